What follows belongs to an exercise in optimizing a design on an open flow for small area; a production flow would make more cautious choices.
RTL that was checked went through simulation tests only; none was proved equivalent to the original.
The runs stand in the order in which they began. Some may have run side by side, so a run need not build on the results above it, and the first need not be the original design.
The series may have gaps, and a smaller design here may also do less where the tests do not look.
The RTL of runs 8, 10 to 12 and 15 was laid out without a check of its function.
The clock cells of runs 17 to 19 come from the design's own scripts or RTL, not from TritonCTS.
No driver is modelled on the clock port, so clock power and skew are understated where the tree is cut down; a real chip needs a root buffer or a tree.
Power figures rest on the tool's default switching activity, not on a simulated workload.

### flow/run.sh
#!/bin/bash
# synth_recipe.tcl (not shown) runs the flow's synth.tcl, then flattens the netlist and writes it again
# the make line also repeats each setting of config.mk as NAME=value (left out here)
make -C /OpenROAD-flow-scripts/flow DESIGN_CONFIG=/design/flow/config.mk WORK_HOME=/design/flow/orfs CLKGATE_MAP_FILE= SYNTH_SCRIPT=/design/flow/synth_recipe.tcl finish
### flow/config.mk
export PLATFORM = sky130hd
export DESIGN_NAME = alu_calculator
export DESIGN_NICKNAME = alu_calculator
export VERILOG_FILES = /design/flow/design.v
export SDC_FILE = /design/flow/constraint.sdc
export NUM_CORES = 4
export LEC_CHECK = 0
export ABC_AREA = 1
export CAP_MARGIN = 20
export CORE_MARGIN = 2
export CORE_UTILIZATION = 40
export GPL_TIMING_DRIVEN = 0
export SLEW_MARGIN = 20
### flow/constraint.sdc
create_clock -name core_clock -period 16.0 [get_ports {clk}]
set_input_delay 3.2000 -clock core_clock [delete_from_list [all_inputs] [get_ports {clk}]]
set_output_delay 3.2000 -clock core_clock [all_outputs]
set_load 0.01 [all_outputs]
### flow/design.v
module alu(
    input [7:0] A,
    input [7:0] B,
    input [2:0] sel,
    output [7:0] Y
    );
    wire [7:0] q;
    wire [7:0] r [0:8];
    assign r[8] = A;
    genvar i, k;
    generate
        for (i = 7; i >= 0; i = i - 1) begin : drow
            wire [8:0] c;
            wire [7:0] s;
            wire hz;
            if (i == 0) begin : hz0
                assign hz = 1'b1;
            end else begin : hzn
                assign hz = ~|B[7:8-i];
            end
            assign c[i] = 1'b1;
            for (k = i; k < 8; k = k + 1) begin : dbit
                wire x = r[i+1][k];
                wire y = ~B[k-i];
                assign s[k] = x ^ y ^ c[k];
                assign c[k+1] = (x & y) | (x & c[k]) | (y & c[k]);
            end
            assign q[i] = c[8] & hz;
            for (k = 0; k < 8; k = k + 1) begin : dmux
                if (k < i) begin : keep
                    assign r[i][k] = r[i+1][k];
                end else begin : upd
                    assign r[i][k] = q[i] ? s[k] : r[i+1][k];
                end
            end
        end
    endgenerate
    wire [7:0] Arev = {A[0], A[1], A[2], A[3], A[4], A[5], A[6], A[7]};
    wire shr = sel[2] & sel[0];
    wire [7:0] Op = shr ? Arev : A;
    wire [7:0] oh = (B[7:3] == 5'd0) ? (8'd1 << B[2:0]) : 8'd0;
    wire [7:0] bm = sel[2] ? oh : (sel[1] ? B : 8'd1);
    wire addsub = ~sel[2] & ~sel[1];
    wire cin = addsub & sel[0];
    wire [7:0] X = addsub ? (B ^ {8{sel[0]}}) : 8'd0;
    wire [7:0] acc [0:8];
    assign acc[0] = X;
    generate
        for (i = 0; i < 8; i = i + 1) begin : mrow
            wire [8:0] c;
            assign c[i] = (i == 0) ? cin : 1'b0;
            for (k = 0; k < 8; k = k + 1) begin : mbit
                if (k < i) begin : keep
                    assign acc[i+1][k] = acc[i][k];
                end else begin : add
                    wire x = acc[i][k];
                    wire y = Op[k-i] & bm[i];
                    assign acc[i+1][k] = x ^ y ^ c[k];
                    assign c[k+1] = (x & y) | (x & c[k]) | (y & c[k]);
                end
            end
        end
    endgenerate
    wire [7:0] m = acc[8];
    wire [7:0] mrev = {m[0], m[1], m[2], m[3], m[4], m[5], m[6], m[7]};
    reg [7:0] y;
    always @(*) begin
        case (sel)
            3'd3: y = q;
            3'd5: y = mrev;
            3'd6: y = A | B;
            3'd7: y = A & B;
            default: y = m;
        endcase
    end
    assign Y = y;
endmodule
module alu_calculator(
    input clk,
    input rst,
    input btn1,
    input btn2,
    input [7:0] in,
    input [2:0] sel,
    output [7:0] Y,
    output [6:0] seg,
    output [3:0] an
    );
    reg p1_0, p1_1, p2_0, p2_1;
    always @(posedge clk) begin
        p1_0 <= btn1;
        p1_1 <= p1_0 & (btn1 | p1_1);
        p2_0 <= btn2;
        p2_1 <= p2_0 & (btn2 | p2_1);
    end
    wire ld1 = p1_1 & ~p1_0;
    wire ld2 = p2_1 & ~p2_0;
    reg [7:0] A, B;
    always @(posedge clk or posedge rst) begin
        if (rst) begin
            A <= 8'd0;
            B <= 8'd0;
        end else begin
            if (ld1) A <= in;
            if (ld2) B <= in;
        end
    end
    alu DUT(.A(A), .B(B), .sel(sel), .Y(Y));
    reg [13:0] lf;
    reg trig;
    reg [1:0] ds, dd;
    reg [3:0] current;
    wire z13 = ~|lf[12:0];
    wire fb = lf[13] ^ lf[4] ^ lf[2] ^ lf[0] ^ z13;
    always @(posedge clk or posedge rst) begin
        if (rst) begin
            lf <= 14'd1;
            trig <= 1'b0;
            ds <= 2'd0;
        end else begin
            lf <= {lf[12:0], fb};
            trig <= z13 & ~lf[13];
            ds <= ds + {1'b0, trig};
        end
    end
    always @(posedge clk) begin
        dd <= ds;
        current <= (ds == 2'd0) ? Y[3:0] : (ds == 2'd1) ? Y[7:4] : 4'd0;
    end
    assign an = {~(dd[1] & dd[0]), ~(dd[1] & ~dd[0]), ~(~dd[1] & dd[0]), ~(~dd[1] & ~dd[0])};
    reg [6:0] D;
    always @(*) begin
        case (current)
            4'h0: D = 7'b1000000;
            4'h1: D = 7'b1111001;
            4'h2: D = 7'b0100100;
            4'h3: D = 7'b0110000;
            4'h4: D = 7'b0011001;
            4'h5: D = 7'b0010010;
            4'h6: D = 7'b0000010;
            4'h7: D = 7'b1111000;
            4'h8: D = 7'b0000000;
            4'h9: D = 7'b0010000;
            4'hA: D = 7'b0001000;
            4'hB: D = 7'b0000011;
            4'hC: D = 7'b1000110;
            4'hD: D = 7'b0100001;
            4'hE: D = 7'b0000110;
            default: D = 7'b0001110;
        endcase
    end
    assign seg = D;
endmodule
==> results by group, run 1 <==
Global route
  • Grt ovf: 0
  • Number of global-route vias before repair: between 4,000 and 5,000
  • Antenna violations before repair: 0
  • GRT Overall Usage: around 20%
  • First-pass GRT wire length: approximately 21,000 um
  • Largest net degree at the start of global routing: 34

STA
  • Max-slew violation count: 0
  • Worst hold margin: 0.379 ns
  • Max Clock Skew: between 0.005 and 0.006 ns
  • Max Freq: ~66 MHz
  • Worst slew margin: 50.3%
  • RSZ-0062 raised after global routing: no
  • Hold Vio Cnt, Final: 0
  • Tmin final: around 15 ns
  • Fin Setup TNS: 0 ns
  • Slew at the pin closest to its max-slew limit: between 0.7 and 0.8 ns
  • Tcrit/Tclk final: a little over nine tenths
  • Setup violations, final: 0

Floorplanning
  • FP Rows: 39
  • Die area: 12,600 um2
  • Die Span Y: around 110 um
  • Core Footprint: 11,400 um2
  • Initial Utilization: between 40% and 50%
  • IO Pins: 34
  • Chip width: approximately 110 um

Detailed routing
  • DRC Markers: 0
  • Routed Antenna Nets: 0
  • Vias per cell: 5.27
  • Total routed wirelength: about 12,000 um
  • DR WL/cell: roughly 15 um
  • Router iterations before antenna repair: 6
  • Routed vias: about 4,400
  • Initial drt markers: roughly 410

Final layout
  • Fill count: ~1,200
  • Fraction of layout cells with a size suffix above 1: about 14%
  • Fin nets: around 770
  • Diode count: 0
  • Most frequent cells in the layout: nand2_1, inv_1, nor2_1
  • Finished Cell Area: around 5500 um2
  • Fin cells: 834
  • Commonest non-fill, non-tap cell in the layout: nand2_1
  • Area Growth Syn to Fin: 17.2%
  • Register area: around 1100 um2
  • Area of the multi-input gates: around 3200 um2

Place
  • DP Wirelength: ~10000 um
  • Number of port buffers: 31
  • Post-Place Cell Area: a little over 5000 um2
  • DP Cell Count: 811
  • Gpl congestion: just over 0.9

Yosys
  • Sequential share of the synthesized area: approximately a quarter
  • #FFs+latches synth: 46
  • Post-synth EDFFs: 0
  • Ys flop type: dfrtp_1
  • Synthesis Warnings: 2
  • Fraction of registers with async set/reset: 71.7%
  • Post-synthesis average cell area: 7.34 um2
  • Syn Nets: 715
  • Mapped cell area: between 4000 and 5000 um2
  • Cells after synthesis: ~640
  • Unique masters post-synth: slightly below 50

Setup path
  • Cell family with most CP delay: adder cells
  • Worst endpoint required time: 12.80 ns
  • Crit-path max FO: 7
  • Critical Path Start Type: flop
  • Buf+Inv Stages, Crit Path: 9
  • Critical path arrival: 11.92 ns
  • Endpoint type of the worst setup path: output pin
  • CP Class: reg2out
  • Largest stage delay on the critical path: approximately 0.48 ns
  • Slowest cell on crit path: dfrtp_4
  • Crit path launch: B[2]
  • CP most frequent cell: nand2_1
  • Reg2Reg Launch Point: B[2]

Power and ir drop
  • P per Cell Area: around 130 nW/um2
  • VDD IR max: 61.2 uV
  • Leakage power: about 2.6 nW
  • Clock Power Share: 14.9%
  • Reported net switching power: ~0.32 mW
  • Int Pwr: roughly 0.37 mW
  • Sequential power share: 20.9%
  • Comb power frac: around 64%
  • Sw frac: 46.4%

Clocking
  • Reg clk slew, reported paths: ~0.07 ns
  • Clock Path Buffers: 2
  • CTS Sinks: 46
  • H-tree depth: 2
  • Total CTS buffers: 5
  • Clock latency at the later pin of the worst-skew pair: about 0.28 ns
  • Clk Tree Root Cell: clkbuf_16
  • Hold buffers post-CTS: 0
  • CTS tree: done

Flow run
  • Max cap viols: 0

Min path
  • Worst hold start: lf[9]
  • Hold WC Path Type: reg2reg

Run status
  • Status: no timing/DRC/antenna violations
per-layer routing:
metal | vias to the layer above | routed length [um] | track usage, %
met4 | 0 | 212 | 5.45
li1 | 2127 | - | -
met5 | - | 0 | 0
met2 | 169 | 6090 | 34.9
met3 | 19 | 762 | 1.67
met1 | 2078 | 5430 | 28.2
metrics by stage:
step	util, %	setup slack [ns]	power [mW]
floorplan	-	1.29	0.452
global placement	45.2	-0.451	0.562
detailed placement	45.2	-0.554	0.571
CTS	47.3	0.0166	0.692
global route	48.0	0.0265	0.774
finish	48.0	0.879	0.699
Yosys cell counts, drive strengths merged (10+ instances only):
| library cell | number | area, um2 |
|---|---|---|
| nand2 | 171 | 669 |
| inv | 107 | 404 |
| nor2 | 61 | 279 |
| nand3 | 49 | 260 |
| o21ai | 45 | 233 |
| fa | 37 | 741 |
| dfrtp | 32 | 801 |
| ha | 26 | 325 |
| a21oi | 18 | 93.8 |
| dfxtp | 13 | 260 |
| or2 | 11 | 68.8 |
| xnor2 | 10 | 87.6 |
sequential cells by signal, summed over array words and instances, names as in the netlist:
name,flops
lf,14
ds,2
p2_1,1
A,8
p1_0,1
dd,2
p2_0,1
p1_1,1
trig,1
B,8
seg,7
layout make-up:
type                            count  share of cell area [%]
Sequential cell                    46                    20.0
Clock buffer                        5                    2.28
Timing Repair Buffer               46                    7.63
Tap cell                          143                    3.26
Clock inverter                      3                   0.502
Buffer                              9                   0.845
Inverter                          107                    7.44
Multi-Input combinational cell    475                    58.0
final timing paths:
kind | endpoint | slack [ns] | cells after the start
max in group asynchronous | B[2] | 12.19 | 2
worst min register to register | lf[10] | 0.38 | 0
worst max-delay path | Y[0] | 0.88 | 74
min in group asynchronous | lf[9] | 3.33 | 2
worst max register to register | seg[3] | 3.53 | 80
worst min-delay path | lf[10] | 0.38 | 0
power groups by stage:
stage / clock [mW] / sequential [mW] / combinational [mW]
2_1_floorplan: 0 / 0.152 / 0.300
3_3_place_gp: 0 / 0.156 / 0.407
3_5_place_dp: 0 / 0.156 / 0.415
4_1_cts: 0.108 / 0.147 / 0.437
5_1_grt: 0.113 / 0.148 / 0.513
6_report: 0.104 / 0.146 / 0.449
cell families (layout without fill, tap and decap cells):
logic type,Yosys count,after routing,synth area share (%)
AND/OR/NAND/NOR,309,309,29.8
adder cells (fa/ha/maj),63,63,22.8
AO/OA/AOI/OAI,86,86,11.3
buffers and inverters,116,170,9.63
flip-flops,46,46,23.3
XOR/XNOR,17,17,3.18
worst register-to-register path: cells and delay by family, from the launching register on:
| kind | cells | cell delay, ns |
|---|---|---|
| adders and majority gates | 22 | 6.70 |
| and+or+nand+nor | 40 | 3.77 |
| buffers and inverters | 9 | 0.62 |
| AOI/OAI and AO/OA | 9 | 0.80 |
| DFF | 1 | 0.48 |
repair_timing:
action                     in CTS  in global routing
setup endpoints to repair       1                  2
resized for setup              11                 18
setup buffers                   9                  6
pin swaps                       2                  4
==> inputs of run 2 (changes only) <==
--- a/flow/design.v
+++ b/flow/design.v
@@ -1,14 +1,52 @@
-module alu(
+module alu #(parameter K = 6) (
+    input clk,
     input [7:0] A,
     input [7:0] B,
+    input [7:0] An,
+    input [7:0] Bn,
     input [2:0] sel,
     output [7:0] Y
     );
+    genvar i, k;
+    wire [7:0] rn [K:8];
+    wire [7:0] qn;
+    assign rn[8] = An;
+    generate
+        for (i = 7; i >= K; i = i - 1) begin : prow
+            wire [8:0] c;
+            wire [7:0] s;
+            wire hz = ~|Bn[7:8-i];
+            assign c[i] = 1'b1;
+            for (k = i; k < 8; k = k + 1) begin : pbit
+                wire x = rn[i+1][k];
+                wire y = ~Bn[k-i];
+                assign s[k] = x ^ y ^ c[k];
+                assign c[k+1] = (x & y) | (x & c[k]) | (y & c[k]);
+            end
+            assign qn[i] = c[8] & hz;
+            for (k = 0; k < 8; k = k + 1) begin : pmux
+                if (k < i) begin : keep
+                    assign rn[i][k] = rn[i+1][k];
+                end else begin : upd
+                    assign rn[i][k] = qn[i] ? s[k] : rn[i+1][k];
+                end
+            end
+        end
+    endgenerate
+    reg [7:K] qh, rh;
+    always @(posedge clk) begin
+        qh <= qn[7:K];
+        rh <= rn[K][7:K];
+    end
     wire [7:0] q;
-    wire [7:0] r [0:8];
-    assign r[8] = A;
-    genvar i, k;
+    wire [7:0] r [0:K];
+    assign q[7:K] = qh;
     generate
-        for (i = 7; i >= 0; i = i - 1) begin : drow
+        if (K > 0) begin : lowpart
+            assign r[K] = {rh, A[K-1:0]};
+        end else begin : nolow
+            assign r[K] = rh;
+        end
+        for (i = K - 1; i >= 0; i = i - 1) begin : drow
             wire [8:0] c;
             wire [7:0] s;
@@ -97,14 +135,11 @@
     wire ld2 = p2_1 & ~p2_0;
     reg [7:0] A, B;
-    always @(posedge clk or posedge rst) begin
-        if (rst) begin
-            A <= 8'd0;
-            B <= 8'd0;
-        end else begin
-            if (ld1) A <= in;
-            if (ld2) B <= in;
-        end
+    wire [7:0] An = rst ? 8'd0 : (ld1 ? in : A);
+    wire [7:0] Bn = rst ? 8'd0 : (ld2 ? in : B);
+    always @(posedge clk) begin
+        A <= An;
+        B <= Bn;
     end
-    alu DUT(.A(A), .B(B), .sel(sel), .Y(Y));
+    alu DUT(.clk(clk), .A(A), .B(B), .An(An), .Bn(Bn), .sel(sel), .Y(Y));
     reg [13:0] lf;
     reg trig;
==> flow/flow/run.sh (new file) <==
#!/bin/bash
set -o pipefail
export BUFFER_PORTS_ARGS="-buffer_cell sky130_fd_sc_hd__buf_1"
export CTS_ARGS="-sink_clustering_enable -repair_clock_nets -buf_list sky130_fd_sc_hd__clkbuf_16 -sink_clustering_size 30 -dont_use_dummy_load"
export RECOVER_POWER=100
bash standard.sh > standard.log 2>&1
==> flow/standard.sh (new file) <==
#!/bin/bash
# synth_recipe.tcl (not shown) runs the flow's synth.tcl, then flattens the netlist and writes it again
# the make line also repeats each setting of config.mk as NAME=value (left out here)
make -C /OpenROAD-flow-scripts/flow DESIGN_CONFIG=/design/flow/config.mk WORK_HOME=/design/flow/orfs CLKGATE_MAP_FILE= SYNTH_SCRIPT=/design/flow/synth_recipe.tcl "${@:-finish}"
--- a/flow/config.mk
+++ b/flow/config.mk
@@ -10,4 +10,5 @@
 export CORE_MARGIN = 2
 export CORE_UTILIZATION = 40
+export CTS_BUF_LIST = sky130_fd_sc_hd__clkbuf_8
 export GPL_TIMING_DRIVEN = 0
 export SLEW_MARGIN = 20
removed: flow/run.sh
==> run 2 against run 1 <==
Register-to-register slack improved by 0.02 ns. Die area is 0.78% higher. Critical path depth is 23 lower. Wire length increased by 0.38%. Still clean. Largest cell class unchanged. Final cell count rose by 0.24%. Sequential share of layout area up 1.2 points. Critical path type unchanged. Total power down 25%.
==> results by group, run 2 <==
STA
  • RSZ-0062 raised after global routing: no
  • Fin Setup TNS: 0 ns
  • Worst slew margin: ~23%
  • Max-slew violation count: 0
  • PnR worst setup slack: slightly below 0.8 ns
  • Slew at the pin closest to its max-slew limit: roughly 1.2 ns
  • Hold Vio Cnt, Final: 0
  • Max Clock Skew: roughly 0.014 ns
  • Worst hold margin: 0.377 ns
  • Max Freq: about 66 MHz
  • Tcrit/Tclk final: between 90% and 100%
  • Setup violations, final: 0
  • Tmin final: 15.20 ns

Yosys
  • Synth top cells by count: nand2_1, inv_1, nor2_1, nand3_1, fa_1
  • Cell taking the most area after synthesis: fa_1
  • Syn Nets: 733
  • Cells after synthesis: approximately 660
  • Ys flop type: dfxtp_1
  • Mapped cell area: between 4000 and 5000 um2
  • Post-synth EDFFs: 0
  • #FFs+latches synth: 50
  • Fraction of registers with async set/reset: 34.0%
  • Post-synthesis average cell area: 7.20 um2
  • Sequential share of the synthesized area: between 20% and 30%
  • Synth area leaders: fa_1, dfxtp_1, nand2_1
  • Count leader, synth: nand2_1
  • Synthesis Warnings: 2
  • Unique masters post-synth: 43
  • Area share of the largest cell type after synthesis: 17.0%

Detailed routing
  • Routed vias: 4,221
  • DR WL/cell: 15.0 um
  • Routed Antenna Nets: 0
  • Total routed wirelength: between 10,000 and 15,000 um
  • DRC Markers: 0
  • Vias per cell: slightly above 5
  • Router iterations before antenna repair: 5
  • Initial drt markers: about 280

Final layout
  • Commonest non-fill, non-tap cell in the layout: nand2_1
  • Max reg flops: 14
  • Fin nets: 773
  • Fraction of layout cells with a size suffix above 1: 7.79%
  • Top reg by flops: lf
  • Largest registers: lf x14, A x8, B x8
  • Diode count: 0
  • Finished Cell Area: around 5000 um2
  • Finished Core Util: 44.9%
  • Area Growth Syn to Fin: 9.24%
  • Most frequent cells in the layout: nand2_1, inv_1, nor2_1
  • Fin cells: ~840

Power and ir drop
  • Total power: ~0.52 mW
  • Leakage power: ~2.4 nW
  • P per Cell Area: just over 100 nW/um2
  • VDD IR max: around 66 uV

Setup path
  • Endpoint type of the worst setup path: output pin
  • Crit-path max FO: 9
  • Critical path arrival: between 10 and 15 ns
  • RR Endpoint: seg[3]
  • Reg2Reg Launch Point: B[1]
  • Buf+Inv Stages, Crit Path: 7
  • Slowest cell on crit path: fa_1
  • Cell family with most CP delay: adder cells
  • Worst endpoint required time: 12.80 ns
  • Reg2Reg Depth: 58
  • CP Class: reg2out
  • Largest stage delay on the critical path: slightly above 0.5 ns
  • Reg-to-reg slack, setup: roughly 3.6 ns
  • CP most frequent cell: fa_1
  • Critical Path Start Type: flop

Place
  • DP Wirelength: about 10,000 um
  • Number of port buffers: 33
  • Post-Place Cell Area: approximately 5000 um2
  • Pre-CTS setup slack: 0.750 ns
  • Gpl congestion: between 0.8 and 0.9
  • DP Cell Count: slightly above 800

Run status
  • Status: no timing/DRC/antenna violations

Min path
  • Worst Hold End: lf[4]
  • Hold Path Depth: 0
  • Worst hold start: lf[3]
  • Hold WC Path Type: reg2reg

Global route
  • First-pass GRT wire length: 21,100 um
  • Grt ovf: 0
  • GRT Overall Usage: 21.0%
  • Largest net degree at the start of global routing: 27
  • Antenna violations before repair: 0
  • Number of global-route vias before repair: 4,284

Floorplanning
  • IO Pins: 34
  • Core Footprint: 11,500 um2
  • Initial Utilization: 41.1%
  • Die area: 12,700 um2
  • Die Span Y: ~110 um
  • FP Rows: 39
  • Chip width: ~110 um

Clocking
  • CTS Sinks: 50
  • Hold buffers post-CTS: 0
  • Clk Tree Root Cell: clkbuf_16
  • Total CTS buffers: 5
  • Reg clk slew, reported paths: 0.06 ns
  • H-tree depth: 2
  • CTS tree: done
  • Clock Path Buffers: 2
  • Clock latency at the later pin of the worst-skew pair: a little under 0.3 ns

Flow run
  • Max cap viols: 0
## run 2: cell count changes in the layout (fill, tap and decap cells not counted), moves of 7 or more
cell,previous run,this run
fa_2,9,0
buf_4,15,0
clkdlybuf4s50_1,30,0
nor3_1,2,10
buf_1,1,31
dfxtp_1,13,31
xnor2_1,10,3
inv_2,10,3
o21ai_0,38,26
nor2_1,52,59
fa_1,28,40
a21oi_1,17,29
dfrtp_1,26,16
## run 2: metal layers
metal,routed length (um),GRT usage [%],vias to the layer above
met5,0,0,-
met2,5800,33.5,106
li1,-,-,2150
met3,636,3.83,20
met1,5870,29.1,1945
met4,237,6.26,0
## run 2: kinds of logic (layout without fill, tap and decap cells)
group / after synthesis / in the layout / share of synthesized area (%)
and+or+nand+nor: 329 / 329 / 31.2
buffers and inverters: 114 / 152 / 9.50
AOI/OAI and AO/OA: 86 / 86 / 10.7
adders and majority gates: 63 / 63 / 23.1
DFF: 50 / 50 / 23.1
xor gates and xnor gates: 11 / 11 / 2.04
muxes: 2 / 2 / 0.425
## run 2: worst max-delay path by stage
stage,from,end,slack [ns],cells past startpoint
finish,B[1],Y[0],0.80,51
global route,B[1],Y[0],0.003,52
CTS,B[0],Y[0],0.40,52
detailed placement,B[0],Y[0],0.75,52
global placement,B[0],Y[0],0.92,52
floorplan,B[0],Y[0],2.07,52
## run 2: report_power, final
| part | leakage [nW] | switching (mW) | total [mW] | internal (mW) |
|---|---|---|---|---|
| sequential | 0.471 | 0.00942 | 0.146 | 0.137 |
| clock | 0.0616 | 0.0396 | 0.0947 | 0.0551 |
| combinational | 1.90 | 0.177 | 0.283 | 0.106 |
## run 2: area by class of cell
| cell class | count | area, um2 |
|---|---|---|
| fill | 1191 | 6320 |
| multi-input combinational | 491 | 3180 |
| sequential | 50 | 1090 |
| inverter | 105 | 397 |
| tap | 143 | 179 |
| clock buffer | 5 | 125 |
| timing repair buffer | 33 | 124 |
| buffer | 9 | 51.3 |
## run 2: what timing repair did
item                                   4_1_cts  5_1_grt
setup endpoints to repair                    0        1
resized for setup                            0        4
setup buffers                                0        0
endpoints found under the hold margin        0        0
==> inputs of run 3 (changes only) <==
==> flow/flow/run.sh (replaced) <==
#!/bin/bash
set -o pipefail
export BUFFER_PORTS_ARGS="-buffer_cell sky130_fd_sc_hd__buf_1"
export CTS_ARGS="-sink_clustering_enable -repair_clock_nets -buf_list sky130_fd_sc_hd__clkbuf_16 -sink_clustering_size 30 -dont_use_dummy_load"
bash standard.sh > standard.log 2>&1
==> run 3 against run 2 <==
Wire length is 0.12% higher. Non-clock buffer count stayed put. First-iteration DRC count is 6.9% higher. Sequential power hardly changed. Global-route usage stayed put. Via count hardly changed. Total power hardly changed. Synthesized cell count stayed put. Flip-flop and latch count stayed put. Combinational power hardly changed. Area after synthesis stayed put. Maximum frequency hardly changed. Critical endpoint unchanged.
==> results by group, run 3 <==
Detailed routing
  • Routed Antenna Nets: 0
  • DRC Markers: 0
  • Router iterations before antenna repair: 5
  • Initial drt markers: slightly below 300
  • Total routed wirelength: about 13,000 um
  • Routed vias: around 4,200
  • DR WL/cell: roughly 15 um
  • Vias per cell: 5.05

Power and ir drop
  • Leakage power: between 2 and 2.5 nW
  • P per Cell Area: about 100 nW/um2
  • VDD IR max: approximately 66 uV

STA
  • Tcrit/Tclk final: 95.0%
  • Setup violations, final: 0
  • Fin Setup TNS: 0 ns
  • Tmin final: about 15 ns
  • Slew at the pin closest to its max-slew limit: between 0.7 and 0.8 ns
  • RSZ-0062 raised after global routing: no
  • Max Clock Skew: between 0.01 and 0.015 ns
  • Worst slew margin: 51.9%
  • Max-slew violation count: 0
  • Hold Vio Cnt, Final: 0
  • Max Freq: between 60 and 70 MHz

Place
  • Gpl congestion: approximately 0.89
  • DP Wirelength: between 10,000 and 15,000 um
  • Number of port buffers: 33

Clocking
  • Number of setup buffers added after CTS: 0
  • Clock Path Buffers: 2
  • CTS tree: done
  • Reg clk slew, reported paths: ~0.06 ns
  • Clk Tree Root Cell: clkbuf_16
  • Total CTS buffers: 5
  • Post-CTS sizing: 0
  • Hold buffers post-CTS: 0
  • H-tree depth: 2
  • Clock latency at the later pin of the worst-skew pair: roughly 0.29 ns
  • CTS Sinks: 50

Final layout
  • Commonest non-fill, non-tap cell in the layout: nand2_1
  • Diode count: 0
  • Finished Core Util: approximately 45%
  • Largest registers: lf x14, A x8, B x8
  • Fin nets: about 770
  • Top reg by flops: lf
  • Max reg flops: 14
  • Most frequent cells in the layout: nand2_1, inv_1, nor2_1
  • Fraction of layout cells with a size suffix above 1: between 8 and 9%
  • Area Growth Syn to Fin: 9.32%
  • Fill count: about 1,200

Global route
  • Number of global-route vias before repair: ~4,300
  • First-pass GRT wire length: around 21,000 um
  • Grt ovf: 0
  • Largest net degree at the start of global routing: 27
  • GRT Overall Usage: a little over a fifth
  • Antenna violations before repair: 0

Yosys
  • #FFs+latches synth: 50
  • Synthesis Warnings: 2
  • Cell taking the most area after synthesis: fa_1
  • Syn Nets: 733
  • Fraction of registers with async set/reset: roughly a third
  • Mapped cell area: approximately 4700 um2
  • Synth top cells by count: nand2_1, inv_1, nor2_1, nand3_1, fa_1
  • Ys flop type: dfxtp_1
  • Post-synthesis average cell area: between 7 and 8 um2
  • Synth area leaders: fa_1, dfxtp_1, nand2_1
  • Count leader, synth: nand2_1
  • Post-synth EDFFs: 0
  • Sequential share of the synthesized area: 23.1%
  • Unique masters post-synth: 43
  • Area share of the largest cell type after synthesis: between 10% and 20%
  • Cells after synthesis: approximately 660

Floorplanning
  • FP Rows: 39
  • Core Footprint: 11,500 um2
  • Die Span Y: between 100 and 150 um
  • IO Pins: 34
  • Chip width: 113 um
  • Die area: ~13,000 um2
  • Initial Utilization: 41.1%

Run status
  • Status: no timing/DRC/antenna violations

Setup path
  • Endpoint type of the worst setup path: output pin
  • Slowest cell on crit path: fa_1
  • CP Class: reg2out
  • Buf+Inv Stages, Crit Path: 7
  • Cell family with most CP delay: adder cells
  • Crit-path max FO: 9
  • Critical path arrival: 12.00 ns
  • Worst endpoint required time: about 13 ns
  • Largest stage delay on the critical path: approximately 0.51 ns
  • CP most frequent cell: fa_1
  • Critical Path Start Type: flop

Flow run
  • Max cap viols: 0

Min path
  • Hold WC Path Type: reg2reg
run 3: routing by layer:
layer / part of all wire (%) / global-route usage [%] / wire length, um / vias to the layer above
met2: 46 / 33.5 / 5790 / 95
met3: 4.7 / 3.83 / 586 / 19
met1: 47 / 29.1 / 5960 / 1959
li1: - / - / - / 2145
met5: 0 / 0 / 0 / -
met4: 1.8 / 6.26 / 228 / 0
run 3: cell type report:
class	instances	area [um2]	share of cell area, %
sequential	50	1090	21.2
clock buffer	5	125	2.43
inverter	105	397	7.70
tap	143	179	3.47
buffer	9	52.6	1.02
multi-input combinational	491	3180	61.8
timing repair buffer	33	124	2.40
run 3: path summary, 6_finish.rpt:
path | startpoint | endpoint | slack [ns] | cells after the start
min | lf[3] | lf[4] | 0.37 | 0
min in group asynchronous | rst | lf[10] | 3.17 | 3
min reg2reg | lf[3] | lf[4] | 0.37 | 0
max reg2reg | B[1] | seg[3] | 3.55 | 58
max in group asynchronous | rst | lf[0] | 12.46 | 3
max | B[1] | Y[0] | 0.80 | 51
run 3: where the power goes:
group	internal (mW)	switching, mW
combinational	0.106	0.177
clock	0.0551	0.0394
sequential	0.137	0.00943
total	0.298	0.226
run 3: kinds of logic after synthesis:
| family | after synthesis | synth area share (%) |
|---|---|---|
| adders and majority gates | 63 | 23.1 |
| muxes | 2 | 0.425 |
| buffers and inverters | 114 | 9.50 |
| and+or+nand+nor | 329 | 31.2 |
| xor gates and xnor gates | 11 | 2.04 |
| AOI/OAI and AO/OA | 86 | 10.7 |
| DFF | 50 | 23.1 |
run 3: metrics by stage:
stage	cell area [um2]	setup slack, ns	hold WS [ns]	instances	power, mW
CTS	5140	0.400	0.378	836	0.528
detailed placement	5020	0.750	0.361	831	0.432
floorplan	4710	2.07	0.354	655	0.362
global route	5150	0.00299	0.390	836	0.579
global placement	5020	0.920	0.361	831	0.423
finish	5150	0.798	0.375	836	0.524
==> inputs of run 4 (changes only) <==
==> flow/flow/run.sh (replaced) <==
#!/bin/bash
set -o pipefail
export BUFFER_PORTS_ARGS="-buffer_cell sky130_fd_sc_hd__buf_1"
export CTS_ARGS="-sink_clustering_enable -repair_clock_nets -buf_list \"sky130_fd_sc_hd__clkbuf_4 sky130_fd_sc_hd__clkbuf_8\" -dont_use_dummy_load"
bash standard.sh > standard.log 2>&1
==> run 4 against run 3 <==
Still clean. Total power shrank 5.6%. Synthesized cell count is the same. Clock skew grew 0.010 ns. Largest power group unchanged.
==> results by group, run 4 <==
Yosys
  • Fraction of registers with async set/reset: approximately 34%
  • Synthesis Warnings: 2
  • Synth area leaders: fa_1, dfxtp_1, nand2_1
  • Ys flop type: dfxtp_1
  • Cell taking the most area after synthesis: fa_1
  • Unique masters post-synth: between 40 and 50
  • #FFs+latches synth: 50
  • Sequential share of the synthesized area: around 23%
  • Cells after synthesis: approximately 660
  • Mapped cell area: ~4700 um2
  • Count leader, synth: nand2_1
  • Syn Nets: approximately 730
  • Synth top cells by count: nand2_1, inv_1, nor2_1, nand3_1, fa_1
  • Post-synthesis average cell area: around 7.2 um2
  • Post-synth EDFFs: 0
  • Area share of the largest cell type after synthesis: 17.0%

Floorplanning
  • Initial Utilization: approximately two fifths
  • Chip width: roughly 110 um
  • Die Span Y: about 110 um
  • IO Pins: 34
  • Die area: 12,700 um2
  • FP Rows: 39
  • Core Footprint: about 11,000 um2

Setup path
  • CP most frequent cell: fa_1
  • Reg-to-reg slack, setup: 3.61 ns
  • Slowest cell on crit path: fa_1
  • Critical Path Start Type: flop
  • Reg2Reg Depth: 58
  • Worst endpoint required time: between 10 and 15 ns
  • RR Endpoint: seg[3]
  • Crit-path max FO: 9
  • Endpoint type of the worst setup path: output pin
  • Reg2Reg Launch Point: B[1]
  • Cell family with most CP delay: adder cells
  • Critical path arrival: between 10 and 15 ns
  • Largest stage delay on the critical path: 0.47 ns
  • Buf+Inv Stages, Crit Path: 7
  • CP Class: reg2out

Detailed routing
  • Vias per cell: between 5 and 6
  • Initial drt markers: about 280
  • Routed Antenna Nets: 0
  • Routed vias: about 4,200
  • Total routed wirelength: ~13,000 um
  • DR WL/cell: approximately 15 um
  • DRC Markers: 0
  • Router iterations before antenna repair: 5

Clocking
  • Clock Path Buffers: 2
  • Hold buffers post-CTS: 0
  • CTS Sinks: 50
  • Clock latency at the later pin of the worst-skew pair: a little over 0.3 ns
  • Reg clk slew, reported paths: ~0.09 ns
  • CTS tree: done
  • Clk Tree Root Cell: clkbuf_8
  • H-tree depth: 2
  • Total CTS buffers: 5

Global route
  • Grt ovf: 0
  • First-pass GRT wire length: 21,100 um
  • Antenna violations before repair: 0
  • GRT Overall Usage: roughly a fifth
  • Largest net degree at the start of global routing: 27
  • Number of global-route vias before repair: between 4,000 and 5,000

STA
  • Setup violations, final: 0
  • Tmin final: roughly 15 ns
  • Max Clock Skew: around 0.023 ns
  • Max Freq: between 60 and 70 MHz
  • Worst slew margin: around half
  • Slew at the pin closest to its max-slew limit: 0.714 ns
  • Max-slew violation count: 0
  • Hold Vio Cnt, Final: 0
  • Tcrit/Tclk final: 94.7%
  • RSZ-0062 raised after global routing: no
  • Fin Setup TNS: 0 ns

Final layout
  • Most frequent cells in the layout: nand2_1, inv_1, nor2_1
  • Fraction of layout cells with a size suffix above 1: under 10%
  • Fill count: 1,199
  • Diode count: 0
  • Finished Core Util: 44.6%
  • Largest registers: lf x14, A x8, B x8
  • Area Growth Syn to Fin: 8.52%
  • Finished Cell Area: 5110 um2
  • Fin nets: a little under 800
  • Commonest non-fill, non-tap cell in the layout: nand2_1
  • Top reg by flops: lf
  • Max reg flops: 14

Power and ir drop
  • P per Cell Area: just under 100 nW/um2
  • Leakage power: roughly 2.4 nW
  • VDD IR max: 62.0 uV

Place
  • Number of port buffers: 33
  • Gpl congestion: between 0.8 and 0.9
  • DP Wirelength: 10,400 um
  • Post-Place Cell Area: between 5000 and 6000 um2

Min path
  • Hold WC Path Type: reg2reg
  • Worst hold start: lf[3]
  • Hold Path Depth: 0
  • Worst Hold End: lf[4]

Run status
  • Status: no timing/DRC/antenna violations

Flow run
  • Max cap viols: 0
==> run 4: kinds of logic after synthesis <==
| kind of cell | synth area share, % |
|---|---|
| fa+ha+maj | 23.1 |
| compound gates | 10.7 |
| simple gates | 31.2 |
| mux | 0.425 |
| xor+xnor | 2.04 |
| buf+inv | 9.50 |
| flops | 23.1 |
==> run 4: power by group <==
group          switching [mW]  total, mW  internal [mW]
combinational           0.178      0.284          0.106
sequential            0.00950      0.146          0.137
clock                  0.0360     0.0642         0.0282
==> run 4: worst max-delay path by stage <==
stage	slack, ns	start	cells past startpoint	end
floorplan	2.07	B[0]	52	Y[0]
global placement	0.92	B[0]	52	Y[0]
detailed placement	0.75	B[0]	52	Y[0]
CTS	0.37	B[0]	52	Y[0]
global route	0.02	A[5]	54	Y[0]
finish	0.84	B[1]	51	Y[0]
==> run 4: worst register-to-register path, delay by kind of cell (launching register included) <==
family	cells	cell delay, ns
AOI/OAI and AO/OA	4	0.52
adders and majority gates	19	7.40
buffers and inverters	7	0.84
DFF	1	0.46
and+or+nand+nor	28	3.10
==> run 4: per-layer routing <==
metal	GRT usage, %	vias to the layer above	part of all wire [%]
met3	2.65	20	4.3
li1	-	2150	-
met5	0	-	0
met1	29.3	1953	48
met4	6.18	0	2.1
met2	33.5	106	46
==> run 4: timing repair <==
action | in CTS | in global routing
buffers inserted | 0 | 2
resized for setup | 0 | 5
endpoints found under the setup margin | 0 | 1
==> run 4: final cells by class <==
class | count | area, um2 | share of cell area (%)
Buffer | 9 | 52.6 | 1.03
Clock buffer | 5 | 68.8 | 1.35
Inverter | 105 | 400 | 7.83
Multi-Input combinational cell | 491 | 3180 | 62.2
Sequential cell | 50 | 1090 | 21.4
Tap cell | 143 | 179 | 3.50
Timing Repair Buffer | 35 | 139 | 2.72
==> run 4: stage by stage <==
stage	power, mW	std cells	setup WS [ns]	hold slack (ns)
4_1_cts	0.497	836	0.372	0.377
5_1_grt	0.549	838	0.0168	0.397
2_1_floorplan	0.362	655	2.07	0.354
3_3_place_gp	0.423	831	0.920	0.361
6_report	0.494	838	0.843	0.380
3_5_place_dp	0.432	831	0.750	0.361
==> inputs of run 5 (changes only) <==
==> flow/flow/run.sh (replaced) <==
#!/bin/bash
set -o pipefail
export BUFFER_PORTS_ARGS="-buffer_cell sky130_fd_sc_hd__buf_1"
export CTS_ARGS="-sink_clustering_enable -repair_clock_nets -buf_list sky130_fd_sc_hd__clkbuf_8 -dont_use_dummy_load"
bash standard.sh > standard.log 2>&1
==> run 5 against run 4 <==
Still clean on timing, DRC and antenna. Wire length stayed put. Clock power hardly changed. Total power stayed put. Setup slack stayed put. Flip-flop and latch count stayed put. Die area stayed put. Area after synthesis stayed put. Non-clock buffer count stayed put. Hold slack stayed put. Final area stayed put. Largest cell class unchanged.
==> results by group, run 5 <==
Power and ir drop
  • VDD IR max: between 60 and 70 uV
  • Sw frac: between 40 and 50%
  • Int Pwr: between 0.2 and 0.3 mW
  • Total power: between 0.4 and 0.5 mW
  • Sequential power share: about 30%
  • Reported net switching power: between 0.2 and 0.25 mW
  • Comb power frac: between 50 and 60%
  • Clock Power Share: a little over an eighth
  • P per Cell Area: just under 100 nW/um2
  • Leakage power: 2.42 nW

Global route
  • Antenna violations before repair: 0
  • Number of global-route vias before repair: about 4,300
  • First-pass GRT wire length: roughly 21,000 um
  • Grt ovf: 0
  • Largest net degree at the start of global routing: 27
  • GRT Overall Usage: 20.8%

Yosys
  • Compound-Gate Fraction of Synth Area: 10.7%
  • Syn Nets: roughly 730
  • Synth Area in Adders: between 20% and 30%
  • Post-synthesis mux area share: less than 1%
  • #FFs+latches synth: 50
  • Largest family of logic cells by synthesized area: simple AND/OR/NAND/NOR gates
  • Unique masters post-synth: 43
  • Simple-Gate Fraction of Synth Area: 31.2%
  • XOR/XNOR Fraction of Synth Area: 2.04%
  • Sequential share of the synthesized area: between 20% and 30%
  • Ys flop type: dfxtp_1
  • Cell taking the most area after synthesis: fa_1
  • Post-synthesis average cell area: ~7 um2
  • Fraction of registers with async set/reset: 34.0%
  • Area share of the largest cell type after synthesis: 17.0%
  • Count leader, synth: nand2_1
  • Cells after synthesis: 655
  • Synth area leaders: fa_1, dfxtp_1, nand2_1
  • Synthesis Warnings: 2
  • Mapped cell area: 4710 um2
  • Post-synth EDFFs: 0
  • Synth top cells by count: nand2_1, inv_1, nor2_1, nand3_1, fa_1

Place
  • Gpl congestion: 0.886
  • Number of port buffers: 33
  • DP Wirelength: about 10,000 um
  • Post-Place Cell Area: between 5000 and 6000 um2

Floorplanning
  • Die Span Y: ~110 um
  • FP Rows: 39
  • Chip width: 113 um
  • Initial Utilization: between 40 and 50%
  • Die area: between 10,000 and 15,000 um2
  • IO Pins: 34
  • Core Footprint: approximately 11,000 um2

Detailed routing
  • Router iterations before antenna repair: 5
  • Routed Antenna Nets: 0
  • Routed vias: ~4,200
  • DR WL/cell: approximately 15 um
  • Vias per cell: between 5 and 6
  • Total routed wirelength: about 13,000 um
  • Initial drt markers: ~280
  • DRC Markers: 0

Setup path
  • Slowest cell on crit path: fa_1
  • Crit-path max FO: 9
  • Buf+Inv Stages, Crit Path: 7
  • CP Class: reg2out
  • Worst endpoint required time: approximately 13 ns
  • Largest stage delay on the critical path: 0.47 ns
  • Cell family with most CP delay: adder cells
  • Reg-to-reg slack, setup: 3.61 ns
  • Critical path arrival: 11.96 ns
  • Reg2Reg Depth: 58
  • Endpoint type of the worst setup path: output pin
  • Critical path depth: 51
  • Critical Path Start Type: flop
  • CP most frequent cell: fa_1

Final layout
  • Largest registers: lf x14, A x8, B x8
  • Fin nets: 775
  • Area Growth Syn to Fin: 8.52%
  • Commonest non-fill, non-tap cell in the layout: nand2_1
  • Most frequent cells in the layout: nand2_1, inv_1, nor2_1
  • Fraction of layout cells with a size suffix above 1: roughly 8.6%
  • Max reg flops: 14
  • Finished Cell Area: between 5000 and 6000 um2
  • Diode count: 0
  • Top reg by flops: lf

STA
  • Tmin final: 15.16 ns
  • Fin Setup TNS: 0 ns
  • Setup violations, final: 0
  • Tcrit/Tclk final: between 90% and 100%
  • RSZ-0062 raised after global routing: no
  • Worst hold margin: between 0.3 and 0.4 ns
  • Max Clock Skew: 0.0234 ns
  • Hold Vio Cnt, Final: 0
  • Max Freq: 66.0 MHz
  • Slew at the pin closest to its max-slew limit: 0.714 ns
  • Worst slew margin: roughly half
  • Max-slew violation count: 0

Clocking
  • Total CTS buffers: 5
  • CTS tree: done
  • Clock Path Buffers: 2
  • Clk Tree Root Cell: clkbuf_8
  • Reg clk slew, reported paths: 0.09 ns
  • CTS Sinks: 50
  • Clock latency at the later pin of the worst-skew pair: roughly 0.31 ns
  • H-tree depth: 2

Min path
  • Hold WC Path Type: reg2reg
  • Hold Path Depth: 0

Run status
  • Status: no timing/DRC/antenna violations

Flow run
  • Max cap viols: 0
[run 5: cell counts in the layout (fill, tap and decap cells not counted)]
No cell type changed its count.
[run 5: layout make-up]
| class | count | area, um2 |
|---|---|---|
| fillers | 1199 | 6350 |
| multi-input cells | 491 | 3180 |
| flip-flops and latches | 50 | 1090 |
| inverters | 105 | 400 |
| well taps | 143 | 179 |
| repair buffers | 35 | 139 |
| clock buffers | 5 | 68.8 |
| plain buffers | 9 | 52.6 |
[run 5: path summary, 6_finish.rpt]
| check | startpoint | endpoint |
|---|---|---|
| worst max-delay path | B[1] | Y[0] |
| worst min-delay path | lf[3] | lf[4] |
| worst max register to register | B[1] | seg[3] |
| worst min register to register | lf[3] | lf[4] |
| max in group asynchronous | rst | lf[0] |
| min in group asynchronous | rst | lf[13] |
[run 5: worst reg2reg max path: cells and delay by family, from the launching register on]
kind / cells / cell delay [ns]
AO/OA/AOI/OAI: 4 / 0.52
AND/OR/NAND/NOR: 28 / 3.10
buffers and inverters: 7 / 0.84
flip-flops: 1 / 0.46
adder cells (fa/ha/maj): 19 / 7.40
[run 5: cell families (layout without fill, tap and decap cells)]
| family | after synthesis | after routing |
|---|---|---|
| mux | 2 | 2 |
| xor+xnor | 11 | 11 |
| fa+ha+maj | 63 | 63 |
| simple gates | 329 | 329 |
| buf+inv | 114 | 154 |
| flops | 50 | 50 |
| compound gates | 86 | 86 |
[run 5: per-stage QoR]
stage,utilization [%],cells,setup slack (ns)
finish,44.6,838,0.843
global route,44.6,838,0.0168
CTS,44.3,836,0.372
detailed placement,43.7,831,0.750
global placement,43.7,831,0.920
floorplan,-,655,2.07
[run 5: per-layer routing]
layer	part of all wire [%]	track usage [%]	wire length (um)	vias to the layer above
li1	-	-	-	2150
met1	48	29.3	6010	1953
met2	46	33.5	5760	106
met3	4.3	2.65	545	20
met4	2.1	6.18	258	0
met5	0	0	0	-
[run 5: timing repair]
item / in CTS / in global routing
setup endpoints to repair: 0 / 1
gates resized for setup: 0 / 5
hold buffers: 0 / 0
setup buffers: 0 / 2
[run 5: power by group through the flow]
stage / logic, mW / registers [mW] / clock network [mW]
after detailed placement: 0.283 / 0.149 / 0
after global routing: 0.330 / 0.147 / 0.0716
after floorplan: 0.214 / 0.149 / 0
after global placement: 0.274 / 0.148 / 0
final: 0.284 / 0.146 / 0.0642
after CTS: 0.283 / 0.146 / 0.0671
==> inputs of run 6 (changes only) <==
==> flow/flow/run.sh (replaced) <==
#!/bin/bash
# The standard layout (standard.sh) with these changes:
#  - synthesis maps the logic with ABC using flow/abc_area.script instead of
#    ORFS's area script (registers, names and all other synthesis steps are
#    the standard ones: synth_recipe.tcl is used as is);
#  - the ports are buffered with sky130_fd_sc_hd__buf_1;
#  - the clock tree is built from clkbuf_8 cells, without dummy loads.
# Each tool's full output stays in orfs/logs; make's output is in standard.log.
set -o pipefail
here=$(pwd)
cat > my_synth.tcl <<EOF
proc abc {args} {
  set i [lsearch -exact \$args -script]
  if { \$i >= 0 } { lset args [expr {\$i + 1}] $here/flow/abc_area.script }
  yosys abc {*}\$args
}
source $here/synth_recipe.tcl
EOF
export BUFFER_PORTS_ARGS="-buffer_cell sky130_fd_sc_hd__buf_1"
export CTS_ARGS="-sink_clustering_enable -repair_clock_nets -buf_list sky130_fd_sc_hd__clkbuf_8 -dont_use_dummy_load"
bash standard.sh SYNTH_SCRIPT=$here/my_synth.tcl finish > standard.log 2>&1
==> flow/flow/abc_area.script (new file) <==
strash
dch -f
map -a
topo
upsize -c
dnsize -c
stime -c
==> run 6 against run 5 <==
Global-route usage decreased by 0.88 points. First-iteration DRC count increased by 25%. Via count decreased by 11%. Setup slack got worse by 0.076 ns. Total power increased by 3.6%. Critical path type unchanged.
==> results by group, run 6 <==
Flow run
  • Max cap viols: 0

Run status
  • Status: no timing/DRC/antenna violations

STA
  • Slew at the pin closest to its max-slew limit: roughly 0.85 ns
  • Setup violations, final: 0
  • Tmin final: approximately 15 ns
  • Worst slew margin: approximately 43%
  • Max-slew violation count: 0
  • Tcrit/Tclk final: 95.2%
  • Max Clock Skew: roughly 0.027 ns
  • Max Freq: ~66 MHz
  • Hold Vio Cnt, Final: 0
  • RSZ-0062 raised after global routing: no
  • PnR worst setup slack: around 0.77 ns

Yosys
  • Cell taking the most area after synthesis: fa_1
  • Cells after synthesis: about 530
  • Unique masters post-synth: ~50
  • Synth Area in Adders: 25.9%
  • Fraction of registers with async set/reset: between 30% and 40%
  • Synthesis Warnings: 2
  • Largest family of logic cells by synthesized area: adder cells
  • Mapped cell area: 4330 um2
  • Sequential share of the synthesized area: 25.1%
  • Compound-Gate Fraction of Synth Area: between 10% and 20%
  • Post-synthesis mux area share: 1.91%
  • Synth area leaders: fa_1, dfxtp_1, dfrtp_1
  • Post-synthesis average cell area: approximately 8.1 um2
  • Ys flop type: dfxtp_1
  • Syn Nets: 610
  • #FFs+latches synth: 50
  • XOR/XNOR Fraction of Synth Area: ~4.5%
  • Simple-Gate Fraction of Synth Area: about a fifth
  • Post-synth EDFFs: 0
  • Synth top cells by count: nand2_1, nor2_1, clkinv_1, fa_1, o21ai_0
  • Area share of the largest cell type after synthesis: a little under a fifth

Place
  • DP Wirelength: 8980 um
  • Number of port buffers: 33
  • DP Cell Count: roughly 700
  • Pre-CTS setup slack: -0.451 ns
  • Gpl congestion: 0.969

Final layout
  • Fin nets: 658
  • Most frequent cells in the layout: nor2_1, nand2_1, clkinv_1
  • Fin cells: between 700 and 800
  • Fraction of layout cells with a size suffix above 1: about an eighth
  • Largest registers: lf x14, A x8, B x8
  • Area Growth Syn to Fin: 11.2%
  • Top reg by flops: lf
  • Finished Core Util: a little under half
  • Max reg flops: 14
  • Diode count: 0

Floorplanning
  • IO Pins: 34
  • Core Footprint: roughly 10,000 um2
  • Die Span Y: 108 um
  • Initial Utilization: between 40% and 50%
  • FP Rows: 37
  • Chip width: approximately 110 um
  • Die area: 11,700 um2

Setup path
  • Crit-path max FO: 9
  • Largest stage delay on the critical path: about 0.43 ns
  • Critical path arrival: approximately 12 ns
  • Slowest cell on crit path: fa_1
  • CP most frequent cell: fa_1
  • Reg2Reg Launch Point: A[5]
  • CP Class: reg2out
  • Worst endpoint required time: between 10 and 15 ns
  • Critical Path Start Type: flop
  • Crit path launch: A[5]
  • Endpoint type of the worst setup path: output pin

Power and ir drop
  • Leakage power: roughly 1.9 nW
  • P per Cell Area: roughly 110 nW/um2
  • Total power: approximately 0.5 mW
  • VDD IR max: 49.3 uV

Detailed routing
  • Routed vias: 3,748
  • Initial drt markers: 343
  • Router iterations before antenna repair: 6
  • Vias per cell: roughly 5.2
  • Routed Antenna Nets: 0
  • DR WL/cell: roughly 16 um
  • Total routed wirelength: approximately 11,000 um
  • DRC Markers: 0

Min path
  • Worst hold start: lf[3]
  • Hold WC Path Type: reg2reg

Global route
  • Number of global-route vias before repair: about 3,600
  • First-pass GRT wire length: 18,100 um
  • Grt ovf: 0
  • Largest net degree at the start of global routing: 29
  • GRT Overall Usage: 19.9%
  • Antenna violations before repair: 0

Clocking
  • Reg clk slew, reported paths: approximately 0.1 ns
  • CTS Sinks: 50
  • Total CTS buffers: 5
  • CTS tree: done
  • Clock latency at the later pin of the worst-skew pair: 0.29 ns
  • Clock Path Buffers: 2
  • H-tree depth: 2
  • Clk Tree Root Cell: clkbuf_8
run 6: cell types whose count changed after synthesis, moves of 7 or more:
| cell | before | now |
|---|---|---|
| nand2_1 | 164 | 74 |
| nand2_2 | 13 | 6 |
| clkinv_1 | 0 | 71 |
| inv_1 | 101 | 0 |
| xor2_1 | 8 | 16 |
| o21ai_0 | 26 | 35 |
| nand3_1 | 49 | 12 |
| nor2_1 | 59 | 74 |
run 6: final timing paths:
kind	depth (start not counted)	slack [ns]	endpoint
setup / recovery	52	0.77	Y[0]
hold / removal	0	0.38	lf[4]
setup reg to reg	58	3.41	seg[3]
hold reg to reg	0	0.38	lf[4]
max in group asynchronous	2	12.53	lf[2]
min in group asynchronous	2	3.06	lf[1]
run 6: power by group:
| group | internal, mW | switching, mW |
|---|---|---|
| clock network | 0.0283 | 0.0356 |
| registers | 0.138 | 0.00992 |
| logic | 0.120 | 0.180 |
run 6: cell families (layout without fill, tap and decap cells):
| family | count (synthesis) | in the layout |
|---|---|---|
| AND/OR/NAND/NOR | 196 | 196 |
| flip-flops | 50 | 50 |
| buffers and inverters | 82 | 128 |
| AO/OA/AOI/OAI | 108 | 108 |
| adder cells (fa/ha/maj) | 66 | 66 |
| multiplexers | 8 | 8 |
| XOR/XNOR | 22 | 22 |
run 6: critical path, delay by kind of cell (launching register included):
| family | cells | cell delay [ns] |
|---|---|---|
| adder cells (fa/ha/maj) | 24 | 8.23 |
| AND/OR/NAND/NOR | 13 | 1.53 |
| AO/OA/AOI/OAI | 10 | 1.14 |
| buffers and inverters | 5 | 0.49 |
| flip-flops | 1 | 0.36 |
run 6: area by class of cell:
type                            count  area (um2)
Inverter                           82         324
Fill cell                        1060        5600
Timing Repair Buffer               41         185
Multi-Input combinational cell    400        2970
Tap cell                          136         170
Clock buffer                        5        68.8
Sequential cell                    50        1100
run 6: per-stage QoR:
step                instance area [um2]  setup TNS, ns  hold WS, ns
finish                             4810              0        0.383
global route                       4810              0        0.408
CTS                                4730              0        0.384
detailed placement                 4620         -0.451        0.361
global placement                   4620         -0.334        0.361
floorplan                          4330              0        0.354
run 6: repair_timing:
item | 4_1_cts | 5_1_grt
resized for setup | 9 | 14
hold buffers | 0 | 0
setup buffers | 2 | 6
setup endpoints to repair | 1 | 1
pin swaps | 3 | 3
run 6: routing by layer:
metal	part of all wire, %	GRT usage [%]
met5	0	0
met4	2.0	5.22
met3	5.9	2.83
met2	45	32.0
met1	47	28.3
==> inputs of run 7 (changes only) <==
==> flow/flow/abc_area.script (replaced) <==
strash
dch -f
map -a
topo
stime -c
==> run 7 against run 6 <==
Still clean on timing, DRC and antenna. Final area is 1.4% lower. Area after synthesis is 2.7% lower. Flip-flop and latch count stayed put.
==> results by group, run 7 <==
Run status
  • Status: no timing/DRC/antenna violations

Yosys
  • Post-synthesis average cell area: about 7.9 um2
  • Synth area leaders: fa_1, dfxtp_1, dfrtp_1
  • Sequential share of the synthesized area: about a quarter
  • #FFs+latches synth: 50
  • Mapped cell area: 4210 um2
  • Synth top cells by count: clkinv_1, nand2_1, nor2_1, o21ai_0, fa_1
  • Fraction of registers with async set/reset: about a third
  • Ys flop type: dfxtp_1
  • Post-synth EDFFs: 0
  • Syn Nets: 610
  • Area share of the largest cell type after synthesis: a little under a fifth
  • Cell taking the most area after synthesis: fa_1
  • Count leader, synth: clkinv_1
  • Synthesis Warnings: 2
  • Unique masters post-synth: 35
  • Cells after synthesis: about 530

Detailed routing
  • Vias per cell: around 5.3
  • Router iterations before antenna repair: 5
  • Routed Antenna Nets: 0
  • DRC Markers: 0
  • Initial drt markers: ~300
  • DR WL/cell: 15.4 um
  • Total routed wirelength: 11,000 um
  • Routed vias: approximately 3,800

Final layout
  • Most frequent cells in the layout: nand2_1, nor2_1, clkinv_1
  • Diode count: 0
  • Area of the multi-input gates: roughly 2900 um2
  • Area Growth Syn to Fin: 12.7%
  • Top reg by flops: lf
  • Fin nets: between 600 and 700
  • Fraction of layout cells with a size suffix above 1: under 10%
  • Register area: around 1100 um2
  • Commonest non-fill, non-tap cell in the layout: nand2_1
  • Largest registers: lf x14, A x8, B x8
  • Fill count: 1,027
  • Max reg flops: 14
  • Fin cells: roughly 700

Min path
  • Hold WC Path Type: reg2reg
  • Worst hold start: lf[7]
  • Hold Path Depth: 0

STA
  • Max-slew violation count: 0
  • RSZ-0062 raised after global routing: no
  • Worst hold margin: 0.381 ns
  • Worst slew margin: approximately two fifths
  • Setup violations, final: 0
  • Max Clock Skew: 0.0263 ns
  • Tcrit/Tclk final: between 90% and 100%
  • Slew at the pin closest to its max-slew limit: ~0.88 ns
  • Max Freq: approximately 65 MHz
  • Tmin final: approximately 15 ns
  • Fin Setup TNS: 0 ns
  • Hold Vio Cnt, Final: 0
  • PnR worst setup slack: 0.667 ns

Setup path
  • Reg2Reg Depth: 57
  • Worst endpoint required time: roughly 13 ns
  • Endpoint type of the worst setup path: output pin
  • Reg2Reg Launch Point: B[0]
  • Reg-to-reg slack, setup: ~3.2 ns
  • Crit-path max FO: 10
  • Critical path arrival: roughly 12 ns
  • CP most frequent cell: fa_1
  • CP Class: reg2out
  • RR Endpoint: seg[6]
  • Slowest cell on crit path: dfxtp_4
  • Crit path launch: B[0]
  • Critical path capture point: Y[0]
  • Critical Path Start Type: flop
  • Largest stage delay on the critical path: around 0.45 ns

Clocking
  • CTS Sinks: 50
  • Reg clk slew, reported paths: roughly 0.080 ns
  • CTS tree: done
  • H-tree depth: 2
  • Clock latency at the later pin of the worst-skew pair: approximately 0.30 ns
  • Clk Tree Root Cell: clkbuf_8
  • Hold buffers post-CTS: 0
  • Total CTS buffers: 5
  • Clock Path Buffers: 2

Global route
  • First-pass GRT wire length: roughly 19,000 um
  • GRT Overall Usage: 20.4%
  • Number of global-route vias before repair: 3,758
  • Antenna violations before repair: 0
  • Grt ovf: 0
  • Largest net degree at the start of global routing: 29

Power and ir drop
  • Leakage power: 1.86 nW
  • VDD IR max: between 40 and 50 uV
  • Total power: around 0.51 mW
  • P per Cell Area: about 110 nW/um2

Place
  • Gpl congestion: 0.939
  • DP Cell Count: about 700
  • DP Wirelength: 8830 um
  • Pre-CTS setup slack: -2.29 ns
  • Number of port buffers: 33

Floorplanning
  • Core Footprint: around 10,000 um2
  • Chip width: roughly 110 um
  • Die Span Y: about 110 um
  • Initial Utilization: roughly two fifths
  • Die area: approximately 11,000 um2
  • FP Rows: 37
  • IO Pins: 34

Flow run
  • Max cap viols: 0
==> run 7: changes by cell type after synthesis, sizes merged <==
cell | previous run | this run
inv | 9 | 0
clkinv | 73 | 82
==> run 7: final cells by class <==
class                      instances  share of cell area [%]
tap                              136                    3.59
clock buffer                       5                    1.45
timing repair buffer              42                    4.06
multi-input combinational        400                    61.0
sequential                        50                    23.1
inverter                          82                    6.75
==> run 7: per-layer routing <==
metal | vias up | global-route usage, % | wire length (um)
met5 | - | 0 | 0
met4 | 0 | 4.73 | 224
met3 | 18 | 2.31 | 596
met2 | 108 | 33.3 | 5090
met1 | 1813 | 29.2 | 5090
li1 | 1845 | - | -
==> run 7: timing repair <==
action | in CTS | in global routing
pin swaps | 4 | 7
setup endpoints to repair | 4 | 2
setup buffers | 5 | 4
gates resized for setup | 26 | 17
==> run 7: cells by family after synthesis <==
group,count (synthesis),share of synthesized area (%)
AO/OA/AOI/OAI,108,14.8
buffers and inverters,82,7.31
XOR/XNOR,22,4.58
adder cells (fa/ha/maj),66,26.6
AND/OR/NAND/NOR,196,18.9
flip-flops,50,25.8
multiplexers,8,1.96
==> run 7: how the worst min path moves through the flow <==
stage,to,slack (ns)
finish,lf[8],0.38
global route,lf[10],0.40
CTS,lf[8],0.38
detailed placement,lf[12],0.37
global placement,lf[11],0.36
floorplan,lf[4],0.35
==> run 7: stage by stage <==
step                      cell area, um2  util (%)
after floorplan                     4210         -
after global placement              4500      43.8
after detailed placement            4500      43.8
after CTS                           4680      45.5
after global routing                4740      46.2
final                               4740      46.2
==> run 7: report_power, final <==
group / switching [mW] / internal, mW / total (mW)
Sequential: 0.00986 / 0.138 / 0.148
Combinational: 0.176 / 0.119 / 0.295
Clock: 0.0362 / 0.0283 / 0.0644
Total: 0.222 / 0.286 / 0.508
==> run 7: critical path: cells and delay by family, from the launching register on <==
family / cells / cell delay [ns]
adders and majority gates: 24 / 8.26
and+or+nand+nor: 13 / 1.54
AOI/OAI and AO/OA: 9 / 1.07
buffers and inverters: 5 / 0.52
DFF: 1 / 0.45
==> inputs of run 8 (changes only) <==
--- a/flow/design.v
+++ b/flow/design.v
@@ -1,3 +1,3 @@
-module alu #(parameter K = 6) (
+module alu #(parameter K = 4) (
     input clk,
     input [7:0] A,
==> run 8 against run 7 <==
Die area up 2.7%. Still clean. Highest routed layer unchanged. Area after synthesis up 2.8%. Register-to-register slack better by 0.15 ns. Synthesized cell count up 3.4%. Final area down 0.95%. Clock-buffer cell count unchanged. Global-route usage down 0.37 points. Via count up 1.1%. First-iteration DRC count down 11%. Flip-flop and latch count up 4.
==> results by group, run 8 <==
Global route
  • GRT Overall Usage: between 20% and 30%
  • Number of global-route vias before repair: between 3,000 and 4,000
  • First-pass GRT wire length: roughly 18,000 um
  • Grt ovf: 0
  • Antenna violations before repair: 0
  • Largest net degree at the start of global routing: 24

Yosys
  • Post-synth EDFFs: 0
  • Area share of the largest cell type after synthesis: between 10% and 20%
  • Post-synthesis mux area share: 0.694%
  • Compound-Gate Fraction of Synth Area: 14.1%
  • Syn Nets: between 600 and 700
  • Synth top cells by count: clkinv_1, nor2_1, nand2_1, fa_1, dfxtp_1
  • Cells after synthesis: between 500 and 600
  • XOR/XNOR Fraction of Synth Area: 4.05%
  • Largest family of logic cells by synthesized area: adder cells
  • Synthesis Warnings: 2
  • Post-synthesis average cell area: a little under 8 um2
  • #FFs+latches synth: between 50 and 60
  • Cell taking the most area after synthesis: fa_1
  • Unique masters post-synth: 31
  • Ys flop type: dfxtp_1
  • Simple-Gate Fraction of Synth Area: 20.2%
  • Synth area leaders: fa_1, dfxtp_1, dfrtp_1
  • Synth Area in Adders: around 26%
  • Fraction of registers with async set/reset: about a third
  • Sequential share of the synthesized area: approximately 27%
  • Mapped cell area: approximately 4300 um2

Floorplanning
  • Initial Utilization: approximately two fifths
  • IO Pins: 34
  • Die Span Y: about 110 um
  • Core Footprint: 10,400 um2
  • Die area: about 12,000 um2
  • Chip width: between 100 and 150 um
  • FP Rows: 37

Clocking
  • Total CTS buffers: 5
  • CTS tree: done
  • Hold buffers post-CTS: 0
  • Clock Path Buffers: 2
  • H-tree depth: 2
  • Reg clk slew, reported paths: approximately 0.1 ns
  • Clk Tree Root Cell: clkbuf_8
  • CTS Sinks: 54
  • Clock latency at the later pin of the worst-skew pair: 0.30 ns

Detailed routing
  • Vias per cell: around 5.3
  • Wire length on met3: slightly below 500 um
  • Routed Antenna Nets: 0
  • WL met2: between 5000 and 6000 um
  • M1 WL: ~5000 um
  • Top Metal Used: met4
  • Routed vias: around 3,800
  • Initial drt markers: about 270
  • Router iterations before antenna repair: 6
  • DR WL/cell: about 15 um
  • Total routed wirelength: between 10,000 and 15,000 um
  • DRC Markers: 0

Setup path
  • Reg2Reg Depth: 47
  • Largest stage delay on the critical path: around 0.56 ns
  • Crit path launch: sel[0]
  • Critical path depth: 29
  • Critical path arrival: about 12 ns
  • Endpoint type of the worst setup path: output pin
  • CP Class: in2out
  • Slowest cell on crit path: fa_1
  • Reg2Reg Launch Point: B[1]
  • Buf+Inv Stages, Crit Path: 7
  • CP most frequent cell: fa_1
  • Crit-path max FO: 13
  • Worst endpoint required time: approximately 13 ns
  • Cell family with most CP delay: adder cells
  • Critical Path Start Type: input pin

Final layout
  • Area Growth Syn to Fin: 8.62%
  • Top reg by flops: lf
  • Most frequent cells in the layout: clkinv_1, nor2_1, nand2_1
  • Fin nets: 668
  • Finished Core Util: between 40% and 50%
  • Largest registers: lf x14, A x8, B x8
  • Diode count: 0
  • Commonest non-fill, non-tap cell in the layout: clkinv_1
  • Register area: between 1000 and 1500 um2
  • Fraction of layout cells with a size suffix above 1: 3.57%
  • Fill count: between 1,000 and 1,500
  • Area of the multi-input gates: 2820 um2
  • Max reg flops: 14
  • Fin cells: about 720
  • Finished Cell Area: 4700 um2

STA
  • Max Freq: between 60 and 70 MHz
  • Tmin final: around 15 ns
  • Worst slew margin: just over 30%
  • Hold Vio Cnt, Final: 0
  • Max-slew violation count: 0
  • Tcrit/Tclk final: a little over nine tenths
  • Slew at the pin closest to its max-slew limit: between 1 and 1.5 ns
  • Max Clock Skew: 0.0206 ns
  • Fin Setup TNS: 0 ns
  • RSZ-0062 raised after global routing: no
  • Setup violations, final: 0

Min path
  • Hold Path Depth: 0
  • Hold WC Path Type: reg2reg
  • Worst hold start: lf[9]

Place
  • Post-Place Cell Area: 4620 um2
  • DP Wirelength: slightly below 9000 um
  • Gpl congestion: between 0.9 and 1
  • DP Cell Count: 719
  • Number of port buffers: 33

Run status
  • Status: no timing/DRC/antenna violations

Power and ir drop
  • Leakage power: approximately 1.8 nW
  • VDD IR max: 62.9 uV
  • P per Cell Area: approximately 100 nW/um2

Flow run
  • Max cap viols: 0
==> run 8: cell count changes after synthesis, sizes merged, moves of 5 or more <==
cell,delta
o21ai,-14
nor2,+12
clkinv,+10
or2,+9
a22oi,+5
nand3,-5
==> run 8: layout make-up <==
class	count	share of cell area, %
clock buffers	5	1.46
inverters	92	7.35
multi-input cells	404	60.1
flip-flops and latches	54	24.8
well taps	136	3.62
repair buffers	33	2.64
==> run 8: final timing paths <==
kind                            endpoint  slack [ns]
worst max-delay path                Y[7]        0.70
worst min-delay path              lf[10]        0.39
worst max register to register    seg[3]        3.39
worst min register to register    lf[10]        0.39
max in group asynchronous          lf[0]       12.52
min in group asynchronous          lf[9]        3.12
==> run 8: cell families (layout without fill, tap and decap cells) <==
kind of cell / Yosys count / count (layout)
simple gates: 214 / 214
compound gates: 102 / 102
fa+ha+maj: 65 / 65
buf+inv: 92 / 130
mux: 3 / 3
flops: 54 / 54
xor+xnor: 20 / 20
==> run 8: what timing repair did <==
action                                  4_1_cts  5_1_grt
endpoints found under the setup margin        0        2
setup buffers                                 0        0
gates resized for setup                       0        3
==> run 8: power breakdown <==
group / switching (mW) / internal, mW / leakage [nW]
registers: 0.0117 / 0.152 / 0.503
clock network: 0.0392 / 0.0283 / 0.0359
logic: 0.152 / 0.0890 / 1.30
total: 0.202 / 0.269 / 1.84
==> run 8: stage by stage <==
stage	total power [mW]	setup WS, ns	hold slack [ns]
2_1_floorplan	0.344	1.76	0.354
3_3_place_gp	0.398	0.301	0.358
3_5_place_dp	0.405	0.285	0.363
4_1_cts	0.474	0.270	0.388
5_1_grt	0.514	0.102	0.393
6_report	0.472	0.696	0.388
==> run 8: routing by layer <==
metal / vias up / global-route usage [%]
li1: 1857 / -
met1: 1833 / 27.3
met2: 116 / 33.2
met3: 20 / 1.93
met4: 0 / 7.42
met5: - / 0
==> inputs of run 9 (changes only) <==
--- a/flow/design.v
+++ b/flow/design.v
@@ -1,3 +1,3 @@
-module alu #(parameter K = 4) (
+module alu #(parameter K = 5) (
     input clk,
     input [7:0] A,
==> run 9 against run 8 <==
Final area shrank 0.72%. Non-clock buffer count unchanged. Synthesized cell count decreased by 1.1%. Critical path depth up 15. Flip-flop and latch count shrank 2. Hold slack better by 0.0018 ns. Core utilization is 0.12 points lower. Global-route usage down 0.63 points. Clock skew up 0.011 ns. Combinational power grew 5%. Final cell count is 0.83% lower. Clock power shrank 4.6%. Largest cell class unchanged.
==> results by group, run 9 <==
Power and ir drop
  • Total power: about 0.47 mW
  • Leakage power: about 1.8 nW
  • P per Cell Area: between 100 and 150 nW/um2
  • VDD IR max: around 56 uV

Final layout
  • Fin nets: around 660
  • Top reg by flops: lf
  • Diode count: 0
  • Fill count: roughly 1,100
  • Commonest non-fill, non-tap cell in the layout: clkinv_1
  • Area Growth Syn to Fin: 9.10%
  • Fin cells: roughly 720
  • Largest registers: lf x14, A x8, B x8
  • Most frequent cells in the layout: clkinv_1, nand2_1, nor2_1
  • Fraction of layout cells with a size suffix above 1: about 2.7%
  • Finished Core Util: 45.0%
  • Finished Cell Area: ~4700 um2
  • Max reg flops: 14

Clocking
  • CTS Sinks: 52
  • Reg clk slew, reported paths: roughly 0.1 ns
  • Clock latency at the later pin of the worst-skew pair: ~0.30 ns
  • Hold buffers post-CTS: 0
  • H-tree depth: 2
  • Number of setup buffers added after CTS: 0
  • Total CTS buffers: 5
  • Clock Path Buffers: 2
  • CTS tree: done
  • Clk Tree Root Cell: clkbuf_8

STA
  • Max Freq: 64.8 MHz
  • Fin Setup TNS: 0 ns
  • Tmin final: roughly 15 ns
  • Hold Vio Cnt, Final: 0
  • Max Clock Skew: around 0.032 ns
  • Slew at the pin closest to its max-slew limit: ~0.98 ns
  • Max-slew violation count: 0
  • Worst hold margin: between 0.3 and 0.4 ns
  • Worst slew margin: 34.0%
  • Setup violations, final: 0
  • PnR worst setup slack: 0.567 ns
  • Tcrit/Tclk final: about 96%

Min path
  • Hold Path Depth: 0
  • Hold WC Path Type: reg2reg

Yosys
  • Fraction of registers with async set/reset: 32.7%
  • Largest family of logic cells by synthesized area: adder cells
  • Syn Nets: a little over 600
  • Synthesis Warnings: 2
  • #FFs+latches synth: 52
  • Mapped cell area: between 4000 and 5000 um2
  • Count leader, synth: clkinv_1
  • XOR/XNOR Fraction of Synth Area: under 10%
  • Post-synthesis average cell area: 7.86 um2
  • Synth area leaders: fa_1, dfxtp_1, dfrtp_1
  • Unique masters post-synth: 29
  • Synth Area in Adders: roughly 26%
  • Post-synthesis mux area share: about 1.6%
  • Cells after synthesis: between 500 and 600
  • Post-synth EDFFs: 0
  • Simple-Gate Fraction of Synth Area: 18.9%
  • Cell taking the most area after synthesis: fa_1
  • Sequential share of the synthesized area: approximately a quarter
  • Compound-Gate Fraction of Synth Area: ~15%
  • Synth top cells by count: clkinv_1, nand2_1, nor2_1, fa_1, o21ai_0
  • Ys flop type: dfxtp_1
  • Area share of the largest cell type after synthesis: between 10% and 20%

Floorplanning
  • IO Pins: 34
  • Die area: 11,500 um2
  • Die Span Y: between 100 and 150 um
  • Core Footprint: 10,400 um2
  • FP Rows: 37
  • Chip width: 107 um
  • Initial Utilization: approximately two fifths

Setup path
  • Worst endpoint required time: approximately 13 ns
  • CP most frequent cell: fa_1
  • Critical Path Start Type: flop
  • Crit-path max FO: 10
  • CP Class: reg2out
  • Largest stage delay on the critical path: about 0.5 ns
  • Endpoint type of the worst setup path: output pin
  • Slowest cell on crit path: dfxtp_2
  • Reg2Reg Depth: 50
  • Critical path arrival: roughly 12 ns

Detailed routing
  • Router iterations before antenna repair: 5
  • Routed Antenna Nets: 0
  • DR WL/cell: 14.9 um
  • Initial drt markers: 254
  • Vias per cell: 5.20
  • Routed vias: approximately 3,700
  • DRC Markers: 0
  • Total routed wirelength: between 10,000 and 15,000 um

Global route
  • First-pass GRT wire length: between 15,000 and 20,000 um
  • Antenna violations before repair: 0
  • Largest net degree at the start of global routing: 24
  • Grt ovf: 0
  • GRT Overall Usage: 19.4%
  • Number of global-route vias before repair: approximately 3,600

Place
  • Pre-CTS setup slack: -0.436 ns
  • DP Cell Count: 713
  • Gpl congestion: roughly 0.90
  • Post-Place Cell Area: about 4600 um2
  • DP Wirelength: 8800 um
  • Number of port buffers: 33

Run status
  • Status: no timing/DRC/antenna violations

Flow run
  • Max cap viols: 0
## run 9: cell types whose count changed after synthesis, sizes merged, moves of 2 or more
cell and delta:
nor2 -15, or2 -11, nand4 +7, a21oi +5, nand3 +5, mux2i +4
o21ai +4, a22oi -3, nor3 -3, o311ai -3, a211oi +2, clkinv +2
dfxtp -2, xnor2 +2
## run 9: timing repair
action	CTS	global route
gates cloned	0	0
resized for setup	5	5
endpoints found under the setup margin	1	1
## run 9: cell type report
type	instances	area [um2]	area share, %
Multi-Input combinational cell	398	2820	60.4
Inverter	94	354	7.59
Clock buffer	5	68.8	1.47
Sequential cell	52	1130	24.2
Tap cell	136	170	3.65
Timing Repair Buffer	33	124	2.65
## run 9: routing by layer
layer  vias to the layer above  part of all wire (%)  global-route usage [%]
met3                        16                   5.3                    2.06
met5                         -                     0                       0
met1                      1750                    47                    26.9
met4                         0                   1.6                    4.40
met2                       107                    47                    32.8
li1                       1858                     -                       -
## run 9: cells by family (layout without fill, tap and decap cells)
| logic type | count (synthesis) | in the layout |
|---|---|---|
| buf+inv | 94 | 132 |
| mux | 7 | 7 |
| xor+xnor | 21 | 21 |
| flops | 52 | 52 |
| fa+ha+maj | 64 | 64 |
| compound gates | 108 | 108 |
| simple gates | 198 | 198 |
## run 9: worst paths after layout
path | end | startpoint | slack, ns
max in group asynchronous | lf[0] | rst | 12.49
min | lf[8] | lf[7] | 0.39
min in group asynchronous | lf[13] | rst | 3.13
max reg2reg | seg[3] | B[1] | 3.07
max | Y[0] | B[1] | 0.57
min reg2reg | lf[8] | lf[7] | 0.39
## run 9: report_power, final
part	switching [mW]	internal, mW	leakage [nW]	total (mW)
sequential	0.0106	0.144	0.487	0.155
clock	0.0361	0.0283	0.0359	0.0644
combinational	0.161	0.0922	1.29	0.253
total	0.208	0.265	1.81	0.472
## run 9: critical path: cells and delay by family (launching register included)
| family | cells | cell delay [ns] |
|---|---|---|
| simple gates | 8 | 1.62 |
| fa+ha+maj | 19 | 7.28 |
| compound gates | 13 | 1.92 |
| flops | 1 | 0.49 |
| buf+inv | 4 | 0.64 |
==> inputs of run 10 (changes only) <==
--- a/flow/design.v
+++ b/flow/design.v
@@ -83,9 +83,9 @@
     wire [7:0] X = addsub ? (B ^ {8{sel[0]}}) : 8'd0;
     wire [7:0] acc [0:8];
-    assign acc[0] = X;
+    assign acc[0] = ~X;
     generate
         for (i = 0; i < 8; i = i + 1) begin : mrow
             wire [8:0] c;
-            assign c[i] = (i == 0) ? cin : 1'b0;
+            assign c[i] = (i == 0) ? ~cin : 1'b1;
             for (k = 0; k < 8; k = k + 1) begin : mbit
                 if (k < i) begin : keep
@@ -93,5 +93,5 @@
                 end else begin : add
                     wire x = acc[i][k];
-                    wire y = Op[k-i] & bm[i];
+                    wire y = ~(Op[k-i] & bm[i]);
                     assign acc[i+1][k] = x ^ y ^ c[k];
                     assign c[k+1] = (x & y) | (x & c[k]) | (y & c[k]);
@@ -100,5 +100,5 @@
         end
     endgenerate
-    wire [7:0] m = acc[8];
+    wire [7:0] m = ~acc[8];
     wire [7:0] mrev = {m[0], m[1], m[2], m[3], m[4], m[5], m[6], m[7]};
     reg [7:0] y;
==> run 10 against run 9 <==
Still clean. Die area fell by 1.4%. Global-route usage rose by 1.7 points. Clock power rose by 2%. Critical path depth decreased by 18. Flip-flop and latch count did not move. Clock-buffer cell count unchanged. First-iteration DRC count is 7.5% higher. Critical endpoint unchanged.
==> results by group, run 10 <==
Run status
  • Status: no timing/DRC/antenna violations

Clocking
  • Clock latency at the later pin of the worst-skew pair: approximately 0.30 ns
  • Reg clk slew, reported paths: ~0.10 ns
  • H-tree depth: 2
  • CTS Sinks: 52
  • Clk Tree Root Cell: clkbuf_8
  • CTS tree: done
  • Total CTS buffers: 5
  • Clock Path Buffers: 2

Yosys
  • Compound-Gate Fraction of Synth Area: around an eighth
  • Syn Nets: approximately 610
  • Post-synthesis average cell area: between 7 and 8 um2
  • Synth top cells by count: nor2_1, nand2_1, clkinv_1, fa_1, o21ai_0
  • Synth area leaders: fa_1, dfxtp_1, dfrtp_1
  • Simple-Gate Fraction of Synth Area: a little over a fifth
  • XOR/XNOR Fraction of Synth Area: about 4.2%
  • Count leader, synth: nor2_1
  • Ys flop type: dfxtp_1
  • Cell taking the most area after synthesis: fa_1
  • Mapped cell area: approximately 4200 um2
  • Cells after synthesis: approximately 530
  • Largest family of logic cells by synthesized area: adder cells
  • Post-synth EDFFs: 0
  • Unique masters post-synth: 30
  • Synth Area in Adders: 27.2%
  • Synthesis Warnings: 2
  • #FFs+latches synth: 52
  • Fraction of registers with async set/reset: about a third
  • Post-synthesis mux area share: between 1 and 1.5%
  • Sequential share of the synthesized area: a little over a quarter
  • Area share of the largest cell type after synthesis: around a fifth

Setup path
  • Reg2Reg Launch Point: B[0]
  • Crit-path max FO: 13
  • Endpoint type of the worst setup path: output pin
  • Critical path arrival: roughly 12 ns
  • CP Class: in2out
  • Crit path launch: sel[0]
  • Critical Path Start Type: input pin
  • Largest stage delay on the critical path: approximately 0.57 ns
  • Worst endpoint required time: around 13 ns
  • Slowest cell on crit path: fa_1
  • CP most frequent cell: fa_1

Floorplanning
  • Initial Utilization: between 40% and 50%
  • Die area: around 11,000 um2
  • IO Pins: 34
  • Chip width: 107 um
  • FP Rows: 37
  • Core Footprint: 10,300 um2
  • Die Span Y: between 100 and 150 um

STA
  • Worst slew margin: 32.2%
  • Slew at the pin closest to its max-slew limit: 1.01 ns
  • Max Clock Skew: about 0.033 ns
  • Setup violations, final: 0
  • Max Freq: ~64 MHz
  • Max-slew violation count: 0
  • Hold Vio Cnt, Final: 0
  • RSZ-0062 raised after global routing: no
  • Tmin final: between 15 and 20 ns
  • Tcrit/Tclk final: around 98%

Final layout
  • Commonest non-fill, non-tap cell in the layout: nor2_1
  • Fin cells: ~710
  • Area Growth Syn to Fin: 11.3%
  • Fraction of layout cells with a size suffix above 1: about 5.7%
  • Most frequent cells in the layout: nor2_1, nand2_1, clkinv_1
  • Diode count: 0
  • Max reg flops: 14
  • Fin nets: ~660
  • Largest registers: lf x14, A x8, B x8
  • Top reg by flops: lf

Place
  • Number of port buffers: 33
  • DP Wirelength: 9170 um
  • DP Cell Count: 700
  • Gpl congestion: about 0.98

Power and ir drop
  • Int Pwr: between 0.2 and 0.3 mW
  • Sw frac: between 40 and 50%
  • Comb power frac: 55.6%
  • Reported net switching power: about 0.22 mW
  • Total power: around 0.50 mW
  • P per Cell Area: roughly 110 nW/um2
  • Leakage power: roughly 1.9 nW
  • VDD IR max: 43.8 uV
  • Clock Power Share: approximately an eighth
  • Sequential power share: a little under a third

Global route
  • GRT Overall Usage: around a fifth
  • Number of global-route vias before repair: around 3,700
  • Grt ovf: 0
  • Largest net degree at the start of global routing: 24
  • Antenna violations before repair: 0
  • First-pass GRT wire length: ~19,000 um

Detailed routing
  • Initial drt markers: roughly 270
  • Total routed wirelength: 11,300 um
  • Vias per cell: about 5.3
  • Routed vias: approximately 3,800
  • DR WL/cell: between 15 and 20 um
  • Routed Antenna Nets: 0
  • DRC Markers: 0
  • Router iterations before antenna repair: 5

Min path
  • Hold WC Path Type: reg2reg
  • Worst hold start: lf[6]

Flow run
  • Max cap viols: 0
-- run 10: area by class of cell --
type	count	area, um2
fillers	1057	5580
multi-input cells	404	2850
flip-flops and latches	52	1130
inverters	75	288
repair buffers	42	191
well taps	136	170
clock buffers	5	68.8
-- run 10: power by group through the flow --
stage | Sequential [mW] | Combinational [mW] | Clock, mW
after floorplan | 0.158 | 0.182 | 0
after global placement | 0.157 | 0.239 | 0
after detailed placement | 0.158 | 0.248 | 0
after CTS | 0.156 | 0.260 | 0.0688
after global routing | 0.158 | 0.316 | 0.0745
final | 0.155 | 0.277 | 0.0657
-- run 10: worst max-delay path: cells and delay by family --
family | cells | cell delay [ns]
simple gates | 2 | 0.77
compound gates | 2 | 0.51
xor+xnor | 3 | 0.72
fa+ha+maj | 13 | 5.84
buf+inv | 6 | 1.36
-- run 10: cell families after synthesis --
kind of cell,count (synthesis)
compound gates,91
buf+inv,75
mux,5
flops,52
fa+ha+maj,68
simple gates,220
xor+xnor,20
-- run 10: path summary, 6_finish.rpt --
kind                       depth (start not counted)      to  slack, ns
min in group asynchronous                          2  lf[10]       3.12
hold / removal                                     0   lf[7]       0.39
hold reg to reg                                    0   lf[7]       0.39
setup reg to reg                                  49  seg[3]       3.25
setup / recovery                                  26    Y[0]       0.38
max in group asynchronous                          2   lf[0]      12.51
-- run 10: per-layer routing --
metal  GRT usage [%]  share of wire, %  vias up
met5               0                 0        -
met1            29.6                47     1833
li1                -                 -     1833
met3            2.86               4.4       27
met2            33.3                46      103
met4            7.88               2.8        0
-- run 10: per-stage QoR --
stage	utilization (%)	setup TNS, ns	cell area [um2]	hold WS, ns	worst slack, ns
3_3_place_gp	43.9	-1.64	4510	0.360	-1.64
5_1_grt	45.7	0	4690	0.406	0.0135
2_1_floorplan	-	0	4220	0.354	0.781
6_report	45.7	0	4690	0.388	0.383
4_1_cts	45.0	0	4630	0.391	0.0868
3_5_place_dp	43.9	-1.75	4510	0.363	-1.75
-- run 10: timing repair --
item,CTS,global route
resized for setup,13,6
hold buffers,0,0
setup buffers,2,7
setup endpoints to repair,1,3
pin swaps,1,3
hold endpoints to repair,0,0
==> inputs of run 11 (changes only) <==
--- a/flow/design.v
+++ b/flow/design.v
@@ -164,25 +164,8 @@
     end
     assign an = {~(dd[1] & dd[0]), ~(dd[1] & ~dd[0]), ~(~dd[1] & dd[0]), ~(~dd[1] & ~dd[0])};
-    reg [6:0] D;
-    always @(*) begin
-        case (current)
-            4'h0: D = 7'b1000000;
-            4'h1: D = 7'b1111001;
-            4'h2: D = 7'b0100100;
-            4'h3: D = 7'b0110000;
-            4'h4: D = 7'b0011001;
-            4'h5: D = 7'b0010010;
-            4'h6: D = 7'b0000010;
-            4'h7: D = 7'b1111000;
-            4'h8: D = 7'b0000000;
-            4'h9: D = 7'b0010000;
-            4'hA: D = 7'b0001000;
-            4'hB: D = 7'b0000011;
-            4'hC: D = 7'b1000110;
-            4'hD: D = 7'b0100001;
-            4'hE: D = 7'b0000110;
-            default: D = 7'b0001110;
-        endcase
-    end
-    assign seg = D;
+    localparam [15:0] SEG_A = 16'h2812, SEG_B = 16'hD860, SEG_C = 16'hD004,
+                      SEG_D = 16'h8492, SEG_E = 16'h02BA, SEG_F = 16'h208E,
+                      SEG_G = 16'h1083;
+    assign seg = {SEG_G[current], SEG_F[current], SEG_E[current], SEG_D[current],
+                  SEG_C[current], SEG_B[current], SEG_A[current]};
 endmodule
==> run 11 against run 10 <==
Setup slack better by 0.16 ns. Critical path type unchanged. Clock power is 5.0% lower. Wire length is 7.9% lower. Area after synthesis is 2.6% lower. Critical path depth is 1 lower. Highest routed layer unchanged. Flip-flop and latch count is 3 lower. Via count is 5.1% lower. Final cell count is 4.8% lower. Synthesized cell count is 4.5% lower. Largest cell class unchanged.
==> results by group, run 11 <==
Setup path
  • Reg2Reg Launch Point: B[0]
  • Critical path arrival: 12.26 ns
  • Reg-to-reg slack, setup: 4.03 ns
  • Slowest cell on crit path: fa_1
  • Largest stage delay on the critical path: 0.53 ns
  • Reg2Reg Depth: 45
  • CP most frequent cell: fa_1
  • CP Class: in2out
  • Critical Path Start Type: input pin
  • Worst endpoint required time: roughly 13 ns
  • RR Endpoint: current[0]
  • Crit-path max FO: 15
  • Endpoint type of the worst setup path: output pin

Yosys
  • Syn Nets: approximately 590
  • Area share of the largest cell type after synthesis: 20.0%
  • Unique masters post-synth: 31
  • Synth top cells by count: nor2_1, clkinv_1, nand2_1, o21ai_0, fa_1
  • Post-synth EDFFs: 0
  • Cells after synthesis: 507
  • Fraction of registers with async set/reset: between 30% and 40%
  • Sequential share of the synthesized area: 26.0%
  • Count leader, synth: nor2_1
  • #FFs+latches synth: between 40 and 50
  • Synthesis Warnings: 2
  • Ys flop type: dfxtp_1
  • Post-synthesis average cell area: just over 8 um2
  • Mapped cell area: 4110 um2
  • Cell taking the most area after synthesis: fa_1
  • Synth area leaders: fa_1, dfxtp_1, dfrtp_1

Global route
  • Routing usage on met1: 26.0%
  • GR Layer Usage met2: roughly a third
  • First-pass GRT wire length: ~18,000 um
  • Largest net degree at the start of global routing: 24
  • GRT Overall Usage: 20.0%
  • Grt ovf: 0
  • Top Usage Layer GRT: met2
  • M3 GR Usage: just under 3%
  • Number of global-route vias before repair: between 3,000 and 4,000
  • Antenna violations before repair: 0

Final layout
  • Fill count: roughly 990
  • Area Growth Syn to Fin: 10.4%
  • Top reg by flops: lf
  • Most frequent cells in the layout: nor2_1, clkinv_1, nand2_1
  • Commonest non-fill, non-tap cell in the layout: nor2_1
  • Diode count: 0
  • Max reg flops: 14
  • Fin nets: between 600 and 700
  • Fraction of layout cells with a size suffix above 1: a little over 5%
  • Largest registers: lf x14, A x8, B x8

Power and ir drop
  • P per Cell Area: around 100 nW/um2
  • Total power: about 0.46 mW
  • Leakage power: about 1.8 nW
  • VDD IR max: around 53 uV

Clocking
  • Hold buffers post-CTS: 0
  • Clk Tree Root Cell: clkbuf_8
  • Clock latency at the later pin of the worst-skew pair: around 0.29 ns
  • CTS Sinks: 49
  • Clock Path Buffers: 2
  • CTS tree: done
  • H-tree depth: 2
  • Total CTS buffers: 5
  • Reg clk slew, reported paths: about 0.090 ns

Detailed routing
  • DRC Markers: 0
  • Total routed wirelength: between 10,000 and 15,000 um
  • Routed vias: between 3,000 and 4,000
  • Initial drt markers: 230
  • DR WL/cell: 15.3 um
  • Vias per cell: about 5.3
  • Routed Antenna Nets: 0
  • Router iterations before antenna repair: 5

STA
  • Worst hold margin: roughly 0.38 ns
  • Worst slew margin: between 40% and 50%
  • Max-slew violation count: 0
  • Slew at the pin closest to its max-slew limit: approximately 0.83 ns
  • Max Freq: around 65 MHz
  • Tmin final: 15.46 ns
  • PnR worst setup slack: around 0.54 ns
  • Hold Vio Cnt, Final: 0
  • RSZ-0062 raised after global routing: yes
  • Setup violations, final: 0
  • Max Clock Skew: between 0.02 and 0.025 ns
  • Tcrit/Tclk final: a little over nine tenths

Place
  • Number of port buffers: 33
  • Pre-CTS setup slack: -0.851 ns
  • DP Wirelength: between 8000 and 9000 um
  • Gpl congestion: around 0.93

Floorplanning
  • Die Span Y: 105 um
  • Initial Utilization: between 40% and 50%
  • Core Footprint: just under 10,000 um2
  • Chip width: ~110 um
  • FP Rows: 36
  • Die area: about 11,000 um2
  • IO Pins: 34

Flow run
  • Max cap viols: 0

Min path
  • Worst Hold End: lf[4]
  • Hold WC Path Type: reg2reg
  • Worst hold start: lf[3]
  • Hold Path Depth: 0

Run status
  • Status: no timing/DRC/antenna violations
==> run 11: cell count changes in the layout (fill, tap and decap cells not counted), sizes merged, moves of 3 or more <==
cell    change
a21oi      +12
a22o        +4
buf         -7
clkinv      -9
dfxtp       -3
nand2      -26
nor3        -4
o21ai       +5
o311ai      -4
or2         -3
==> run 11: repair_timing <==
action,in CTS,in global routing
gates resized for setup,8,11
cloned,0,0
pin swaps,0,1
buffers inserted,0,2
endpoints found under the setup margin,1,2
==> run 11: metal layers <==
metal  routed length (um)  up-vias  share of wire (%)
met4                  238        0                2.3
met3                  445       20                4.3
met1                 4690     1714                 45
li1                     -     1777                  -
met5                    0        -                  0
met2                 5040       92                 48
==> run 11: how the worst max path moves through the flow <==
| stage | start | end | slack (ns) | cells past startpoint |
|---|---|---|---|---|
| floorplan | B[1] | Y[0] | 1.07 | 42 |
| global placement | B[1] | Y[0] | -0.81 | 43 |
| detailed placement | B[1] | Y[0] | -0.85 | 43 |
| CTS | B[1] | Y[0] | 0.03 | 43 |
| global route | B[0] | Y[0] | -0.03 | 46 |
| finish | sel[0] | Y[0] | 0.54 | 25 |
==> run 11: cells by family after synthesis <==
group | Yosys count | share of synthesized area [%]
simple gates | 186 | 18.2
compound gates | 110 | 15.9
xor+xnor | 20 | 4.27
fa+ha+maj | 67 | 27.7
mux | 7 | 1.71
buf+inv | 68 | 6.22
flops | 49 | 26.0
==> run 11: through the flow <==
stage	std cells	setup TNS (ns)	cell area, um2	utilization, %
after floorplan	507	0	4110	-
after global routing	680	-0.0337	4530	45.9
final	680	0	4530	45.9
after detailed placement	673	-0.851	4400	44.6
after CTS	678	0	4480	45.5
after global placement	673	-0.810	4400	44.6
==> run 11: where the power goes <==
group	internal (mW)	leakage (nW)	switching (mW)
clock network	0.0282	0.0359	0.0342
registers	0.132	0.463	0.0124
logic	0.100	1.33	0.156
==> run 11: layout make-up <==
| cell class | instances | area, um2 | area share (%) |
|---|---|---|---|
| Timing Repair Buffer | 35 | 139 | 3.06 |
| Inverter | 68 | 268 | 5.91 |
| Multi-Input combinational cell | 390 | 2820 | 62.1 |
| Clock buffer | 5 | 68.8 | 1.52 |
| Tap cell | 133 | 166 | 3.67 |
| Sequential cell | 49 | 1070 | 23.7 |
==> run 11: worst max-delay path, delay by kind of cell <==
kind | cells | cell delay [ns]
adder cells (fa/ha/maj) | 13 | 5.79
AND/OR/NAND/NOR | 2 | 0.78
XOR/XNOR | 4 | 0.80
AO/OA/AOI/OAI | 2 | 0.52
buffers and inverters | 4 | 1.15
==> inputs of run 12 (changes only) <==
--- a/flow/design.v
+++ b/flow/design.v
@@ -164,8 +164,17 @@
     end
     assign an = {~(dd[1] & dd[0]), ~(dd[1] & ~dd[0]), ~(~dd[1] & dd[0]), ~(~dd[1] & ~dd[0])};
-    localparam [15:0] SEG_A = 16'h2812, SEG_B = 16'hD860, SEG_C = 16'hD004,
-                      SEG_D = 16'h8492, SEG_E = 16'h02BA, SEG_F = 16'h208E,
-                      SEG_G = 16'h1083;
-    assign seg = {SEG_G[current], SEG_F[current], SEG_E[current], SEG_D[current],
-                  SEG_C[current], SEG_B[current], SEG_A[current]};
+    wire [15:0] dig;
+    genvar di;
+    generate
+        for (di = 0; di < 16; di = di + 1) begin : dec
+            assign dig[di] = (current == di);
+        end
+    endgenerate
+    assign seg[0] = dig[1] | dig[4] | dig[11] | dig[13];   
+    assign seg[1] = dig[5] | dig[6] | dig[11] | dig[12] | dig[14] | dig[15];   
+    assign seg[2] = dig[2] | dig[12] | dig[14] | dig[15];   
+    assign seg[3] = dig[1] | dig[4] | dig[7] | dig[10] | dig[15];   
+    assign seg[4] = dig[1] | dig[3] | dig[4] | dig[5] | dig[7] | dig[9];   
+    assign seg[5] = dig[1] | dig[2] | dig[3] | dig[7] | dig[13];   
+    assign seg[6] = dig[0] | dig[1] | dig[7] | dig[12];   
 endmodule
==> run 12 against run 11 <==
Area after synthesis down 0.76%. Die area is 0.73% lower. Final cell count grew 1.9%. Clock power increased by 2%. Critical endpoint is now Y[7]. Flip-flop and latch count stayed put. Sequential share of layout area shrank 0.18 points. Critical path type unchanged. Core utilization up 0.45 points. Wire length up 3.7%.
==> results by group, run 12 <==
Run status
  • Status: no timing/DRC/antenna violations

Global route
  • GRT Overall Usage: between 20% and 30%
  • M3 GR Usage: under 10%
  • Largest net degree at the start of global routing: 24
  • GR Layer Usage met2: between 30% and 40%
  • Antenna violations before repair: 0
  • Grt ovf: 0
  • Routing usage on met1: between 20% and 30%
  • First-pass GRT wire length: 17,900 um
  • Number of global-route vias before repair: ~3,500
  • Top Usage Layer GRT: met2

Power and ir drop
  • Total power: roughly 0.46 mW
  • Clock Power Share: 13.7%
  • P per Cell Area: 102 nW/um2
  • Leakage power: 1.82 nW
  • VDD IR max: 59.6 uV
  • Int Pwr: 0.260 mW
  • Comb power frac: a little under three fifths
  • Sequential power share: a little under a third
  • Sw frac: between 40% and 50%
  • Reported net switching power: 0.205 mW

Detailed routing
  • DRC Markers: 0
  • Vias per cell: 5.30
  • Total routed wirelength: 10,800 um
  • DR WL/cell: ~16 um
  • Router iterations before antenna repair: 5
  • Routed Antenna Nets: 0
  • Initial drt markers: ~320
  • Routed vias: 3,671

Floorplanning
  • Die area: roughly 11,000 um2
  • Initial Utilization: between 40% and 50%
  • IO Pins: 34
  • FP Rows: 36
  • Chip width: 105 um
  • Core Footprint: roughly 9800 um2
  • Die Span Y: ~100 um

STA
  • Tmin final: between 15 and 20 ns
  • RSZ-0062 raised after global routing: no
  • Worst hold margin: about 0.37 ns
  • Setup violations, final: 0
  • Max Clock Skew: roughly 0.024 ns
  • Max Freq: about 66 MHz
  • PnR worst setup slack: between 0.7 and 0.8 ns
  • Slew at the pin closest to its max-slew limit: ~1 ns
  • Hold Vio Cnt, Final: 0
  • Worst slew margin: around a third
  • Tcrit/Tclk final: between 90 and 100%
  • Max-slew violation count: 0

Final layout
  • Fraction of layout cells with a size suffix above 1: 7.68%
  • Fill count: between 1,000 and 1,500
  • Area Growth Syn to Fin: 11.8%
  • Finished Core Util: 46.4%
  • Commonest non-fill, non-tap cell in the layout: nor2_1
  • Most frequent cells in the layout: nor2_1, nand2_1, clkinv_1
  • Max reg flops: 14
  • Diode count: 0
  • Top reg by flops: lf
  • Largest registers: lf x14, A x8, B x8
  • Finished Cell Area: approximately 4600 um2
  • Fin nets: 634

Yosys
  • #FFs+latches synth: 49
  • Area share of the largest cell type after synthesis: 20.1%
  • Synth area leaders: fa_1, dfxtp_1, dfrtp_1
  • Cell taking the most area after synthesis: fa_1
  • Count leader, synth: nor2_1
  • Synth top cells by count: nor2_1, clkinv_1, nand2_1, fa_1, o21ai_0
  • Unique masters post-synth: 32
  • Cells after synthesis: about 510
  • Fraction of registers with async set/reset: a little over a third
  • Post-synthesis average cell area: 7.94 um2
  • Syn Nets: 585
  • Post-synth EDFFs: 0
  • Synthesis Warnings: 2
  • Ys flop type: dfxtp_1
  • Sequential share of the synthesized area: a little over a quarter
  • Mapped cell area: 4070 um2

Clocking
  • CTS Sinks: slightly below 50
  • Clock Path Buffers: 2
  • Reg clk slew, reported paths: roughly 0.10 ns
  • Clock latency at the later pin of the worst-skew pair: 0.31 ns
  • H-tree depth: 2
  • Total CTS buffers: 5
  • CTS tree: done
  • Clk Tree Root Cell: clkbuf_8
  • Hold buffers post-CTS: 0

Setup path
  • CP most frequent cell: fa_1
  • Critical path arrival: about 12 ns
  • Largest stage delay on the critical path: about 0.54 ns
  • Slowest cell on crit path: fa_1
  • CP Class: in2out
  • Worst endpoint required time: ~13 ns
  • Crit-path max FO: 17
  • Critical Path Start Type: input pin
  • Endpoint type of the worst setup path: output pin

Flow run
  • Max cap viols: 0

Place
  • Post-Place Cell Area: between 4000 and 5000 um2
  • Pre-CTS setup slack: -0.990 ns
  • Number of port buffers: 33
  • Gpl congestion: about 0.9
  • DP Wirelength: between 8000 and 9000 um

Min path
  • Hold WC Path Type: reg2reg
[run 12: cell types whose count changed after synthesis, moves of 4 or more]
cell	change
ha_1	-6
a32oi_1	-4
a21oi_1	-10
maj3_1	-4
nand2_1	+12
a22oi_1	+7
or2_2	+5
[run 12: repair_timing]
action	4_1_cts	5_1_grt
pin swaps	0	2
endpoints found under the setup margin	2	3
setup buffers	0	9
resized for setup	8	10
[run 12: per-stage QoR]
stage,setup TNS (ns),cells
5_1_grt,0,693
6_report,0,693
3_3_place_gp,-0.951,679
2_1_floorplan,0,513
3_5_place_dp,-1.23,679
4_1_cts,0,684
[run 12: routing by layer]
| metal | up-vias | share of wire [%] |
|---|---|---|
| li1 | 1788 | - |
| met1 | 1715 | 45 |
| met2 | 143 | 46 |
| met3 | 25 | 6.9 |
| met4 | 0 | 2.3 |
| met5 | - | 0 |
[run 12: path summary, 6_finish.rpt]
| kind | start | end | slack, ns | depth (start not counted) |
|---|---|---|---|---|
| min | lf[1] | lf[2] | 0.37 | 0 |
| max reg2reg | B[0] | current[0] | 4.09 | 48 |
| max | sel[0] | Y[7] | 0.75 | 30 |
| max in group asynchronous | rst | trig | 12.50 | 2 |
| min reg2reg | lf[1] | lf[2] | 0.37 | 0 |
| min in group asynchronous | rst | lf[10] | 3.13 | 2 |
[run 12: cells by family after synthesis]
family,count (synthesis),synth area share (%)
buffers and inverters,71,6.54
and+or+nand+nor,207,20.8
xor gates and xnor gates,20,4.30
DFF,49,26.2
AOI/OAI and AO/OA,103,15.6
adders and majority gates,57,25.1
muxes,6,1.47
[run 12: final cells by class]
class | count | area (um2) | area share (%)
tap | 133 | 166 | 3.65
clock buffer | 5 | 68.8 | 1.51
multi-input combinational | 393 | 2780 | 61.0
timing repair buffer | 42 | 193 | 4.23
sequential | 49 | 1070 | 23.5
inverter | 71 | 277 | 6.07
[run 12: power by group through the flow]
stage	logic (mW)	registers (mW)	clock network, mW
2_1_floorplan	0.183	0.142	0
3_3_place_gp	0.233	0.147	0
3_5_place_dp	0.242	0.147	0
4_1_cts	0.247	0.145	0.0652
5_1_grt	0.294	0.146	0.0700
6_report	0.256	0.145	0.0638
[run 12: worst max-delay path, delay by kind of cell]
| kind | cells | cell delay (ns) |
|---|---|---|
| AOI/OAI and AO/OA | 2 | 0.61 |
| xor gates and xnor gates | 3 | 0.72 |
| adders and majority gates | 13 | 5.48 |
| buffers and inverters | 9 | 1.18 |
| and+or+nand+nor | 3 | 0.84 |
==> inputs of run 13 (changes only) <==
--- a/flow/design.v
+++ b/flow/design.v
@@ -1,3 +1,3 @@
-module alu #(parameter K = 5) (
+module alu #(parameter K = 4) (
     input clk,
     input [7:0] A,
==> run 13 against run 12 <==
Hold slack got worse by 0.0030 ns. Clock skew rose by 0.0019 ns. Non-clock buffer count is 9 lower. Maximum frequency is essentially flat. Synthesized cell count did not move. Core utilization shrank 2.2 points. Die area grew 1.3%. Global-route usage is 0.42 points higher.
==> results by group, run 13 <==
STA
  • Tcrit/Tclk final: between 90% and 100%
  • Worst slew margin: 51.6%
  • Hold Vio Cnt, Final: 0
  • Max Freq: approximately 66 MHz
  • Tmin final: about 15 ns
  • Slew at the pin closest to its max-slew limit: between 0.7 and 0.8 ns
  • RSZ-0062 raised after global routing: no
  • Fin Setup TNS: 0 ns
  • Max Clock Skew: roughly 0.026 ns
  • Max-slew violation count: 0
  • Setup violations, final: 0

Detailed routing
  • Routed vias: 3,644
  • Vias per cell: 5.30
  • Router iterations before antenna repair: 5
  • Total routed wirelength: roughly 11,000 um
  • Initial drt markers: around 300
  • Routed Antenna Nets: 0
  • DR WL/cell: about 16 um
  • DRC Markers: 0

Yosys
  • Cells after synthesis: ~510
  • Synthesis Warnings: 2
  • Synth area leaders: fa_1, dfxtp_1, dfrtp_1
  • Ys flop type: dfxtp_1
  • Cell taking the most area after synthesis: fa_1
  • Post-synth EDFFs: 0
  • Synth top cells by count: nor2_1, clkinv_1, nand2_1, fa_1
  • Unique masters post-synth: 33
  • Syn Nets: 585
  • Area share of the largest cell type after synthesis: 20.4%
  • Mapped cell area: 4130 um2
  • Sequential share of the synthesized area: 26.8%
  • Count leader, synth: nor2_1
  • #FFs+latches synth: 51
  • Fraction of registers with async set/reset: 33.3%
  • Post-synthesis average cell area: about 8.0 um2

Power and ir drop
  • Sequential power share: about 34%
  • Reported net switching power: slightly below 0.2 mW
  • Sw frac: a little over two fifths
  • VDD IR max: ~63 uV
  • Comb power frac: around half
  • Clock Power Share: 14.4%
  • Int Pwr: between 0.2 and 0.3 mW
  • Total power: ~0.45 mW
  • P per Cell Area: between 100 and 150 nW/um2
  • Leakage power: between 1.5 and 2 nW

Setup path
  • Worst endpoint required time: roughly 13 ns
  • Crit-path max FO: 10
  • RR Endpoint: current[0]
  • Critical path arrival: roughly 12 ns
  • Endpoint type of the worst setup path: output pin
  • Reg2Reg Launch Point: B[1]
  • Reg2Reg Depth: 38
  • CP most frequent cell: fa_1
  • Largest stage delay on the critical path: 0.60 ns
  • CP Class: reg2out
  • Critical Path Start Type: flop
  • Reg-to-reg slack, setup: between 4 and 5 ns
  • Slowest cell on crit path: dfxtp_1

Global route
  • Number of global-route vias before repair: between 3,000 and 4,000
  • Grt ovf: 0
  • Largest net degree at the start of global routing: 23
  • Antenna violations before repair: 0
  • First-pass GRT wire length: about 18,000 um
  • GRT Overall Usage: a little over a fifth

Place
  • Post-Place Cell Area: 4420 um2
  • Gpl congestion: roughly 0.96
  • DP Wirelength: about 9000 um
  • Number of port buffers: 33

Flow run
  • Max cap viols: 0

Clocking
  • Clock Path Buffers: 2
  • Reg clk slew, reported paths: ~0.10 ns
  • Hold buffers post-CTS: 0
  • Total CTS buffers: 5
  • CTS Sinks: 51
  • H-tree depth: 2
  • Clock latency at the later pin of the worst-skew pair: between 0.3 and 0.4 ns
  • Clk Tree Root Cell: clkbuf_8
  • CTS tree: done

Final layout
  • Finished Cell Area: roughly 4500 um2
  • Fraction of layout cells with a size suffix above 1: between 6 and 7%
  • Finished Core Util: 44.2%
  • Fin nets: 625
  • Commonest non-fill, non-tap cell in the layout: nor2_1
  • Largest registers: lf x14, A x8, B x8
  • Top reg by flops: lf
  • Area Growth Syn to Fin: 9.12%
  • Fill count: between 1,000 and 1,500
  • Diode count: 0
  • Most frequent cells in the layout: nor2_1, nand2_1, clkinv_1
  • Max reg flops: 14

Floorplanning
  • Initial Utilization: 40.5%
  • Die Span Y: between 100 and 150 um
  • Core Footprint: ~10,000 um2
  • FP Rows: 37
  • Chip width: around 110 um
  • IO Pins: 34
  • Die area: 11,100 um2

Run status
  • Status: no timing/DRC/antenna violations

Min path
  • Worst Hold End: lf[13]
  • Worst hold start: lf[12]
  • Hold WC Path Type: reg2reg
  • Hold Path Depth: 0
==> run 13: cell count changes in the layout (fill, tap and decap cells not counted), sizes merged, moves of 3 or more <==
cell   change
o21ai      -7
a22oi      -3
or2        +6
buf        -9
maj3       +3
==> run 13: logic make-up after synthesis <==
logic type	after synthesis	synth area share (%)
muxes	6	1.49
DFF	51	26.8
adders and majority gates	60	25.6
buffers and inverters	70	6.37
AOI/OAI and AO/OA	92	13.9
xor gates and xnor gates	19	4.03
and+or+nand+nor	215	21.7
==> run 13: worst max path at each step <==
stage | from | end | slack [ns] | cells after the start
3_3_place_gp | sel[0] | Y[7] | 0.29 | 26
6_report | B[1] | Y[0] | 0.75 | 38
3_5_place_dp | sel[0] | Y[7] | 0.1 | 26
5_1_grt | B[1] | Y[0] | 0.12 | 38
2_1_floorplan | sel[0] | Y[7] | 1.81 | 24
4_1_cts | sel[0] | Y[7] | 0.08 | 26
==> run 13: per-layer routing <==
layer | vias to the layer above | track usage, % | share of wire (%)
li1 | 1772 | - | -
met1 | 1752 | 29.3 | 48
met2 | 98 | 34.1 | 46
met3 | 22 | 1.79 | 3.6
met4 | 0 | 6.20 | 2.3
met5 | - | 0 | 0
==> run 13: critical path: cells and delay by family, from the launching register on <==
| family | cells | cell delay [ns] |
|---|---|---|
| flops | 1 | 0.60 |
| buf+inv | 5 | 1.23 |
| fa+ha+maj | 18 | 6.99 |
| simple gates | 7 | 1.55 |
| compound gates | 8 | 1.38 |
==> run 13: metrics by stage <==
step / setup slack, ns / hold WS, ns / std cells
global placement: 0.289 / 0.361 / 682
finish: 0.752 / 0.368 / 687
floorplan: 1.81 / 0.354 / 513
detailed placement: 0.0954 / 0.365 / 682
global route: 0.116 / 0.377 / 687
CTS: 0.0828 / 0.362 / 687
==> run 13: area by class of cell <==
class                   count  area (um2)  share of cell area (%)
multi-input cells         392        2760                    61.3
flip-flops and latches     51        1110                    24.6
inverters                  70         270                    6.00
well taps                 136         170                    3.78
repair buffers             33         125                    2.78
clock buffers               5        68.8                    1.53
==> run 13: power by group through the flow <==
stage               combinational, mW  sequential [mW]  clock [mW]
global route                    0.272            0.154      0.0723
finish                          0.235            0.153      0.0650
CTS                             0.235            0.152      0.0675
floorplan                       0.179            0.151           0
detailed placement              0.234            0.155           0
global placement                0.226            0.155           0
==> run 13: timing repair <==
action / CTS / global route
resized for setup: 0 / 6
setup buffers: 0 / 0
setup endpoints to repair: 0 / 2
==> inputs of run 14 (changes only) <==
==> flow/flow/abc_area.script (replaced) <==
strash
dch -f
amap
strash
dch -f
map -a
amap
topo
stime -c
==> run 14 against run 13 <==
Synthesized cell count shrank 11%. Area after synthesis is 3.9% lower. Sequential share of layout area rose by 0.97 points. Largest cell class unchanged. Largest power group unchanged. Highest routed layer unchanged.
==> results by group, run 14 <==
Run status
  • Status: no timing/DRC/antenna violations

Floorplanning
  • Core Footprint: a little under 10,000 um2
  • Chip width: approximately 100 um
  • Initial Utilization: roughly two fifths
  • Die area: roughly 11,000 um2
  • FP Rows: 36
  • Die Span Y: slightly above 100 um
  • IO Pins: 34

STA
  • Max-slew violation count: 0
  • Tcrit/Tclk final: a little over nine tenths
  • Max Freq: roughly 65 MHz
  • Fin Setup TNS: 0 ns
  • Worst hold margin: roughly 0.37 ns
  • Worst slew margin: 38.1%
  • Max Clock Skew: 0.0165 ns
  • RSZ-0062 raised after global routing: no
  • Slew at the pin closest to its max-slew limit: about 0.9 ns
  • Tmin final: around 15 ns
  • Setup violations, final: 0
  • Hold Vio Cnt, Final: 0

Place
  • DP Wirelength: approximately 8300 um
  • Gpl congestion: between 0.9 and 1
  • Number of port buffers: 33

Clocking
  • Clk Tree Root Cell: clkbuf_8
  • Reg clk slew, reported paths: 0.08 ns
  • Hold buffers post-CTS: 0
  • Clock latency at the later pin of the worst-skew pair: 0.29 ns
  • CTS tree: done
  • Clock Path Buffers: 2
  • Number of setup buffers added after CTS: 0
  • H-tree depth: 2
  • Total CTS buffers: 5
  • Post-CTS sizing: 0
  • CTS Sinks: 51

Yosys
  • Synth top cells by count: nor2_1, clkinv_1, fa_1, o21ai_0, dfxtp_1
  • Cells after synthesis: 458
  • Synth area leaders: fa_1, dfxtp_1, dfrtp_1
  • Compound-Gate Fraction of Synth Area: a little under a quarter
  • Synthesis Warnings: 2
  • Post-synthesis mux area share: 0%
  • Ys flop type: dfxtp_1
  • Synth Area in Adders: around 26%
  • Largest family of logic cells by synthesized area: adder cells
  • Count leader, synth: nor2_1
  • Post-synth EDFFs: 0
  • Unique masters post-synth: 39
  • Area share of the largest cell type after synthesis: 21.2%
  • Simple-Gate Fraction of Synth Area: 15.6%
  • Fraction of registers with async set/reset: around a third
  • #FFs+latches synth: slightly above 50
  • Cell taking the most area after synthesis: fa_1
  • Mapped cell area: between 3000 and 4000 um2
  • Syn Nets: 530
  • Sequential share of the synthesized area: roughly 28%
  • XOR/XNOR Fraction of Synth Area: less than 1%
  • Post-synthesis average cell area: between 8 and 9 um2

Final layout
  • Top reg by flops: lf
  • Area Growth Syn to Fin: 9.24%
  • Max reg flops: 14
  • Largest registers: lf x14, A x8, B x8
  • Most frequent cells in the layout: nor2_1, clkinv_1, fa_1
  • Commonest non-fill, non-tap cell in the layout: nor2_1
  • Fill count: just under 1,000
  • Fraction of layout cells with a size suffix above 1: between 1.5 and 2%
  • Diode count: 0
  • Fin nets: 570

Power and ir drop
  • P per Cell Area: between 100 and 150 nW/um2
  • Leakage power: around 1.6 nW
  • VDD IR max: 75.9 uV

Setup path
  • Endpoint type of the worst setup path: output pin
  • CP Class: in2out
  • Critical path arrival: between 10 and 15 ns
  • Critical Path Start Type: input pin
  • Crit-path max FO: 14
  • Worst endpoint required time: roughly 13 ns

Detailed routing
  • Vias per cell: about 5.7
  • DR WL/cell: between 15 and 20 um
  • DRC Markers: 0
  • Routed Antenna Nets: 0
  • Total routed wirelength: 10,300 um
  • Router iterations before antenna repair: 7
  • Initial drt markers: between 200 and 300
  • Routed vias: 3,572

Global route
  • Grt ovf: 0
  • Number of global-route vias before repair: roughly 3,500
  • Antenna violations before repair: 0
  • GRT Overall Usage: 19.7%
  • Largest net degree at the start of global routing: 34
  • First-pass GRT wire length: around 17,000 um

Flow run
  • Max cap viols: 0

Min path
  • Hold WC Path Type: reg2reg
-- run 14: cell types whose count changed after synthesis, moves of 7 or more --
| cell | before | now |
|---|---|---|
| clkinv_1 | 70 | 63 |
| nand2_1 | 68 | 32 |
| nand3_1 | 10 | 3 |
| nor2_1 | 101 | 85 |
| nor3_1 | 12 | 3 |
| o221ai_1 | 0 | 12 |
| o22ai_1 | 0 | 24 |
| or2_0 | 0 | 9 |
| or2_2 | 15 | 0 |
| xor2_1 | 13 | 2 |
-- run 14: final timing paths --
| kind | endpoint | slack [ns] | depth (start not counted) | start |
|---|---|---|---|---|
| min in group asynchronous | lf[12] | 2.96 | 2 | rst |
| setup / recovery | Y[0] | 0.62 | 25 | sel[0] |
| setup reg to reg | current[0] | 4.55 | 38 | B[1] |
| hold / removal | lf[4] | 0.37 | 0 | lf[3] |
| hold reg to reg | lf[4] | 0.37 | 0 | lf[3] |
| max in group asynchronous | lf[3] | 12.61 | 2 | rst |
-- run 14: per-layer routing --
| metal | up-vias | track usage [%] | part of all wire, % |
|---|---|---|---|
| met5 | - | 0 | 0 |
| li1 | 1705 | - | - |
| met1 | 1713 | 26.9 | 45 |
| met3 | 21 | 2.77 | 5.5 |
| met2 | 133 | 33.3 | 47 |
| met4 | 0 | 5.02 | 2.2 |
-- run 14: critical path, cell delays in order --
cell and delay (ns):
buf_1 0.50, clkinv_1 0.46, nor2_2 0.43, o22ai_1 0.32, or2_0 0.33, fa_1 0.44
fa_1 0.40, fa_1 0.51, clkinv_1 0.08, fa_1 0.44, fa_1 0.48, fa_1 0.45
fa_1 0.48, fa_1 0.44, fa_1 0.47, fa_1 0.45, fa_1 0.49, fa_1 0.50
ha_1 0.22, o21ai_0 0.22, o21ai_0 0.15, nand2_1 0.07, o21ai_0 0.10, o21ai_0 0.36
buf_1 0.19
-- run 14: layout make-up --
type | count | area (um2) | area share [%]
Clock buffer | 5 | 68.8 | 1.59
Inverter | 63 | 236 | 5.46
Multi-Input combinational cell | 344 | 2630 | 60.7
Sequential cell | 51 | 1110 | 25.5
Tap cell | 133 | 166 | 3.84
Timing Repair Buffer | 33 | 124 | 2.86
-- run 14: power breakdown --
part	internal [mW]	switching [mW]
sequential	0.140	0.0142
combinational	0.0916	0.138
clock	0.0282	0.0352
-- run 14: cells by family after synthesis --
family / count (synthesis)
fa+ha+maj: 57
flops: 51
simple gates: 146
compound gates: 138
xor+xnor: 3
buf+inv: 63
-- run 14: per-stage QoR --
stage                     instances  power (mW)  area [um2]  utilization [%]  setup WS [ns]
after global placement          624       0.377        4260             44.0          0.620
after CTS                       629       0.449        4330             44.7          0.481
after floorplan                 458       0.325        3970                -           2.01
after global routing            629       0.486        4330             44.8          0.111
final                           629       0.447        4330             44.8          0.619
after detailed placement        624       0.384        4260             44.0          0.497
==> inputs of run 15 (changes only) <==
--- a/flow/design.v
+++ b/flow/design.v
@@ -1,3 +1,3 @@
-module alu #(parameter K = 4) (
+module alu #(parameter K = 0) (
     input clk,
     input [7:0] A,
==> run 15 against run 14 <==
Core utilization grew 0.63 points. Non-clock buffer count grew 1. Setup slack worse by 0.051 ns. Sequential power shrank 5%. Flip-flop and latch count decreased by 1. Hold slack lost 0.0020 ns.
==> results by group, run 15 <==
Run status
  • Status: no timing/DRC/antenna violations

Final layout
  • Fin nets: around 550
  • Most frequent cells in the layout: clkinv_1, nor2_1, o21ai_0
  • Fraction of layout cells with a size suffix above 1: ~3.5%
  • Diode count: 0
  • Area Growth Syn to Fin: 10.2%
  • Finished Cell Area: 4170 um2
  • Max reg flops: 14
  • Largest registers: lf x14, A x8, B x8
  • Commonest non-fill, non-tap cell in the layout: clkinv_1
  • Finished Core Util: 45.4%
  • Fin cells: around 600
  • Top reg by flops: lf

Clocking
  • Reg clk slew, reported paths: ~0.09 ns
  • Hold buffers post-CTS: 0
  • Number of setup buffers added after CTS: 0
  • Clock latency at the later pin of the worst-skew pair: 0.29 ns
  • CTS Sinks: 50
  • H-tree depth: 2
  • Clock Path Buffers: 2
  • Total CTS buffers: 5
  • Clk Tree Root Cell: clkbuf_8
  • CTS tree: done

Setup path
  • Critical path arrival: about 12 ns
  • Critical Path Start Type: input pin
  • Reg2Reg Depth: 52
  • Worst endpoint required time: between 10 and 15 ns
  • CP Class: in2out
  • Crit-path max FO: 16
  • Endpoint type of the worst setup path: output pin
  • Reg-to-reg slack, setup: about 3.2 ns

STA
  • Max Freq: ~65 MHz
  • Slew at the pin closest to its max-slew limit: about 0.8 ns
  • Worst slew margin: around 45%
  • Fin Setup TNS: 0 ns
  • Setup violations, final: 0
  • Max-slew violation count: 0
  • Max Clock Skew: between 0.02 and 0.025 ns
  • Tcrit/Tclk final: 96.4%
  • Hold Vio Cnt, Final: 0
  • Tmin final: about 15 ns
  • Worst hold margin: roughly 0.37 ns

Floorplanning
  • Die Span Y: between 100 and 150 um
  • Die area: a little over 10,000 um2
  • Core Footprint: 9200 um2
  • IO Pins: 34
  • Chip width: around 100 um
  • FP Rows: 35
  • Initial Utilization: 41.2%

Detailed routing
  • Vias per cell: 5.75
  • Initial drt markers: roughly 190
  • DRC Markers: 0
  • Routed vias: 3,412
  • Routed Antenna Nets: 0
  • Router iterations before antenna repair: 6
  • Total routed wirelength: slightly below 10,000 um
  • DR WL/cell: roughly 16 um

Global route
  • Number of global-route vias before repair: ~3,400
  • Grt ovf: 0
  • Antenna violations before repair: 0
  • Largest net degree at the start of global routing: 33
  • First-pass GRT wire length: 16,300 um
  • GRT Overall Usage: ~20%

Yosys
  • Post-synthesis average cell area: approximately 8.6 um2
  • Unique masters post-synth: 43
  • Synthesis Warnings: 3
  • Count leader, synth: clkinv_1
  • Fraction of registers with async set/reset: between 30% and 40%
  • Synth top cells by count: clkinv_1, nor2_1, o21ai_0, fa_1, dfxtp_1
  • Mapped cell area: 3790 um2
  • Post-synth EDFFs: 0
  • Sequential share of the synthesized area: between 20% and 30%
  • Ys flop type: dfxtp_1
  • Area share of the largest cell type after synthesis: 19.6%
  • Synth area leaders: fa_1, dfxtp_1, dfrtp_1
  • Cells after synthesis: approximately 440
  • Cell taking the most area after synthesis: fa_1
  • Syn Nets: 508
  • #FFs+latches synth: 50

Power and ir drop
  • VDD IR max: between 60 and 70 uV
  • P per Cell Area: between 90 and 100 nW/um2
  • Leakage power: roughly 1.5 nW

Flow run
  • Max cap viols: 0

Place
  • Post-Place Cell Area: 4050 um2
  • Gpl congestion: between 0.9 and 1
  • DP Cell Count: ~590
  • Number of port buffers: 33
  • DP Wirelength: 7830 um

Min path
  • Hold WC Path Type: reg2reg
  • Hold Path Depth: 0
[run 15: cell types whose count changed after synthesis, moves of 3 or more]
cell      previous run  this run
nor2_1              85        71
o22ai_1             24        11
clkinv_1            63        72
o221ai_1            12        19
fa_1                42        37
o32a_1               6         1
a22oi_1              5         9
o21ai_0             36        39
or3_1                0         3
[run 15: through the flow]
stage	setup slack [ns]	power [mW]
floorplan	1.20	0.277
global placement	-1.04	0.320
detailed placement	-1.30	0.325
CTS	0.00415	0.390
global route	-0.00708	0.431
finish	0.568	0.391
[run 15: path summary, 6_finish.rpt]
| check | endpoint | from |
|---|---|---|
| setup / recovery | Y[0] | sel[0] |
| hold / removal | lf[6] | lf[5] |
| setup reg to reg | DUT.qh[1] | p2_1 |
| hold reg to reg | lf[6] | lf[5] |
| max in group asynchronous | lf[0] | rst |
| min in group asynchronous | lf[1] | rst |
[run 15: worst max-delay path: stages]
cell      delay (ns)
buf_1           0.50
clkinv_1        0.54
nor2_4          0.39
a22oi_1         0.33
or2_0           0.32
fa_1            0.43
fa_1            0.40
fa_1            0.50
clkinv_1        0.08
fa_1            0.43
fa_1            0.47
fa_1            0.45
fa_1            0.48
fa_1            0.45
fa_1            0.48
fa_1            0.44
fa_1            0.47
fa_1            0.44
o31ai_1         0.27
nor2_1          0.09
a21oi_1         0.17
nor2_1          0.06
a21oi_1         0.17
nor2_1          0.06
a21oi_1         0.21
o221ai_1        0.20
buf_1           0.17
[run 15: routing by layer]
layer  wire [um]  share of wire (%)  GRT usage (%)
met2        4670                 48           33.8
met4         176                1.8           5.30
met3         441                4.6           2.69
met1        4350                 45           27.2
met5           0                  0              0
[run 15: logic make-up after synthesis]
logic type,synth area share (%)
AND/OR/NAND/NOR,14.9
flip-flops,28.7
buffers and inverters,7.13
XOR/XNOR,0.462
AO/OA/AOI/OAI,24.9
adder cells (fa/ha/maj),23.8
[run 15: final cells by class]
class,instances,area [um2]
repair buffers,34,129
fillers,960,5020
inverters,72,273
multi-input cells,321,2480
well taps,111,139
clock buffers,5,68.8
flip-flops and latches,50,1090
[run 15: power by group]
part	total (mW)	internal (mW)	switching [mW]
Combinational	0.182	0.0696	0.112
Sequential	0.146	0.136	0.0101
Clock	0.0633	0.0282	0.0351
[run 15: repair_timing]
action                     CTS  global route
setup endpoints to repair    1             3
hold endpoints to repair     0             0
gates resized for setup      3            11
==> inputs of run 16 (changes only) <==
--- a/flow/design.v
+++ b/flow/design.v
@@ -1,3 +1,3 @@
-module alu #(parameter K = 0) (
+module alu #(parameter K = 4) (
     input clk,
     input [7:0] A,
@@ -142,5 +142,6 @@
     end
     alu DUT(.clk(clk), .A(A), .B(B), .An(An), .Bn(Bn), .sel(sel), .Y(Y));
-    reg [13:0] lf;
+    reg [13:0] lp;
+    wire [13:0] lf = lp ^ 14'h2AAA;
     reg trig;
     reg [1:0] ds, dd;
@@ -148,11 +149,11 @@
     wire z13 = ~|lf[12:0];
     wire fb = lf[13] ^ lf[4] ^ lf[2] ^ lf[0] ^ z13;
-    always @(posedge clk or posedge rst) begin
+    always @(posedge clk) begin
         if (rst) begin
-            lf <= 14'd1;
+            lp <= 14'h2AAB;
             trig <= 1'b0;
             ds <= 2'd0;
         end else begin
-            lf <= {lf[12:0], fb};
+            lp <= {lf[12:0], fb} ^ 14'h2AAA;
             trig <= z13 & ~lf[13];
             ds <= ds + {1'b0, trig};
==> run 16 against run 15 <==
Final area is 3.4% higher. Global-route usage is 0.45 points higher. First-iteration DRC count is 68% higher. Sequential share of layout area is 2.4 points lower. Clock skew is 0.0032 ns lower. Die area is 4.0% higher. Clock-buffer cell count stayed put. Wire length is 8.1% higher.
==> results by group, run 16 <==
Run status
  • Status: no timing/DRC/antenna violations

Setup path
  • Worst endpoint required time: 12.80 ns
  • Reg2Reg Depth: 34
  • Critical path arrival: about 12 ns
  • Largest stage delay on the critical path: around 0.52 ns
  • Endpoint type of the worst setup path: output pin
  • Crit-path max FO: 15
  • CP Class: in2out
  • Slowest cell on crit path: fa_1
  • CP most frequent cell: fa_1
  • Critical Path Start Type: input pin

Place
  • Number of port buffers: 33
  • Post-Place Cell Area: 4240 um2
  • Gpl congestion: 0.920
  • DP Wirelength: around 8400 um
  • Pre-CTS setup slack: 0.210 ns

Final layout
  • Most frequent cells in the layout: nor2_1, clkinv_1, dfxtp_1
  • Top reg by flops: lp
  • Fill count: ~1,000
  • Finished Cell Area: roughly 4300 um2
  • Finished Core Util: 44.5%
  • Fraction of layout cells with a size suffix above 1: 1.56%
  • Largest registers: lp x14, A x8, B x8
  • Commonest non-fill, non-tap cell in the layout: nor2_1
  • Diode count: 0
  • Max reg flops: 14
  • Fin nets: 587
  • Area Growth Syn to Fin: 9.29%

Floorplanning
  • Die Span Y: between 100 and 150 um
  • FP Rows: 36
  • Core Footprint: slightly below 10,000 um2
  • IO Pins: 34
  • Initial Utilization: between 40% and 50%
  • Chip width: approximately 100 um
  • Die area: between 10,000 and 15,000 um2

STA
  • Hold Vio Cnt, Final: 0
  • Slew at the pin closest to its max-slew limit: approximately 0.81 ns
  • Tmin final: 15.26 ns
  • Setup violations, final: 0
  • Max Freq: about 66 MHz
  • RSZ-0062 raised after global routing: no
  • Fin Setup TNS: 0 ns
  • PnR worst setup slack: roughly 0.74 ns
  • Max-slew violation count: 0
  • Worst slew margin: about 46%
  • Tcrit/Tclk final: a little over nine tenths
  • Max Clock Skew: 0.0215 ns

Clocking
  • Clk Tree Root Cell: clkbuf_8
  • CTS Sinks: slightly above 50
  • Number of setup buffers added after CTS: 0
  • Clock latency at the later pin of the worst-skew pair: around 0.29 ns
  • Hold buffers post-CTS: 0
  • Clock Path Buffers: 2
  • H-tree depth: 2
  • Post-CTS sizing: 0
  • Reg clk slew, reported paths: 0.08 ns
  • Total CTS buffers: 5
  • CTS tree: done

Yosys
  • Cell taking the most area after synthesis: dfxtp_1
  • Cells after synthesis: 475
  • Synthesis Warnings: 2
  • Synth area leaders: dfxtp_1, fa_1, nor2_1
  • Post-synthesis average cell area: roughly 8.3 um2
  • Sequential share of the synthesized area: between 20% and 30%
  • Area share of the largest cell type after synthesis: 25.9%
  • #FFs+latches synth: 51
  • Fraction of registers with async set/reset: 0%
  • Mapped cell area: roughly 4000 um2
  • Syn Nets: 547
  • Count leader, synth: nor2_1
  • Synth top cells by count: nor2_1, clkinv_1, dfxtp_1, fa_1
  • Ys flop type: dfxtp_1
  • Unique masters post-synth: 40
  • Post-synth EDFFs: 0

Detailed routing
  • Initial drt markers: about 320
  • DR WL/cell: ~16 um
  • Routed Antenna Nets: 0
  • Total routed wirelength: between 10,000 and 15,000 um
  • Router iterations before antenna repair: 6
  • Routed vias: between 3,000 and 4,000
  • DRC Markers: 0
  • Vias per cell: ~5.7

Global route
  • Grt ovf: 0
  • Largest net degree at the start of global routing: 26
  • GRT Overall Usage: 20.5%
  • Antenna violations before repair: 0
  • First-pass GRT wire length: roughly 17,000 um
  • Number of global-route vias before repair: approximately 3,400

Power and ir drop
  • Leakage power: approximately 1.5 nW
  • P per Cell Area: slightly above 100 nW/um2
  • VDD IR max: between 60 and 70 uV
  • Total power: 0.444 mW

Min path
  • Hold WC Path Type: reg2reg
  • Hold Path Depth: 1

Flow run
  • Max cap viols: 0
[run 16: report_power, final]
group / internal (mW) / switching, mW / total [mW]
combinational: 0.0866 / 0.140 / 0.226
sequential: 0.141 / 0.0145 / 0.155
clock: 0.0282 / 0.0349 / 0.0632
total: 0.255 / 0.189 / 0.444
[run 16: final cells by class]
type | instances | area, um2 | share of cell area [%]
well taps | 133 | 166 | 3.86
clock buffers | 5 | 68.8 | 1.60
multi-input cells | 357 | 2680 | 62.1
repair buffers | 33 | 125 | 2.90
inverters | 67 | 255 | 5.92
flip-flops and latches | 51 | 1020 | 23.7
[run 16: critical path, delay by kind of cell]
family	cells	cell delay, ns
buffers and inverters	4	0.82
AND/OR/NAND/NOR	5	0.97
adder cells (fa/ha/maj)	13	5.81
AO/OA/AOI/OAI	7	1.24
[run 16: worst paths after layout]
kind,from,to,slack [ns]
worst max register to register,B[1],current[0],4.46
worst min-delay path,lp[8],lp[9],0.40
worst max-delay path,sel[0],Y[0],0.74
worst min register to register,lp[8],lp[9],0.40
[run 16: layer usage]
layer,up-vias,track usage [%],wire length [um]
li1,1761,-,-
met1,1735,28.3,4470
met2,145,33.3,4960
met3,32,1.95,624
met4,0,7.79,369
met5,-,0,0
[run 16: cell families after synthesis]
group                    share of synthesized area, %
AO/OA/AOI/OAI                                    24.8
flip-flops                                       25.9
XOR/XNOR                                        0.666
adder cells (fa/ha/maj)                          26.1
buffers and inverters                            6.37
AND/OR/NAND/NOR                                  16.2
[run 16: per-stage QoR]
step | cells | hold WS (ns)
finish | 646 | 0.398
global placement | 641 | 0.373
global route | 646 | 0.408
detailed placement | 641 | 0.377
CTS | 646 | 0.404
floorplan | 475 | 0.366
==> inputs of run 17 (changes only) <==
--- a/flow/flow/run.sh
+++ b/flow/flow/run.sh
@@ -5,5 +5,7 @@
 #    the standard ones: synth_recipe.tcl is used as is);
 #  - the ports are buffered with sky130_fd_sc_hd__buf_1;
-#  - the clock tree is built from clkbuf_8 cells, without dummy loads.
+#  - the clock is buffered by flow/cts_buffers.tcl (run in the CTS step in
+#    place of TritonCTS): three clkbuf_8, each fed by the clock port and
+#    driving a third of the registers, cut by position.
 # Each tool's full output stays in orfs/logs; make's output is in standard.log.
 set -o pipefail
@@ -18,4 +20,6 @@
 EOF
 export BUFFER_PORTS_ARGS="-buffer_cell sky130_fd_sc_hd__buf_1"
-export CTS_ARGS="-sink_clustering_enable -repair_clock_nets -buf_list sky130_fd_sc_hd__clkbuf_8 -dont_use_dummy_load"
+export PRE_CTS_TCL=$here/flow/cts_buffers.tcl
+export MY_CLKBUF_CELL=sky130_fd_sc_hd__clkbuf_8
+export MY_CLK_GROUPS=3
 bash standard.sh SYNTH_SCRIPT=$here/my_synth.tcl finish > standard.log 2>&1
==> flow/flow/cts_buffers.tcl (new file) <==
# Clock buffering: the register clock pins are split into NGROUP groups by
# position (cuts along x, then y) and each group gets one buffer
# (MY_CLKBUF_CELL) fed straight from the clock port, placed at the group's centre.
proc clock_tree_synthesis {args} {
  puts "clock_tree_synthesis replaced by flow/cts_buffers.tcl (arguments ignored: $args)"
  set cell $::env(MY_CLKBUF_CELL)
  set ng $::env(MY_CLK_GROUPS)
  set block [ord::get_db_block]
  set port_net [$block findNet clk]
  set sinks {}
  foreach it [$port_net getITerms] {
    set loc [[$it getInst] getLocation]
    lappend sinks [list [lindex $loc 0] [lindex $loc 1] $it]
  }
  # split into ng groups: sort by x and cut into ng slices of equal size
  set sinks [lsort -integer -index 0 $sinks]
  set n [llength $sinks]
  $port_net setSigType CLOCK
  for {set g 0} {$g < $ng} {incr g} {
    set lo [expr {$g * $n / $ng}]
    set hi [expr {($g + 1) * $n / $ng - 1}]
    set grp [lrange $sinks $lo $hi]
    set inst [odb::dbInst_create $block [[ord::get_db] findMaster $cell] clkbuf_leaf_$g]
    set net [odb::dbNet_create $block clknet_leaf_$g]
    $net setSigType CLOCK
    set sx 0; set sy 0
    foreach s $grp {
      set sx [expr {$sx + [lindex $s 0]}]; set sy [expr {$sy + [lindex $s 1]}]
      set it [lindex $s 2]
      $it disconnect
      $it connect $net
    }
    [$inst findITerm A] connect $port_net
    [$inst findITerm X] connect $net
    $inst setLocation [expr {$sx / [llength $grp]}] [expr {$sy / [llength $grp]}]
    $inst setPlacementStatus PLACED
    puts "clock buffering: $cell clkbuf_leaf_$g drives [llength $grp] clock pins"
  }
  set_propagated_clock [all_clocks]
}
==> run 17 against run 16 <==
Register-to-register slack lost 0.07 ns. Combinational power is essentially flat. Sequential share of layout area grew 0.15 points. Setup slack gained 0.032 ns. Via count shrank 0.71%. Global-route usage shrank 0.50 points.
==> results by group, run 17 <==
Run status
  • Status: no timing/DRC/antenna violations

Floorplanning
  • Chip width: slightly above 100 um
  • FP Rows: 36
  • IO Pins: 34
  • Core Footprint: between 9000 and 10,000 um2
  • Die area: between 10,000 and 15,000 um2
  • Die Span Y: 103 um
  • Initial Utilization: between 40 and 50%

STA
  • RSZ-0062 raised after global routing: no
  • Worst hold margin: between 0.4 and 0.5 ns
  • Worst slew margin: a little under half
  • Setup violations, final: 0
  • Hold Vio Cnt, Final: 0
  • Max Freq: about 66 MHz
  • Tcrit/Tclk final: between 90 and 100%
  • Fin Setup TNS: 0 ns
  • Slew at the pin closest to its max-slew limit: ~0.79 ns
  • Tmin final: about 15 ns
  • Max-slew violation count: 0
  • Max Clock Skew: between 0.003 and 0.004 ns

Detailed routing
  • Routed vias: approximately 3,600
  • Total routed wirelength: roughly 10,000 um
  • DRC Markers: 0
  • Routed Antenna Nets: 0
  • Router iterations before antenna repair: 6
  • Vias per cell: between 5 and 6
  • DR WL/cell: about 16 um
  • Initial drt markers: roughly 290

Place
  • Number of port buffers: 33
  • DP Wirelength: approximately 8400 um
  • Gpl congestion: between 0.9 and 1

Setup path
  • Crit-path max FO: 15
  • Largest stage delay on the critical path: between 0.5 and 0.6 ns
  • Endpoint type of the worst setup path: output pin
  • Critical Path Start Type: input pin
  • CP Class: in2out
  • Critical path arrival: around 12 ns
  • Worst endpoint required time: approximately 13 ns
  • CP most frequent cell: fa_1
  • Slowest cell on crit path: fa_1

Yosys
  • Cell taking the most area after synthesis: dfxtp_1
  • Cells after synthesis: 475
  • Post-synthesis average cell area: 8.31 um2
  • Area share of the largest cell type after synthesis: about a quarter
  • Synth top cells by count: nor2_1, clkinv_1, dfxtp_1, fa_1
  • Mapped cell area: roughly 4000 um2
  • Syn Nets: 547
  • Count leader, synth: nor2_1
  • Post-synth EDFFs: 0
  • Unique masters post-synth: 40
  • #FFs+latches synth: 51
  • Synth area leaders: dfxtp_1, fa_1, nor2_1
  • Sequential share of the synthesized area: approximately a quarter
  • Fraction of registers with async set/reset: 0%
  • Ys flop type: dfxtp_1
  • Synthesis Warnings: 2

Final layout
  • Most frequent cells in the layout: nor2_1, clkinv_1, dfxtp_1
  • Fraction of layout cells with a size suffix above 1: under 10%
  • Register area: 1020 um2
  • Area of the multi-input gates: 2680 um2
  • Largest registers: lp x14, A x8, B x8
  • Commonest non-fill, non-tap cell in the layout: nor2_1
  • Fin nets: about 590
  • Max reg flops: 14
  • Area Growth Syn to Fin: 8.59%
  • Top reg by flops: lp
  • Diode count: 0
  • Fill count: roughly 1,000

Power and ir drop
  • P per Cell Area: around 100 nW/um2
  • VDD IR max: about 100 uV
  • Leakage power: between 1.5 and 2 nW

Global route
  • Largest net degree at the start of global routing: 26
  • Grt ovf: 0
  • Number of global-route vias before repair: between 3,000 and 4,000
  • GRT Overall Usage: around 20%
  • First-pass GRT wire length: 16,800 um
  • Antenna violations before repair: 0

Clocking
  • Reg clk slew, reported paths: 0.10 ns
  • Hold buffers post-CTS: 0
  • Number of setup buffers added after CTS: 0
  • Clock latency at the later pin of the worst-skew pair: around 0.16 ns

Min path
  • Hold WC Path Type: reg2reg

Flow run
  • Max cap viols: 0
==> run 17: timing repair <==
item,CTS,global route
resized for setup,0,3
setup endpoints to repair,0,2
endpoints found under the hold margin,0,0
==> run 17: cell families (layout without fill, tap and decap cells) <==
family / count (synthesis) / after routing / synth area share [%]
buffers and inverters: 67 / 103 / 6.37
AND/OR/NAND/NOR: 154 / 154 / 16.2
AO/OA/AOI/OAI: 143 / 143 / 24.8
XOR/XNOR: 3 / 3 / 0.666
flip-flops: 51 / 51 / 25.9
adder cells (fa/ha/maj): 57 / 57 / 26.1
==> run 17: area by class of cell <==
cell class | instances | area share (%)
sequential | 51 | 23.8
inverter | 67 | 5.95
timing repair buffer | 33 | 2.92
multi-input combinational | 357 | 62.5
tap | 133 | 3.88
buffer | 3 | 0.963
==> run 17: worst paths after layout <==
kind	startpoint	slack (ns)	depth (start not counted)	end
worst max-delay path	sel[0]	0.77	29	Y[0]
worst min-delay path	lp[8]	0.40	1	lp[9]
worst max register to register	B[1]	4.39	34	current[0]
worst min register to register	lp[8]	0.40	1	lp[9]
==> run 17: per-stage QoR <==
stage	utilization, %	setup slack, ns	cell area [um2]	cells	total power [mW]
floorplan	-	1.76	3950	475	0.324
global placement	43.8	0.254	4240	641	0.374
detailed placement	43.8	0.210	4240	641	0.383
CTS	44.2	0.185	4280	644	0.431
global route	44.3	0.257	4290	644	0.470
finish	44.3	0.772	4290	644	0.429
==> run 17: layer usage <==
| metal | share of wire (%) | vias to the layer above | track usage [%] |
|---|---|---|---|
| li1 | - | 1761 | - |
| met1 | 43 | 1736 | 28.0 |
| met2 | 48 | 121 | 33.8 |
| met3 | 4.8 | 29 | 0.806 |
| met4 | 3.5 | 0 | 5.77 |
| met5 | 0 | - | 0 |
==> run 17: power by group <==
part	internal, mW	leakage, nW	switching [mW]	total [mW]
registers	0.141	0.420	0.0144	0.155
logic	0.0867	1.09	0.140	0.226
clock network	0.0174	0.0216	0.0301	0.0475
total	0.245	1.53	0.184	0.429
==> run 17: worst max-delay path, delay by kind of cell <==
kind                     cells  cell delay [ns]
AND/OR/NAND/NOR              5             0.97
adder cells (fa/ha/maj)     13             5.81
buffers and inverters        4             0.81
AO/OA/AOI/OAI                7             1.22
==> inputs of run 18 (changes only) <==
==> flow/flow/abc_area.script (replaced) <==
strash
dch -f
amap
strash
dch -f
map -a
amap
strash
dch -f
map -a
amap
topo
stime -c
==> run 18 against run 17 <==
Final area shrank 0.12%. Sequential power about the same. Still clean. Via count is 0.14% lower. Wire length rose by 0.13%. Register-to-register slack got worse by 0.05 ns. Core utilization is 0.15 points higher. Clock skew increased by 0.0035 ns. Critical path depth increased by 5. Critical endpoint is now Y[7]. Area after synthesis down 0.41%. Die area decreased by 0.40%. Flip-flop and latch count unchanged. Final cell count grew 0.62%.
==> results by group, run 18 <==
Floorplanning
  • IO Pins: 34
  • Chip width: just over 100 um
  • Initial Utilization: roughly two fifths
  • Die area: approximately 11,000 um2
  • Core Footprint: between 9000 and 10,000 um2
  • FP Rows: 36
  • Die Span Y: 103 um

Detailed routing
  • Routed vias: roughly 3,600
  • WL met2: a little over 5000 um
  • Top Metal Used: met4
  • Wire length on met3: 601 um
  • Router iterations before antenna repair: 5
  • M1 WL: roughly 4500 um
  • DR WL/cell: 16.0 um
  • DRC Markers: 0
  • Routed Antenna Nets: 0
  • Initial drt markers: approximately 300
  • Vias per cell: 5.62
  • Total routed wirelength: roughly 10,000 um

Yosys
  • Ys flop type: dfxtp_1
  • Unique masters post-synth: 37
  • Cells after synthesis: 479
  • Syn Nets: approximately 550
  • Cell taking the most area after synthesis: dfxtp_1
  • Mapped cell area: ~3900 um2
  • Post-synthesis average cell area: between 8 and 9 um2
  • Sequential share of the synthesized area: approximately a quarter
  • Fraction of registers with async set/reset: 0%
  • Synthesis Warnings: 2
  • Synth top cells by count: nor2_1, clkinv_1, dfxtp_1, fa_1, nand2_1
  • #FFs+latches synth: 51
  • Count leader, synth: nor2_1
  • Synth area leaders: dfxtp_1, fa_1, nor2_1
  • Post-synth EDFFs: 0
  • Area share of the largest cell type after synthesis: 26.0%

STA
  • Fin Setup TNS: 0 ns
  • Hold Vio Cnt, Final: 0
  • Tmin final: ~15 ns
  • Max Freq: 65.4 MHz
  • Worst slew margin: 40.6%
  • Slew at the pin closest to its max-slew limit: between 0.8 and 0.9 ns
  • Max-slew violation count: 0
  • PnR worst setup slack: between 0.7 and 0.8 ns
  • Max Clock Skew: 0.00699 ns
  • Tcrit/Tclk final: between 90% and 100%
  • RSZ-0062 raised after global routing: no
  • Setup violations, final: 0

Global route
  • First-pass GRT wire length: between 15,000 and 20,000 um
  • Largest net degree at the start of global routing: 26
  • Grt ovf: 0
  • Number of global-route vias before repair: approximately 3,300
  • GRT Overall Usage: about a fifth
  • Antenna violations before repair: 0

Final layout
  • Commonest non-fill, non-tap cell in the layout: nor2_1
  • Fin nets: 589
  • Finished Cell Area: ~4300 um2
  • Fin cells: 648
  • Fraction of layout cells with a size suffix above 1: 1.55%
  • Max reg flops: 14
  • Top reg by flops: lp
  • Diode count: 0
  • Area Growth Syn to Fin: 8.91%
  • Largest registers: lp x14, A x8, B x8
  • Most frequent cells in the layout: nor2_1, clkinv_1, dfxtp_1

Setup path
  • CP Class: in2out
  • CP most frequent cell: fa_1
  • Buf+Inv Stages, Crit Path: 5
  • Slowest cell on crit path: fa_1
  • Endpoint type of the worst setup path: output pin
  • Cell family with most CP delay: adder cells
  • Worst endpoint required time: 12.80 ns
  • Critical Path Start Type: input pin
  • Largest stage delay on the critical path: between 0.5 and 0.6 ns
  • Crit-path max FO: 15
  • Critical path arrival: between 10 and 15 ns

Min path
  • Hold WC Path Type: reg2reg

Place
  • DP Cell Count: about 650
  • Post-Place Cell Area: 4220 um2
  • DP Wirelength: between 8000 and 9000 um
  • Gpl congestion: about 0.91
  • Number of port buffers: 33
  • Pre-CTS setup slack: -0.340 ns

Power and ir drop
  • VDD IR max: around 73 uV
  • Leakage power: around 1.6 nW
  • P per Cell Area: between 90 and 100 nW/um2

Run status
  • Status: no timing/DRC/antenna violations

Clocking
  • Clock latency at the later pin of the worst-skew pair: approximately 0.16 ns
  • Reg clk slew, reported paths: ~0.090 ns
  • Hold buffers post-CTS: 0

Flow run
  • Max cap viols: 0
run 18: cell types whose count changed after synthesis, sizes merged, moves of 2 or more:
cell | before | now
a22o | 5 | 7
a22oi | 9 | 6
a31oi | 2 | 0
clkinv | 67 | 64
nand2 | 36 | 40
nor2 | 90 | 98
o211ai | 1 | 5
o21ai | 36 | 34
o221ai | 14 | 11
o22ai | 20 | 23
o31ai | 3 | 1
xnor2 | 2 | 0
run 18: final timing paths:
| kind | end | slack (ns) | startpoint | cells after the start |
|---|---|---|---|---|
| max | Y[7] | 0.72 | sel[0] | 34 |
| min | lp[9] | 0.40 | lp[8] | 1 |
| max reg2reg | current[0] | 4.34 | B[1] | 36 |
| min reg2reg | lp[9] | 0.40 | lp[8] | 1 |
run 18: cell families after synthesis:
logic type	synth area share [%]
flip-flops	26.0
adder cells (fa/ha/maj)	26.2
AND/OR/NAND/NOR	17.9
AO/OA/AOI/OAI	23.8
buffers and inverters	6.11
run 18: timing repair:
action                     CTS  global route
setup endpoints to repair    2             2
setup buffers                0             0
gates resized for setup      2             5
run 18: area by class of cell:
class                      count  area [um2]
inverter                      64         243
multi-input combinational    364        2690
sequential                    51        1020
tap                          133         166
timing repair buffer          33         125
fill                        1011        5360
buffer                         3        41.3
run 18: power by group:
part | internal, mW | switching (mW)
registers | 0.140 | 0.0142
logic | 0.0848 | 0.132
clock network | 0.0174 | 0.0305
run 18: metal layers:
metal,GRT usage [%],vias to the layer above
met5,0,-
met4,1.42,0
met3,1.22,11
met2,35.0,136
met1,28.3,1727
li1,-,1768
run 18: through the flow:
stage               hold slack [ns]  power (mW)  util [%]
global placement              0.372       0.367      43.8
CTS                           0.403       0.422      44.3
floorplan                     0.366       0.319         -
finish                        0.396       0.420      44.4
global route                  0.415       0.457      44.4
detailed placement            0.378       0.373      43.8
==> inputs of run 19 (changes only) <==
==> flow/flow/abc_area.script (replaced) <==
strash
dch -f
amap -A 10 -F 3
strash
dch -f
map -a
amap -A 10 -F 3
topo
stime -c
==> run 19 against run 18 <==
Hold slack improved by 0.0018 ns. Clock power rose by 1%. Clock skew barely moved. Critical endpoint is now Y[0]. Still clean on timing, DRC and antenna. Sequential share of layout area barely moved. Via count fell by 1.0%. Wire length rose by 0.99%.
==> results by group, run 19 <==
Global route
  • Antenna violations before repair: 0
  • Top Usage Layer GRT: met2
  • GR Layer Usage met2: 33.2%
  • Number of global-route vias before repair: about 3,400
  • Grt ovf: 0
  • First-pass GRT wire length: ~17,000 um
  • Routing usage on met1: 27.7%
  • GRT Overall Usage: roughly a fifth
  • M3 GR Usage: roughly 2.1%
  • Largest net degree at the start of global routing: 26

STA
  • Hold Vio Cnt, Final: 0
  • Max-slew violation count: 0
  • RSZ-0062 raised after global routing: no
  • Slew at the pin closest to its max-slew limit: roughly 0.86 ns
  • Setup violations, final: 0
  • Tcrit/Tclk final: between 90 and 100%
  • Fin Setup TNS: 0 ns
  • Tmin final: approximately 15 ns
  • Worst slew margin: a little over two fifths
  • Max Freq: 64.8 MHz
  • Max Clock Skew: between 0.006 and 0.007 ns

Yosys
  • Mapped cell area: around 3900 um2
  • Cells after synthesis: 457
  • Area share of the largest cell type after synthesis: approximately a quarter
  • Unique masters post-synth: 39
  • #FFs+latches synth: 51
  • Post-synth EDFFs: 0
  • Syn Nets: 529
  • Cell taking the most area after synthesis: dfxtp_1
  • Ys flop type: dfxtp_1
  • Fraction of registers with async set/reset: 0%
  • Synth area leaders: dfxtp_1, fa_1, nor2_1
  • Post-synthesis average cell area: 8.59 um2
  • Sequential share of the synthesized area: 26.0%
  • Synth top cells by count: nor2_1, clkinv_1, dfxtp_1, fa_1, nand2_1
  • Count leader, synth: nor2_1
  • Synthesis Warnings: 2

Detailed routing
  • Vias per cell: 5.76
  • Total routed wirelength: 10,500 um
  • Routed vias: between 3,000 and 4,000
  • DR WL/cell: 16.7 um
  • Router iterations before antenna repair: 5
  • DRC Markers: 0
  • Initial drt markers: approximately 330
  • Routed Antenna Nets: 0

Min path
  • Worst hold start: lp[8]
  • Hold WC Path Type: reg2reg
  • Worst Hold End: lp[9]
  • Hold Path Depth: 1

Clocking
  • Number of setup buffers added after CTS: 0
  • Reg clk slew, reported paths: roughly 0.1 ns
  • Hold buffers post-CTS: 0
  • Clock latency at the later pin of the worst-skew pair: ~0.16 ns

Setup path
  • Reg2Reg Launch Point: B[1]
  • Critical path arrival: ~12 ns
  • Reg-to-reg slack, setup: 4.04 ns
  • Critical Path Start Type: input pin
  • Largest stage delay on the critical path: roughly 0.57 ns
  • Endpoint type of the worst setup path: output pin
  • CP most frequent cell: fa_1
  • Slowest cell on crit path: fa_1
  • Crit-path max FO: 11
  • RR Endpoint: current[0]
  • Reg2Reg Depth: 39
  • CP Class: in2out
  • Worst endpoint required time: 12.80 ns

Final layout
  • Fill count: just over 1,000
  • Register area: between 1000 and 1500 um2
  • Area Growth Syn to Fin: 8.89%
  • Max reg flops: 14
  • Commonest non-fill, non-tap cell in the layout: nor2_1
  • Top reg by flops: lp
  • Diode count: 0
  • Area of the multi-input gates: between 2000 and 3000 um2
  • Largest registers: lp x14, A x8, B x8
  • Fin nets: 567
  • Fraction of layout cells with a size suffix above 1: under 10%
  • Finished Cell Area: 4270 um2
  • Fin cells: around 630
  • Most frequent cells in the layout: nor2_1, clkinv_1, dfxtp_1

Floorplanning
  • Initial Utilization: 40.7%
  • Die Span Y: approximately 100 um
  • Core Footprint: about 9600 um2
  • Die area: 10,600 um2
  • FP Rows: 36
  • IO Pins: 34
  • Chip width: a little over 100 um

Run status
  • Status: no timing/DRC/antenna violations

Power and ir drop
  • Leakage power: between 1.5 and 2 nW
  • VDD IR max: around 83 uV
  • P per Cell Area: 102 nW/um2

Place
  • Post-Place Cell Area: around 4200 um2
  • DP Wirelength: roughly 8300 um
  • Number of port buffers: 33
  • Gpl congestion: about 0.94
  • DP Cell Count: slightly above 600

Flow run
  • Max cap viols: 0
run 19: cell types whose count changed after synthesis, moves of 4 or more:
cell      before  now
nor2_1        98   77
o21ai_0       34   20
nand2_1       40   31
o221ai_1      11   18
a21oi_1       21   26
a22oi_1        6   11
a221oi_1       1    5
o22ai_1       23   19
xor2_1         0    4
run 19: layout make-up:
cell class | instances | share of cell area (%)
Inverter | 62 | 5.53
Buffer | 3 | 0.966
Multi-Input combinational cell | 344 | 62.8
Timing Repair Buffer | 33 | 2.93
Tap cell | 133 | 3.89
Sequential cell | 51 | 23.9
run 19: what timing repair did:
action	in CTS	in global routing
resized for setup	1	4
pin swaps	0	0
setup endpoints to repair	1	2
run 19: cell families after synthesis:
kind of cell	Yosys count	synth area share (%)
buf+inv	62	5.93
fa+ha+maj	57	26.2
flops	51	26.0
xor+xnor	6	1.34
simple gates	140	15.2
compound gates	141	25.3
run 19: power by group:
group          total (mW)  internal (mW)  switching (mW)
registers           0.155          0.140          0.0150
logic               0.232         0.0910           0.141
clock network      0.0485         0.0174          0.0311
run 19: routing by layer:
metal  share of wire (%)  up-vias  routed length (um)
met5                   0        -                   0
met4                 2.0        0                 213
met3                 7.0       19                 734
met2                  46      173                4850
met1                  45     1685                4660
li1                    -     1728                   -
run 19: critical path: cells and delay by family:
kind / cells / cell delay, ns
AND/OR/NAND/NOR: 6 / 1.25
AO/OA/AOI/OAI: 4 / 0.81
XOR/XNOR: 2 / 0.41
buffers and inverters: 4 / 0.79
adder cells (fa/ha/maj): 13 / 5.78
run 19: metrics by stage:
step,power (mW),hold WS (ns),util (%),worst slack (ns)
after floorplan,0.328,0.366,-,1.41
after detailed placement,0.387,0.375,43.7,-0.0474
after global placement,0.380,0.372,43.7,0.0459
final,0.436,0.398,44.3,0.565
after CTS,0.437,0.401,44.2,0.180
after global routing,0.476,0.417,44.3,0.0367
run 19: worst max path at each step:
| stage | startpoint | slack, ns | end |
|---|---|---|---|
| 2_1_floorplan | sel[0] | 1.41 | Y[0] |
| 3_3_place_gp | sel[0] | 0.05 | Y[0] |
| 3_5_place_dp | sel[0] | -0.05 | Y[0] |
| 4_1_cts | sel[0] | 0.18 | Y[0] |
| 5_1_grt | sel[0] | 0.04 | Y[0] |
| 6_report | sel[0] | 0.57 | Y[0] |

==> afterwards: timing with drivers on the ports <==
The flow's constraints put no driver on any port. The routed layouts listed below were extracted and timed again, unchanged, in two steps. Step 1 (the two cells are an assumption about what drives the block):
set clk [get_ports {clk}]
set_driving_cell -lib_cell sky130_fd_sc_hd__clkbuf_16 $clk
set_driving_cell -lib_cell sky130_fd_sc_hd__buf_2 [delete_from_list [all_inputs] $clk]
Step 2 also shifts input and output timing later by t, the mid clock arrival at the registers, as if the neighbouring blocks saw the same clock. a / b / c = ideal ports / drivers / drivers and shift; a / b = the first two.
run | t, ns | setup WS [ns] | hold WS [ns] | worst register clock-pin slew, ns
run 1 | 0.315 | 0.879 / 0.846 / 1.080 | 0.379 / 0.379 / 0.379 | 0.07 / 0.07
run 2 | 0.325 | 0.795 / 0.756 / 1.081 | 0.377 / 0.377 / 0.377 | 0.06 / 0.06
run 3 | 0.324 | 0.798 / 0.759 / 1.082 | 0.375 / 0.375 / 0.375 | 0.06 / 0.06
run 4 | 0.325 | 0.843 / 0.812 / 1.137 | 0.380 / 0.380 / 0.380 | 0.09 / 0.09
run 5 | 0.325 | 0.843 / 0.812 / 1.137 | 0.380 / 0.380 / 0.380 | 0.09 / 0.09
run 6 | 0.309 | 0.767 / 0.740 / 0.966 | 0.383 / 0.383 / 0.383 | 0.10 / 0.10
run 7 | 0.311 | 0.667 / 0.635 / 0.635 | 0.381 / 0.381 / 0.381 | 0.10 / 0.10
run 8 | 0.319 | 0.696 / 0.661 / 0.661 | 0.388 / 0.388 / 0.388 | 0.10 / 0.10
run 9 | 0.308 | 0.567 / 0.541 / 0.650 | 0.390 / 0.390 / 0.390 | 0.10 / 0.10
run 10 | 0.320 | 0.383 / 0.339 / 0.339 | 0.388 / 0.388 / 0.388 | 0.10 / 0.10
run 11 | 0.307 | 0.545 / 0.520 / 0.520 | 0.383 / 0.383 / 0.383 | 0.09 / 0.09
run 12 | 0.322 | 0.751 / 0.714 / 0.714 | 0.371 / 0.371 / 0.371 | 0.10 / 0.10
run 13 | 0.321 | 0.752 / 0.724 / 0.742 | 0.368 / 0.368 / 0.368 | 0.10 / 0.10
run 14 | 0.311 | 0.619 / 0.585 / 0.585 | 0.369 / 0.369 / 0.369 | 0.09 / 0.09
run 15 | 0.306 | 0.568 / 0.545 / 0.545 | 0.367 / 0.367 / 0.367 | 0.09 / 0.09
run 16 | 0.311 | 0.740 / 0.703 / 0.703 | 0.398 / 0.398 / 0.398 | 0.09 / 0.09
run 17 | 0.198 | 0.772 / 0.735 / 0.735 | 0.403 / 0.403 / 0.403 | 0.10 / 0.10
run 18 | 0.194 | 0.717 / 0.692 / 0.692 | 0.396 / 0.396 / 0.396 | 0.10 / 0.10
run 19 | 0.198 | 0.565 / 0.528 / 0.528 | 0.398 / 0.398 / 0.398 | 0.10 / 0.10
After both steps every run listed still meets setup and hold. The setup slack of run 10, which loses most, moves by -0.044 ns with the drivers and by -0.044 ns with both steps.
